What follows belongs to an exercise in optimizing a design on an open flow for small area; a production flow would make more cautious choices. Where RTL was checked, it was by simulation tests only, not by an equivalence proof against the original. The runs stand in the order in which they began. Some may have run side by side, so a run need not build on the results above it, and the first need not be the original design. The series may have gaps, and a smaller design here may also do less where the tests do not look. Only the layout flow was run in runs 2, 3, 5 to 8, 15, 16 and 21; the RTL was not checked for function there.

[flow/design.v]
module Demosaic_getBayer#(
	parameter Cols = 512,	
			  Lines = 768
)
(	input wire PCLK,
	input wire RSTN,
	input wire VSYNC,
	input wire HSYNC,
	input wire [7:0] BAYERDATA,
	output wire CAL_EN,
	output wire [7:0] O_DATA  	);
reg [10:0] i;   
reg [10:0] j;   
wire rst;
reg o_vsync;
reg o_hsync;
reg [7:0] o_data;
reg cal_en;
assign CAL_EN = cal_en;
assign rst = !RSTN;
assign O_DATA = o_data;
always @(posedge PCLK or posedge rst) begin
	if(rst) begin
		o_data <= 0;
		i <= 0;
		j <= 0;
		cal_en <= 0;
	end
	else if (VSYNC && HSYNC) begin
		o_data <= BAYERDATA;
		if (j == Cols - 1 && i == 2) begin
			j <= 0;
			cal_en <= 1;
		end
		else if (j == Cols - 1) begin
			j <= 0;
			i <= i + 1;
		end
		else begin
			j <= j + 1;
		end
	end
	else if (!VSYNC) begin
		j <= 0;
		i <= 0;
		cal_en <= 0;
	end
	else begin
		o_data <= 0;
		o_hsync <= HSYNC;		
	end
end
endmodule
module Demosaic_pre_G_RB#(
	parameter Lines = 768 + 20,
			  Cols = 512 + 50 	
)
(	input wire INCLK,
	input wire RSTN,
	input wire DATA_EN,
	input wire HSYNC,
	input wire [7:0] DATA1,   
	input wire [7:0] DATA2,
	input wire [7:0] DATA3,
	input wire [7:0] DATA4,
	input wire [7:0] DATA5,
	output wire [7:0] UU,
	output wire [7:0] UPDATA,
	output wire [7:0] MID,
	output wire [7:0] DOWNDATA,
	output wire [7:0] DD,
	output wire [7:0] LEFTDATA,
	output wire [7:0] LL,
	output wire [7:0] RR,
	output wire [7:0] RIGHTDATA,
	output wire O_EN   );
wire rst;
assign rst = !RSTN;
reg [10:0] cntLine;
reg [10:0] cntCol;
reg [7:0] updata;
reg [7:0] downdata;
reg [7:0] leftdata;
reg [7:0] rightdata;
assign UPDATA = updata;
assign DOWNDATA = downdata;
assign LEFTDATA =leftdata;
assign RIGHTDATA = rightdata;
reg [7:0] uu;
reg [7:0] dd;
reg [7:0] ll;
reg [7:0] rr;
reg [7:0] uur;
reg [7:0] uurr;
reg [7:0] ddr;
reg [7:0] ddrr;
reg [7:0] ur;
reg [7:0] urr;
reg [7:0] dr;
reg [7:0] drr;
assign UU = uu;
assign DD = dd;
assign LL = ll;
assign RR = rr;
reg [7:0] mid;
assign MID = mid;
reg o_en;
reg cntDelay;
assign O_EN = o_en;
reg [1:0] state_1;
reg [1:0] state_2;
reg [1:0] state_3;
reg [1:0] state_4;
reg [1:0] state_5;
always @(posedge INCLK or posedge rst) begin
	if (rst) begin
		cntCol <= 0;
		cntLine <= 0;
	end
	else if (DATA_EN && HSYNC) begin
		if (cntCol == Cols) begin
			cntCol <= 0;
			if(cntLine == Lines) begin
				cntLine <= 0;
			end
			else begin
				cntLine <= cntLine + 1;
			end
		end	
		else begin
			cntCol <= cntCol + 1;
		end
	end
end
always @(posedge INCLK or posedge rst) begin
	if(rst) begin
		uu <= 1'd0;
		uur <= 1'd0;
		uurr <= 1'd0;
		state_1 <= 2'b0;
	end
	else if (DATA_EN && HSYNC) begin
		case (state_1)
			2'b00: begin
				if (cntCol == 0) begin
					uu <= (cntLine == 0 || cntLine == 1) ? DATA5 : DATA1;
					state_1 <= 2'b01;
				end
				else begin
					uu <= uur;
					uur <= uurr;
					uurr <= (cntLine == 0 || cntLine == 1) ? DATA5 : DATA1;
				end
			end
			2'b01: begin
				if (cntCol == 1) begin
					uur <= (cntLine == 0 || cntLine == 1) ? DATA5 : DATA1;
				end
				else begin
					uur <= uurr;
				end
				state_1 <= 2'b10;				
			end
			2'b10: begin
				uurr <= DATA1;
				state_1 <= 2'b0;				
			end
		endcase
	end
	else begin
		uu <= 0;
		uur <= 0;
		uurr <= 0;
	end
end
always @(posedge INCLK or posedge rst) begin
	if(rst) begin
		updata <= 0;
		ur <= 0;
		urr <= 0;
		state_2 <= 2'b0;
	end
	else if (DATA_EN && HSYNC) begin
		case (state_2)
			2'b00: begin
				if (cntCol == 0) begin
					updata <= (cntLine == 0) ? DATA4 : DATA2;
					state_2 <= 2'b01;
				end
				else begin
					updata <= ur;
					ur <= urr;
					urr <= (cntLine == 0) ? DATA4 : DATA2;
				end
			end
			2'b01: begin
				ur <= (cntLine == 0) ? DATA4 : DATA2;
				state_2 <= 2'b10;				
			end
			2'b10: begin
				urr <= DATA2;
				state_2 <= 2'b00;				
			end
		endcase
	end	
	else begin
		updata <= 0;
		ur <= 0;
		urr <= 0;
	end
end
always @(posedge INCLK or posedge rst) begin
	if(rst) begin
		ll <= 0;
		leftdata <= 0;
		mid <= 0;
		rightdata <= 0;
		rr <= 0;
		state_3 <= 2'b00;
		o_en <= 0;
		cntDelay <= 0;
	end
	else if (DATA_EN && HSYNC) begin
		case (state_3)
			2'b00: begin
				if (cntCol == 0) begin
					mid <= DATA3;
					state_3 <= 2'b01;
				end
				else if (cntCol == Cols) begin
					o_en <= 0;
				end
				else begin
					mid <= rightdata;
					rightdata <= rr;
					rr <= DATA3;
					leftdata <= mid;
					if (cntCol == 3) begin
						ll <= DATA3;
					end
					else begin
						ll <= leftdata;					
					end
				end
			end
			2'b01: begin
				if (cntCol == 1) begin
					leftdata <= DATA3;
					rightdata <= DATA3;
				end
				else begin
					rightdata <= rightdata;
				end
				state_3 <= 2'b10;				
			end
			2'b10: begin
				rr <= DATA3;
				if (cntCol == 2) begin
					ll <= rr;
				end
				else begin
					ll <= leftdata;
				end
				o_en <= 1;
				state_3 <= 2'b00;				
			end
		endcase
	end
	else begin
		ll <= 0;
		leftdata <= 0;
		mid <= 0;
		rightdata <= 0;
		rr <= 0;		
	end
end
always @(posedge INCLK or posedge rst) begin
	if(rst) begin
		downdata <= 0;
		dr <= 0;
		drr <= 0;
		state_4 <= 2'b00;
	end
	else if (DATA_EN && HSYNC) begin
		case (state_4)
			2'b00: begin
				if (cntCol == 0) begin
					downdata <= (cntLine == Lines - 1) ? DATA2 : DATA4;
					state_4 <= 2'b01;
				end
				else begin
					downdata <= dr;
					dr <= drr;
					drr <= DATA4;
				end
			end
			2'b01: begin
				if (cntCol == 1) begin
					dr <= (cntLine == Lines - 1) ? DATA2 : DATA4;
				end
				else begin
					dr <= drr;
				end
				state_4 <= 2'b10;				
			end
			2'b10: begin
				drr <= (cntLine == Lines - 1) ? DATA2 : DATA4;
				state_4 <= 2'b00;				
			end
		endcase
	end
	else begin
		downdata <= 0;
		dr <= 0;
		drr <= 0;
	end	
end
always @(posedge INCLK or posedge rst) begin
	if(rst) begin
		dd <= 0;
		ddr <= 0;
		ddrr <= 0;
		state_5 <= 2'b00;
	end
	else if (DATA_EN && HSYNC) begin
		case (state_5)
			2'b00: begin
				if (cntCol == 0) begin
					dd <= (cntLine == Lines - 1 || cntLine == Lines - 2) ? DATA1 : DATA5;
					state_5 <= 2'b01;
				end
				else begin
					dd <= ddr;
					ddr <= ddrr;
					ddrr <= DATA5;
				end
			end
			2'b01: begin
				ddr <= (cntLine == Lines - 1 || cntLine == Lines - 2) ? DATA1 : DATA5;
				state_5 <= 2'b10;		
			end
			2'b10: begin
				ddrr <= (cntLine == Lines - 1 || cntLine == Lines - 2) ? DATA1 : DATA5;
				state_5 <= 2'b00;				
			end
		endcase
	end
	else begin
		dd <= 0;
		ddr <= 0;
		ddrr <= 0;
	end	
end
endmodule
module Demosaic_calG_RB#(
	parameter Cols = 512,
			  Lines = 768			  
)
(	input wire INCLK,
	input wire RSTN,
	input wire IN_EN,   
	input wire [7:0] UU,
	input wire [7:0] UPDATA,
	input wire [7:0] MID,
	input wire [7:0] DOWNDATA,
	input wire [7:0] DD,
	input wire [7:0] LEFTDATA,
	input wire [7:0] LL,
	input wire [7:0] RR,
	input wire [7:0] RIGHTDATA,	
	output wire O_EN,
	output wire [23:0] O_DATA	);
wire rst;
assign rst = !RSTN;
reg [1:0] BGR;
reg [1:0] RGB1;
reg [1:0] RGB2;
reg [1:0] RGB3;
reg [1:0] RGB4;
reg is_even;
reg layer1_en;
reg layer2_en;
reg layer3_en;
reg layer4_en;
reg [10:0] cntCol;
reg [10:0] cntLine;
reg o_en;
reg [7:0] updata;
reg [7:0] downdata;
reg [7:0] leftdata;
reg [7:0] rightdata;
reg [7:0] mid;
reg [7:0] uu;
reg [7:0] dd;
reg [7:0] ll;
reg [7:0] rr;
reg [7:0] resultG;
reg [10:0] dH;
reg [10:0] dV;
reg [23:0] o_data;
assign O_DATA = o_data;
reg [7:0] tempA1;
reg [7:0] tempB1;
reg [7:0] tempC1;
reg [7:0] tempD1;
reg [7:0] tempE1;
reg [7:0] tempF1;
reg [7:0] tempG1;
reg [7:0] tempH1;
reg [7:0] tempA2;
reg [7:0] tempB2;
reg [7:0] tempC2;
reg [7:0] tempD2;
reg [7:0] tempE2;
reg [7:0] tempF2;
reg [7:0] tempG2;
reg [7:0] tempH2;
reg [7:0] tempA3;
reg [7:0] tempB3;
reg [7:0] tempC3;
reg [7:0] tempE3;
reg [7:0] tempF3;
reg [7:0] tempG3;
reg [7:0] tempH3;
reg [7:0] G_temp;
reg [7:0] G0;
reg [7:0] G1;
reg [7:0] G2;
reg [7:0] G3;
reg G_Ostatus;
reg G_Ostatus0;
reg G_Ostatus1;
reg G_Ostatus2;
reg G_Ostatus3;
assign O_EN = o_en;
parameter is_B = 2'b00,
		  is_G = 2'b01,
		  is_R = 2'b10;
always @(posedge INCLK or posedge rst) begin
	if (rst) begin
		layer1_en <= 0;
		is_even <= 0;
		BGR <= is_R;
		RGB1 <= 1;
		G_Ostatus <= 0;
		cntCol <= 0;
		cntLine <= 0;
		G_temp <= 0;
		updata <= 0;
		downdata <= 0;
		leftdata <= 0;
		rightdata <= 0;
		uu <= 0;
		dd <= 0;
		ll <= 0;
		rr <= 0;
		mid <= 0;
	end
	else if (IN_EN) begin
		uu <= UU;
		dd <= DD;
		ll <= LL;
		rr <= RR;
		mid <= MID;
		updata <= UPDATA;
		downdata <= DOWNDATA;
		leftdata <= LEFTDATA;
		rightdata <= RIGHTDATA;
		layer1_en <= 1;
		case (BGR)
			is_R: begin
				RGB1 <= 1;
				G_Ostatus <= 0;				
				BGR <= is_G;
			end
			is_B: begin
				RGB1 <= 0;
				G_Ostatus <= 0;				
				BGR <= (cntCol == Cols - 1) ? is_R : is_G;
			end
			is_G: begin
				G_temp <= mid;
				G_Ostatus <= 1;
				BGR <= is_even ? is_B : is_R;
			end
		endcase
		if (cntCol == Cols - 1) begin
			cntCol <= 0;
			if(cntLine == Lines - 1) begin
				cntLine <= 0;
				is_even <= 0;
			end
			else begin
				cntLine <= cntLine + 1;
				is_even <= 1;
			end
		end	
		else begin
			cntCol <= cntCol + 1;
		end		
	end
	else begin
		layer1_en <= 0;
	end
end
always @(posedge INCLK or posedge rst) begin
	if (rst) begin
		tempA1 <= 0;
		layer2_en <= 0;
		RGB2 <= 1;
	end
	else if (layer1_en) begin
		layer2_en <= 1;
		RGB2 <= RGB1;
		tempA1 <= abs(LEFTDATA, RIGHTDATA);
	end
	else begin
		layer2_en <= 0;	
	end
end
always @(posedge INCLK or posedge rst) begin
	if (rst) begin
		tempB1 <= 0;
	end
	else if (layer1_en) begin
		tempB1 <= abs(MID, LL);
	end
	else begin
		tempB1 <= tempB1;
	end
end	
always @(posedge INCLK or posedge rst) begin
	if (rst) begin
		tempC1 <= 0;	
	end
	else if (layer1_en) begin
		tempC1 <= abs(MID, RR);
	end
	else begin
		tempC1 <= tempC1;
	end	
end
always @(posedge INCLK or posedge rst) begin
	if (rst) begin
		tempD1 <= 0;
	end
	else if (layer1_en) begin
		tempD1 <= abs(UPDATA, DOWNDATA);
	end
	else begin
		tempD1 <= tempD1;
	end	
end
always @(posedge INCLK or posedge rst) begin
	if (rst) begin
		tempE1 <= 0;
	end
	else if (layer1_en) begin
		tempE1 <= abs(MID, UU);
	end
	else begin
		tempE1 <= tempE1;
	end	
end
always @(posedge INCLK or posedge rst) begin
	if (rst) begin
		tempF1 <= 0;
	end
	else if (layer1_en) begin
		tempF1 <= abs(MID, DD);
	end
	else begin
		tempF1 <= tempC1;
	end	
end
always @(posedge INCLK or posedge rst) begin
	if(rst) begin
		tempG1 <= 0;
	end
	else if (layer1_en) begin
		tempG1 <= UPDATA + DOWNDATA;
	end
	else begin
		tempG1 <= tempG1;
	end
end
always @(posedge INCLK or posedge rst) begin
	if(rst) begin
		tempH1 <= 0;
	end
	else if (layer1_en) begin
		tempH1 <= LEFTDATA + RIGHTDATA;
	end
	else begin
		tempH1 <= tempH1;
	end
end
always @(posedge INCLK or posedge rst) begin
	if(rst) begin
		tempB2 <= 0;
		RGB3 <= 1;
		layer3_en <= 0;
	end
	else if (layer2_en) begin
		layer3_en <= 1;
		RGB3 <= RGB2;
		tempB2 <= tempB1 + tempC1;
	end
	else begin
		layer3_en <= 0;
	end	
end	
always @(posedge INCLK or posedge rst) begin
	if(rst) begin
		tempE2 <= 0;
	end
	else if (layer2_en) begin
		tempE2 <= tempE1 + tempF1;
	end
	else begin
		tempE2 <= tempE2;
	end
end
always @(posedge INCLK or posedge rst) begin
	if(rst) begin
		tempA2 <= 0;
		tempD2 <= 0;
	end
	else if (layer2_en) begin
		tempA2 <= tempA1;
		tempD2 <= tempD1;
	end
	else begin
		tempA2 <= tempA2;
	end
end
always @(posedge INCLK or posedge rst) begin
	if(rst) begin
		tempG2 <= 0;
		tempH2 <= 0;
	end
	else if (layer2_en) begin
		tempH2 <= tempH1 >> 1;
		tempG2 <= tempG1 >> 1;
	end
	else begin
		tempG2 <= tempG2;
	end
end
always @(posedge INCLK or posedge rst) begin
	if(rst) begin
		dH <= 0;
		dV <= 0;
		RGB4 <= 1;
		layer4_en <= 0;
	end
	else if (layer3_en) begin
		dH <= tempA2 + tempB2;
		dV <= tempD2 + tempE2;
		RGB4 <= RGB3;
		layer4_en <= 1;
	end
	else begin
		layer4_en <= 0;
	end
end
always @(posedge INCLK or posedge rst) begin
	if(rst) begin
		tempG3 <= 0;
		tempH3 <= 0;
	end
	else if (layer3_en) begin
		tempG3 <= tempG2;
		tempH3 <= tempH2;
	end
	else begin
		tempG3 <= tempG3;
	end
end
always @(posedge INCLK or posedge rst) begin
	if(rst) begin
		tempB3 <= 0;
		tempE3 <= 0;
	end
	else if (layer3_en) begin
		tempB3 <= tempB2 >> 2;
		tempE3 <= tempE2 >> 2;
	end
	else begin
		tempB3 <= tempB3;
	end
end 
always @(posedge INCLK or posedge rst) begin
	if(rst) begin
		resultG <= 0;
		o_en <= 0;
	end
	else if (layer4_en) begin
		o_en <= 1;
		if (dH > dV) begin
			resultG <= tempE3 + tempH3;
		end
		else begin
			resultG <= tempB3 + tempG3;
		end
	end
	else begin
		o_en <= 0;
	end
end
always @(posedge INCLK or posedge rst) begin
	if(rst) begin
		G0 <= 0;
		G1 <= 0;
		G2 <= 0;
		G3 <= 0;	
		G_Ostatus0 <= 0;
		G_Ostatus1 <= 0;
		G_Ostatus2 <= 0;
		G_Ostatus3 <= 0;		
	end
	else begin
		G0 <= G_temp;
		G1 <= G0;
		G2 <= G1;
		G3 <= G2;
		G_Ostatus0 <= G_Ostatus;
		G_Ostatus1 <= G_Ostatus0;
		G_Ostatus2 <= G_Ostatus1;
		G_Ostatus3 <= G_Ostatus2;
	end
end
always @(posedge INCLK or posedge rst) begin
	if (rst) begin
		o_data <= 24'b000000000000000000000000;
	end
	else if (RGB4 == 1 && o_en) begin
		o_data [23:16] <= 8'b00000000;
		o_data [15:8] <= resultG;
		o_data [7:0] <= G3;
	end
	else if (G_Ostatus3 == 1) begin
		o_data [23:16] <= 8'b00000000;
		o_data [15:8] <= G3;
		o_data [7:0] <= 8'b00000000;
	end
	else if (RGB4 == 0 && o_en) begin
		o_data [23:16] <= G3;
		o_data [15:8] <= resultG;
		o_data [7:0] <= 8'b00000000;
	end	
	else begin
		o_data <= 0;
	end
end
function [7:0] abs;
input [7:0] a;
input [7:0] b;
reg [7:0] dout;
begin
	if (a > b) begin
		dout = a-b;
	end
	else begin
		dout = b-a;
	end
	abs = dout;
end
endfunction
endmodule
module demosaic_g_rb_top (
	input  wire        clk,
	input  wire        rstn,
	input  wire        vsync,
	input  wire        hsync,
	input  wire [7:0]  bayer_data,
	output wire [7:0]  lb_wdata,
	input  wire [7:0]  lb_tap1,
	input  wire [7:0]  lb_tap2,
	input  wire [7:0]  lb_tap3,
	input  wire [7:0]  lb_tap4,
	input  wire [7:0]  lb_tap5,
	output wire        o_en,
	output wire [23:0] o_data
);
wire cal_en;
wire [7:0] uu, updata, mid, downdata, dd, leftdata, ll, rr, rightdata;
wire pre_en;
Demosaic_getBayer #(.Cols(512), .Lines(768)) getBayer (
	.PCLK(clk),
	.RSTN(rstn),
	.VSYNC(vsync),
	.HSYNC(hsync),
	.BAYERDATA(bayer_data),
	.CAL_EN(cal_en),
	.O_DATA(lb_wdata)
);
Demosaic_pre_G_RB #(.Lines(788), .Cols(532)) pre (
	.INCLK(clk),
	.RSTN(rstn),
	.DATA_EN(cal_en),
	.HSYNC(hsync),
	.DATA1(lb_tap1),
	.DATA2(lb_tap2),
	.DATA3(lb_tap3),
	.DATA4(lb_tap4),
	.DATA5(lb_tap5),
	.UU(uu),
	.UPDATA(updata),
	.MID(mid),
	.DOWNDATA(downdata),
	.DD(dd),
	.LEFTDATA(leftdata),
	.LL(ll),
	.RR(rr),
	.RIGHTDATA(rightdata),
	.O_EN(pre_en)
);
Demosaic_calG_RB #(.Cols(512), .Lines(768)) calG (
	.INCLK(clk),
	.RSTN(rstn),
	.IN_EN(pre_en),
	.UU(uu),
	.UPDATA(updata),
	.MID(mid),
	.DOWNDATA(downdata),
	.DD(dd),
	.LEFTDATA(leftdata),
	.LL(ll),
	.RR(rr),
	.RIGHTDATA(rightdata),
	.O_EN(o_en),
	.O_DATA(o_data)
);
endmodule
[flow/run.sh]
#!/bin/bash
# synth_recipe.tcl (not shown) runs the flow's synth.tcl, then flattens the netlist and writes it again
# the make line also repeats each setting of config.mk as NAME=value (left out here)
make -C /OpenROAD-flow-scripts/flow DESIGN_CONFIG=/design/flow/config.mk WORK_HOME=/design/flow/orfs CLKGATE_MAP_FILE= SYNTH_SCRIPT=/design/flow/synth_recipe.tcl finish
[flow/constraint.sdc]
create_clock -name core_clock -period 4.5 [get_ports {clk}]
set_input_delay 0.9000 -clock core_clock [delete_from_list [all_inputs] [get_ports {clk}]]
set_output_delay 0.9000 -clock core_clock [all_outputs]
set_load 0.01 [all_outputs]
[flow/config.mk]
export PLATFORM = sky130hd
export DESIGN_NAME = demosaic_g_rb_top
export DESIGN_NICKNAME = demosaic_g_rb_top
export VERILOG_FILES = /design/flow/design.v
export SDC_FILE = /design/flow/constraint.sdc
export NUM_CORES = 4
export LEC_CHECK = 0
export CAP_MARGIN = 20
export CORE_MARGIN = 2
export CORE_UTILIZATION = 40
export PLACE_DENSITY = 0.6
export SLEW_MARGIN = 20
==> flow_summary.ini, run 1 <==
[sta]
skew_ns = 0.02327
tns_ns = 0
setup_viol = 0
slew_violations = 0
tightest_slew_ns = 1.050
clock.fmax_ghz = 0.3213
hold_violations = 0
setup_ws_ns = 1.387
maxSlewHeadroom_pct = 29.61
fin_crit_ns = 3.113
rsz0062_at_grt = no
fin_crit_sh_pct = 69.17
whs_ns = 0.3434

[cts]
cts-root-buf = clkbuf_16
htree_levels = 2
clockBufferDepth = 3
cts_hold_buffers = 0
cts_inserted_buffers = 54
cts_setup_buffers = 0
cts_tree = built
clkLatencyLatePin_ns = 0.62
clk_pin_slew_ns = 0.06
cts_resized = 0
cts_sinks = 471

[floorplanning]
ios = 85
core_sq_um = 65510
initial_utilization_pct = 40.26
dieWidth_microns = 260.8
die-area_sq_um = 68000
rows = 94
dieHeight_microns = 260.8

[global_routing]
grt.overflow.total = 0
grt_util_met3_pct = 2.933
grt.total_usage_pct = 19.48
antenna_found_initial = 1
grt_pass1_vias = 19740
busiest_layer = met2
use_met1_pct = 28.16
grt_max_degree = 103
grt_use_met2_pct = 30.45
grt_pass1_wl_microns = 107600

[setup_path]
crit_path_end_kind = flop
crit_chain = inv_1 -> ha_1 -> a211oi_1 -> o21ai_0 -> o21ai_2 -> mux2_2 -> or4_1 -> nand3_1
critical-path-max-stage-delay_ns = 0.48
critPathSlowestCell = dfrtp_1
worst_setup_path_start_kind = flop
cp.required_ns = 5.04
path_buf_inv = 1
reg2reg_from = pre.rr[5]
critical_path_class = reg -> reg
crit_arrival_ns = 3.65
startpoint = pre.rr[5]
cpLargestDelayFamily = compound AO/OA/AOI/OAI gates
cp_max_fo = 8

[routing]
firstDrtPassIters = 5
first_iter_violations = 1395
remaining_drc_errors = 0
ant_nets = 0
wl_per_cell_microns = 17.84
wirelength_microns = 65200
via_per_inst = 5.448
vias = 19910

[yosys]
synthFlopType = dfrtp_1
synth_cells = 2681
syn_nets = 2941
syn_avg_cell_area_sq_um = 9.836
synth_area_sq_um = 26370
async_reset_ff_share_pct = 100.0
synth_warnings = 3
synth_cell_types = 84
synth_seq_cells = 471
synth-edff-count = 0
synth-seq-area-share_pct = 44.72

[layout]
nNetsFinal = 3008
multiInputGateArea_sq_um = 13580
drive_gt1_share_pct = 9.244
seq_area_sq_um = 11800
fillCellCount = 6033
syn_to_final_growth_pct = 14.20
antenna_cells = 0

[hold_path]
hold_class = reg -> reg
hold_path_startpoint = calG.G0[4]

[placed_design]
globalplace.congestion = 0.8690
post-place-ws_ns = 1.002
place_hpwl_microns = 47750
port_buffers = 84

[run]
max_cap_viol_count = 0

[outcome]
outcome = complete, no violations
[cells by family after synthesis]
logic type | Yosys count | share of synthesized area (%)
DFF | 471 | 44.72
adders and majority gates | 208 | 10.44
muxes | 190 | 7.691
buffers and inverters | 260 | 3.819
and+or+nand+nor | 808 | 15.25
AOI/OAI and AO/OA | 665 | 15.46
xor gates and xnor gates | 79 | 2.624
[cell usage in the layout (no fill, tap or decap), drive strengths merged, types with 36 or more instances in the layout]
| cell type | n |
|---|---|
| dfrtp | 466 |
| o21ai | 265 |
| nand2 | 243 |
| nor2 | 202 |
| ha | 188 |
| a21oi | 170 |
| inv | 156 |
| mux2 | 101 |
| mux2i | 89 |
| clkdlybuf4s50 | 83 |
| clkbuf | 82 |
| or3 | 55 |
| xnor2 | 54 |
| nand3 | 48 |
| nand4 | 38 |
| nor2b | 36 |
[Yosys cell counts, drive strengths merged, types with 7 or more instances]
| library cell | number | area [sq um] |
|---|---|---|
| ha | 188 | 2352 |
| o21ai | 265 | 1334 |
| nor4 | 14 | 87.58 |
| nand4 | 38 | 265.3 |
| inv | 156 | 585.6 |
| or3 | 55 | 344.1 |
| nand2 | 243 | 912.1 |
| clkbuf | 81 | 304.0 |
| nand3b | 16 | 120.1 |
| dfrtp | 466 | 11660 |
| mux2i | 89 | 890.9 |
| nand2b | 27 | 168.9 |
| o31a | 7 | 61.31 |
| a21oi | 170 | 854.6 |
| buf | 23 | 117.6 |
| a221oi | 7 | 61.31 |
| nor2 | 202 | 789.5 |
| a211oi | 17 | 127.6 |
| nand3 | 48 | 245.2 |
| fa | 20 | 400.4 |
| a21o | 29 | 217.7 |
| and4 | 14 | 122.6 |
| a22o | 24 | 210.2 |
| o2bb2ai | 25 | 219.0 |
| o211ai | 9 | 67.56 |
| o21a | 21 | 157.7 |
| mux2 | 101 | 1137 |
| xnor2 | 54 | 473.0 |
| xor2 | 25 | 219.0 |
| and2 | 29 | 181.4 |
| and3 | 31 | 193.9 |
| nor3 | 32 | 176.4 |
| o31ai | 11 | 82.58 |
| a211o | 9 | 78.83 |
| a31oi | 18 | 112.6 |
| nor2b | 36 | 225.2 |
[flip-flops by register name, indices dropped and copies added (netlist names), 9 cells and up]
signal,count
getBayer.j,11
calG.cntLine,11
calG.dH,9
pre.cntCol,11
calG.cntCol,11
calG.o_data,24
getBayer.i,11
calG.dV,9
pre.cntLine,11
[area by class of cell]
| type | count | share of cell area [%] |
|---|---|---|
| inverter | 156 | 1.944 |
| clock buffer | 82 | 5.513 |
| tap | 864 | 3.589 |
| clock inverter | 17 | 0.9015 |
| sequential | 471 | 39.17 |
| multi-input combinational | 1950 | 45.10 |
| timing repair buffer | 115 | 3.789 |
[through the flow]
stage,utilization [%],cell area (sq um),std cells
2_1_floorplan,-,26370,2681
3_3_place_gp,43.02,28180,3556
3_5_place_dp,43.02,28180,3556
4_1_cts,45.97,30120,3655
5_1_grt,45.97,30120,3655
6_report,45.97,30120,3655
[path summary, 6_finish.rpt]
| check | end | slack [ns] | depth (start not counted) |
|---|---|---|---|
| setup reg to reg | calG.tempC1[6] | 1.39 | 8 |
| max in group asynchronous | pre.urr[5] | 3.15 | 2 |
| hold reg to reg | calG.G1[4] | 0.34 | 0 |
| min in group asynchronous | calG.tempB3[3] | 0.37 | 1 |
| hold / removal | calG.G1[4] | 0.34 | 0 |
| setup / recovery | calG.tempC1[6] | 1.39 | 8 |
[layer usage]
metal	vias to the layer above	wire length [microns]	share of wire (%)
met1	9717	31650	49
met2	475	29200	45
li1	9614	-	-
met4	2	1423	2.2
met3	104	2909	4.5
met5	-	14	0.021
Power of run 1 is not shown: the default activity estimate is doubtful for this run.
==> inputs of run 2 (changes only) <==
==> flow/design.v (replaced) <==
module Demosaic_getBayer (
	input  wire       PCLK,
	input  wire       RSTN,
	input  wire       VSYNC,
	input  wire       HSYNC,
	input  wire [7:0] BAYERDATA,
	output wire       CAL_EN,
	output wire [7:0] O_DATA );
reg [8:0] j;
reg [1:0] st;
reg [7:0] o_data;
assign CAL_EN = &st;
assign O_DATA = o_data;
always @(posedge PCLK or negedge RSTN) begin
	if (!RSTN) begin
		o_data <= 0;
		j <= 0;
		st <= 0;
	end
	else if (VSYNC && HSYNC) begin
		o_data <= BAYERDATA;
		j <= j + 1'b1;
		if ((&j) && !(&st))
			st <= st + 1'b1;
	end
	else if (!VSYNC) begin
		j <= 0;
		st <= 0;
	end
	else begin
		o_data <= 0;
	end
end
endmodule
module Demosaic_pre_G_RB (
	input  wire       INCLK,
	input  wire       RSTN,
	input  wire       DATA_EN,
	input  wire       HSYNC,
	input  wire [7:0] DATA1,
	input  wire [7:0] DATA2,
	input  wire [7:0] DATA3,
	input  wire [7:0] DATA4,
	input  wire [7:0] DATA5,
	output wire [8:0] DV,       
	output wire [5:0] E2Q,      
	output wire [6:0] GS,       
	output wire [7:0] LL,
	output wire [7:0] LEFTDATA,
	output wire [7:0] MID,
	output wire [7:0] RIGHTDATA,
	output wire [7:0] RR,
	output wire       O_EN );
wire en = DATA_EN & HSYNC;
reg [9:0] cntCol;
reg [9:0] cntLine;
reg o_en;
assign O_EN = o_en;
wire c0   = (cntCol == 10'd0);
wire c1   = (cntCol == 10'd1);
wire c2   = (cntCol == 10'd2);
wire c3   = (cntCol == 10'd3);
wire cend = (cntCol == 10'd532);
always @(posedge INCLK or negedge RSTN) begin
	if (!RSTN) begin
		cntCol <= 0;
		cntLine <= 0;
		o_en <= 0;
	end
	else if (en) begin
		if (cend) begin
			cntCol <= 0;
			cntLine <= (cntLine == 10'd788) ? 10'd0 : cntLine + 1'b1;
			o_en <= 0;
		end
		else begin
			cntCol <= cntCol + 1'b1;
			if (c2) o_en <= 1;
		end
	end
end
wire l01  = (cntLine == 10'd0) || (cntLine == 10'd1);
wire l0   = (cntLine == 10'd0);
wire l787 = (cntLine == 10'd787);
wire l786 = (cntLine == 10'd786);
wire [7:0] s1 = l01 ? DATA5 : DATA1;
wire [7:0] s2 = l0 ? DATA4 : DATA2;
wire [7:0] s4 = l787 ? DATA2 : DATA4;
wire [7:0] s5 = (l787 || l786) ? DATA1 : DATA5;
reg [7:0] uur, uurr, ur, urr, dr, drr, ddr, ddrr;
reg [7:0] ll, left, mid, right, rr;
reg [8:0] dv;
reg [5:0] e2q;
reg [6:0] gs;
assign DV = dv;
assign E2Q = e2q;
assign GS = gs;
assign LL = ll;
assign LEFTDATA = left;
assign MID = mid;
assign RIGHTDATA = right;
assign RR = rr;
always @(posedge INCLK) begin
	if (!en) begin
		uur <= 0; uurr <= 0; ur <= 0; urr <= 0;
		dr <= 0; drr <= 0; ddr <= 0; ddrr <= 0;
	end
	else if (c1) begin
		uur <= s1; ur <= s2; dr <= s4; ddr <= s5;
	end
	else if (c2) begin
		uurr <= DATA1; urr <= DATA2; drr <= s4; ddrr <= s5;
	end
	else if (!c0) begin
		uur <= uurr; ur <= urr; dr <= drr; ddr <= ddrr;
		uurr <= s1; urr <= s2; drr <= DATA4; ddrr <= DATA5;
	end
end
always @(posedge INCLK) begin
	if (!en) begin
		ll <= 0; left <= 0; mid <= 0; right <= 0; rr <= 0;
	end
	else if (c0) begin
		mid <= DATA3;
	end
	else if (c1) begin
		left <= DATA3;
		right <= DATA3;
	end
	else if (c2) begin
		rr <= DATA3;
		ll <= rr;
	end
	else if (!cend) begin
		mid <= right;
		right <= rr;
		rr <= DATA3;
		left <= mid;
		ll <= c3 ? DATA3 : left;
	end
end
wire [7:0] vm  = c0 ? DATA3 : (cend ? mid : right);
wire [7:0] vuu = c0 ? s1 : uur;
wire [7:0] vup = c0 ? s2 : ur;
wire [7:0] vdn = c0 ? s4 : dr;
wire [7:0] vdd = c0 ? s5 : ddr;
wire [7:0] e2  = absd(vm, vuu) + absd(vm, vdd);
wire [7:0] ud  = absd(vup, vdn);
wire [7:0] gsum = vup + vdn;
always @(posedge INCLK) begin
	if (!en) begin
		dv <= 0; e2q <= 0; gs <= 0;
	end
	else if (!(c1 || c2)) begin
		dv <= {1'b0, ud} + {1'b0, e2};
		e2q <= e2[7:2];
		gs <= gsum[7:1];
	end
end
function [7:0] absd;
	input [7:0] a;
	input [7:0] b;
	begin
		absd = (a > b) ? a - b : b - a;
	end
endfunction
endmodule
module Demosaic_calG_RB (
	input  wire        INCLK,
	input  wire        RSTN,
	input  wire        IN_EN,
	input  wire [8:0]  DV,
	input  wire [5:0]  E2Q,
	input  wire [6:0]  GS,
	input  wire [7:0]  LL,
	input  wire [7:0]  LEFTDATA,
	input  wire [7:0]  MID,
	input  wire [7:0]  RIGHTDATA,
	input  wire [7:0]  RR,
	output wire        O_EN,
	output wire [23:0] O_DATA );
localparam is_B = 2'b00, is_G = 2'b01, is_R = 2'b10;
reg [1:0] BGR;
reg [8:0] cntCol;
reg [9:0] cntLine;
wire is_even = |cntLine;
reg [7:0] mid;
reg [7:0] G_temp;
reg G_Ostatus;
reg RGB1;
always @(posedge INCLK or negedge RSTN) begin
	if (!RSTN) begin
		BGR <= is_R;
		cntCol <= 0;
		cntLine <= 0;
		G_temp <= 0;
		G_Ostatus <= 0;
	end
	else if (IN_EN) begin
		case (BGR)
			is_R: begin
				G_Ostatus <= 0;
				BGR <= is_G;
			end
			is_B: begin
				G_Ostatus <= 0;
				BGR <= (&cntCol) ? is_R : is_G;
			end
			default: begin
				G_temp <= mid;
				G_Ostatus <= 1;
				BGR <= is_even ? is_B : is_R;
			end
		endcase
		cntCol <= cntCol + 1'b1;
		if (&cntCol)
			cntLine <= (cntLine == 10'd767) ? 10'd0 : cntLine + 1'b1;
	end
end
always @(posedge INCLK) begin
	if (IN_EN) begin
		mid <= MID;
		if (BGR == is_R) RGB1 <= 1'b1;
		else if (BGR == is_B) RGB1 <= 1'b0;
	end
end
wire [7:0] a1 = absd(LEFTDATA, RIGHTDATA);
wire [7:0] b2 = absd(MID, LL) + absd(MID, RR);
wire [8:0] dH = {1'b0, a1} + {1'b0, b2};
wire [7:0] hsum = LEFTDATA + RIGHTDATA;
wire hsel = dH > DV;
wire [7:0] resG = hsel ? ({2'b0, E2Q} + {1'b0, hsum[7:1]}) : ({2'b0, b2[7:2]} + {1'b0, GS});
reg [7:0] R1, R2, R3, R4;
reg [7:0] G0, G1, G2, G3, Gd;
reg r1, r2, r3;
always @(posedge INCLK) begin
	R1 <= resG; R2 <= R1; R3 <= R2; R4 <= R3;
	G0 <= G_temp; G1 <= G0; G2 <= G1; G3 <= G2; Gd <= G3;
	r1 <= RGB1; r2 <= r1; r3 <= r2;
end
reg l1, l2, l3, l4, o_en;
reg GO0, GO1, GO2, GO3;
reg m2, m0;
reg [7:0] lane1;
always @(posedge INCLK or negedge RSTN) begin
	if (!RSTN) begin
		l1 <= 0; l2 <= 0; l3 <= 0; l4 <= 0; o_en <= 0;
		GO0 <= 0; GO1 <= 0; GO2 <= 0; GO3 <= 0;
		m2 <= 0; m0 <= 0; lane1 <= 0;
	end
	else begin
		l1 <= IN_EN; l2 <= l1; l3 <= l2; l4 <= l3; o_en <= l4;
		GO0 <= G_Ostatus; GO1 <= GO0; GO2 <= GO1; GO3 <= GO2;
		m0 <= r3 & o_en;
		m2 <= o_en & !r3 & !GO3;
		lane1 <= (o_en & (r3 | !GO3)) ? R4 : (GO3 ? G3 : 8'd0);
	end
end
assign O_EN = o_en;
assign O_DATA = {Gd & {8{m2}}, lane1, Gd & {8{m0}}};
function [7:0] absd;
	input [7:0] a;
	input [7:0] b;
	begin
		absd = (a > b) ? a - b : b - a;
	end
endfunction
endmodule
module demosaic_g_rb_top (
	input  wire        clk,
	input  wire        rstn,
	input  wire        vsync,
	input  wire        hsync,
	input  wire [7:0]  bayer_data,
	output wire [7:0]  lb_wdata,
	input  wire [7:0]  lb_tap1,
	input  wire [7:0]  lb_tap2,
	input  wire [7:0]  lb_tap3,
	input  wire [7:0]  lb_tap4,
	input  wire [7:0]  lb_tap5,
	output wire        o_en,
	output wire [23:0] o_data
);
wire cal_en;
wire pre_en;
wire [8:0] dv;
wire [5:0] e2q;
wire [6:0] gs;
wire [7:0] ll, leftdata, mid, rightdata, rr;
Demosaic_getBayer getBayer (
	.PCLK(clk), .RSTN(rstn), .VSYNC(vsync), .HSYNC(hsync),
	.BAYERDATA(bayer_data), .CAL_EN(cal_en), .O_DATA(lb_wdata));
Demosaic_pre_G_RB pre (
	.INCLK(clk), .RSTN(rstn), .DATA_EN(cal_en), .HSYNC(hsync),
	.DATA1(lb_tap1), .DATA2(lb_tap2), .DATA3(lb_tap3), .DATA4(lb_tap4), .DATA5(lb_tap5),
	.DV(dv), .E2Q(e2q), .GS(gs),
	.LL(ll), .LEFTDATA(leftdata), .MID(mid), .RIGHTDATA(rightdata), .RR(rr),
	.O_EN(pre_en));
Demosaic_calG_RB calG (
	.INCLK(clk), .RSTN(rstn), .IN_EN(pre_en),
	.DV(dv), .E2Q(e2q), .GS(gs),
	.LL(ll), .LEFTDATA(leftdata), .MID(mid), .RIGHTDATA(rightdata), .RR(rr),
	.O_EN(o_en), .O_DATA(o_data));
endmodule
==> run 2 against run 1 <==
The layout now fails its checks (negative setup slack); clock skew decreased by 0.0025 ns; worst hold slack got worse by 0.020 ns; global-route usage increased by 1.4 points; register-to-register slack got worse by 2.4 ns; sequential share of layout area decreased by 12 points.
==> flow_summary.ini, run 2 <==
[yosys]
synth_area_sq_um = 17800
synth-edff-count = 9
syn_avg_cell_area_sq_um = 8.883
synth-seq-area-share_pct = 36.64
synth_seq_cells = 299
synth_warnings = 3
synth_top_area_share_pct = 22.60
synth_most_common_cell = nor2_1
syn_nets = 2246
async_reset_ff_share_pct = 29.77
yosysTopAreaCell = dfxtp_1
yosys-top-cells-count = nor2_1, dfxtp_1, a21oi_1
yosys-top-cells-area = dfxtp_1, dfrtp_1, ha_1
synth_cell_types = 64
synthFlopType = dfxtp_1
synth_cells = 2004

[cts]
cts_inserted_buffers = 36
cts_tree = built
clk_pin_slew_ns = 0.06
cts_hold_buffers = 0
clkLatencyLatePin_ns = 0.55
cts_sinks = 299
clockBufferDepth = 3
htree_levels = 2
cts-root-buf = clkbuf_16

[layout]
reg_top3 = calG.cntLine: 10 flops, pre.cntCol: 10 flops, pre.cntLine: 10 flops
mostFrequentLayoutCells = buf_4, nor2_1, dfxtp_1, a21oi_1, ha_1
fillCellCount = 3997
finalCoreUtilization_pct = 55.00
layout_commonest_cell = buf_4
drive_gt1_share_pct = 25.33
syn_to_final_growth_pct = 36.03
antenna_cells = 0
nNetsFinal = 2670

[routing]
remaining_drc_errors = 0
vias = 15540
wl_per_cell_microns = 15.97
firstDrtPassIters = 6
wirelength_microns = 48690
first_iter_violations = 878
via_per_inst = 5.099
ant_nets = 0

[setup_path]
crit_arrival_ns = 5.92
cp_max_fo = 7
critPathSlowestCell = dfrtp_2
cp.required_ns = 4.92
crit_path_end_kind = flop
critical_path_class = reg -> reg
critical-path-max-stage-delay_ns = 0.42
worst_setup_path_start_kind = flop

[sta]
fin_crit_ns = 5.499
tightest_slew_ns = 1.094
clock.fmax_ghz = 0.1819
hold_violations = 0
setup_ws_ns = -0.9990
slew_violations = 0
fin_crit_sh_pct = 122.2
setup_viol = 22
maxSlewHeadroom_pct = 26.76
rsz0062_at_grt = yes
skew_ns = 0.02078

[floorplanning]
rows = 77
ios = 85
dieHeight_microns = 215.0
die-area_sq_um = 46210
initial_utilization_pct = 40.43
core_sq_um = 44030
dieWidth_microns = 215.0

[run]
max_cap_viol_count = 0

[outcome]
outcome = finished with violations
violations = negative setup slack

[global_routing]
grt.total_usage_pct = 20.85
grt.overflow.total = 0
grt_pass1_wl_microns = 78940
antenna_found_initial = 0
grt_pass1_vias = 15500
grt_max_degree = 66

[hold_path]
hold_class = reg -> reg

[placed_design]
place_hpwl_microns = 36050
globalplace.congestion = 0.9164
port_buffers = 84
## run 2: cell count changes after synthesis, moves of 24 or more
cell	before	now
a211oi_1	17	85
dfrtp_1	466	88
dfxtp_1	0	201
mux2_2	101	27
nand2_1	243	150
o21ai_0	263	88
o2bb2ai_1	25	1
or3_1	55	6
xnor2_1	54	80
## run 2: cells by family (layout without fill, tap and decap cells)
kind of cell,Yosys count,count (layout),synth area share (%)
AOI/OAI and AO/OA,510,510,17.92
xor gates and xnor gates,109,109,5.363
adders and majority gates,190,190,14.20
buffers and inverters,241,692,5.292
DFF,299,299,36.64
muxes,115,115,6.656
and+or+nand+nor,540,541,13.94
## run 2: routing by layer
| layer | GRT usage [%] | part of all wire (%) |
|---|---|---|
| met1 | 26.92 | 46 |
| met2 | 36.32 | 48 |
| met3 | 2.859 | 3.6 |
| met4 | 5.926 | 2.3 |
| met5 | 0 | 0 |
## run 2: layout make-up
cell class	instances	area [sq um]	share of cell area, %
tap	592	740.7	3.059
multi-input combinational	1465	11220	46.33
sequential	299	6528	26.95
clock inverter	16	207.7	0.8577
clock buffer	50	1046	4.319
timing repair buffer	481	3928	16.22
inverter	145	546.8	2.258
## run 2: path summary, 6_finish.rpt
check                               start                  to  slack (ns)  cells after the start
max                        pre.cntLine[5]           pre.dv[8]        -1.0                     28
min                            calG.R3[2]          calG.R4[2]        0.32                      0
max reg2reg                pre.cntLine[5]           pre.dv[8]        -1.0                     28
min reg2reg                    calG.R3[2]          calG.R4[2]        0.32                      0
max in group asynchronous            rstn      calG.G_temp[3]        3.15                      2
min in group asynchronous            rstn  getBayer.o_data[3]        0.44                      1
## run 2: timing repair
action / 4_1_cts / 5_1_grt
gates cloned: 1 / 0
setup endpoints to repair: 22 / 22
gates resized for setup: 95 / 40
pin swaps: 59 / 49
setup buffers: 27 / 16
## run 2: worst max-delay path: cells and delay by family (launching register included)
kind	cells	cell delay, ns
AOI/OAI and AO/OA	11	1.70
and+or+nand+nor	6	0.98
adders and majority gates	3	0.85
buffers and inverters	4	0.55
muxes	2	0.50
DFF	1	0.42
xor gates and xnor gates	2	0.36
## run 2: through the flow
stage	hold WS (ns)	cell area [sq um]	worst slack, ns	TNS [ns]	instances
6_report	0.3231	24220	-0.9990	-13.99	3048
3_3_place_gp	0.3100	21890	-1.043	-14.62	2937
2_1_floorplan	0.3096	18040	-0.7804	-6.774	2004
5_1_grt	0.3298	24220	-1.295	-19.83	3048
4_1_cts	0.3232	23870	-0.9457	-12.94	3032
3_5_place_dp	0.3121	21900	-1.166	-16.75	2938
Power of run 2 is not shown: the default activity estimate is doubtful for this run.
==> inputs of run 3 (changes only) <==
--- a/flow/design.v
+++ b/flow/design.v
@@ -42,24 +42,25 @@
 	input  wire [7:0] DATA3,
 	input  wire [7:0] DATA4,
 	input  wire [7:0] DATA5,
-	output wire [8:0] DV,       
-	output wire [5:0] E2Q,      
-	output wire [6:0] GS,       
-	output wire [7:0] LL,
-	output wire [7:0] LEFTDATA,
+	output wire [8:0] DV,
+	output wire [5:0] E2Q,
+	output wire [6:0] GS,
+	output wire [7:0] HA,
+	output wire [7:0] HB,
+	output wire [7:0] HC,
+	output wire [6:0] H7,
 	output wire [7:0] MID,
-	output wire [7:0] RIGHTDATA,
-	output wire [7:0] RR,
 	output wire       O_EN );
 wire en = DATA_EN & HSYNC;
 reg [9:0] cntCol;
 reg [9:0] cntLine;
 reg o_en;
 assign O_EN = o_en;
-wire c0   = (cntCol == 10'd0);
 wire c1   = (cntCol == 10'd1);
 wire c2   = (cntCol == 10'd2);
 wire c3   = (cntCol == 10'd3);
+wire c0   = (cntCol == 10'd0);
+wire c531 = (cntCol == 10'd531);
 wire cend = (cntCol == 10'd532);
 always @(posedge INCLK or negedge RSTN) begin
 	if (!RSTN) begin
@@ -87,76 +88,63 @@
 wire [7:0] s2 = l0 ? DATA4 : DATA2;
 wire [7:0] s4 = l787 ? DATA2 : DATA4;
 wire [7:0] s5 = (l787 || l786) ? DATA1 : DATA5;
-reg [7:0] uur, uurr, ur, urr, dr, drr, ddr, ddrr;
-reg [7:0] ll, left, mid, right, rr;
-reg [8:0] dv;
-reg [5:0] e2q;
-reg [6:0] gs;
-assign DV = dv;
-assign E2Q = e2q;
-assign GS = gs;
-assign LL = ll;
-assign LEFTDATA = left;
-assign MID = mid;
-assign RIGHTDATA = right;
-assign RR = rr;
+wire [7:0] tuu = c2 ? DATA1 : s1;
+wire [7:0] tup = c2 ? DATA2 : s2;
+wire [7:0] tdn = (c1 || c2) ? s4 : DATA4;
+wire [7:0] tdd = (c1 || c2) ? s5 : DATA5;
+reg [7:0] uu2, up2, dn2, dd2;
+reg [7:0] e1_1, e2_1, ud_1;
+reg [6:0] gs_1;
+reg [8:0] dv_0;
+reg [5:0] e2q_0;
+reg [6:0] gs_0;
+reg [7:0] mid, right, rr;
+reg [7:0] ha, hb, hc;
+reg [6:0] h7;
+wire [7:0] pm = (c2 || c531) ? right : rr;
+wire [7:0] gsum = up2 + dn2;
+wire [7:0] e2s = e1_1 + e2_1;
+wire [7:0] hp = c2 ? mid : right;
+wire [7:0] xn = absd(hp, DATA3);
+wire [7:0] msum = mid + rr;
 always @(posedge INCLK) begin
 	if (!en) begin
-		uur <= 0; uurr <= 0; ur <= 0; urr <= 0;
-		dr <= 0; drr <= 0; ddr <= 0; ddrr <= 0;
-	end
-	else if (c1) begin
-		uur <= s1; ur <= s2; dr <= s4; ddr <= s5;
-	end
-	else if (c2) begin
-		uurr <= DATA1; urr <= DATA2; drr <= s4; ddrr <= s5;
-	end
-	else if (!c0) begin
-		uur <= uurr; ur <= urr; dr <= drr; ddr <= ddrr;
-		uurr <= s1; urr <= s2; drr <= DATA4; ddrr <= DATA5;
-	end
-end
-always @(posedge INCLK) begin
-	if (!en) begin
-		ll <= 0; left <= 0; mid <= 0; right <= 0; rr <= 0;
-	end
-	else if (c0) begin
-		mid <= DATA3;
-	end
-	else if (c1) begin
-		left <= DATA3;
-		right <= DATA3;
-	end
-	else if (c2) begin
+		uu2 <= 0; up2 <= 0; dn2 <= 0; dd2 <= 0;
+		e1_1 <= 0; e2_1 <= 0; ud_1 <= 0; gs_1 <= 0;
+		dv_0 <= 0; e2q_0 <= 0; gs_0 <= 0;
+		mid <= 0; right <= 0; rr <= 0;
+		ha <= 0; hb <= 0; hc <= 0; h7 <= 0;
+	end
+	else begin
+		uu2 <= tuu; up2 <= tup; dn2 <= tdn; dd2 <= tdd;
+		e1_1 <= absd(pm, uu2);
+		e2_1 <= absd(pm, dd2);
+		ud_1 <= absd(up2, dn2);
+		gs_1 <= gsum[7:1];
+		dv_0 <= {1'b0, ud_1} + {1'b0, e2s};
+		e2q_0 <= e2s[7:2];
+		gs_0 <= gs_1;
 		rr <= DATA3;
-		ll <= rr;
-	end
-	else if (!cend) begin
-		mid <= right;
-		right <= rr;
-		rr <= DATA3;
-		left <= mid;
-		ll <= c3 ? DATA3 : left;
-	end
-end
-wire [7:0] vm  = c0 ? DATA3 : (cend ? mid : right);
-wire [7:0] vuu = c0 ? s1 : uur;
-wire [7:0] vup = c0 ? s2 : ur;
-wire [7:0] vdn = c0 ? s4 : dr;
-wire [7:0] vdd = c0 ? s5 : ddr;
-wire [7:0] e2  = absd(vm, vuu) + absd(vm, vdd);
-wire [7:0] ud  = absd(vup, vdn);
-wire [7:0] gsum = vup + vdn;
-always @(posedge INCLK) begin
-	if (!en) begin
-		dv <= 0; e2q <= 0; gs <= 0;
-	end
-	else if (!(c1 || c2)) begin
-		dv <= {1'b0, ud} + {1'b0, e2};
-		e2q <= e2[7:2];
-		gs <= gsum[7:1];
-	end
-end
+		if (c0) mid <= DATA3;
+		else if (!(c1 || c2)) mid <= right;
+		if (c1) right <= DATA3;
+		else if (!c2) right <= rr;
+		if (!cend) begin
+			ha <= hc;
+			hb <= c3 ? xn : ha;
+			hc <= xn;
+			h7 <= msum[7:1];
+		end
+	end
+end
+assign DV = dv_0;
+assign E2Q = e2q_0;
+assign GS = gs_0;
+assign HA = ha;
+assign HB = hb;
+assign HC = hc;
+assign H7 = h7;
+assign MID = mid;
 function [7:0] absd;
 	input [7:0] a;
 	input [7:0] b;
@@ -172,11 +160,11 @@
 	input  wire [8:0]  DV,
 	input  wire [5:0]  E2Q,
 	input  wire [6:0]  GS,
-	input  wire [7:0]  LL,
-	input  wire [7:0]  LEFTDATA,
+	input  wire [7:0]  HA,
+	input  wire [7:0]  HB,
+	input  wire [7:0]  HC,
+	input  wire [6:0]  H7,
 	input  wire [7:0]  MID,
-	input  wire [7:0]  RIGHTDATA,
-	input  wire [7:0]  RR,
 	output wire        O_EN,
 	output wire [23:0] O_DATA );
 localparam is_B = 2'b00, is_G = 2'b01, is_R = 2'b10;
@@ -224,17 +212,18 @@
 		else if (BGR == is_B) RGB1 <= 1'b0;
 	end
 end
-wire [7:0] a1 = absd(LEFTDATA, RIGHTDATA);
-wire [7:0] b2 = absd(MID, LL) + absd(MID, RR);
-wire [8:0] dH = {1'b0, a1} + {1'b0, b2};
-wire [7:0] hsum = LEFTDATA + RIGHTDATA;
+wire [7:0] b2 = HB + HC;
+wire [8:0] dH = {1'b0, HA} + {1'b0, b2};
 wire hsel = dH > DV;
-wire [7:0] resG = hsel ? ({2'b0, E2Q} + {1'b0, hsum[7:1]}) : ({2'b0, b2[7:2]} + {1'b0, GS});
-reg [7:0] R1, R2, R3, R4;
+wire [5:0] opA = hsel ? E2Q : b2[7:2];
+wire [6:0] opB = hsel ? H7 : GS;
+reg [5:0] A1;
+reg [6:0] B1;
+reg [7:0] R2, R3, R4;
 reg [7:0] G0, G1, G2, G3, Gd;
 reg r1, r2, r3;
 always @(posedge INCLK) begin
-	R1 <= resG; R2 <= R1; R3 <= R2; R4 <= R3;
+	A1 <= opA; B1 <= opB; R2 <= {2'b0, A1} + {1'b0, B1}; R3 <= R2; R4 <= R3;
 	G0 <= G_temp; G1 <= G0; G2 <= G1; G3 <= G2; Gd <= G3;
 	r1 <= RGB1; r2 <= r1; r3 <= r2;
 end
@@ -286,7 +275,8 @@
 wire [8:0] dv;
 wire [5:0] e2q;
 wire [6:0] gs;
-wire [7:0] ll, leftdata, mid, rightdata, rr;
+wire [7:0] ha, hb, hc, mid;
+wire [6:0] h7;
 Demosaic_getBayer getBayer (
 	.PCLK(clk), .RSTN(rstn), .VSYNC(vsync), .HSYNC(hsync),
 	.BAYERDATA(bayer_data), .CAL_EN(cal_en), .O_DATA(lb_wdata));
@@ -294,11 +284,11 @@
 	.INCLK(clk), .RSTN(rstn), .DATA_EN(cal_en), .HSYNC(hsync),
 	.DATA1(lb_tap1), .DATA2(lb_tap2), .DATA3(lb_tap3), .DATA4(lb_tap4), .DATA5(lb_tap5),
 	.DV(dv), .E2Q(e2q), .GS(gs),
-	.LL(ll), .LEFTDATA(leftdata), .MID(mid), .RIGHTDATA(rightdata), .RR(rr),
+	.HA(ha), .HB(hb), .HC(hc), .H7(h7), .MID(mid),
 	.O_EN(pre_en));
 Demosaic_calG_RB calG (
 	.INCLK(clk), .RSTN(rstn), .IN_EN(pre_en),
 	.DV(dv), .E2Q(e2q), .GS(gs),
-	.LL(ll), .LEFTDATA(leftdata), .MID(mid), .RIGHTDATA(rightdata), .RR(rr),
+	.HA(ha), .HB(hb), .HC(hc), .H7(h7), .MID(mid),
 	.O_EN(o_en), .O_DATA(o_data));
 endmodule
==> run 3 against run 2 <==
The run now finishes clean; worst hold slack worse by 0.0019 ns; via count shrank 28%; worst setup slack better by 1.5 ns; area after synthesis shrank 12%; global-route usage decreased by 3.8 points; sequential share of layout area up 11 points; routed wire length is 30% lower; final area down 25%; highest routed layer unchanged.
==> flow_summary.ini, run 3 <==
[global_routing]
grt_pass1_wl_microns = 56170
grt_pass1_vias = 10890
grt.total_usage_pct = 17.02
antenna_found_initial = 0
grt.overflow.total = 0
grt_max_degree = 69

[yosys]
synth_seq_cells = 318
yosys-top-cells-area = dfxtp_1, dfrtp_1, ha_1
synth-edff-count = 9
synthFlopType = dfxtp_1
yosysTopAreaCell = dfxtp_1
synth_xor_area_share_pct = 4.216
synth_warnings = 3
synth_mux_area_share_pct = 7.075
syn_avg_cell_area_sq_um = 9.873
synth_fa_ha_area_share_pct = 12.69
yosys.area_share.simple_pct = 14.34
synth-seq-area-share_pct = 44.31
synth_most_common_cell = dfxtp_1
synth_cells = 1578
synth_cell_types = 69
synth_compound_area_share_pct = 12.93
synth_top_family_by_area = simple AND/OR/NAND/NOR gates
yosys-top-cells-count = dfxtp_1, ha_1, inv_1
synth_top_area_share_pct = 28.27
synth_area_sq_um = 15580
syn_nets = 1779
async_reset_ff_share_pct = 27.99

[layout]
drive_gt1_share_pct = 6.999
antenna_cells = 0
syn_to_final_growth_pct = 16.61
finalCoreUtilization_pct = 47.12
reg_top3 = calG.cntLine: 10 flops, pre.cntCol: 10 flops, pre.cntLine: 10 flops
mostFrequentLayoutCells = dfxtp_1, ha_1, inv_1, nor2_1, nand2_1
layout_commonest_cell = dfxtp_1
nNetsFinal = 1859
final_cells = 2204

[hold_path]
hold_depth = 0
hold_class = reg -> reg

[cts]
cts-root-buf = clkbuf_16
clk_pin_slew_ns = 0.06
htree_levels = 2
clkLatencyLatePin_ns = 0.53
cts_inserted_buffers = 36
cts_sinks = 318
cts_setup_buffers = 0
cts_hold_buffers = 0
clockBufferDepth = 3
cts_tree = built

[placed_design]
dp.cells = 2138
port_buffers = 84
post-place-ws_ns = 0.3651
place_hpwl_microns = 25660
globalplace.congestion = 0.8704

[sta]
tightest_slew_ns = 1.046
hold_violations = 0
setup_ws_ns = 0.4676
fin_crit_sh_pct = 89.61
rsz0062_at_grt = no
slew_violations = 0
maxSlewHeadroom_pct = 30.26
clock.fmax_ghz = 0.2480
skew_ns = 0.009080
setup_viol = 0
tns_ns = 0
fin_crit_ns = 4.032

[setup_path]
crit_chain = nor4_4 -> and3_1 -> a32oi_4 -> mux2_2 -> inv_1 -> ha_1 -> fa_1 -> nor2b_1 -> o21ai_1 -> o211ai_1 -> nand2_1 -> a31oi_1 -> mux2i_1
cp.required_ns = 4.95
critical_path_class = reg -> reg
reg2reg_depth = 13
crit_path_end_kind = flop
critical-path-max-stage-delay_ns = 0.47
crit_arrival_ns = 4.49
cp_max_fo = 8
critPathSlowestCell = and3_1
worst_setup_path_start_kind = flop

[routing]
ant_nets = 0
wl_per_cell_microns = 15.49
remaining_drc_errors = 0
wirelength_microns = 34140
routed.top_layer = met4
vias = 11170
wl_met1_microns = 15310
wl_met3_microns = 1729
firstDrtPassIters = 5
wl_met2_microns = 16210
via_per_inst = 5.067
first_iter_violations = 576

[floorplanning]
dieWidth_microns = 201.4
ios = 85
core_sq_um = 38560
rows = 72
dieHeight_microns = 201.4
initial_utilization_pct = 40.41
die-area_sq_um = 40540

[run]
max_cap_viol_count = 0

[outcome]
outcome = complete, no violations
run 3: changes by cell type in the layout (fill, tap and decap cells not counted), moves of 15 or more:
cell	delta
inv_1	-19
dfxtp_1	+20
nor2_1	-89
ha_4	-19
a21oi_2	-15
a21o_1	-18
buf_4	-369
a211oi_1	-61
a21oi_1	-82
nand2_1	-47
nor3_1	+15
ha_1	-16
run 3: per-layer routing:
metal  global-route usage, %  up-vias
li1                        -     5623
met1                   22.07     5238
met2                   28.82      247
met3                   3.013       60
met4                   5.436        0
met5                       0        -
run 3: worst max-delay path, delay by kind of cell, from the launching register on:
kind                     cells  cell delay (ns)
multiplexers                 2             0.52
adder cells (fa/ha/maj)      2             0.59
buffers and inverters        1             0.06
AND/OR/NAND/NOR              4             1.31
AO/OA/AOI/OAI                4             1.03
flip-flops                   1             0.45
run 3: cell families after synthesis:
family          count (synthesis)
mux                           106
buf+inv                       172
simple gates                  447
fa+ha+maj                     149
compound gates                311
flops                         318
xor+xnor                       75
run 3: area by class of cell:
type / count / area (sq um)
multi-input combinational: 1088 / 8008
fill: 3609 / 20390
tap: 518 / 648.1
clock inverter: 15 / 217.7
sequential: 318 / 6903
inverter: 120 / 450.4
clock buffer: 51 / 1027
timing repair buffer: 94 / 913.4
run 3: per-stage QoR:
stage	cell area [sq um]	hold WS, ns
floorplan	15580	0.3096
global placement	16910	0.3106
detailed placement	16910	0.3121
CTS	18150	0.3226
global route	18170	0.3265
finish	18170	0.3212
run 3: path summary, 6_finish.rpt:
check / end / from / slack [ns]
worst min-delay path: calG.G2[4] / calG.G1[4] / 0.32
worst min register to register: calG.G2[4] / calG.G1[4] / 0.32
worst max-delay path: pre.e1_1[6] / pre.cntCol[5] / 0.47
max in group asynchronous: calG.cntCol[2] / rstn / 3.14
min in group asynchronous: getBayer.o_data[7] / rstn / 0.49
worst max register to register: pre.e1_1[6] / pre.cntCol[5] / 0.47
run 3: timing repair:
item / CTS / global route
endpoints found under the setup margin: 0 / 4
gates resized for setup: 0 / 2
hold endpoints to repair: 0 / 0
Power of run 3 is not shown: the default activity estimate is doubtful for this run.
==> inputs of run 4 (changes only) <==
--- a/flow/design.v
+++ b/flow/design.v
@@ -247,13 +247,6 @@
 end
 assign O_EN = o_en;
 assign O_DATA = {Gd & {8{m2}}, lane1, Gd & {8{m0}}};
-function [7:0] absd;
-	input [7:0] a;
-	input [7:0] b;
-	begin
-		absd = (a > b) ? a - b : b - a;
-	end
-endfunction
 endmodule
 module demosaic_g_rb_top (
 	input  wire        clk,
==> run 4 against run 3 <==
Routed wire length unchanged; maximum frequency did not move; final cell count is the same; first-iteration DRC count unchanged; via count unchanged; clock skew stayed put; critical path type unchanged; utilization is the same.
==> flow_summary.ini, run 4 <==
[routing]
via_per_inst = 5.067
wl_per_cell_microns = 15.49
first_iter_violations = 576
vias = 11170
wirelength_microns = 34140
firstDrtPassIters = 5
remaining_drc_errors = 0
ant_nets = 0

[sta]
rsz0062_at_grt = no
setup_viol = 0
clock.fmax_ghz = 0.2480
skew_ns = 0.009080
tns_ns = 0
whs_ns = 0.3212
slew_violations = 0
tightest_slew_ns = 1.046
fin_crit_sh_pct = 89.61
hold_violations = 0
fin_crit_ns = 4.032
setup_ws_ns = 0.4676
maxSlewHeadroom_pct = 30.26

[placed_design]
port_buffers = 84
globalplace.congestion = 0.8704
post-place-ws_ns = 0.3651
dpl_cell_area_sq_um = 16910
place_hpwl_microns = 25660

[yosys]
syn_nets = 1779
synth_area_sq_um = 15580
synth_xor_area_share_pct = 4.216
yosys.area_share.simple_pct = 14.34
synth_compound_area_share_pct = 12.93
synth_mux_area_share_pct = 7.075
synth_seq_cells = 318
synth_warnings = 3
synth_cell_types = 69
yosys-top-cells-area = dfxtp_1, dfrtp_1, ha_1
synth-edff-count = 9
synth_most_common_cell = dfxtp_1
synth_top_family_by_area = simple AND/OR/NAND/NOR gates
syn_avg_cell_area_sq_um = 9.873
yosys-top-cells-count = dfxtp_1, ha_1, inv_1
synthFlopType = dfxtp_1
synth-seq-area-share_pct = 44.31
synth_fa_ha_area_share_pct = 12.69
async_reset_ff_share_pct = 27.99
yosysTopAreaCell = dfxtp_1
synth_cells = 1578
synth_top_area_share_pct = 28.27

[floorplanning]
dieWidth_microns = 201.4
rows = 72
die-area_sq_um = 40540
core_sq_um = 38560
ios = 85
dieHeight_microns = 201.4
initial_utilization_pct = 40.41

[setup_path]
reg2reg_slack_ns = 0.47
crit_path_end_kind = flop
crit_arrival_ns = 4.49
critical_path_class = reg -> reg
r2r-end = pre.e1_1[6]
cp.required_ns = 4.95
reg2reg_from = pre.cntCol[5]
cp_max_fo = 8
worst_setup_path_start_kind = flop
reg2reg_depth = 13

[layout]
mostFrequentLayoutCells = dfxtp_1, ha_1, inv_1, nor2_1, nand2_1
syn_to_final_growth_pct = 16.61
layout_commonest_cell = dfxtp_1
reg_top3 = calG.cntLine: 10 flops, pre.cntCol: 10 flops, pre.cntLine: 10 flops
nNetsFinal = 1859
antenna_cells = 0
drive_gt1_share_pct = 6.999
design_area_sq_um = 18170

[outcome]
outcome = complete, no violations

[hold_path]
hold_class = reg -> reg
hold_depth = 0
hold_path_startpoint = calG.G1[4]
whs_endpoint = calG.G2[4]

[global_routing]
antenna_found_initial = 0
grt.overflow.total = 0
grt_pass1_vias = 10890
grt_max_degree = 69
grt.total_usage_pct = 17.02
grt_pass1_wl_microns = 56170

[cts]
htree_levels = 2
clkLatencyLatePin_ns = 0.53
cts_tree = built
cts_sinks = 318
clk_pin_slew_ns = 0.06
clockBufferDepth = 3
cts-root-buf = clkbuf_16
cts_inserted_buffers = 36

[run]
max_cap_viol_count = 0
run 4: cell counts after synthesis:
No cell type changed its count.
run 4: final cells by class:
type | count | area (sq um)
tap | 518 | 648.1
inverter | 120 | 450.4
sequential | 318 | 6903
timing repair buffer | 94 | 913.4
multi-input combinational | 1088 | 8008
clock buffer | 51 | 1027
fill | 3609 | 20390
clock inverter | 15 | 217.7
run 4: repair_timing:
action,CTS,global route
endpoints found under the hold margin,0,0
hold buffers,0,0
buffers inserted,0,0
endpoints found under the setup margin,0,4
resized for setup,0,2
run 4: worst max-delay path by stage:
| stage | from | end | cells after the start |
|---|---|---|---|
| final | pre.cntCol[5] | pre.e1_1[6] | 13 |
| after global placement | pre.cntCol[2] | pre.e2_1[2] | 12 |
| after floorplan | pre.hc[0] | calG.A1[0] | 15 |
| after CTS | pre.cntCol[2] | pre.e2_1[2] | 12 |
| after global routing | pre.cntCol[2] | pre.e1_1[7] | 13 |
| after detailed placement | pre.cntCol[2] | pre.e2_1[2] | 12 |
run 4: cell families after synthesis:
logic type,count (synthesis)
and+or+nand+nor,447
DFF,318
adders and majority gates,149
buffers and inverters,172
muxes,106
AOI/OAI and AO/OA,311
xor gates and xnor gates,75
run 4: critical path, stage by stage, from the launching register on:
cell	delay, ns
dfrtp_1	0.45
nor4_4	0.44
and3_1	0.47
a32oi_4	0.18
mux2_2	0.32
inv_1	0.06
ha_1	0.21
fa_1	0.38
nor2b_1	0.13
o21ai_1	0.12
o211ai_1	0.46
nand2_1	0.27
a31oi_1	0.27
mux2i_1	0.20
run 4: through the flow:
step | util (%) | instances
final | 47.12 | 2204
after global routing | 47.12 | 2204
after CTS | 47.08 | 2204
after detailed placement | 43.85 | 2138
after global placement | 43.85 | 2138
after floorplan | - | 1578
run 4: per-layer routing:
metal | vias up | wire length [microns] | global-route usage [%]
met2 | 247 | 16210 | 28.82
met3 | 60 | 1729 | 3.013
li1 | 5623 | - | -
met5 | - | 0 | 0
met4 | 0 | 903 | 5.436
met1 | 5238 | 15310 | 22.07
Power of run 4 is not shown: the default activity estimate is doubtful for this run.
==> inputs of run 5 (changes only) <==
--- a/flow/design.v
+++ b/flow/design.v
@@ -9,6 +9,8 @@
 reg [8:0] j;
 reg [1:0] st;
 reg [7:0] o_data;
+wire act = VSYNC & HSYNC;
+wire [9:0] jn = rinc9(j, act);
 assign CAL_EN = &st;
 assign O_DATA = o_data;
 always @(posedge PCLK or negedge RSTN) begin
@@ -17,20 +19,32 @@
 		j <= 0;
 		st <= 0;
 	end
-	else if (VSYNC && HSYNC) begin
-		o_data <= BAYERDATA;
-		j <= j + 1'b1;
-		if ((&j) && !(&st))
-			st <= st + 1'b1;
-	end
-	else if (!VSYNC) begin
-		j <= 0;
-		st <= 0;
-	end
 	else begin
-		o_data <= 0;
+		j <= VSYNC ? jn[8:0] : 9'd0;
+		if (!VSYNC)
+			st <= 0;
+		else if (jn[9] && !(&st))
+			st <= st + 1'b1;
+		if (act)
+			o_data <= BAYERDATA;
+		else if (VSYNC)
+			o_data <= 0;
 	end
 end
+function [9:0] rinc9;
+	input [8:0] a;
+	input ci;
+	reg c;
+	integer i;
+	begin
+		c = ci;
+		for (i = 0; i < 9; i = i + 1) begin
+			rinc9[i] = a[i] ^ c;
+			c = a[i] & c;
+		end
+		rinc9[9] = c;
+	end
+endfunction
 endmodule
 module Demosaic_pre_G_RB (
 	input  wire       INCLK,
@@ -46,8 +60,8 @@
 	output wire [5:0] E2Q,
 	output wire [6:0] GS,
 	output wire [7:0] HA,
-	output wire [7:0] HB,
-	output wire [7:0] HC,
+	output wire [8:0] HB,
+	output wire [8:0] HC,
 	output wire [6:0] H7,
 	output wire [7:0] MID,
 	output wire       O_EN );
@@ -56,28 +70,30 @@
 reg [9:0] cntLine;
 reg o_en;
 assign O_EN = o_en;
-wire c1   = (cntCol == 10'd1);
-wire c2   = (cntCol == 10'd2);
-wire c3   = (cntCol == 10'd3);
-wire c0   = (cntCol == 10'd0);
-wire c531 = (cntCol == 10'd531);
-wire cend = (cntCol == 10'd532);
+reg c0, c1, c2, c3, cend, cpm;
+wire wrap = en & cend;
+wire [9:0] colInc  = rinc10(cntCol, en);
+wire [9:0] colNext = wrap ? 10'd0 : colInc;
+always @(posedge INCLK) begin
+	c0   <= (colNext == 10'd0);
+	c1   <= (colNext == 10'd1);
+	c2   <= (colNext == 10'd2);
+	c3   <= (colNext == 10'd3);
+	cpm  <= (colNext == 10'd2) || (colNext == 10'd531);
+	cend <= (colNext == 10'd532);
+end
+wire [9:0] lineInc = rinc10(cntLine, wrap);
 always @(posedge INCLK or negedge RSTN) begin
 	if (!RSTN) begin
 		cntCol <= 0;
 		cntLine <= 0;
 		o_en <= 0;
 	end
-	else if (en) begin
-		if (cend) begin
-			cntCol <= 0;
-			cntLine <= (cntLine == 10'd788) ? 10'd0 : cntLine + 1'b1;
-			o_en <= 0;
-		end
-		else begin
-			cntCol <= cntCol + 1'b1;
-			if (c2) o_en <= 1;
-		end
+	else begin
+		cntCol <= colNext;
+		cntLine <= (wrap && cntLine == 10'd788) ? 10'd0 : lineInc;
+		if (wrap) o_en <= 0;
+		else if (en && c2) o_en <= 1;
 	end
 end
 wire l01  = (cntLine == 10'd0) || (cntLine == 10'd1);
@@ -93,20 +109,23 @@
 wire [7:0] tdn = (c1 || c2) ? s4 : DATA4;
 wire [7:0] tdd = (c1 || c2) ? s5 : DATA5;
 reg [7:0] uu2, up2, dn2, dd2;
-reg [7:0] e1_1, e2_1, ud_1;
+reg [8:0] e1_1, e2_1, ud_1;   
 reg [6:0] gs_1;
 reg [8:0] dv_0;
 reg [5:0] e2q_0;
 reg [6:0] gs_0;
 reg [7:0] mid, right, rr;
-reg [7:0] ha, hb, hc;
+reg [7:0] ha;
+reg [8:0] hb, hc;   
 reg [6:0] h7;
-wire [7:0] pm = (c2 || c531) ? right : rr;
-wire [7:0] gsum = up2 + dn2;
-wire [7:0] e2s = e1_1 + e2_1;
+wire [7:0] pm = cpm ? right : rr;
+wire [8:0] gsum = radd(up2, dn2, 1'b0);
+wire [7:0] e2s = e1_1[7:0] + e2_1[7:0] + e1_1[8] + e2_1[8];
+wire [8:0] dvs = {1'b0, ud_1[7:0]} + {1'b0, e2s} + ud_1[8];
 wire [7:0] hp = c2 ? mid : right;
-wire [7:0] xn = absd(hp, DATA3);
-wire [7:0] msum = mid + rr;
+wire [8:0] xn = absf(hp, DATA3);
+wire [7:0] hcx = rinc8(hc[7:0], hc[8]);
+wire [8:0] msum = radd(mid, rr, 1'b0);
 always @(posedge INCLK) begin
 	if (!en) begin
 		uu2 <= 0; up2 <= 0; dn2 <= 0; dd2 <= 0;
@@ -117,11 +136,11 @@
 	end
 	else begin
 		uu2 <= tuu; up2 <= tup; dn2 <= tdn; dd2 <= tdd;
-		e1_1 <= absd(pm, uu2);
-		e2_1 <= absd(pm, dd2);
-		ud_1 <= absd(up2, dn2);
+		e1_1 <= absf(pm, uu2);
+		e2_1 <= absf(pm, dd2);
+		ud_1 <= absc(up2, dn2);
 		gs_1 <= gsum[7:1];
-		dv_0 <= {1'b0, ud_1} + {1'b0, e2s};
+		dv_0 <= dvs;
 		e2q_0 <= e2s[7:2];
 		gs_0 <= gs_1;
 		rr <= DATA3;
@@ -130,8 +149,8 @@
 		if (c1) right <= DATA3;
 		else if (!c2) right <= rr;
 		if (!cend) begin
-			ha <= hc;
-			hb <= c3 ? xn : ha;
+			ha <= hcx;
+			hb <= c3 ? xn : {1'b0, ha};
 			hc <= xn;
 			h7 <= msum[7:1];
 		end
@@ -145,11 +164,74 @@
 assign HC = hc;
 assign H7 = h7;
 assign MID = mid;
-function [7:0] absd;
+function [8:0] radd;
+	input [7:0] a;
+	input [7:0] b;
+	input ci;
+	reg c;
+	integer i;
+	begin
+		c = ci;
+		for (i = 0; i < 8; i = i + 1) begin
+			radd[i] = a[i] ^ b[i] ^ c;
+			c = (a[i] & b[i]) | (a[i] & c) | (b[i] & c);
+		end
+		radd[8] = c;
+	end
+endfunction
+function [7:0] rinc8;
+	input [7:0] a;
+	input ci;
+	reg c;
+	integer i;
+	begin
+		c = ci;
+		for (i = 0; i < 8; i = i + 1) begin
+			rinc8[i] = a[i] ^ c;
+			c = a[i] & c;
+		end
+	end
+endfunction
+function [9:0] rinc10;
+	input [9:0] a;
+	input ci;
+	reg c;
+	integer i;
+	begin
+		c = ci;
+		for (i = 0; i < 10; i = i + 1) begin
+			rinc10[i] = a[i] ^ c;
+			c = a[i] & c;
+		end
+	end
+endfunction
+function [8:0] absc;
+	input [7:0] a;
+	input [7:0] b;
+	reg [8:0] d;
+	begin
+		d = radd(a, ~b, 1'b1);
+		absc = {~d[8], d[7:0] ^ {8{~d[8]}}};
+	end
+endfunction
+function [8:0] absf;
+	input [7:0] a;
+	input [7:0] b;
+	reg [8:0] d;
+	begin
+		d = {1'b0, a} - {1'b0, b};
+		absf = {d[8], d[7:0] ^ {8{d[8]}}};
+	end
+endfunction
+function [7:0] absx;
 	input [7:0] a;
 	input [7:0] b;
+	reg [8:0] d;
+	reg [8:0] e;
 	begin
-		absd = (a > b) ? a - b : b - a;
+		d = radd(a, ~b, 1'b1);
+		e = radd(b, ~a, 1'b1);
+		absx = d[8] ? d[7:0] : e[7:0];
 	end
 endfunction
 endmodule
@@ -161,8 +243,8 @@
 	input  wire [5:0]  E2Q,
 	input  wire [6:0]  GS,
 	input  wire [7:0]  HA,
-	input  wire [7:0]  HB,
-	input  wire [7:0]  HC,
+	input  wire [8:0]  HB,
+	input  wire [8:0]  HC,
 	input  wire [6:0]  H7,
 	input  wire [7:0]  MID,
 	output wire        O_EN,
@@ -172,6 +254,7 @@
 reg [8:0] cntCol;
 reg [9:0] cntLine;
 wire is_even = |cntLine;
+wire [9:0] colInc = rinc9(cntCol, 1'b1);
 reg [7:0] mid;
 reg [7:0] G_temp;
 reg G_Ostatus;
@@ -192,7 +275,7 @@
 			end
 			is_B: begin
 				G_Ostatus <= 0;
-				BGR <= (&cntCol) ? is_R : is_G;
+				BGR <= colInc[9] ? is_R : is_G;
 			end
 			default: begin
 				G_temp <= mid;
@@ -200,8 +283,8 @@
 				BGR <= is_even ? is_B : is_R;
 			end
 		endcase
-		cntCol <= cntCol + 1'b1;
-		if (&cntCol)
+		cntCol <= colInc[8:0];
+		if (colInc[9])
 			cntLine <= (cntLine == 10'd767) ? 10'd0 : cntLine + 1'b1;
 	end
 end
@@ -212,18 +295,19 @@
 		else if (BGR == is_B) RGB1 <= 1'b0;
 	end
 end
-wire [7:0] b2 = HB + HC;
-wire [8:0] dH = {1'b0, HA} + {1'b0, b2};
-wire hsel = dH > DV;
+wire [7:0] b2 = HB[7:0] + HC[7:0] + HB[8] + HC[8];
+wire [9:0] kd = {1'b0, DV} - {2'b0, HA};
+wire hsel = kd[9] | (~kd[8] & (b2 > kd[7:0]));
 wire [5:0] opA = hsel ? E2Q : b2[7:2];
 wire [6:0] opB = hsel ? H7 : GS;
 reg [5:0] A1;
 reg [6:0] B1;
 reg [7:0] R2, R3, R4;
+wire [8:0] rsum = radd({2'b0, A1}, {1'b0, B1}, 1'b0);
 reg [7:0] G0, G1, G2, G3, Gd;
 reg r1, r2, r3;
 always @(posedge INCLK) begin
-	A1 <= opA; B1 <= opB; R2 <= {2'b0, A1} + {1'b0, B1}; R3 <= R2; R4 <= R3;
+	A1 <= opA; B1 <= opB; R2 <= rsum; R3 <= R2; R4 <= R3;
 	G0 <= G_temp; G1 <= G0; G2 <= G1; G3 <= G2; Gd <= G3;
 	r1 <= RGB1; r2 <= r1; r3 <= r2;
 end
@@ -247,6 +331,47 @@
 end
 assign O_EN = o_en;
 assign O_DATA = {Gd & {8{m2}}, lane1, Gd & {8{m0}}};
+function [8:0] radd;
+	input [7:0] a;
+	input [7:0] b;
+	input ci;
+	reg c;
+	integer i;
+	begin
+		c = ci;
+		for (i = 0; i < 8; i = i + 1) begin
+			radd[i] = a[i] ^ b[i] ^ c;
+			c = (a[i] & b[i]) | (a[i] & c) | (b[i] & c);
+		end
+		radd[8] = c;
+	end
+endfunction
+function [9:0] rinc9;
+	input [8:0] a;
+	input ci;
+	reg c;
+	integer i;
+	begin
+		c = ci;
+		for (i = 0; i < 9; i = i + 1) begin
+			rinc9[i] = a[i] ^ c;
+			c = a[i] & c;
+		end
+		rinc9[9] = c;
+	end
+endfunction
+function gt9;
+	input [8:0] a;
+	input [8:0] b;
+	reg c;
+	integer i;
+	begin
+		c = 1'b0;
+		for (i = 0; i < 9; i = i + 1)
+			c = (a[i] & ~b[i]) | (a[i] & c) | (~b[i] & c);
+		gt9 = c;
+	end
+endfunction
 endmodule
 module demosaic_g_rb_top (
 	input  wire        clk,
@@ -268,7 +393,8 @@
 wire [8:0] dv;
 wire [5:0] e2q;
 wire [6:0] gs;
-wire [7:0] ha, hb, hc, mid;
+wire [7:0] ha, mid;
+wire [8:0] hb, hc;
 wire [6:0] h7;
 Demosaic_getBayer getBayer (
 	.PCLK(clk), .RSTN(rstn), .VSYNC(vsync), .HSYNC(hsync),
==> run 5 against run 4 <==
Still clean; die area is 6.2% lower; clock skew increased by 0.021 ns; register-to-register slack better by 0.098 ns; critical path type unchanged; largest cell class is now sequential cells; highest routed layer unchanged.
==> flow_summary.ini, run 5 <==
[outcome]
outcome = complete, no violations

[setup_path]
reg2reg_from = pre.dn2[0]
critical_path_class = reg -> reg
startpoint = pre.dn2[0]
cp_max_fo = 9
cp.required_ns = 4.90
crit_path_end_kind = flop
crit_arrival_ns = 4.33
reg2reg_depth = 12
worst_setup_path_start_kind = flop

[yosys]
synth_area_sq_um = 14590
yosys-top-cells-count = dfxtp_1, nor2_1, ha_1
syn_nets = 1517
syn_avg_cell_area_sq_um = 11.16
synth_warnings = 3
synthFlopType = dfxtp_1
synth_most_common_cell = dfxtp_1
synth_cells = 1308
synth-seq-area-share_pct = 48.81
yosysTopAreaCell = dfxtp_1
yosys-top-cells-area = dfxtp_1, dfrtp_1, ha_1
synth_cell_types = 69
synth-edff-count = 9
synth_top_area_share_pct = 31.69
synth_seq_cells = 329
async_reset_ff_share_pct = 27.05

[sta]
maxSlewHeadroom_pct = 42.42
rsz0062_at_grt = no
tns_ns = 0
hold_violations = 0
clock.fmax_ghz = 0.2542
setup_viol = 0
tightest_slew_ns = 0.8637
slew_violations = 0
fin_crit_ns = 3.934
skew_ns = 0.02992
fin_crit_sh_pct = 87.42

[cts]
clk_pin_slew_ns = 0.06
htree_levels = 2
cts_inserted_buffers = 37
cts_sinks = 329
cts_hold_buffers = 0
cts_tree = built
clockBufferDepth = 3
clkLatencyLatePin_ns = 0.53
cts_setup_buffers = 0
cts_resized = 0
cts-root-buf = clkbuf_16

[layout]
drive_gt1_share_pct = 9.594
layout_commonest_cell = dfxtp_1
mostFrequentLayoutCells = dfxtp_1, nor2_1, ha_1, dfrtp_1, clkdlybuf4s50_1
syn_to_final_growth_pct = 17.95
reg_top3 = calG.cntLine: 10 flops, pre.cntCol: 10 flops, pre.cntLine: 10 flops
antenna_cells = 0
nNetsFinal = 1608
fillCellCount = 3343

[floorplanning]
initial_utilization_pct = 40.83
rows = 69
ios = 85
core_sq_um = 35740
dieWidth_microns = 195.0
dieHeight_microns = 195.0
die-area_sq_um = 38030

[routing]
wl_met3_microns = 1044
vias = 9226
wirelength_microns = 27800
firstDrtPassIters = 5
wl_met2_microns = 13220
ant_nets = 0
remaining_drc_errors = 0
first_iter_violations = 357
wl_met1_microns = 12990
via_per_inst = 4.884
wl_per_cell_microns = 14.72
routed.top_layer = met4

[global_routing]
grt.overflow.total = 0
grt.total_usage_pct = 14.89
antenna_found_initial = 0
grt_pass1_vias = 9174
grt_max_degree = 65
grt_pass1_wl_microns = 45910

[placed_design]
globalplace.congestion = 0.7834
place_hpwl_microns = 20810
port_buffers = 84

[hold_path]
hold_path_startpoint = calG.R2[5]
hold_class = reg -> reg
hold_depth = 0

[run]
max_cap_viol_count = 0
run 5: final timing paths:
kind                                   to  slack, ns
setup / recovery              pre.ud_1[7]       0.57
hold / removal                 calG.R3[5]       0.30
setup reg to reg              pre.ud_1[7]       0.57
hold reg to reg                calG.R3[5]       0.30
max in group asynchronous   getBayer.j[2]       3.10
min in group asynchronous  calG.cntCol[2]       0.44
run 5: cell families (layout without fill, tap and decap cells):
family                   count (synthesis)  count (layout)  share of synthesized area [%]
AO/OA/AOI/OAI                          176             176                          8.531
XOR/XNOR                                80              80                          4.990
adder cells (fa/ha/maj)                157             157                          15.21
buffers and inverters                  120             240                          3.266
flip-flops                             329             329                          48.81
multiplexers                            98              98                          7.347
AND/OR/NAND/NOR                        348             348                          11.85
run 5: final cells by class:
type / count / area, sq um / share of cell area [%]
clock buffer: 51 / 1114 / 6.469
clock inverter: 17 / 177.7 / 1.032
inverter: 74 / 277.8 / 1.614
multi-input combinational: 859 / 7002 / 40.67
sequential: 329 / 7123 / 41.38
tap: 461 / 576.8 / 3.351
timing repair buffer: 98 / 943.4 / 5.480
run 5: through the flow:
step           cells  utilization [%]  hold slack (ns)  setup WS (ns)  area [sq um]
6_report        1889            48.16           0.3046         0.5660         17210
5_1_grt         1889            48.16           0.3081         0.2977         17210
2_1_floorplan   1308                -           0.3096         0.6328         14590
4_1_cts         1889            48.16           0.3036         0.5136         17210
3_5_place_dp    1821            44.55           0.3121         0.1488         15920
3_3_place_gp    1821            44.55           0.3120         0.1970         15920
run 5: per-layer routing:
layer | global-route usage, % | vias up
met4 | 4.156 | 0
met3 | 2.591 | 40
li1 | - | 4641
met2 | 25.85 | 166
met5 | 0 | -
met1 | 19.09 | 4379
run 5: worst max-delay path, cell delays in order (launching register included):
cell     delay [ns]
dfxtp_1        0.34
ha_1           0.14
inv_1          0.05
fa_1           0.44
fa_1           0.46
fa_1           0.46
fa_1           0.47
fa_1           0.42
inv_1          0.09
fa_1           0.20
fa_1           0.47
xor2_1         0.19
nor2_1         0.05
Power of run 5 is not shown: the default activity estimate is doubtful for this run.
==> inputs of run 6 (changes only) <==
--- a/flow/config.mk
+++ b/flow/config.mk
@@ -8,5 +8,6 @@
 export CAP_MARGIN = 20
 export CORE_MARGIN = 2
 export CORE_UTILIZATION = 40
+export CTS_BUF_LIST = sky130_fd_sc_hd__clkbuf_4
 export PLACE_DENSITY = 0.6
 export SLEW_MARGIN = 20
==> run 6 against run 5 <==
Global-route usage increased by 0.26 points; largest cell class unchanged; flip-flop and latch count unchanged; routed wire length increased by 0.53%; first-iteration DRC count increased by 2.8%; still clean on timing, DRC and antenna; clock skew rose by 0.011 ns; via count is 3.4% higher.
==> flow_summary.ini, run 6 <==
[outcome]
outcome = complete, no violations

[yosys]
synth-seq-area-share_pct = 48.81
syn_nets = 1517
synth_seq_cells = 329
syn_avg_cell_area_sq_um = 11.16
synth_cells = 1308
synth-edff-count = 9
yosys-top-cells-count = dfxtp_1, nor2_1, ha_1
async_reset_ff_share_pct = 27.05
synth_warnings = 3
synth_top_area_share_pct = 31.69
synth_most_common_cell = dfxtp_1
yosys-top-cells-area = dfxtp_1, dfrtp_1, ha_1
synth_cell_types = 69
synth_area_sq_um = 14590
yosysTopAreaCell = dfxtp_1
synthFlopType = dfxtp_1

[floorplanning]
initial_utilization_pct = 40.83
rows = 69
core_sq_um = 35740
dieWidth_microns = 195.0
ios = 85
die-area_sq_um = 38030
dieHeight_microns = 195.0

[setup_path]
critical_path_class = reg -> reg
cp.required_ns = 5.04
crit_arrival_ns = 4.46
crit_path_end_kind = flop
worst_setup_path_start_kind = flop
cp_max_fo = 9

[sta]
tns_ns = 0
maxSlewHeadroom_pct = 40.12
setup_viol = 0
slew_violations = 0
clock.fmax_ghz = 0.2548
fin_crit_sh_pct = 87.21
hold_violations = 0
setup_ws_ns = 0.5754
skew_ns = 0.04134
rsz0062_at_grt = no
fin_crit_ns = 3.925
tightest_slew_ns = 0.8970

[placed_design]
port_buffers = 84
globalplace.congestion = 0.7834
post-place-ws_ns = 0.1488
dpl_cell_area_sq_um = 15920
place_hpwl_microns = 20810

[hold_path]
hold_class = in -> async

[global_routing]
grt.overflow.total = 0
antenna_found_initial = 1
grt_pass1_vias = 9570
grt_max_degree = 65
grt.total_usage_pct = 15.14
grt_pass1_wl_microns = 46460

[cts]
cts_setup_buffers = 0
htree_levels = 3
cts_inserted_buffers = 86
cts_tree = built
clockBufferDepth = 3
cts_hold_buffers = 0
cts_sinks = 329
clk_pin_slew_ns = 0.06
clkLatencyLatePin_ns = 0.70
cts_resized = 0
cts-root-buf = clkbuf_4

[run]
max_cap_viol_count = 0

[layout]
syn_to_final_growth_pct = 16.57
drive_gt1_share_pct = 13.43
mostFrequentLayoutCells = dfxtp_1, nor2_1, ha_1, clkbuf_4, dfrtp_1
nNetsFinal = 1657
layout_commonest_cell = dfxtp_1
reg_top3 = calG.cntLine: 10 flops, pre.cntCol: 10 flops, pre.cntLine: 10 flops
fillCellCount = 3459
design_area_sq_um = 17010

[routing]
wl_per_cell_microns = 14.11
firstDrtPassIters = 6
remaining_drc_errors = 0
wl_met2_microns = 13370
first_iter_violations = 367
wirelength_microns = 27950
vias = 9538
wl_met3_microns = 1379
wl_met1_microns = 12750
via_per_inst = 4.815
ant_nets = 0
routed.top_layer = met4
run 6: cell counts after synthesis:
No cell type changed its count.
run 6: cells by family after synthesis:
kind of cell | Yosys count | synth area share [%]
adders and majority gates | 157 | 15.21
xor gates and xnor gates | 80 | 4.990
muxes | 98 | 7.347
and+or+nand+nor | 348 | 11.85
DFF | 329 | 48.81
buffers and inverters | 120 | 3.266
AOI/OAI and AO/OA | 176 | 8.531
run 6: path summary, 6_finish.rpt:
path,from,endpoint,slack (ns),cells after the start
max,pre.up2[0],pre.ud_1[7],0.58,13
min,rstn,calG.cntCol[2],0.27,1
max reg2reg,pre.up2[0],pre.ud_1[7],0.58,13
min reg2reg,calG.R3[3],calG.R4[3],0.30,0
max in group asynchronous,rstn,calG.l1,3.27,2
min in group core_clock,calG.R3[3],calG.R4[3],0.30,0
run 6: worst max-delay path, cell delays in order (launching register included):
cell and delay, ns:
dfxtp_1 0.31, inv_1 0.05, ha_1 0.12, inv_1 0.05, fa_1 0.44, fa_1 0.46
fa_1 0.46, fa_1 0.47, fa_1 0.42, inv_1 0.09, fa_1 0.20, fa_1 0.46
xor2_1 0.19, nor2_1 0.05
run 6: per-stage QoR:
step                      std cells  hold slack [ns]  util (%)
after floorplan                1308           0.3096         -
after global placement         1821           0.3120     44.55
after detailed placement       1821           0.3121     44.55
after CTS                      1980           0.2392     47.59
after global routing           1981           0.2689     47.60
final                          1981           0.2738     47.60
run 6: per-layer routing:
metal	vias to the layer above	global-route usage [%]
met1	4508	18.73
li1	4797	-
met2	192	26.16
met5	-	0
met3	41	3.454
met4	0	4.919
run 6: layout make-up:
class / instances / area [sq um] / area share (%)
clock buffers: 116 / 870.8 / 5.119
repair buffers: 98 / 943.4 / 5.545
diodes: 1 / 2.502 / 0.01471
inverters: 74 / 277.8 / 1.633
flip-flops and latches: 329 / 7123 / 41.87
well taps: 461 / 576.8 / 3.390
multi-input cells: 859 / 7002 / 41.16
clock inverters: 43 / 216.5 / 1.272
Power of run 6 is not shown: the default activity estimate is doubtful for this run.
==> inputs of run 7 (changes only) <==
--- a/flow/config.mk
+++ b/flow/config.mk
@@ -8,6 +8,8 @@
 export CAP_MARGIN = 20
 export CORE_MARGIN = 2
 export CORE_UTILIZATION = 40
-export CTS_BUF_LIST = sky130_fd_sc_hd__clkbuf_4
+export CTS_BUF_LIST = sky130_fd_sc_hd__clkbuf_16
+export CTS_CLUSTER_DIAMETER = 100
+export CTS_CLUSTER_SIZE = 30
 export PLACE_DENSITY = 0.6
 export SLEW_MARGIN = 20
==> run 7 against run 6 <==
Still clean on timing, DRC and antenna; die area is the same; sequential share of layout area grew 1.6 points; critical endpoint unchanged; final cell count shrank 6.8%; highest routed layer unchanged; register-to-register slack is essentially flat; synthesized cell count is the same.
==> flow_summary.ini, run 7 <==
[setup_path]
critical-path-max-stage-delay_ns = 0.47
cp_max_fo = 9
crit_arrival_ns = 4.32
critPathSlowestCell = fa_1
crit_chain = inv_1 -> ha_1 -> inv_1 -> fa_1 -> fa_1 -> fa_1 -> fa_1 -> fa_1 -> inv_1 -> fa_1 -> fa_1 -> xor2_1 -> nor2_1
critPathMostFrequentCell = fa_1
critical_path_class = reg -> reg
crit_path_end_kind = flop
cp.required_ns = 4.88
worst_setup_path_start_kind = flop

[sta]
maxSlewHeadroom_pct = 42.87
rsz0062_at_grt = no
fin_crit_ns = 3.939
skew_ns = 0.02251
slew_violations = 0
clock.fmax_ghz = 0.2538
fin_crit_sh_pct = 87.54
tightest_slew_ns = 0.8558
hold_violations = 0
tns_ns = 0
setup_viol = 0

[placed_design]
port_buffers = 84
globalplace.congestion = 0.7834
dpl_cell_area_sq_um = 15920
place_hpwl_microns = 20810

[cts]
clk_pin_slew_ns = 0.11
cts_hold_buffers = 0
cts-root-buf = clkbuf_16
cts_setup_buffers = 0
htree_levels = 1
clockBufferDepth = 3
clkLatencyLatePin_ns = 0.51
cts_inserted_buffers = 15
cts_tree = built
cts_resized = 0
cts_sinks = 329

[layout]
nNetsFinal = 1586
drive_gt1_share_pct = 6.710
syn_to_final_growth_pct = 12.18
reg_top3 = calG.cntLine: 10 flops, pre.cntCol: 10 flops, pre.cntLine: 10 flops
antenna_cells = 0
fillCellCount = 3416
design_area_sq_um = 16370
mostFrequentLayoutCells = dfxtp_1, nor2_1, ha_1, dfrtp_1, clkdlybuf4s50_1
layout_commonest_cell = dfxtp_1

[yosys]
syn_avg_cell_area_sq_um = 11.16
async_reset_ff_share_pct = 27.05
synth_most_common_cell = dfxtp_1
syn_nets = 1517
synthFlopType = dfxtp_1
synth_cell_types = 69
synth_seq_cells = 329
synth-seq-area-share_pct = 48.81
yosys-top-cells-count = dfxtp_1, nor2_1, ha_1
synth_warnings = 3
synth_top_area_share_pct = 31.69
synth-edff-count = 9
synth_cells = 1308
yosysTopAreaCell = dfxtp_1
synth_area_sq_um = 14590
yosys-top-cells-area = dfxtp_1, dfrtp_1, ha_1

[floorplanning]
die-area_sq_um = 38030
dieWidth_microns = 195.0
dieHeight_microns = 195.0
ios = 85
initial_utilization_pct = 40.83
rows = 69
core_sq_um = 35740

[routing]
first_iter_violations = 330
via_per_inst = 4.896
remaining_drc_errors = 0
wl_per_cell_microns = 14.68
ant_nets = 0
vias = 9042
wirelength_microns = 27120
firstDrtPassIters = 5

[global_routing]
grt_pass1_wl_microns = 44850
grt_max_degree = 65
antenna_found_initial = 0
grt.total_usage_pct = 14.42
grt_pass1_vias = 8954
grt.overflow.total = 0

[run]
max_cap_viol_count = 0

[outcome]
outcome = complete, no violations

[hold_path]
hold_class = reg -> reg
run 7: worst paths after layout:
| check | from | endpoint | slack, ns | cells past startpoint |
|---|---|---|---|---|
| setup / recovery | pre.up2[0] | pre.ud_1[7] | 0.56 | 13 |
| hold / removal | calG.G0[1] | calG.G1[1] | 0.33 | 0 |
| setup reg to reg | pre.up2[0] | pre.ud_1[7] | 0.56 | 13 |
| hold reg to reg | calG.G0[1] | calG.G1[1] | 0.33 | 0 |
| max in group asynchronous | rstn | getBayer.j[3] | 3.11 | 2 |
| min in group asynchronous | rstn | calG.cntCol[2] | 0.45 | 1 |
run 7: stage by stage:
step           util [%]  hold WS, ns  setup WS (ns)  instances
2_1_floorplan         -       0.3096         0.6328       1308
3_3_place_gp      44.55       0.3120         0.1970       1821
3_5_place_dp      44.55       0.3121         0.1488       1821
4_1_cts           45.81       0.3335         0.5073       1847
5_1_grt           45.81       0.3377         0.2792       1847
6_report          45.81       0.3338         0.5605       1847
run 7: critical path: cells and delay by family (launching register included):
kind / cells / cell delay [ns]
adder cells (fa/ha/maj): 8 / 3.04
flip-flops: 1 / 0.33
buffers and inverters: 3 / 0.19
XOR/XNOR: 1 / 0.19
AND/OR/NAND/NOR: 1 / 0.05
run 7: per-layer routing:
metal	up-vias	global-route usage (%)	wire, microns
li1	4569	-	-
met1	4309	18.86	12890
met2	139	25.40	12860
met3	25	2.073	895
met4	0	2.997	469
met5	-	0	0
run 7: kinds of logic (layout without fill, tap and decap cells):
logic type / after synthesis / count (layout) / synth area share [%]
fa+ha+maj: 157 / 157 / 15.21
mux: 98 / 98 / 7.347
simple gates: 348 / 348 / 11.85
buf+inv: 120 / 198 / 3.266
xor+xnor: 80 / 80 / 4.990
flops: 329 / 329 / 48.81
compound gates: 176 / 176 / 8.531
run 7: cell type report:
cell class / instances / area [sq um] / area share [%]
Clock buffer: 15 / 375.4 / 2.293
Clock inverter: 11 / 73.82 / 0.4509
Inverter: 74 / 277.8 / 1.697
Multi-Input combinational cell: 859 / 7002 / 42.77
Sequential cell: 329 / 7123 / 43.51
Tap cell: 461 / 576.8 / 3.523
Timing Repair Buffer: 98 / 943.4 / 5.762
Power of run 7 is not shown: the default activity estimate is doubtful for this run.
==> inputs of run 8 (changes only) <==
--- a/flow/config.mk
+++ b/flow/config.mk
@@ -8,8 +8,8 @@
 export CAP_MARGIN = 20
 export CORE_MARGIN = 2
 export CORE_UTILIZATION = 40
-export CTS_BUF_LIST = sky130_fd_sc_hd__clkbuf_16
-export CTS_CLUSTER_DIAMETER = 100
-export CTS_CLUSTER_SIZE = 30
+export CTS_BUF_LIST = sky130_fd_sc_hd__clkbuf_8
+export CTS_CLUSTER_DIAMETER = 80
+export CTS_CLUSTER_SIZE = 16
 export PLACE_DENSITY = 0.6
 export SLEW_MARGIN = 20
==> run 8 against run 7 <==
Highest routed layer unchanged; non-clock buffer count unchanged; die area unchanged; final area decreased by 0.17%; still clean on timing, DRC and antenna; worst hold slack got worse by 0.0016 ns; flip-flop and latch count unchanged; critical endpoint unchanged; register-to-register slack improved by 0.02 ns; sequential share of layout area increased by 0.073 points; first-iteration DRC count increased by 5.2%; synthesized cell count unchanged; clock skew increased by 0.025 ns; global-route usage increased by 0.098 points; final cell count increased by 0.87%.
==> flow_summary.ini, run 8 <==
[cts]
cts_sinks = 329
cts_hold_buffers = 0
cts_resized = 0
cts_inserted_buffers = 24
htree_levels = 1
clkLatencyLatePin_ns = 0.58
clockBufferDepth = 3
cts_tree = built
cts-root-buf = clkbuf_8
cts_setup_buffers = 0
clk_pin_slew_ns = 0.10

[yosys]
synthFlopType = dfxtp_1
yosys.area_share.simple_pct = 11.85
synth_seq_cells = 329
synth_area_sq_um = 14590
synth_cells = 1308
synth_most_common_cell = dfxtp_1
synth_fa_ha_area_share_pct = 15.21
synth-edff-count = 9
synth_warnings = 3
syn_nets = 1517
syn_avg_cell_area_sq_um = 11.16
synth_xor_area_share_pct = 4.990
yosys-top-cells-area = dfxtp_1, dfrtp_1, ha_1
yosysTopAreaCell = dfxtp_1
async_reset_ff_share_pct = 27.05
synth_top_family_by_area = adder cells
yosys-top-cells-count = dfxtp_1, nor2_1, ha_1
synth_cell_types = 69
synth_compound_area_share_pct = 8.531
synth_mux_area_share_pct = 7.347
synth-seq-area-share_pct = 48.81
synth_top_area_share_pct = 31.69

[hold_path]
hold_class = reg -> reg

[layout]
layout_commonest_cell = dfxtp_1
drive_gt1_share_pct = 7.204
syn_to_final_growth_pct = 11.99
mostFrequentLayoutCells = dfxtp_1, nor2_1, ha_1, inv_1, dfrtp_1
nNetsFinal = 1595
reg_top3 = calG.cntLine: 10 flops, pre.cntCol: 10 flops, pre.cntLine: 10 flops
fillCellCount = 3437
antenna_cells = 0

[setup_path]
cp.required_ns = 4.95
critical_path_class = reg -> reg
crit_path_end_kind = flop
crit_arrival_ns = 4.37
cp_max_fo = 9
worst_setup_path_start_kind = flop

[sta]
rsz0062_at_grt = no
maxSlewHeadroom_pct = 42.94
slew_violations = 0
hold_violations = 0
tns_ns = 0
setup_viol = 0
fin_crit_ns = 3.922
skew_ns = 0.04791
fin_crit_sh_pct = 87.15
tightest_slew_ns = 0.8559
clock.fmax_ghz = 0.2550

[global_routing]
grt_pass1_wl_microns = 45040
grt_pass1_vias = 9023
grt_max_degree = 65
grt.overflow.total = 0
antenna_found_initial = 0
grt.total_usage_pct = 14.51

[routing]
wirelength_microns = 27340
vias = 9081
first_iter_violations = 347
ant_nets = 0
wl_per_cell_microns = 14.67
remaining_drc_errors = 0
via_per_inst = 4.874
firstDrtPassIters = 4

[placed_design]
globalplace.congestion = 0.7834
place_hpwl_microns = 20810
port_buffers = 84

[floorplanning]
dieHeight_microns = 195.0
ios = 85
dieWidth_microns = 195.0
initial_utilization_pct = 40.83
die-area_sq_um = 38030
core_sq_um = 35740
rows = 69

[run]
max_cap_viol_count = 0

[outcome]
outcome = complete, no violations
## run 8: changes by cell type in the layout (fill, tap and decap cells not counted)
cell,before,now
inv_6,1,0
clkinv_8,1,0
clkinvlp_4,0,1
inv_8,2,0
inv_1,80,88
clkbuf_8,0,26
clkbuf_16,15,0
## run 8: worst max-delay path, cell delays in order (launching register included)
cell	delay (ns)
dfxtp_1	0.33
inv_1	0.05
ha_1	0.12
inv_1	0.05
fa_1	0.44
fa_1	0.46
fa_1	0.46
fa_1	0.47
fa_1	0.42
inv_1	0.09
fa_1	0.20
fa_1	0.46
xor2_1	0.19
nor2_1	0.05
## run 8: cell type report
class / count / area, sq um / share of cell area, %
Sequential cell: 329 / 7123 / 43.58
Timing Repair Buffer: 98 / 943.4 / 5.772
Multi-Input combinational cell: 859 / 7002 / 42.84
Inverter: 74 / 277.8 / 1.699
Tap cell: 461 / 576.8 / 3.529
Clock inverter: 16 / 63.81 / 0.3904
Clock buffer: 26 / 357.8 / 2.189
## run 8: stage by stage
stage / instances / hold WS [ns] / worst slack, ns / utilization [%] / cell area [sq um]
6_report: 1863 / 0.3321 / 0.5780 / 45.73 / 16340
5_1_grt: 1863 / 0.3394 / 0.3138 / 45.73 / 16340
4_1_cts: 1863 / 0.3324 / 0.5143 / 45.73 / 16340
3_5_place_dp: 1821 / 0.3121 / 0.1488 / 44.55 / 15920
3_3_place_gp: 1821 / 0.3120 / 0.1970 / 44.55 / 15920
2_1_floorplan: 1308 / 0.3096 / 0.6328 / - / 14590
## run 8: cells by family (layout without fill, tap and decap cells)
kind of cell | count (synthesis) | after routing
compound gates | 176 | 176
simple gates | 348 | 348
xor+xnor | 80 | 80
flops | 329 | 329
fa+ha+maj | 157 | 157
buf+inv | 120 | 214
mux | 98 | 98
## run 8: metal layers
metal  share of wire [%]  up-vias  GRT usage [%]  wire length (microns)
li1                    -     4592              -                      -
met3                 4.5       37          2.349                   1232
met2                  47      156          25.58                  12980
met4                 1.9        0          3.251                    518
met5                   0        -              0                      0
met1                  46     4296          18.72                  12600
## run 8: worst paths after layout
check | from | endpoint | slack [ns] | depth (start not counted)
worst max-delay path | pre.up2[0] | pre.ud_1[7] | 0.58 | 13
worst min-delay path | calG.G0[6] | calG.G1[6] | 0.33 | 0
worst max register to register | pre.up2[0] | pre.ud_1[7] | 0.58 | 13
worst min register to register | calG.G0[6] | calG.G1[6] | 0.33 | 0
max in group asynchronous | rstn | getBayer.o_data[1] | 3.14 | 2
min in group asynchronous | rstn | pre.cntCol[0] | 0.39 | 1
Power of run 8 is not shown: the default activity estimate is doubtful for this run.
==> inputs of run 9 (changes only) <==
--- a/flow/design.v
+++ b/flow/design.v
@@ -79,7 +79,7 @@
 	c1   <= (colNext == 10'd1);
 	c2   <= (colNext == 10'd2);
 	c3   <= (colNext == 10'd3);
-	cpm  <= (colNext == 10'd2) || (colNext == 10'd531);
+	cpm  <= (colNext == 10'd531);
 	cend <= (colNext == 10'd532);
 end
 wire [9:0] lineInc = rinc10(cntLine, wrap);
@@ -136,8 +136,8 @@
 	end
 	else begin
 		uu2 <= tuu; up2 <= tup; dn2 <= tdn; dd2 <= tdd;
-		e1_1 <= absf(pm, uu2);
-		e2_1 <= absf(pm, dd2);
+		e1_1 <= absc(pm, uu2);
+		e2_1 <= absc(pm, dd2);
 		ud_1 <= absc(up2, dn2);
 		gs_1 <= gsum[7:1];
 		dv_0 <= dvs;
--- a/flow/config.mk
+++ b/flow/config.mk
@@ -8,8 +8,8 @@
 export CAP_MARGIN = 20
 export CORE_MARGIN = 2
 export CORE_UTILIZATION = 40
-export CTS_BUF_LIST = sky130_fd_sc_hd__clkbuf_8
+export CTS_BUF_LIST = sky130_fd_sc_hd__clkbuf_16
 export CTS_CLUSTER_DIAMETER = 80
-export CTS_CLUSTER_SIZE = 16
+export CTS_CLUSTER_SIZE = 24
 export PLACE_DENSITY = 0.6
 export SLEW_MARGIN = 20
==> run 9 against run 8 <==
Still clean on timing, DRC and antenna; worst setup slack worse by 0.32 ns; via count is 2.5% lower; worst hold slack worse by 0.0058 ns; sequential share of layout area rose by 0.20 points; final area down 0.45%; clock-buffer cell count shrank 7; utilization up 0.24 points; final cell count decreased by 1.4%; global-route usage about the same; die area decreased by 1.8%; maximum frequency is 7.5% lower; non-clock buffer count grew 4.
==> flow_summary.ini, run 9 <==
[sta]
hold_violations = 0
skew_ns = 0.02279
maxSlewHeadroom_pct = 30.24
tns_ns = 0
slew_violations = 0
setup_ws_ns = 0.2622
fin_crit_ns = 4.238
rsz0062_at_grt = no
setup_viol = 0
tightest_slew_ns = 1.046
fin_crit_sh_pct = 94.17
clock.fmax_ghz = 0.2360

[routing]
first_iter_violations = 408
wl_met1_microns = 12700
wirelength_microns = 26770
via_per_inst = 4.824
remaining_drc_errors = 0
wl_per_cell_microns = 14.58
vias = 8856
firstDrtPassIters = 4
wl_met2_microns = 12680
routed.top_layer = met4
wl_met3_microns = 892
ant_nets = 0

[layout]
nNetsFinal = 1572
mostFrequentLayoutCells = dfxtp_1, nor2_1, ha_1, dfrtp_1, inv_1
syn_to_final_growth_pct = 13.57
antenna_cells = 0
fillCellCount = 3300
final_cells = 1836
drive_gt1_share_pct = 7.418
design_area_sq_um = 16270
layout_commonest_cell = dfxtp_1
reg_top3 = calG.cntLine: 10 flops, pre.cntCol: 10 flops, pre.cntLine: 10 flops

[setup_path]
reg2reg_depth = 13
crit_arrival_ns = 4.62
critical_path_class = reg -> reg
path_depth = 13
path_buf_inv = 2
reg2reg_from = pre.cpm
critPathMostFrequentCell = fa_1
crit_chain = mux2i_1 -> ha_1 -> inv_1 -> fa_1 -> fa_1 -> fa_1 -> fa_1 -> fa_1 -> inv_1 -> fa_1 -> fa_1 -> xor2_1 -> nor2_1
cp.required_ns = 4.88
worst_setup_path_start_kind = flop
crit_path_end_kind = flop
startpoint = pre.cpm
cpLargestDelayFamily = adder cells
reg2reg_slack_ns = 0.26
endpoint = pre.e1_1[7]
critPathSlowestCell = fa_1
cp_max_fo = 3
r2r-end = pre.e1_1[7]
critical-path-max-stage-delay_ns = 0.43

[cts]
clkLatencyLatePin_ns = 0.52
htree_levels = 1
cts-root-buf = clkbuf_16
cts_setup_buffers = 0
cts_sinks = 329
clockBufferDepth = 3
cts_hold_buffers = 0
clk_pin_slew_ns = 0.09
cts_resized = 0
cts_tree = built
cts_inserted_buffers = 19

[yosys]
synth-edff-count = 9
synth_most_common_cell = dfxtp_1
yosys-top-cells-area = dfxtp_1, dfrtp_1, ha_1
yosysTopAreaCell = dfxtp_1
synth_cell_types = 67
synth_area_sq_um = 14330
synthFlopType = dfxtp_1
synth_top_area_share_pct = 32.28
yosys-top-cells-count = dfxtp_1, nor2_1, ha_1
syn_nets = 1495
synth_cells = 1288
synth_warnings = 3
synth-seq-area-share_pct = 49.72
syn_avg_cell_area_sq_um = 11.12
synth_seq_cells = 329
async_reset_ff_share_pct = 27.05

[global_routing]
grt_max_degree = 98
grt.total_usage_pct = 14.48
antenna_found_initial = 0
grt_pass1_vias = 8884
grt_pass1_wl_microns = 44880
grt.overflow.total = 0

[floorplanning]
ios = 85
die-area_sq_um = 37350
core_sq_um = 35400
dieWidth_microns = 193.3
rows = 69
initial_utilization_pct = 40.47
dieHeight_microns = 193.3

[hold_path]
hold_path_startpoint = calG.G1[1]
hold_class = reg -> reg

[outcome]
outcome = complete, no violations

[placed_design]
place_hpwl_microns = 20170
post-place-ws_ns = 0.2503
port_buffers = 84
dp.cells = 1805
dpl_cell_area_sq_um = 15700
globalplace.congestion = 0.8159

[run]
max_cap_viol_count = 0
-- run 9: worst min-delay path by stage --
stage | endpoint | slack (ns) | cells after the start
after detailed placement | calG.G2[5] | 0.31 | 0
final | calG.G2[1] | 0.33 | 0
after global routing | calG.R4[7] | 0.33 | 0
after floorplan | calG.G1[0] | 0.31 | 0
after global placement | calG.G3[2] | 0.31 | 0
after CTS | calG.R4[7] | 0.32 | 0
-- run 9: per-stage QoR --
stage	util (%)	hold WS [ns]
floorplan	-	0.3096
global placement	44.36	0.3109
detailed placement	44.37	0.3121
CTS	45.97	0.3207
global route	45.97	0.3258
finish	45.97	0.3263
-- run 9: area by class of cell --
type,count,area (sq um),share of cell area [%]
repair buffers,102,973.4,5.983
clock buffers,19,475.5,2.922
well taps,461,576.8,3.545
flip-flops and latches,329,7123,43.78
multi-input cells,831,6723,41.32
clock inverters,12,91.34,0.5614
inverters,82,307.8,1.892
-- run 9: worst reg2reg max path, delay by kind of cell, from the launching register on --
family                     cells  cell delay, ns
DFF                            1            0.39
buffers and inverters          2            0.14
muxes                          1            0.39
and+or+nand+nor                1            0.06
adders and majority gates      8            2.95
xor gates and xnor gates       1            0.16
-- run 9: cells by family after synthesis --
kind of cell | synth area share, %
multiplexers | 6.515
flip-flops | 49.72
XOR/XNOR | 3.729
AND/OR/NAND/NOR | 12.03
AO/OA/AOI/OAI | 8.638
adder cells (fa/ha/maj) | 15.95
buffers and inverters | 3.424
-- run 9: per-layer routing --
metal / up-vias / track usage, %
met5: - / 0
met4: 0 / 3.336
met3: 33 / 1.953
met2: 106 / 25.01
met1: 4181 / 19.31
li1: 4536 / -
Power of run 9 is not shown: the default activity estimate is doubtful for this run.
==> inputs of run 10 (changes only) <==
--- a/flow/config.mk
+++ b/flow/config.mk
@@ -9,7 +9,7 @@
 export CORE_MARGIN = 2
 export CORE_UTILIZATION = 40
 export CTS_BUF_LIST = sky130_fd_sc_hd__clkbuf_16
-export CTS_CLUSTER_DIAMETER = 80
-export CTS_CLUSTER_SIZE = 24
+export CTS_CLUSTER_DIAMETER = 100
+export CTS_CLUSTER_SIZE = 30
 export PLACE_DENSITY = 0.6
 export SLEW_MARGIN = 20
==> run 10 against run 9 <==
Largest cell class unchanged; critical path depth did not move; critical endpoint unchanged; first-iteration DRC count shrank 17%; area after synthesis unchanged; clock skew rose by 0.0043 ns.
==> flow_summary.ini, run 10 <==
[cts]
htree_levels = 1
clk_pin_slew_ns = 0.11
cts_tree = built
cts_hold_buffers = 0
clockBufferDepth = 3
cts_setup_buffers = 0
cts_sinks = 329
clkLatencyLatePin_ns = 0.52
cts_inserted_buffers = 15
cts-root-buf = clkbuf_16
cts_resized = 0

[outcome]
outcome = complete, no violations

[global_routing]
antenna_found_initial = 0
use_met1_pct = 19.34
grt_pass1_vias = 8843
grt.overflow.total = 0
grt_util_met3_pct = 1.743
busiest_layer = met2
grt_pass1_wl_microns = 44590
grt_use_met2_pct = 24.78
grt.total_usage_pct = 14.42
grt_max_degree = 98

[layout]
mostFrequentLayoutCells = dfxtp_1, nor2_1, ha_1, dfrtp_1, inv_1
reg_top3 = calG.cntLine: 10 flops, pre.cntCol: 10 flops, pre.cntLine: 10 flops
antenna_cells = 0
syn_to_final_growth_pct = 12.72
fillCellCount = 3314
layout_commonest_cell = dfxtp_1
drive_gt1_share_pct = 6.944
nNetsFinal = 1568

[setup_path]
critical_path_class = reg -> reg
path_buf_inv = 2
cpLargestDelayFamily = adder cells
crit_path_end_kind = flop
cp.required_ns = 4.87
crit_arrival_ns = 4.59
critical-path-max-stage-delay_ns = 0.43
worst_setup_path_start_kind = flop
critPathMostFrequentCell = fa_1
crit_chain = mux2i_1 -> ha_1 -> inv_1 -> fa_1 -> fa_1 -> fa_1 -> fa_1 -> fa_1 -> inv_1 -> fa_1 -> fa_1 -> xor2_1 -> nor2_1
cp_max_fo = 3
critPathSlowestCell = fa_1

[yosys]
yosys-top-cells-area = dfxtp_1, dfrtp_1, ha_1
synthFlopType = dfxtp_1
yosys-top-cells-count = dfxtp_1, nor2_1, ha_1
synth_most_common_cell = dfxtp_1
yosysTopAreaCell = dfxtp_1
async_reset_ff_share_pct = 27.05
synth_cells = 1288
synth_cell_types = 67
synth_top_area_share_pct = 32.28
synth-edff-count = 9
synth-seq-area-share_pct = 49.72
synth_warnings = 3
synth_area_sq_um = 14330
synth_seq_cells = 329
syn_nets = 1495
syn_avg_cell_area_sq_um = 11.12

[sta]
fin_crit_sh_pct = 93.90
hold_violations = 0
fin_crit_ns = 4.226
skew_ns = 0.02706
clock.fmax_ghz = 0.2366
tns_ns = 0
maxSlewHeadroom_pct = 32.59
tightest_slew_ns = 1.011
slew_violations = 0
rsz0062_at_grt = no
setup_viol = 0

[floorplanning]
rows = 69
core_sq_um = 35400
ios = 85
die-area_sq_um = 37350
dieWidth_microns = 193.3
initial_utilization_pct = 40.47
dieHeight_microns = 193.3

[routing]
vias = 8864
wl_per_cell_microns = 14.56
firstDrtPassIters = 5
ant_nets = 0
wirelength_microns = 26640
via_per_inst = 4.846
remaining_drc_errors = 0
first_iter_violations = 339

[placed_design]
place_hpwl_microns = 20170
port_buffers = 84
globalplace.congestion = 0.8159

[run]
max_cap_viol_count = 0

[hold_path]
hold_class = reg -> reg
run 10: area by class of cell:
class | instances | area, sq um | share of cell area, %
clock buffer | 15 | 375.4 | 2.324
clock inverter | 9 | 68.82 | 0.4262
inverter | 82 | 307.8 | 1.906
multi-input combinational | 831 | 6723 | 41.63
sequential | 329 | 7123 | 44.11
tap | 461 | 576.8 | 3.572
timing repair buffer | 102 | 973.4 | 6.028
run 10: cell families after synthesis:
group | after synthesis | synth area share [%]
simple gates | 344 | 12.03
flops | 329 | 49.72
compound gates | 183 | 8.638
fa+ha+maj | 155 | 15.95
buf+inv | 128 | 3.424
mux | 88 | 6.515
xor+xnor | 61 | 3.729
run 10: final timing paths:
path,startpoint,endpoint,slack (ns),depth (start not counted)
min in group asynchronous,rstn,calG.cntLine[9],0.48,1
worst max register to register,pre.cpm,pre.e1_1[7],0.27,13
worst min register to register,calG.G1[4],calG.G2[4],0.33,0
max in group asynchronous,rstn,calG.BGR[1],3.14,2
worst max-delay path,pre.cpm,pre.e1_1[7],0.27,13
worst min-delay path,calG.G1[4],calG.G2[4],0.33,0
run 10: through the flow:
step	setup WS, ns	util, %	instance area (sq um)	hold WS [ns]	cells
2_1_floorplan	0.2426	-	14330	0.3096	1288
3_3_place_gp	0.2865	44.36	15700	0.3109	1805
3_5_place_dp	0.2503	44.37	15700	0.3121	1805
4_1_cts	0.2342	45.62	16150	0.3373	1829
5_1_grt	0.05168	45.62	16150	0.3393	1829
6_report	0.2743	45.62	16150	0.3340	1829
run 10: per-layer routing:
metal / vias up / routed length (microns)
li1: 4524 / -
met1: 4184 / 12710
met2: 124 / 12490
met3: 32 / 850
met4: 0 / 584
met5: - / 0
Power of run 10 is not shown: the default activity estimate is doubtful for this run.
==> inputs of run 11 (changes only) <==
--- a/flow/design.v
+++ b/flow/design.v
@@ -60,8 +60,8 @@
 	output wire [5:0] E2Q,
 	output wire [6:0] GS,
 	output wire [7:0] HA,
-	output wire [8:0] HB,
-	output wire [8:0] HC,
+	output wire [7:0] HB,
+	output wire [7:0] HC,
 	output wire [6:0] H7,
 	output wire [7:0] MID,
 	output wire       O_EN );
@@ -70,17 +70,16 @@
 reg [9:0] cntLine;
 reg o_en;
 assign O_EN = o_en;
-reg c0, c1, c2, c3, cend, cpm;
+wire c1   = (cntCol == 10'd1);
+wire c2   = (cntCol == 10'd2);
+wire c3   = (cntCol == 10'd3);
+wire cend = (cntCol == 10'd532);
+reg cpm;
 wire wrap = en & cend;
 wire [9:0] colInc  = rinc10(cntCol, en);
 wire [9:0] colNext = wrap ? 10'd0 : colInc;
 always @(posedge INCLK) begin
-	c0   <= (colNext == 10'd0);
-	c1   <= (colNext == 10'd1);
-	c2   <= (colNext == 10'd2);
-	c3   <= (colNext == 10'd3);
 	cpm  <= (colNext == 10'd531);
-	cend <= (colNext == 10'd532);
 end
 wire [9:0] lineInc = rinc10(cntLine, wrap);
 always @(posedge INCLK or negedge RSTN) begin
@@ -115,55 +114,121 @@
 reg [5:0] e2q_0;
 reg [6:0] gs_0;
 reg [7:0] mid, right, rr;
-reg [7:0] ha;
-reg [8:0] hb, hc;   
+reg [7:0] ha, hb, hc;
 reg [6:0] h7;
 wire [7:0] pm = cpm ? right : rr;
 wire [8:0] gsum = radd(up2, dn2, 1'b0);
-wire [7:0] e2s = e1_1[7:0] + e2_1[7:0] + e1_1[8] + e2_1[8];
-wire [8:0] dvs = {1'b0, ud_1[7:0]} + {1'b0, e2s} + ud_1[8];
-wire [7:0] hp = c2 ? mid : right;
-wire [8:0] xn = absf(hp, DATA3);
-wire [7:0] hcx = rinc8(hc[7:0], hc[8]);
+wire [8:0] e2t = bkadd(e1_1[7:0], e2_1[7:0], e1_1[8]);
+wire [7:0] e2s = pinc(e2t[7:0], e2_1[8]);
+wire [8:0] dvs = radd(ud_1[7:0], e2s, ud_1[8]);
+wire [7:0] xn = absq(right, DATA3);
 wire [8:0] msum = radd(mid, rr, 1'b0);
 always @(posedge INCLK) begin
 	if (!en) begin
-		uu2 <= 0; up2 <= 0; dn2 <= 0; dd2 <= 0;
-		e1_1 <= 0; e2_1 <= 0; ud_1 <= 0; gs_1 <= 0;
-		dv_0 <= 0; e2q_0 <= 0; gs_0 <= 0;
 		mid <= 0; right <= 0; rr <= 0;
 		ha <= 0; hb <= 0; hc <= 0; h7 <= 0;
 	end
 	else begin
-		uu2 <= tuu; up2 <= tup; dn2 <= tdn; dd2 <= tdd;
-		e1_1 <= absc(pm, uu2);
-		e2_1 <= absc(pm, dd2);
-		ud_1 <= absc(up2, dn2);
-		gs_1 <= gsum[7:1];
-		dv_0 <= dvs;
-		e2q_0 <= e2s[7:2];
-		gs_0 <= gs_1;
 		rr <= DATA3;
-		if (c0) mid <= DATA3;
-		else if (!(c1 || c2)) mid <= right;
-		if (c1) right <= DATA3;
-		else if (!c2) right <= rr;
+		right <= rr;
+		mid <= right;
 		if (!cend) begin
-			ha <= hcx;
-			hb <= c3 ? xn : {1'b0, ha};
+			ha <= hc;
+			hb <= c3 ? xn : ha;
 			hc <= xn;
 			h7 <= msum[7:1];
 		end
 	end
 end
-assign DV = dv_0;
-assign E2Q = e2q_0;
-assign GS = gs_0;
+reg v2, v1, v0;
+always @(posedge INCLK) begin
+	v2 <= en;
+	v1 <= en & v2;
+	v0 <= en & v1;
+	uu2 <= tuu; up2 <= tup; dn2 <= tdn; dd2 <= tdd;
+	e1_1 <= absc(pm, uu2);
+	e2_1 <= absc(pm, dd2);
+	ud_1 <= absc(up2, dn2);
+	gs_1 <= gsum[7:1];
+	dv_0 <= dvs;
+	e2q_0 <= e2s[7:2];
+	gs_0 <= gs_1;
+end
+assign DV = dv_0 & {9{v0}};
+assign E2Q = e2q_0 & {6{v0}};
+assign GS = gs_0 & {7{v0}};
 assign HA = ha;
 assign HB = hb;
 assign HC = hc;
 assign H7 = h7;
 assign MID = mid;
+function [8:0] bkadd;
+	input [7:0] a;
+	input [7:0] b;
+	input ci;
+	reg [7:0] g, p;
+	reg g10, p10, g32, p32, g54, p54, g76, p76;
+	reg g30, p30, g74, p74;
+	reg [8:0] c;
+	integer i;
+	begin
+		g = a & b;
+		p = a ^ b;
+		g[0] = g[0] | (p[0] & ci);
+		g10 = g[1] | (p[1] & g[0]);                p10 = p[1] & p[0];
+		g32 = g[3] | (p[3] & g[2]);                p32 = p[3] & p[2];
+		g54 = g[5] | (p[5] & g[4]);                p54 = p[5] & p[4];
+		g76 = g[7] | (p[7] & g[6]);                p76 = p[7] & p[6];
+		g30 = g32 | (p32 & g10);
+		g74 = g76 | (p76 & g54);                   p74 = p76 & p54;
+		c[0] = ci;
+		c[1] = g[0];
+		c[2] = g10;
+		c[3] = g[2] | (p[2] & g10);
+		c[4] = g30;
+		c[5] = g[4] | (p[4] & g30);
+		c[6] = g54 | (p54 & g30);
+		c[7] = g[6] | (p[6] & c[6]);
+		c[8] = g74 | (p74 & g30);
+		for (i = 0; i < 8; i = i + 1)
+			bkadd[i] = p[i] ^ c[i];
+		bkadd[8] = c[8];
+	end
+endfunction
+function [7:0] pinc;
+	input [7:0] a;
+	input ci;
+	reg [8:0] c;
+	reg a10, a32, a54, a30;
+	integer i;
+	begin
+		a10 = a[1] & a[0];
+		a32 = a[3] & a[2];
+		a54 = a[5] & a[4];
+		a30 = a32 & a10;
+		c[0] = ci;
+		c[1] = ci & a[0];
+		c[2] = ci & a10;
+		c[3] = ci & a10 & a[2];
+		c[4] = ci & a30;
+		c[5] = ci & a30 & a[4];
+		c[6] = ci & a30 & a54;
+		c[7] = ci & a30 & a54 & a[6];
+		for (i = 0; i < 8; i = i + 1)
+			pinc[i] = a[i] ^ c[i];
+	end
+endfunction
+function [7:0] absbk;
+	input [7:0] a;
+	input [7:0] b;
+	reg [8:0] d;
+	reg s;
+	begin
+		d = bkadd(a, ~b, 1'b1);
+		s = ~d[8];
+		absbk = pinc(d[7:0] ^ {8{s}}, s);
+	end
+endfunction
 function [8:0] radd;
 	input [7:0] a;
 	input [7:0] b;
@@ -214,6 +279,15 @@
 		absc = {~d[8], d[7:0] ^ {8{~d[8]}}};
 	end
 endfunction
+function [7:0] absq;
+	input [7:0] a;
+	input [7:0] b;
+	reg [8:0] d;
+	begin
+		d = {1'b0, a} - {1'b0, b};
+		absq = d[8] ? -d[7:0] : d[7:0];
+	end
+endfunction
 function [8:0] absf;
 	input [7:0] a;
 	input [7:0] b;
@@ -243,8 +317,8 @@
 	input  wire [5:0]  E2Q,
 	input  wire [6:0]  GS,
 	input  wire [7:0]  HA,
-	input  wire [8:0]  HB,
-	input  wire [8:0]  HC,
+	input  wire [7:0]  HB,
+	input  wire [7:0]  HC,
 	input  wire [6:0]  H7,
 	input  wire [7:0]  MID,
 	output wire        O_EN,
@@ -254,17 +328,17 @@
 reg [8:0] cntCol;
 reg [9:0] cntLine;
 wire is_even = |cntLine;
-wire [9:0] colInc = rinc9(cntCol, 1'b1);
+wire [9:0] colInc = rinc9(cntCol, IN_EN);
+wire lwrap = colInc[9] && (cntLine == 10'd767);
+wire [10:0] lineInc = rinc10(cntLine, colInc[9]);
 reg [7:0] mid;
 reg [7:0] G_temp;
 reg G_Ostatus;
+reg l1;
 reg RGB1;
 always @(posedge INCLK or negedge RSTN) begin
 	if (!RSTN) begin
 		BGR <= is_R;
-		cntCol <= 0;
-		cntLine <= 0;
-		G_temp <= 0;
 		G_Ostatus <= 0;
 	end
 	else if (IN_EN) begin
@@ -278,40 +352,56 @@
 				BGR <= colInc[9] ? is_R : is_G;
 			end
 			default: begin
-				G_temp <= mid;
 				G_Ostatus <= 1;
 				BGR <= is_even ? is_B : is_R;
 			end
 		endcase
+	end
+end
+always @(posedge INCLK or negedge RSTN) begin
+	if (!RSTN) begin
+		cntCol <= 0;
+		cntLine <= 0;
+	end
+	else begin
 		cntCol <= colInc[8:0];
-		if (colInc[9])
-			cntLine <= (cntLine == 10'd767) ? 10'd0 : cntLine + 1'b1;
+		cntLine <= lwrap ? 10'd0 : lineInc[9:0];
 	end
 end
 always @(posedge INCLK) begin
 	if (IN_EN) begin
-		mid <= MID;
+		if (BGR != is_G) mid <= MID;
 		if (BGR == is_R) RGB1 <= 1'b1;
 		else if (BGR == is_B) RGB1 <= 1'b0;
 	end
 end
-wire [7:0] b2 = HB[7:0] + HC[7:0] + HB[8] + HC[8];
-wire [9:0] kd = {1'b0, DV} - {2'b0, HA};
-wire hsel = kd[9] | (~kd[8] & (b2 > kd[7:0]));
+always @(posedge INCLK or negedge RSTN) begin
+	if (!RSTN)
+		G_temp <= 0;
+	else if (l1 && G_Ostatus)
+		G_temp <= mid;
+end
+wire [8:0] b2s = bkadd(HB, HC, 1'b0);
+wire [7:0] b2 = b2s[7:0];
+wire [8:0] kl = bkadd(DV[7:0], ~HA, 1'b1);
+wire kneg = ~(DV[8] | kl[8]);
+wire kbig = DV[8] & kl[8];
+wire [8:0] kc = bkadd(kl[7:0], ~b2, 1'b1);
+wire hsel = kneg | (~kbig & ~kc[8]);
 wire [5:0] opA = hsel ? E2Q : b2[7:2];
 wire [6:0] opB = hsel ? H7 : GS;
 reg [5:0] A1;
 reg [6:0] B1;
 reg [7:0] R2, R3, R4;
 wire [8:0] rsum = radd({2'b0, A1}, {1'b0, B1}, 1'b0);
-reg [7:0] G0, G1, G2, G3, Gd;
+reg [7:0] G0, G1, G2, Gd;
 reg r1, r2, r3;
 always @(posedge INCLK) begin
 	A1 <= opA; B1 <= opB; R2 <= rsum; R3 <= R2; R4 <= R3;
-	G0 <= G_temp; G1 <= G0; G2 <= G1; G3 <= G2; Gd <= G3;
+	G0 <= G_temp; G1 <= G0; G2 <= G1; Gd <= G2;
 	r1 <= RGB1; r2 <= r1; r3 <= r2;
 end
-reg l1, l2, l3, l4, o_en;
+reg l2, l3, l4, o_en;
 reg GO0, GO1, GO2, GO3;
 reg m2, m0;
 reg [7:0] lane1;
@@ -326,11 +416,44 @@
 		GO0 <= G_Ostatus; GO1 <= GO0; GO2 <= GO1; GO3 <= GO2;
 		m0 <= r3 & o_en;
 		m2 <= o_en & !r3 & !GO3;
-		lane1 <= (o_en & (r3 | !GO3)) ? R4 : (GO3 ? G3 : 8'd0);
+		lane1 <= (o_en & (r3 | !GO3)) ? R4 : (GO3 ? G2 : 8'd0);
 	end
 end
 assign O_EN = o_en;
 assign O_DATA = {Gd & {8{m2}}, lane1, Gd & {8{m0}}};
+function [8:0] bkadd;
+	input [7:0] a;
+	input [7:0] b;
+	input ci;
+	reg [7:0] g, p;
+	reg g10, p10, g32, p32, g54, p54, g76, p76;
+	reg g30, p30, g74, p74;
+	reg [8:0] c;
+	integer i;
+	begin
+		g = a & b;
+		p = a ^ b;
+		g[0] = g[0] | (p[0] & ci);
+		g10 = g[1] | (p[1] & g[0]);                p10 = p[1] & p[0];
+		g32 = g[3] | (p[3] & g[2]);                p32 = p[3] & p[2];
+		g54 = g[5] | (p[5] & g[4]);                p54 = p[5] & p[4];
+		g76 = g[7] | (p[7] & g[6]);                p76 = p[7] & p[6];
+		g30 = g32 | (p32 & g10);
+		g74 = g76 | (p76 & g54);                   p74 = p76 & p54;
+		c[0] = ci;
+		c[1] = g[0];
+		c[2] = g10;
+		c[3] = g[2] | (p[2] & g10);
+		c[4] = g30;
+		c[5] = g[4] | (p[4] & g30);
+		c[6] = g54 | (p54 & g30);
+		c[7] = g[6] | (p[6] & c[6]);
+		c[8] = g74 | (p74 & g30);
+		for (i = 0; i < 8; i = i + 1)
+			bkadd[i] = p[i] ^ c[i];
+		bkadd[8] = c[8];
+	end
+endfunction
 function [8:0] radd;
 	input [7:0] a;
 	input [7:0] b;
@@ -346,6 +469,20 @@
 		radd[8] = c;
 	end
 endfunction
+function [10:0] rinc10;
+	input [9:0] a;
+	input ci;
+	reg c;
+	integer i;
+	begin
+		c = ci;
+		for (i = 0; i < 10; i = i + 1) begin
+			rinc10[i] = a[i] ^ c;
+			c = a[i] & c;
+		end
+		rinc10[10] = c;
+	end
+endfunction
 function [9:0] rinc9;
 	input [8:0] a;
 	input ci;
@@ -393,8 +530,7 @@
 wire [8:0] dv;
 wire [5:0] e2q;
 wire [6:0] gs;
-wire [7:0] ha, mid;
-wire [8:0] hb, hc;
+wire [7:0] ha, hb, hc, mid;
 wire [6:0] h7;
 Demosaic_getBayer getBayer (
 	.PCLK(clk), .RSTN(rstn), .VSYNC(vsync), .HSYNC(hsync),
==> flow/flow/run.sh (new file) <==
#!/bin/bash
# The standard layout, with the port buffers made from the smallest
# buffer cell. make's full output goes to standard.log; ORFS keeps each
# step's log under orfs/logs/.
export BUFFER_PORTS_ARGS="-buffer_cell sky130_fd_sc_hd__buf_1"
bash standard.sh > standard.log 2>&1
==> flow/standard.sh (new file) <==
#!/bin/bash
# synth_recipe.tcl (not shown) runs the flow's synth.tcl, then flattens the netlist and writes it again
# the make line also repeats each setting of config.mk as NAME=value (left out here)
make -C /OpenROAD-flow-scripts/flow DESIGN_CONFIG=/design/flow/config.mk WORK_HOME=/design/flow/orfs CLKGATE_MAP_FILE= SYNTH_SCRIPT=/design/flow/synth_recipe.tcl "${@:-finish}"
--- a/flow/config.mk
+++ b/flow/config.mk
@@ -7,9 +7,9 @@
 export LEC_CHECK = 0
 export CAP_MARGIN = 20
 export CORE_MARGIN = 2
-export CORE_UTILIZATION = 40
+export CORE_UTILIZATION = 60
 export CTS_BUF_LIST = sky130_fd_sc_hd__clkbuf_16
-export CTS_CLUSTER_DIAMETER = 100
-export CTS_CLUSTER_SIZE = 30
-export PLACE_DENSITY = 0.6
+export CTS_CLUSTER_DIAMETER = 90
+export CTS_CLUSTER_SIZE = 26
+export PLACE_DENSITY = 0.75
 export SLEW_MARGIN = 20
removed: flow/run.sh
==> run 11 against run 10 <==
Still clean; die area decreased by 39%; final cell count down 22%; final area is 13% lower; synthesized cell count decreased by 18%; first-iteration DRC count grew 3.5%; flip-flop and latch count fell by 12; worst hold slack got worse by 0.0011 ns; routed wire length down 16%; global-route usage rose by 6.7 points; critical path type unchanged; critical endpoint is now calG.A1[5].
==> flow_summary.ini, run 11 <==
[outcome]
outcome = complete, no violations

[setup_path]
crit_arrival_ns = 4.73
crit_path_end_kind = flop
worst_setup_path_start_kind = flop
cp_max_fo = 7
cp.required_ns = 4.90
critical_path_class = reg -> reg

[yosys]
syn_avg_cell_area_sq_um = 12.10
syn_nets = 1263
synth_top_area_share_pct = 34.11
synthFlopType = dfxtp_1
synth-edff-count = 9
synth_cell_types = 63
synth_cells = 1062
yosysTopAreaCell = dfxtp_1
synth_seq_cells = 317
synth_most_common_cell = dfxtp_1
yosys-top-cells-count = dfxtp_1, ha_1, dfrtp_1
synth-seq-area-share_pct = 53.55
yosys-top-cells-area = dfxtp_1, dfrtp_1, fa_1
synth_warnings = 3
synth_area_sq_um = 12850
async_reset_ff_share_pct = 28.08

[routing]
firstDrtPassIters = 4
via_per_inst = 5.203
wl_per_cell_microns = 15.57
ant_nets = 0
vias = 7441
remaining_drc_errors = 0
first_iter_violations = 351
wirelength_microns = 22270

[cts]
clk_pin_slew_ns = 0.10
cts-root-buf = clkbuf_16
clockBufferDepth = 3
clkLatencyLatePin_ns = 0.51
cts_inserted_buffers = 16
cts_tree = built
htree_levels = 1
cts_hold_buffers = 0
cts_sinks = 317
cts_setup_buffers = 0
cts_resized = 0

[layout]
drive_gt1_share_pct = 5.801
reg_top3 = calG.cntLine: 10 flops, pre.cntCol: 10 flops, pre.cntLine: 10 flops
mostFrequentLayoutCells = dfxtp_1, ha_1, dfrtp_1, buf_1, inv_1
antenna_cells = 0
syn_to_final_growth_pct = 9.150
nNetsFinal = 1347
layout_commonest_cell = dfxtp_1

[global_routing]
grt.total_usage_pct = 21.13
grt_max_degree = 70
grt_pass1_wl_microns = 37730
antenna_found_initial = 0
grt_pass1_vias = 7655
grt.overflow.total = 0

[floorplanning]
dieHeight_microns = 150.4
core_sq_um = 21020
rows = 53
ios = 85
dieWidth_microns = 150.4
die-area_sq_um = 22610
initial_utilization_pct = 61.15

[sta]
fin_crit_sh_pct = 96.24
slew_violations = 0
fin_crit_ns = 4.331
rsz0062_at_grt = no
skew_ns = 0.02389
tightest_slew_ns = 0.9728
setup_viol = 0
maxSlewHeadroom_pct = 35.15
hold_violations = 0
clock.fmax_ghz = 0.2309
tns_ns = 0

[placed_design]
globalplace.congestion = 0.8400
port_buffers = 84
place_hpwl_microns = 16770

[run]
max_cap_viol_count = 0

[hold_path]
hold_class = reg -> reg
## run 11: layer usage
layer	track usage [%]	share of wire, %
met1	28.75	46
met2	36.41	48
met3	2.485	3.5
met4	5.047	2.3
met5	0	0
## run 11: layout make-up
cell class | instances | area (sq um)
fillers | 1569 | 6992
flip-flops and latches | 317 | 6883
inverters | 73 | 274.0
clock buffers | 17 | 425.4
repair buffers | 97 | 414.1
multi-input cells | 641 | 5625
clock inverters | 10 | 63.81
well taps | 275 | 344.1
## run 11: metrics by stage
stage          utilization (%)  cell area (sq um)  hold WS [ns]  std cells  setup slack, ns
4_1_cts                  66.47              13970        0.3340       1428          0.01763
3_5_place_dp             64.14              13480        0.3121       1401          0.03745
6_report                 66.74              14030        0.3329       1430           0.1692
5_1_grt                  66.74              14030        0.3409       1430         0.003561
3_3_place_gp             64.14              13480        0.3110       1401           0.1003
2_1_floorplan                -              12850        0.3096       1062           0.1230
## run 11: worst paths after layout
path	start	to	slack, ns	depth (start not counted)
min in group asynchronous	rstn	calG.cntLine[6]	0.56	1
hold reg to reg	calG.R3[1]	calG.R4[1]	0.33	0
setup reg to reg	pre.v0	calG.A1[5]	0.17	17
setup / recovery	pre.v0	calG.A1[5]	0.17	17
max in group asynchronous	rstn	calG.lane1[2]	3.09	2
hold / removal	calG.R3[1]	calG.R4[1]	0.33	0
## run 11: cell families after synthesis
| group | count (synthesis) | share of synthesized area [%] |
|---|---|---|
| AOI/OAI and AO/OA | 122 | 6.425 |
| xor gates and xnor gates | 57 | 3.884 |
| adders and majority gates | 149 | 18.01 |
| buffers and inverters | 105 | 3.095 |
| DFF | 317 | 53.55 |
| muxes | 52 | 4.458 |
| and+or+nand+nor | 260 | 10.58 |
## run 11: worst max-delay path: stages (launching register included)
cell and delay (ns):
dfxtp_1 0.34, nand2_1 0.09, ha_1 0.15, inv_1 0.05, fa_1 0.44, a21o_1 0.19, a21o_1 0.21, a22o_1 0.22
or2_2 0.29, fa_1 0.41, xor2_1 0.17, ha_1 0.21, or4_1 0.53, nor2_1 0.10, a211o_1 0.18, nor2_2 0.11
o21a_2 0.28, o221ai_1 0.25
Power of run 11 is not shown: the default activity estimate is doubtful for this run.
==> inputs of run 12 (changes only) <==
--- a/flow/design.v
+++ b/flow/design.v
@@ -323,8 +323,11 @@
 	input  wire [7:0]  MID,
 	output wire        O_EN,
 	output wire [23:0] O_DATA );
-localparam is_B = 2'b00, is_G = 2'b01, is_R = 2'b10;
-reg [1:0] BGR;
+localparam st_Rb = 2'b10, st_Rg = 2'b11, st_B = 2'b01, st_G = 2'b00;
+reg [1:0] st;
+wire isR = st[1];
+wire isG = ~st[1] & ~st[0];
+wire G_Ostatus = st[0];
 reg [8:0] cntCol;
 reg [9:0] cntLine;
 wire is_even = |cntLine;
@@ -333,29 +336,18 @@
 wire [10:0] lineInc = rinc10(cntLine, colInc[9]);
 reg [7:0] mid;
 reg [7:0] G_temp;
-reg G_Ostatus;
 reg l1;
 reg RGB1;
 always @(posedge INCLK or negedge RSTN) begin
-	if (!RSTN) begin
-		BGR <= is_R;
-		G_Ostatus <= 0;
-	end
+	if (!RSTN)
+		st <= st_Rb;
 	else if (IN_EN) begin
-		case (BGR)
-			is_R: begin
-				G_Ostatus <= 0;
-				BGR <= is_G;
-			end
-			is_B: begin
-				G_Ostatus <= 0;
-				BGR <= colInc[9] ? is_R : is_G;
-			end
-			default: begin
-				G_Ostatus <= 1;
-				BGR <= is_even ? is_B : is_R;
-			end
-		endcase
+		if (isR)
+			st <= st_G;
+		else if (st[0])
+			st <= colInc[9] ? st_Rb : st_G;
+		else
+			st <= is_even ? st_B : st_Rg;
 	end
 end
 always @(posedge INCLK or negedge RSTN) begin
@@ -370,9 +362,10 @@
 end
 always @(posedge INCLK) begin
 	if (IN_EN) begin
-		if (BGR != is_G) mid <= MID;
-		if (BGR == is_R) RGB1 <= 1'b1;
-		else if (BGR == is_B) RGB1 <= 1'b0;
+		if (!isG) begin
+			mid <= MID;
+			RGB1 <= isR;
+		end
 	end
 end
 always @(posedge INCLK or negedge RSTN) begin
==> flow/flow/run.sh (replaced) <==
#!/bin/bash
# The standard layout with two changes: the port buffers are made from
# the smallest buffer cell, and after floorplanning the combinational logic
# is re-mapped for area (flow/rmp.tcl) before placement continues.
# Each tool's full output goes to a log file of its own here; ORFS keeps
# each step's log under orfs/logs/.
set -e
export BUFFER_PORTS_ARGS="-buffer_cell sky130_fd_sc_hd__buf_1"
bash standard.sh floorplan > standard_floorplan.log 2>&1
awk -f flow/libfilter.awk "$FLOW_HOME/platforms/sky130hd/lib/sky130_fd_sc_hd__tt_025C_1v80.lib" > rmp_lib.lib
openroad -no_init -exit flow/rmp.tcl > rmp.log 2>&1
rm -f rmp_lib.lib
bash standard.sh > standard.log 2>&1
==> flow/flow/libfilter.awk (new file) <==
# Drop the cells the platform marks don't-use (probe and lpflow cells) from a
# liberty file, so that restructure cannot map to them.
BEGIN { skip = 0; depth = 0 }
{
	if (!skip && $0 ~ /^[ \t]*cell[ \t]*\([ \t]*"?sky130_fd_sc_hd__(lpflow_|probe)/) {
		skip = 1; depth = 0
	}
	if (skip) {
		n = gsub(/\{/, "{"); m = gsub(/\}/, "}")
		depth += n - m
		if (depth <= 0 && (n > 0 || m > 0)) skip = 0
		next
	}
	print
}
==> flow/flow/rmp.tcl (new file) <==
# Area recovery on the floorplanned netlist: re-map the combinational logic
# with OpenROAD's restructure (ABC, area target), then size cells back up
# where setup timing needs it. Registers are not touched. ABC maps to
# rmp_lib.lib, the library without the platform's don't-use cells.
set res orfs/results/sky130hd/demosaic_g_rb_top/base
set lib $::env(FLOW_HOME)/platforms/sky130hd/lib/sky130_fd_sc_hd__tt_025C_1v80.lib
read_db $res/2_floorplan.odb
read_liberty $lib
read_sdc $res/2_floorplan.sdc
source $::env(FLOW_HOME)/platforms/sky130hd/setRC.tcl
set_dont_use [get_lib_cells {*probe* *lpflow*}]
report_design_area
report_worst_slack
file mkdir rmp_work
restructure -target area -liberty_file rmp_lib.lib \
	-tielo_port sky130_fd_sc_hd__conb_1/LO -tiehi_port sky130_fd_sc_hd__conb_1/HI \
	-work_dir rmp_work
report_design_area
report_worst_slack
repair_timing -setup_margin 0 -sequence unbuffer,sizeup,swap
report_design_area
report_worst_slack
write_db $res/2_floorplan.odb
==> run 12 against run 11 <==
Still clean on timing, DRC and antenna; utilization fell by 2.7 points; worst hold slack got worse by 0.00055 ns; area after synthesis fell by 0.58%; via count rose by 26%; sequential share of layout area rose by 2.1 points; maximum frequency rose by 10%; routed wire length rose by 6.9%; global-route usage rose by 0.76 points; critical endpoint is now calG.B1[6].
==> flow_summary.ini, run 12 <==
[outcome]
outcome = complete, no violations

[sta]
skew_ns = 0.02099
rsz0062_at_grt = no
fin_crit_ns = 3.932
maxSlewHeadroom_pct = 37.65
tightest_slew_ns = 0.9255
tns_ns = 0
setup_viol = 0
fin_crit_sh_pct = 87.37
hold_violations = 0
clock.fmax_ghz = 0.2543
slew_violations = 0

[global_routing]
antenna_found_initial = 0
grt_pass1_vias = 8710
grt.total_usage_pct = 21.89
grt_pass1_wl_microns = 40120
grt_max_degree = 54
grt.overflow.total = 0

[routing]
firstDrtPassIters = 4
via_per_inst = 5.441
routed.top_layer = met4
wl_met2_microns = 11470
wl_met3_microns = 843
first_iter_violations = 550
remaining_drc_errors = 0
vias = 9347
wl_met1_microns = 10980
ant_nets = 0
wirelength_microns = 23800
wl_per_cell_microns = 13.85

[placed_design]
port_buffers = 84
place_hpwl_microns = 17680
globalplace.congestion = 0.8364

[cts]
clkLatencyLatePin_ns = 0.50
clk_pin_slew_ns = 0.10
cts_sinks = 316
cts-root-buf = clkbuf_16
cts_tree = built
htree_levels = 1
cts_hold_buffers = 0
cts_inserted_buffers = 16
clockBufferDepth = 3

[hold_path]
hold_class = reg -> reg

[layout]
syn_to_final_growth_pct = 4.984
drive_gt1_share_pct = 3.049
reg_top3 = calG.cntLine: 10 flops, pre.cntCol: 10 flops, pre.cntLine: 10 flops
fillCellCount = 1764
antenna_cells = 0
nNetsFinal = 1486
mostFrequentLayoutCells = dfxtp_1, clkinv_1, nor2_1, o22ai_1
layout_commonest_cell = dfxtp_1

[setup_path]
crit_path_end_kind = flop
cp.required_ns = 4.89
worst_setup_path_start_kind = flop
critical_path_class = reg -> reg
crit_arrival_ns = 4.32
cp_max_fo = 9

[floorplanning]
die-area_sq_um = 22480
rows = 53
dieHeight_microns = 149.9
core_sq_um = 20960
initial_utilization_pct = 60.98
ios = 85
dieWidth_microns = 149.9

[yosys]
yosys-top-cells-count = dfxtp_1, ha_1, dfrtp_1
synth_cell_types = 67
synth_most_common_cell = dfxtp_1
synth_cells = 1050
synth_area_sq_um = 12780
synth-edff-count = 9
synth_top_area_share_pct = 34.31
yosys-top-cells-area = dfxtp_1, dfrtp_1, fa_1
synth_seq_cells = 316
synth-seq-area-share_pct = 53.67
async_reset_ff_share_pct = 27.85
syn_nets = 1251
synth_warnings = 3
yosysTopAreaCell = dfxtp_1
synthFlopType = dfxtp_1
syn_avg_cell_area_sq_um = 12.17

[run]
max_cap_viol_count = 0
==> run 12: worst paths after layout <==
kind | startpoint | to | cells past startpoint | slack, ns
worst min-delay path | calG.G1[7] | calG.G2[7] | 0 | 0.33
max in group asynchronous | rstn | pre.cntLine[3] | 2 | 3.08
worst max-delay path | pre.v0 | calG.B1[6] | 22 | 0.57
worst min register to register | calG.G1[7] | calG.G2[7] | 0 | 0.33
min in group asynchronous | rstn | getBayer.j[1] | 1 | 0.44
worst max register to register | pre.v0 | calG.B1[6] | 22 | 0.57
==> run 12: metal layers <==
layer,GRT usage (%),vias to the layer above
met4,5.472,0
met2,38.81,163
met5,0,-
met1,28.53,4301
met3,2.591,34
li1,-,4849
==> run 12: final cells by class <==
cell class | count | area [sq um] | area share, %
Clock inverter | 10 | 80.08 | 0.5969
Multi-Input combinational cell | 794 | 4487 | 33.45
Sequential cell | 316 | 6859 | 51.13
Inverter | 205 | 773.2 | 5.764
Clock buffer | 17 | 425.4 | 3.171
Tap cell | 275 | 344.1 | 2.565
Timing Repair Buffer | 101 | 446.7 | 3.330
==> run 12: worst max-delay path, cell delays in order (launching register included) <==
cell      delay (ns)
dfxtp_1         0.35
clkinv_1        0.07
o21ai_0         0.31
clkinv_1        0.17
a21oi_1         0.17
a21oi_1         0.08
nor2_1          0.11
o22ai_1         0.12
o22ai_1         0.23
o21a_1          0.19
o22ai_1         0.11
o21ai_0         0.23
nor2_1          0.07
a21oi_1         0.17
a21o_1          0.14
o21a_1          0.11
nor2_1          0.04
a21oi_1         0.14
o21ai_0         0.09
buf_4           0.15
nand2_1         0.24
nand2_1         0.27
a32o_1          0.28
==> run 12: kinds of logic after synthesis <==
family	count (synthesis)	share of synthesized area, %
flip-flops	316	53.67
AND/OR/NAND/NOR	243	10.28
adder cells (fa/ha/maj)	149	18.11
AO/OA/AOI/OAI	131	6.590
buffers and inverters	104	3.114
XOR/XNOR	56	3.838
multiplexers	51	4.396
==> run 12: repair_timing <==
| action | in CTS | in global routing |
|---|---|---|
| setup endpoints to repair | 0 | 16 |
| gates resized for setup | 0 | 7 |
| buffers inserted | 0 | 0 |
==> run 12: through the flow <==
step	instance area [sq um]	cells	worst slack, ns	hold WS (ns)	util (%)
floorplan	12780	1050	0.1881	0.3096	-
global placement	12890	1691	0.4937	0.3104	61.52
detailed placement	12890	1691	0.4279	0.3121	61.52
CTS	13400	1718	0.3550	0.3284	63.94
global route	13420	1718	0.07850	0.3382	64.02
finish	13420	1718	0.5682	0.3323	64.02
Power of run 12 is not shown: the default activity estimate is doubtful for this run.
==> inputs of run 13 (changes only) <==
==> flow/flow/run.sh (replaced) <==
#!/bin/bash
# The standard layout with three changes:
#  - after the standard synthesis, the combinational cells are re-mapped for
#    area by Yosys/ABC (flow/remap.ys); the registers are left as they are;
#  - after floorplanning, OpenROAD's restructure re-maps the logic again for
#    area and cells are sized back up where setup timing needs it
#    (flow/rmp.tcl);
#  - the port buffers are made from the smallest buffer cell.
# Each tool's full output goes to a log file of its own here; ORFS keeps
# each step's log under orfs/logs/.
set -e
export BUFFER_PORTS_ARGS="-buffer_cell sky130_fd_sc_hd__buf_1"
LIB="$FLOW_HOME/platforms/sky130hd/lib/sky130_fd_sc_hd__tt_025C_1v80.lib"
awk -v keep=all  -f flow/libfilter.awk "$LIB" > rmp_lib.lib
awk -v keep=comb -f flow/libfilter.awk "$LIB" > rmp_comb.lib
awk -v keep=seq  -f flow/libfilter.awk "$LIB" > rmp_seq.lib
bash standard.sh synth > standard_synth.log 2>&1
cp orfs/results/sky130hd/demosaic_g_rb_top/base/1_2_yosys.v standard_synth_netlist.v
yosys -s flow/remap.ys > remap.log 2>&1
bash standard.sh floorplan > standard_floorplan.log 2>&1
openroad -no_init -exit flow/rmp.tcl > rmp.log 2>&1
rm -f rmp_lib.lib rmp_comb.lib rmp_seq.lib
bash standard.sh > standard.log 2>&1
==> flow/flow/libfilter.awk (replaced) <==
# Filter a liberty file by cell. Always drops the cells the platform marks
# don't-use (probe and lpflow cells). With -v keep=comb it also drops the
# sequential cells (ff, latch or statetable groups), with -v keep=seq the
# combinational ones; keep=all (the default) keeps both.
BEGIN { incell = 0; depth = 0; buf = ""; if (keep == "") keep = "all" }
{
	if (!incell && $0 ~ /^[ \t]*cell[ \t]*\(/) {
		incell = 1; depth = 0; buf = ""; seq = 0
		dontuse = ($0 ~ /sky130_fd_sc_hd__(lpflow_|probe)/)
	}
	if (!incell) { print; next }
	buf = buf $0 "\n"
	if ($0 ~ /^[ \t]*(ff|latch|statetable)[ \t]*\(/) seq = 1
	n = gsub(/\{/, "{"); m = gsub(/\}/, "}")
	depth += n - m
	if (depth <= 0 && (n > 0 || m > 0)) {
		incell = 0
		if (!dontuse && (keep == "all" || (keep == "comb" && !seq) || (keep == "seq" && seq)))
			printf "%s", buf
	}
}
==> flow/flow/remap.abc (new file) <==
strash
dch -f
amap
mfs2
strash
dch -f
amap
topo
==> flow/flow/remap.ys (new file) <==
# Re-map the combinational cells of the standard synthesis for area. The
# registers are library cells read as black boxes, so they keep their
# instances, names and cell types; everything between them is flattened to
# logic and mapped again by ABC (flow/remap.abc) to rmp_lib.lib, the
# library without the platform's don't-use cells.
read_liberty -lib rmp_seq.lib
read_liberty -ignore_miss_func rmp_comb.lib
read_verilog orfs/results/sky130hd/demosaic_g_rb_top/base/1_2_yosys.v
hierarchy -check -top demosaic_g_rb_top
flatten
opt_clean -purge
abc -liberty rmp_lib.lib -script flow/remap.abc
opt_clean -purge
setundef -zero
hilomap -singleton -hicell sky130_fd_sc_hd__conb_1 HI -locell sky130_fd_sc_hd__conb_1 LO
splitnets
opt_clean -purge
read_liberty -lib -overwrite rmp_comb.lib
stat -liberty rmp_lib.lib
check -assert
write_verilog -noattr -noexpr -nohex -nodec orfs/results/sky130hd/demosaic_g_rb_top/base/1_2_yosys.v
==> run 13 against run 12 <==
Die area is 7.3% lower; final cell count down 4.9%; worst hold slack worse by 0.0036 ns; sequential share of layout area is 0.89 points higher; area after synthesis decreased by 7.5%; still clean on timing, DRC and antenna; non-clock buffer count did not move; flip-flop and latch count did not move; global-route usage rose by 0.11 points; final area shrank 1.7%; synthesized cell count rose by 28%; maximum frequency decreased by 0.91%; register-to-register slack worse by 0.04 ns; highest routed layer is now met5.
==> flow_summary.ini, run 13 <==
[outcome]
outcome = complete, no violations

[yosys]
synth_area_sq_um = 11810
synth_warnings = 3
syn_nets = 1391
synth_cells = 1339
syn_avg_cell_area_sq_um = 8.823

[sta]
skew_ns = 0.02413
fin_crit_ns = 3.968
tns_ns = 0
fin_crit_sh_pct = 88.18
maxSlewHeadroom_pct = 36.19
rsz0062_at_grt = no
setup_viol = 0
tightest_slew_ns = 0.9472
clock.fmax_ghz = 0.2520
slew_violations = 0
hold_violations = 0

[setup_path]
critical_path_class = reg -> reg
reg2reg_depth = 20
crit_chain = inv_2 -> o22ai_2 -> nand2_1 -> nor2_1 -> o21a_1 -> xnor2_1 -> o22a_1 -> xnor2_1 -> o22a_1 -> xnor2_1 -> o22a_1 -> xnor2_1 -> o22a_1 -> xnor2_1 -> o22ai_1 -> nor2_1 -> o21ai_0 -> buf_4 -> clkinv_1 -> xnor2_1
cp_max_fo = 9
crit_path_end_kind = flop
reg2reg_from = pre.cpm
worst_setup_path_start_kind = flop
critPathSlowestCell = dfxtp_1
critPathMostFrequentCell = xnor2_1
critical-path-max-stage-delay_ns = 0.52
crit_arrival_ns = 4.35
reg2reg_slack_ns = 0.53
r2r-end = pre.e1_1[3]
cp.required_ns = 4.88

[hold_path]
hold_class = reg -> reg
hold_depth = 0
whs_endpoint = calG.R4[1]
hold_path_startpoint = calG.R3[1]

[cts]
htree_levels = 1
clk_pin_slew_ns = 0.09
clockBufferDepth = 3
cts_inserted_buffers = 16
cts-root-buf = clkbuf_16
cts_setup_buffers = 0
cts_tree = built
clkLatencyLatePin_ns = 0.49
cts_sinks = 316

[routing]
wl_per_cell_microns = 13.71
vias = 8833
via_per_inst = 5.406
first_iter_violations = 425
firstDrtPassIters = 6
remaining_drc_errors = 0
ant_nets = 0
wirelength_microns = 22400

[global_routing]
grt_pass1_vias = 7961
grt_pass1_wl_microns = 36900
grt.total_usage_pct = 21.99
grt.overflow.total = 0
antenna_found_initial = 1
grt_max_degree = 66

[layout]
nNetsFinal = 1414
design_area_sq_um = 13180
drive_gt1_share_pct = 2.995
antenna_cells = 0
syn_to_final_growth_pct = 11.59
layout_commonest_cell = dfxtp_1
fillCellCount = 1561
finalCoreUtilization_pct = 67.96
reg_top3 = calG.cntLine: 10 flops, pre.cntCol: 10 flops, pre.cntLine: 10 flops
final_cells = 1634
mostFrequentLayoutCells = dfxtp_1, nor2_1, clkinv_1, nand2_1, dfrtp_1

[floorplanning]
dieWidth_microns = 144.3
core_sq_um = 19400
die-area_sq_um = 20830
rows = 51
ios = 85
initial_utilization_pct = 60.90
dieHeight_microns = 144.3

[placed_design]
place_hpwl_microns = 16800
port_buffers = 84
globalplace.congestion = 0.8750
dpl_cell_area_sq_um = 12680
dp.cells = 1609

[run]
max_cap_viol_count = 0
-- run 13: cell types whose count changed in the layout (fill, tap and decap cells not counted), moves of 8 or more --
cell	previous run	this run
o22a_1	4	62
a21oi_1	91	43
clkinv_1	204	159
xnor2_1	20	48
nand2_1	69	96
o22ai_1	112	85
nor2_1	191	176
o21ai_0	91	77
a221oi_1	10	1
or2_0	1	10
a22o_1	8	0
-- run 13: how the worst max path moves through the flow --
stage,cells past startpoint,endpoint,from
3_5_place_dp,21,pre.dv_0[7],pre.e2_1[0]
6_report,20,pre.e1_1[3],pre.cpm
3_3_place_gp,21,pre.dv_0[7],pre.e2_1[0]
2_1_floorplan,14,pre.cntLine[9],hsync
5_1_grt,21,pre.dv_0[7],pre.e2_1[0]
4_1_cts,21,pre.dv_0[7],pre.e2_1[0]
-- run 13: metrics by stage --
step	hold WS, ns	setup WS, ns
final	0.3287	0.5320
after global routing	0.3348	0.04196
after CTS	0.3302	0.2290
after detailed placement	0.3121	0.3007
after global placement	0.3098	0.5374
after floorplan	0.3096	0.1594
-- run 13: layout make-up --
class	instances	area [sq um]	share of cell area, %
clock inverters	8	56.30	0.4271
repair buffers	101	446.7	3.388
flip-flops and latches	316	6858	52.02
well taps	265	331.6	2.515
clock buffers	17	425.4	3.227
multi-input cells	767	4464	33.86
inverters	160	600.6	4.556
-- run 13: worst max-delay path: cells and delay by family (launching register included) --
family	cells	cell delay [ns]
AOI/OAI and AO/OA	8	1.54
xor gates and xnor gates	6	0.96
buffers and inverters	3	0.46
DFF	1	0.52
and+or+nand+nor	3	0.37
-- run 13: metal layers --
layer	wire length, microns	share of wire (%)	vias to the layer above	track usage, %
met5	13	0.058	-	0
met4	469	2.1	2	6.132
li1	-	-	4572	-
met3	970	4.3	32	3.113
met2	10690	48	180	38.09
met1	10260	46	4047	29.01
-- run 13: what timing repair did --
item | CTS | global route
setup endpoints to repair | 0 | 12
resized for setup | 0 | 7
hold buffers | 0 | 0
Power of run 13 is not shown: the default activity estimate is doubtful for this run.
==> inputs of run 14 (changes only) <==
--- a/flow/flow/run.sh
+++ b/flow/flow/run.sh
@@ -18,6 +18,6 @@
 cp orfs/results/sky130hd/demosaic_g_rb_top/base/1_2_yosys.v standard_synth_netlist.v
 yosys -s flow/remap.ys > remap.log 2>&1
 bash standard.sh floorplan > standard_floorplan.log 2>&1
-openroad -no_init -exit flow/rmp.tcl > rmp.log 2>&1
+# (no restructure in this variant)
 rm -f rmp_lib.lib rmp_comb.lib rmp_seq.lib
 bash standard.sh > standard.log 2>&1
removed: flow/flow/rmp.tcl
==> run 14 against run 13 <==
Clock skew rose by 0.0023 ns; final area fell by 0.56%; synthesized cell count did not move; global-route usage rose by 0.71 points; first-iteration DRC count rose by 6.1%; flip-flop and latch count did not move; sequential share of layout area rose by 0.32 points.
==> flow_summary.ini, run 14 <==
[setup_path]
reg2reg_depth = 23
cpLargestDelayFamily = compound AO/OA/AOI/OAI gates
critical_path_class = reg -> reg
r2r-end = calG.A1[1]
cp_max_fo = 8
critPathMostFrequentCell = a21oi_1
crit_chain = and2_0 -> nor2_1 -> a21oi_1 -> a21oi_1 -> and2_0 -> o22ai_1 -> a21oi_1 -> a22oi_1 -> nand2_1 -> o21ai_0 -> nand2_1 -> o21a_1 -> nor2_1 -> nor2_1 -> a21oi_1 -> nand2_1 -> nor2b_1 -> nand2_2 -> clkinv_1 -> o22ai_2 -> nor2b_1 -> buf_4 -> a32o_1
path_depth = 23
reg2reg_from = pre.ha[0]
worst_setup_path_start_kind = flop
critical-path-max-stage-delay_ns = 0.38
cp.required_ns = 4.89
crit_arrival_ns = 4.34
crit_path_end_kind = flop
critPathSlowestCell = dfxtp_1
reg2reg_slack_ns = 0.55
path_buf_inv = 2
endpoint = calG.A1[1]
startpoint = pre.ha[0]

[layout]
mostFrequentLayoutCells = nor2_1, dfxtp_1, clkinv_1, nand2_1, o21ai_0
nNetsFinal = 1507
seq_area_sq_um = 6862
antenna_cells = 0
syn_to_final_growth_pct = 10.96
fillCellCount = 1601
layout_commonest_cell = nor2_1
reg_top3 = calG.cntLine: 10 flops, pre.cntCol: 10 flops, pre.cntLine: 10 flops
multiInputGateArea_sq_um = 4432
drive_gt1_share_pct = 3.076
finalCoreUtilization_pct = 67.58

[cts]
clockBufferDepth = 3
clkLatencyLatePin_ns = 0.51
cts_inserted_buffers = 16
cts_sinks = 316
cts_tree = built
clk_pin_slew_ns = 0.10
htree_levels = 1
cts-root-buf = clkbuf_16
cts_hold_buffers = 0

[yosys]
syn_avg_cell_area_sq_um = 8.823
synth_warnings = 3
synth_area_sq_um = 11810
syn_nets = 1391
synth_cells = 1339

[run]
max_cap_viol_count = 0

[sta]
hold_violations = 0
skew_ns = 0.02644
setup_viol = 0
slew_violations = 0
fin_crit_sh_pct = 87.80
maxSlewHeadroom_pct = 40.73
tightest_slew_ns = 0.8891
clock.fmax_ghz = 0.2531
fin_crit_ns = 3.951

[placed_design]
place_hpwl_microns = 17090
globalplace.congestion = 0.8683
port_buffers = 84

[global_routing]
grt_pass1_vias = 8329
grt_pass1_wl_microns = 38150
antenna_found_initial = 0
grt.total_usage_pct = 22.70
grt_max_degree = 70
grt.overflow.total = 0

[outcome]
outcome = complete, no violations

[hold_path]
hold_class = reg -> reg

[floorplanning]
die-area_sq_um = 20830
dieHeight_microns = 144.3
rows = 51
dieWidth_microns = 144.3
initial_utilization_pct = 60.90
core_sq_um = 19400
ios = 85

[routing]
wl_met1_microns = 10530
wl_met3_microns = 875
routed.top_layer = met4
firstDrtPassIters = 6
vias = 9211
wirelength_microns = 22900
via_per_inst = 5.330
ant_nets = 0
wl_per_cell_microns = 13.25
remaining_drc_errors = 0
wl_met2_microns = 11010
first_iter_violations = 451
==> run 14: cell types whose count changed in the layout (fill, tap and decap cells not counted), moves of 21 or more <==
cell	delta
o21ai_0	+51
a21oi_1	+54
a2bb2oi_1	-22
o22a_1	-21
nor2_1	+61
xnor2_1	-48
nand2_1	+49
o22ai_1	-34
==> run 14: timing repair <==
item | CTS | global route
buffers inserted | 0 | 0
resized for setup | 0 | 31
endpoints found under the setup margin | 0 | 34
==> run 14: how the worst min path moves through the flow <==
stage / slack (ns) / startpoint / to / depth (start not counted)
floorplan: 0.31 / calG.G0[0] / calG.G1[0] / 0
global placement: 0.31 / calG.R2[1] / calG.R3[1] / 0
detailed placement: 0.31 / calG.G1[2] / calG.G2[2] / 0
CTS: 0.33 / calG.G0[7] / calG.G1[7] / 0
global route: 0.34 / calG.R3[5] / calG.R4[5] / 0
finish: 0.33 / calG.G0[4] / calG.G1[4] / 0
==> run 14: area by class of cell <==
cell class                      instances  share of cell area, %
Clock buffer                           17                  3.245
Sequential cell                       316                  52.34
Multi-Input combinational cell        871                  33.81
Timing Repair Buffer                   98                  3.236
Tap cell                              265                  2.529
Inverter                              152                  4.381
Clock inverter                          9                 0.4581
==> run 14: worst register-to-register path: cells and delay by family, from the launching register on <==
family	cells	cell delay (ns)
flops	1	0.38
simple gates	11	1.34
compound gates	10	1.84
buf+inv	2	0.30
==> run 14: stage by stage <==
stage	setup slack [ns]	cells	TNS, ns	hold slack, ns	area (sq um)
floorplan	0.1594	1339	0	0.3096	11810
global placement	0.4296	1702	0	0.3108	12570
detailed placement	0.1677	1702	0	0.3121	12570
CTS	0.05780	1728	0	0.3339	13060
global route	-0.003574	1728	-0.003574	0.3395	13110
finish	0.5490	1728	0	0.3327	13110
==> run 14: routing by layer <==
metal	up-vias	GRT usage (%)
met1	4155	29.28
met4	0	5.570
li1	4850	-
met5	-	0
met3	33	2.715
met2	173	40.86
Power of run 14 is not shown: the default activity estimate is doubtful for this run.
==> inputs of run 15 (changes only) <==
==> flow/design.v (replaced) <==
module Demosaic_getBayer (
	input  wire       PCLK,
	input  wire       RSTN,
	input  wire       VSYNC,
	input  wire       HSYNC,
	input  wire [7:0] BAYERDATA,
	output wire       CAL_EN,
	output wire [7:0] O_DATA );
reg [8:0] j;
reg [1:0] st;
reg [7:0] o_data;
wire act = VSYNC & HSYNC;
assign CAL_EN = &st;
assign O_DATA = o_data;
always @(posedge PCLK or negedge RSTN) begin
	if (!RSTN) begin
		o_data <= 0;
		j <= 0;
		st <= 0;
	end
	else begin
		j <= VSYNC ? j + act : 9'd0;
		if (!VSYNC)
			st <= 0;
		else if (act && (&j) && !(&st))
			st <= st + 1'b1;
		if (act)
			o_data <= BAYERDATA;
		else if (VSYNC)
			o_data <= 0;
	end
end
endmodule
module Demosaic_pre_G_RB (
	input  wire       INCLK,
	input  wire       RSTN,
	input  wire       DATA_EN,
	input  wire       HSYNC,
	input  wire [7:0] DATA1,
	input  wire [7:0] DATA2,
	input  wire [7:0] DATA3,
	input  wire [7:0] DATA4,
	input  wire [7:0] DATA5,
	output wire [8:0] DV,       
	output wire [5:0] E2Q,      
	output wire [6:0] GS,       
	output wire [7:0] HA,
	output wire [7:0] HB,
	output wire [7:0] HC,
	output wire [6:0] H7,
	output wire [7:0] MID,
	output wire       O_EN );
wire en = DATA_EN & HSYNC;
reg [9:0] cntCol;
reg [9:0] cntLine;
reg o_en;
assign O_EN = o_en;
wire c1   = (cntCol == 10'd1);
wire c2   = (cntCol == 10'd2);
wire c3   = (cntCol == 10'd3);
wire cend = (cntCol == 10'd532);
reg cpm;
wire wrap = en & cend;
wire [9:0] colNext = wrap ? 10'd0 : cntCol + en;
always @(posedge INCLK) begin
	cpm <= (colNext == 10'd531);
end
always @(posedge INCLK or negedge RSTN) begin
	if (!RSTN) begin
		cntCol <= 0;
		cntLine <= 0;
		o_en <= 0;
	end
	else begin
		cntCol <= colNext;
		cntLine <= (wrap && cntLine == 10'd788) ? 10'd0 : cntLine + wrap;
		if (wrap) o_en <= 0;
		else if (en && c2) o_en <= 1;
	end
end
wire l01  = (cntLine == 10'd0) || (cntLine == 10'd1);
wire l0   = (cntLine == 10'd0);
wire l787 = (cntLine == 10'd787);
wire l786 = (cntLine == 10'd786);
wire [7:0] s1 = l01 ? DATA5 : DATA1;
wire [7:0] s2 = l0 ? DATA4 : DATA2;
wire [7:0] s4 = l787 ? DATA2 : DATA4;
wire [7:0] s5 = (l787 || l786) ? DATA1 : DATA5;
wire [7:0] tuu = c2 ? DATA1 : s1;
wire [7:0] tup = c2 ? DATA2 : s2;
wire [7:0] tdn = (c1 || c2) ? s4 : DATA4;
wire [7:0] tdd = (c1 || c2) ? s5 : DATA5;
reg [7:0] uu2, up2, dn2, dd2;
reg [7:0] e1_1, e2_1, ud_1;
reg [6:0] gs_1;
reg [8:0] dv_0;
reg [5:0] e2q_0;
reg [6:0] gs_0;
reg [7:0] mid, right, rr;
reg [7:0] ha, hb, hc;
reg [6:0] h7;
wire [7:0] pm = cpm ? right : rr;
wire [7:0] gsum = up2 + dn2;
wire [7:0] e2s = e1_1 + e2_1;
wire [7:0] xn = absd(right, DATA3);
wire [7:0] msum = mid + rr;
always @(posedge INCLK) begin
	if (!en) begin
		mid <= 0; right <= 0; rr <= 0;
		ha <= 0; hb <= 0; hc <= 0; h7 <= 0;
	end
	else begin
		rr <= DATA3;
		right <= rr;
		mid <= right;
		if (!cend) begin
			ha <= hc;
			hb <= c3 ? xn : ha;
			hc <= xn;
			h7 <= msum[7:1];
		end
	end
end
reg v2, v1, v0;
always @(posedge INCLK) begin
	v2 <= en;
	v1 <= en & v2;
	v0 <= en & v1;
	uu2 <= tuu; up2 <= tup; dn2 <= tdn; dd2 <= tdd;
	e1_1 <= absd(pm, uu2);
	e2_1 <= absd(pm, dd2);
	ud_1 <= absd(up2, dn2);
	gs_1 <= gsum[7:1];
	dv_0 <= {1'b0, ud_1} + {1'b0, e2s};
	e2q_0 <= e2s[7:2];
	gs_0 <= gs_1;
end
assign DV = dv_0 & {9{v0}};
assign E2Q = e2q_0 & {6{v0}};
assign GS = gs_0 & {7{v0}};
assign HA = ha;
assign HB = hb;
assign HC = hc;
assign H7 = h7;
assign MID = mid;
function [7:0] absd;
	input [7:0] a;
	input [7:0] b;
	reg [8:0] d;
	begin
		d = {1'b0, a} - {1'b0, b};
		absd = d[8] ? -d[7:0] : d[7:0];
	end
endfunction
endmodule
module Demosaic_calG_RB (
	input  wire        INCLK,
	input  wire        RSTN,
	input  wire        IN_EN,
	input  wire [8:0]  DV,
	input  wire [5:0]  E2Q,
	input  wire [6:0]  GS,
	input  wire [7:0]  HA,
	input  wire [7:0]  HB,
	input  wire [7:0]  HC,
	input  wire [6:0]  H7,
	input  wire [7:0]  MID,
	output wire        O_EN,
	output wire [23:0] O_DATA );
localparam st_Rb = 2'b10, st_Rg = 2'b11, st_B = 2'b01, st_G = 2'b00;
reg [1:0] st;
wire isR = st[1];
wire isG = ~st[1] & ~st[0];
wire G_Ostatus = st[0];
reg [8:0] cntCol;
reg [9:0] cntLine;
wire is_even = |cntLine;
wire colWrap = IN_EN & (&cntCol);
reg [7:0] mid;
reg [7:0] G_temp;
reg l1, l2, l3, l4, o_en;
reg RGB1;
always @(posedge INCLK or negedge RSTN) begin
	if (!RSTN)
		st <= st_Rb;
	else if (IN_EN) begin
		if (isR)
			st <= st_G;
		else if (st[0])
			st <= colWrap ? st_Rb : st_G;
		else
			st <= is_even ? st_B : st_Rg;
	end
end
always @(posedge INCLK or negedge RSTN) begin
	if (!RSTN) begin
		cntCol <= 0;
		cntLine <= 0;
	end
	else begin
		cntCol <= cntCol + IN_EN;
		cntLine <= (colWrap && cntLine == 10'd767) ? 10'd0 : cntLine + colWrap;
	end
end
always @(posedge INCLK) begin
	if (IN_EN && !isG) begin
		mid <= MID;
		RGB1 <= isR;
	end
end
always @(posedge INCLK or negedge RSTN) begin
	if (!RSTN)
		G_temp <= 0;
	else if (l1 && G_Ostatus)
		G_temp <= mid;
end
wire [7:0] b2 = HB + HC;
wire [9:0] dH = {2'b0, HA} + {2'b0, b2};
wire hsel = dH > {1'b0, DV};
wire [5:0] opA = hsel ? E2Q : b2[7:2];
wire [6:0] opB = hsel ? H7 : GS;
reg [5:0] A1;
reg [6:0] B1;
reg [7:0] R2, R3, R4;
reg [7:0] G0, G1, G2, Gd;
reg r1, r2, r3;
always @(posedge INCLK) begin
	A1 <= opA; B1 <= opB; R2 <= {2'b0, A1} + {1'b0, B1}; R3 <= R2; R4 <= R3;
	G0 <= G_temp; G1 <= G0; G2 <= G1; Gd <= G2;
	r1 <= RGB1; r2 <= r1; r3 <= r2;
end
reg GO0, GO1, GO2, GO3;
reg m2, m0;
reg [7:0] lane1;
always @(posedge INCLK or negedge RSTN) begin
	if (!RSTN) begin
		l1 <= 0; l2 <= 0; l3 <= 0; l4 <= 0; o_en <= 0;
		GO0 <= 0; GO1 <= 0; GO2 <= 0; GO3 <= 0;
		m2 <= 0; m0 <= 0; lane1 <= 0;
	end
	else begin
		l1 <= IN_EN; l2 <= l1; l3 <= l2; l4 <= l3; o_en <= l4;
		GO0 <= G_Ostatus; GO1 <= GO0; GO2 <= GO1; GO3 <= GO2;
		m0 <= r3 & o_en;
		m2 <= o_en & !r3 & !GO3;
		lane1 <= (o_en & (r3 | !GO3)) ? R4 : (GO3 ? G2 : 8'd0);
	end
end
assign O_EN = o_en;
assign O_DATA = {Gd & {8{m2}}, lane1, Gd & {8{m0}}};
endmodule
module demosaic_g_rb_top (
	input  wire        clk,
	input  wire        rstn,
	input  wire        vsync,
	input  wire        hsync,
	input  wire [7:0]  bayer_data,
	output wire [7:0]  lb_wdata,
	input  wire [7:0]  lb_tap1,
	input  wire [7:0]  lb_tap2,
	input  wire [7:0]  lb_tap3,
	input  wire [7:0]  lb_tap4,
	input  wire [7:0]  lb_tap5,
	output wire        o_en,
	output wire [23:0] o_data
);
wire cal_en;
wire pre_en;
wire [8:0] dv;
wire [5:0] e2q;
wire [6:0] gs;
wire [7:0] ha, hb, hc, mid;
wire [6:0] h7;
Demosaic_getBayer getBayer (
	.PCLK(clk), .RSTN(rstn), .VSYNC(vsync), .HSYNC(hsync),
	.BAYERDATA(bayer_data), .CAL_EN(cal_en), .O_DATA(lb_wdata));
Demosaic_pre_G_RB pre (
	.INCLK(clk), .RSTN(rstn), .DATA_EN(cal_en), .HSYNC(hsync),
	.DATA1(lb_tap1), .DATA2(lb_tap2), .DATA3(lb_tap3), .DATA4(lb_tap4), .DATA5(lb_tap5),
	.DV(dv), .E2Q(e2q), .GS(gs),
	.HA(ha), .HB(hb), .HC(hc), .H7(h7), .MID(mid),
	.O_EN(pre_en));
Demosaic_calG_RB calG (
	.INCLK(clk), .RSTN(rstn), .IN_EN(pre_en),
	.DV(dv), .E2Q(e2q), .GS(gs),
	.HA(ha), .HB(hb), .HC(hc), .H7(h7), .MID(mid),
	.O_EN(o_en), .O_DATA(o_data));
endmodule
==> flow/flow/run.sh (replaced) <==
#!/bin/bash
# The standard layout with two changes:
#  - after the standard synthesis, the combinational cells are re-mapped for
#    area by Yosys/ABC (flow/remap.ys, flow/remap.abc); the registers are
#    left as they are (same instances, names and cells);
#  - the port buffers are made from the smallest buffer cell.
# Placement, clock tree, routing and their timing repair are the standard
# flow's. Each tool's full output goes to a log file of its own here; ORFS
# keeps each step's log under orfs/logs/.
set -e
export BUFFER_PORTS_ARGS="-buffer_cell sky130_fd_sc_hd__buf_1"
LIB="$FLOW_HOME/platforms/sky130hd/lib/sky130_fd_sc_hd__tt_025C_1v80.lib"
awk -v keep=all  -f flow/libfilter.awk "$LIB" > rmp_lib.lib
awk -v keep=comb -f flow/libfilter.awk "$LIB" > rmp_comb.lib
awk -v keep=seq  -f flow/libfilter.awk "$LIB" > rmp_seq.lib
bash standard.sh synth > standard_synth.log 2>&1
cp orfs/results/sky130hd/demosaic_g_rb_top/base/1_2_yosys.v standard_synth_netlist.v
yosys -s flow/remap.ys > remap.log 2>&1
rm -f rmp_lib.lib rmp_comb.lib rmp_seq.lib
bash standard.sh > standard.log 2>&1
==> flow/flow/remap.abc (replaced) <==
strash
ifraig
dch -f
amap
mfs2
strash
dch -f
amap
topo
==> run 15 against run 14 <==
Via count decreased by 0.39%; worst hold slack is essentially flat; clock-buffer cell count did not move; highest routed layer unchanged.
==> flow_summary.ini, run 15 <==
[outcome]
outcome = complete, no violations

[routing]
wl_met3_microns = 817
remaining_drc_errors = 0
routed.top_layer = met4
via_per_inst = 5.291
ant_nets = 0
wirelength_microns = 23320
first_iter_violations = 440
wl_met2_microns = 11330
firstDrtPassIters = 5
vias = 9175
wl_per_cell_microns = 13.45
wl_met1_microns = 10670

[hold_path]
whs_endpoint = calG.G2[3]
hold_path_startpoint = calG.G1[3]
hold_class = reg -> reg
hold_depth = 0

[yosys]
syn_nets = 1398
syn_avg_cell_area_sq_um = 8.823
synth_area_sq_um = 11880
synth_warnings = 3
synth_cells = 1346

[placed_design]
post-place-ws_ns = 0.01371
globalplace.congestion = 0.8646
place_hpwl_microns = 17270
port_buffers = 84

[sta]
setup_viol = 0
clock.fmax_ghz = 0.2451
hold_violations = 0
tns_ns = 0
skew_ns = 0.02299
setup_ws_ns = 0.4201
maxSlewHeadroom_pct = 41.60
fin_crit_ns = 4.080
slew_violations = 0
fin_crit_sh_pct = 90.66
tightest_slew_ns = 0.8761

[global_routing]
grt.overflow.total = 0
grt_pass1_vias = 8322
grt_pass1_wl_microns = 38580
grt.total_usage_pct = 22.96
grt_max_degree = 68
antenna_found_initial = 0

[cts]
clk_pin_slew_ns = 0.10
cts-root-buf = clkbuf_16
clockBufferDepth = 3
cts_hold_buffers = 0
htree_levels = 1
clkLatencyLatePin_ns = 0.51
cts_inserted_buffers = 16
cts_setup_buffers = 0
cts_tree = built
cts_sinks = 313

[layout]
antenna_cells = 0
finalCoreUtilization_pct = 67.68
mostFrequentLayoutCells = nor2_1, dfxtp_1, clkinv_1, a21oi_1, o21ai_0
syn_to_final_growth_pct = 10.91
nNetsFinal = 1513
reg_top3 = calG.cntLine: 10 flops, pre.cntCol: 10 flops, pre.cntLine: 10 flops
drive_gt1_share_pct = 3.336
layout_commonest_cell = nor2_1

[floorplanning]
ios = 85
dieWidth_microns = 144.7
die-area_sq_um = 20940
core_sq_um = 19460
dieHeight_microns = 144.7
rows = 51
initial_utilization_pct = 61.02

[setup_path]
reg2reg_from = pre.hc[1]
crit_path_end_kind = flop
cp.required_ns = 4.90
r2r-end = calG.A1[0]
crit_arrival_ns = 4.48
reg2reg_slack_ns = 0.42
cp_max_fo = 18
critical_path_class = reg -> reg
worst_setup_path_start_kind = flop
reg2reg_depth = 25

[run]
max_cap_viol_count = 0
run 15: how the worst max path moves through the flow:
stage	slack [ns]	from	to	cells after the start
after floorplan	0.05	hsync	pre.cntLine[9]	18
after CTS	0.07	pre.cpm	pre.e2_1[7]	26
after global routing	-0.05	pre.hc[1]	calG.A1[2]	26
after global placement	0.25	pre.cpm	pre.e2_1[7]	26
final	0.42	pre.hc[1]	calG.A1[0]	25
after detailed placement	0.01	pre.cpm	pre.e1_1[7]	24
run 15: final cells by class:
type                            count  area [sq um]
Fill cell                        1563          6290
Inverter                          174         653.1
Clock buffer                       17         425.4
Multi-Input combinational cell    859          4489
Timing Repair Buffer               97         416.7
Sequential cell                   313          6802
Tap cell                          265         331.6
Clock inverter                      9         55.05
run 15: metal layers:
metal	up-vias	GRT usage, %
met3	32	3.060
met2	153	41.38
met5	-	0
met4	0	5.365
met1	4111	29.49
li1	4879	-
run 15: timing repair:
item / 4_1_cts / 5_1_grt
setup endpoints to repair: 2 / 20
gates resized for setup: 1 / 22
hold endpoints to repair: 0 / 0
run 15: through the flow:
stage | cell area, sq um | instances | hold WS (ns)
2_1_floorplan | 11880 | 1346 | 0.3096
3_3_place_gp | 12620 | 1708 | 0.3103
3_5_place_dp | 12620 | 1708 | 0.3121
4_1_cts | 13110 | 1734 | 0.3334
5_1_grt | 13170 | 1734 | 0.3371
6_report | 13170 | 1734 | 0.3329
run 15: critical path, cell delays in order (launching register included):
cell and delay, ns:
dfxtp_1 0.36, clkinv_1 0.11, o22ai_1 0.23, nor2_1 0.09, a21oi_1 0.17, nor2_1 0.10
a21oi_2 0.14, nor2_1 0.07, a21oi_1 0.22, o22ai_1 0.20, nor2_1 0.19, a21oi_2 0.07
a21oi_1 0.19, nand2_1 0.08, o21ai_0 0.16, a21oi_1 0.11, o21bai_1 0.18, nand2_1 0.10
o21ai_0 0.12, nor2_1 0.15, nor2_1 0.08, o311a_1 0.12, o21ai_1 0.17, clkinv_1 0.08
buf_4 0.20, a32o_1 0.28
Power of run 15 is not shown: the default activity estimate is doubtful for this run.
==> inputs of run 16 (changes only) <==
--- a/flow/design.v
+++ b/flow/design.v
@@ -219,13 +219,12 @@
 wire hsel = dH > {1'b0, DV};
 wire [5:0] opA = hsel ? E2Q : b2[7:2];
 wire [6:0] opB = hsel ? H7 : GS;
-reg [5:0] A1;
-reg [6:0] B1;
-reg [7:0] R2, R3, R4;
+wire [7:0] resG = {2'b0, opA} + {1'b0, opB};
+reg [7:0] R1, R2, R3, R4;
 reg [7:0] G0, G1, G2, Gd;
 reg r1, r2, r3;
 always @(posedge INCLK) begin
-	A1 <= opA; B1 <= opB; R2 <= {2'b0, A1} + {1'b0, B1}; R3 <= R2; R4 <= R3;
+	R1 <= resG; R2 <= R1; R3 <= R2; R4 <= R3;
 	G0 <= G_temp; G1 <= G0; G2 <= G1; Gd <= G2;
 	r1 <= RGB1; r2 <= r1; r3 <= r2;
 end
==> run 16 against run 15 <==
Now fails the layout checks on negative setup slack; flip-flop and latch count shrank 5; final area rose by 4.1%; register-to-register slack worse by 0.54 ns; clock-buffer cell count fell by 1; first-iteration DRC count rose by 13%; sequential share of layout area decreased by 2.7 points; clock skew is 0.0010 ns lower; routed wire length up 4.8%; critical path depth rose by 9; critical path type unchanged.
==> flow_summary.ini, run 16 <==
[cts]
cts-root-buf = clkbuf_16
htree_levels = 1
cts_inserted_buffers = 15
clockBufferDepth = 3
cts_sinks = 308
cts_tree = built
clk_pin_slew_ns = 0.09
clkLatencyLatePin_ns = 0.50

[layout]
nNetsFinal = 1553
reg_top3 = calG.cntLine: 10 flops, pre.cntCol: 10 flops, pre.cntLine: 10 flops
drive_gt1_share_pct = 10.67
mostFrequentLayoutCells = nor2_1, dfxtp_1, clkinv_1, a21oi_1, dfrtp_1
antenna_cells = 0
layout_commonest_cell = nor2_1
finalCoreUtilization_pct = 70.92
final_cells = 1774
syn_to_final_growth_pct = 16.81

[setup_path]
critical-path-max-stage-delay_ns = 0.37
cpLargestDelayFamily = compound AO/OA/AOI/OAI gates
crit_path_end_kind = flop
critPathSlowestCell = dfxtp_4
reg2reg_slack_ns = -0.12
cp.required_ns = 4.89
cp_max_fo = 6
critical_path_class = reg -> reg
path_buf_inv = 3
worst_setup_path_start_kind = flop
critPathMostFrequentCell = a21oi_2
crit_arrival_ns = 5.01

[sta]
clock.fmax_ghz = 0.2163
setup_viol = 4
slew_violations = 0
fin_crit_ns = 4.622
hold_violations = 0
tightest_slew_ns = 0.8879
skew_ns = 0.02198
setup_ws_ns = -0.1224
maxSlewHeadroom_pct = 40.81
rsz0062_at_grt = yes
fin_crit_sh_pct = 102.7

[routing]
vias = 9607
wirelength_microns = 24440
ant_nets = 0
first_iter_violations = 498
wl_per_cell_microns = 13.78
remaining_drc_errors = 0
firstDrtPassIters = 5
via_per_inst = 5.415

[floorplanning]
rows = 51
ios = 85
dieHeight_microns = 143.9
dieWidth_microns = 143.9
die-area_sq_um = 20700
core_sq_um = 19330
initial_utilization_pct = 60.72

[yosys]
synth_warnings = 3
syn_avg_cell_area_sq_um = 8.787
syn_nets = 1388
synth_area_sq_um = 11740
synth_cells = 1336

[global_routing]
grt.overflow.total = 0
grt_pass1_wl_microns = 39270
grt_pass1_vias = 8701
antenna_found_initial = 0
grt_max_degree = 63
grt.total_usage_pct = 23.58

[outcome]
outcome = finished with violations
violations = negative setup slack

[placed_design]
port_buffers = 84
post-place-ws_ns = -0.2240
globalplace.congestion = 0.8813
place_hpwl_microns = 17600
dp.cells = 1734

[hold_path]
hold_class = reg -> reg

[run]
max_cap_viol_count = 0
-- run 16: layout make-up --
| type | instances | area, sq um |
|---|---|---|
| clock buffers | 16 | 400.4 |
| clock inverters | 9 | 38.79 |
| fillers | 1491 | 5622 |
| inverters | 177 | 688.2 |
| multi-input cells | 851 | 4735 |
| flip-flops and latches | 308 | 6709 |
| well taps | 265 | 331.6 |
| repair buffers | 148 | 810.8 |
-- run 16: routing by layer --
metal / up-vias / global-route usage, % / routed length [microns] / share of wire (%)
met4: 0 / 7.069 / 651 / 2.7
met2: 221 / 43.51 / 12390 / 51
met1: 4386 / 28.72 / 10430 / 43
met5: - / 0 / 0 / 0
li1: 4948 / - / - / -
met3: 52 / 3.032 / 965 / 3.9
-- run 16: through the flow --
step,hold WS [ns],instance area (sq um),TNS (ns)
after global routing,0.3318,13710,-1.784
after global placement,0.3100,12830,-0.04144
after detailed placement,0.3121,12830,-0.5204
final,0.3306,13710,-0.3756
after CTS,0.3291,13460,0
after floorplan,0.3096,11810,0
-- run 16: worst register-to-register path, delay by kind of cell (launching register included) --
family	cells	cell delay [ns]
AOI/OAI and AO/OA	19	2.33
and+or+nand+nor	12	1.40
buffers and inverters	3	0.38
DFF	1	0.37
-- run 16: final timing paths --
check,from,end,cells after the start
min in group asynchronous,rstn,getBayer.o_data[2],1
min reg2reg,calG.R3[2],calG.R4[2],0
max reg2reg,pre.hc[1],calG.R1[6],34
max,pre.hc[1],calG.R1[6],34
min,calG.R3[2],calG.R4[2],0
max in group asynchronous,rstn,calG.lane1[4],2
-- run 16: timing repair --
item | 4_1_cts | 5_1_grt
setup endpoints to repair | 3 | 16
hold buffers | 0 | 0
resized for setup | 44 | 49
pin swaps | 16 | 22
setup buffers | 6 | 10
Power of run 16 is not shown: the default activity estimate is doubtful for this run.
==> inputs of run 17 (changes only) <==
--- a/flow/design.v
+++ b/flow/design.v
@@ -91,7 +91,7 @@
 wire [7:0] tdn = (c1 || c2) ? s4 : DATA4;
 wire [7:0] tdd = (c1 || c2) ? s5 : DATA5;
 reg [7:0] uu2, up2, dn2, dd2;
-reg [7:0] e1_1, e2_1, ud_1;
+reg [7:0] e2_1, ud_1;
 reg [6:0] gs_1;
 reg [8:0] dv_0;
 reg [5:0] e2q_0;
@@ -101,7 +101,6 @@
 reg [6:0] h7;
 wire [7:0] pm = cpm ? right : rr;
 wire [7:0] gsum = up2 + dn2;
-wire [7:0] e2s = e1_1 + e2_1;
 wire [7:0] xn = absd(right, DATA3);
 wire [7:0] msum = mid + rr;
 always @(posedge INCLK) begin
@@ -127,12 +126,11 @@
 	v1 <= en & v2;
 	v0 <= en & v1;
 	uu2 <= tuu; up2 <= tup; dn2 <= tdn; dd2 <= tdd;
-	e1_1 <= absd(pm, uu2);
-	e2_1 <= absd(pm, dd2);
+	e2_1 <= absd(pm, uu2) + absd(pm, dd2);
 	ud_1 <= absd(up2, dn2);
 	gs_1 <= gsum[7:1];
-	dv_0 <= {1'b0, ud_1} + {1'b0, e2s};
-	e2q_0 <= e2s[7:2];
+	dv_0 <= {1'b0, ud_1} + {1'b0, e2_1};
+	e2q_0 <= e2_1[7:2];
 	gs_0 <= gs_1;
 end
 assign DV = dv_0 & {9{v0}};
@@ -219,12 +217,13 @@
 wire hsel = dH > {1'b0, DV};
 wire [5:0] opA = hsel ? E2Q : b2[7:2];
 wire [6:0] opB = hsel ? H7 : GS;
-wire [7:0] resG = {2'b0, opA} + {1'b0, opB};
-reg [7:0] R1, R2, R3, R4;
+reg [5:0] A1;
+reg [6:0] B1;
+reg [7:0] R2, R3, R4;
 reg [7:0] G0, G1, G2, Gd;
 reg r1, r2, r3;
 always @(posedge INCLK) begin
-	R1 <= resG; R2 <= R1; R3 <= R2; R4 <= R3;
+	A1 <= opA; B1 <= opB; R2 <= {2'b0, A1} + {1'b0, B1}; R3 <= R2; R4 <= R3;
 	G0 <= G_temp; G1 <= G0; G2 <= G1; Gd <= G2;
 	r1 <= RGB1; r2 <= r1; r3 <= r2;
 end
==> run 17 against run 16 <==
The run now finishes clean; synthesized cell count fell by 1.0%; area after synthesis decreased by 0.92%; register-to-register slack better by 0.46 ns; critical endpoint is now pre.e2_1[7]; non-clock buffer count shrank 39; global-route usage grew 0.053 points; worst setup slack gained 0.46 ns; highest routed layer unchanged.
==> flow_summary.ini, run 17 <==
[outcome]
outcome = complete, no violations

[setup_path]
cp_max_fo = 6
reg2reg_depth = 30
worst_setup_path_start_kind = flop
startpoint = pre.cpm
crit_arrival_ns = 4.60
critical-path-max-stage-delay_ns = 0.40
reg2reg_from = pre.cpm
critPathMostFrequentCell = nor2_1
critPathSlowestCell = dfxtp_4
crit_path_end_kind = flop
critical_path_class = reg -> reg
path_buf_inv = 3
r2r-end = pre.e2_1[7]
cpLargestDelayFamily = compound AO/OA/AOI/OAI gates
reg2reg_slack_ns = 0.34
cp.required_ns = 4.93

[sta]
setup_viol = 0
fin_crit_ns = 4.165
maxSlewHeadroom_pct = 49.11
tightest_slew_ns = 0.7606
whs_ns = 0.3226
tns_ns = 0
hold_violations = 0
fin_crit_sh_pct = 92.55
skew_ns = 0.01409
slew_violations = 0
clock.fmax_ghz = 0.2401

[floorplanning]
die-area_sq_um = 20520
dieHeight_microns = 143.2
core_sq_um = 18890
ios = 85
dieWidth_microns = 143.2
initial_utilization_pct = 61.57
rows = 50

[routing]
wl_met2_microns = 11600
routed.top_layer = met4
wl_per_cell_microns = 13.72
wirelength_microns = 23550
wl_met1_microns = 10480
wl_met3_microns = 972
first_iter_violations = 440
firstDrtPassIters = 5
ant_nets = 0
remaining_drc_errors = 0
vias = 9189
via_per_inst = 5.355

[hold_path]
hold_depth = 0
hold_class = reg -> reg
hold_path_startpoint = pre.gs_1[6]
whs_endpoint = pre.gs_0[6]

[layout]
design_area_sq_um = 13040
antenna_cells = 0
multiInputGateArea_sq_um = 4542
reg_top3 = calG.cntLine: 10 flops, pre.cntCol: 10 flops, pre.cntLine: 10 flops
drive_gt1_share_pct = 5.632
mostFrequentLayoutCells = nor2_1, dfxtp_1, clkinv_1, a21oi_1
syn_to_final_growth_pct = 12.12
seq_area_sq_um = 6641
finalCoreUtilization_pct = 69.03
nNetsFinal = 1500
fillCellCount = 1573
layout_commonest_cell = nor2_1

[yosys]
syn_nets = 1374
synth_area_sq_um = 11630
syn_avg_cell_area_sq_um = 8.799
synth_warnings = 3
synth_cells = 1322

[placed_design]
globalplace.congestion = 0.9125
dpl_cell_area_sq_um = 12450
port_buffers = 84
place_hpwl_microns = 17400

[global_routing]
antenna_found_initial = 0
grt_pass1_vias = 8451
grt.total_usage_pct = 23.64
grt_pass1_wl_microns = 39320
grt.overflow.total = 0
grt_max_degree = 49

[cts]
clkLatencyLatePin_ns = 0.50
cts_inserted_buffers = 15
clk_pin_slew_ns = 0.10
clockBufferDepth = 3
cts-root-buf = clkbuf_16
cts_hold_buffers = 0
cts_sinks = 305
htree_levels = 1
cts_tree = built

[run]
max_cap_viol_count = 0
## run 17: stage by stage
stage,std cells,worst slack [ns]
floorplan,1322,0.2093
global placement,1688,0.1459
detailed placement,1688,-0.04372
CTS,1713,0.05558
global route,1716,-0.07228
finish,1716,0.3353
## run 17: how the worst max path moves through the flow
stage | endpoint | slack [ns] | cells past startpoint
floorplan | pre.e2_1[7] | 0.21 | 30
global placement | pre.e2_1[7] | 0.15 | 30
detailed placement | pre.e2_1[7] | -0.04 | 30
CTS | pre.e2_1[7] | 0.06 | 30
global route | pre.e2_1[7] | -0.07 | 32
finish | pre.e2_1[7] | 0.34 | 30
## run 17: what timing repair did
action / 4_1_cts / 5_1_grt
endpoints found under the setup margin: 1 / 11
gates resized for setup: 7 / 52
pin swaps: 0 / 6
buffers inserted: 0 / 3
endpoints found under the hold margin: 0 / 0
## run 17: worst register-to-register path: cells and delay by family (launching register included)
family	cells	cell delay, ns
simple gates	14	1.44
buf+inv	3	0.33
flops	1	0.40
compound gates	13	1.94
## run 17: layout make-up
| cell class | count | area share, % |
|---|---|---|
| multi-input cells | 856 | 34.82 |
| clock buffers | 15 | 2.878 |
| inverters | 161 | 4.653 |
| well taps | 260 | 2.494 |
| repair buffers | 109 | 3.885 |
| clock inverters | 10 | 0.3454 |
| flip-flops and latches | 305 | 50.92 |
## run 17: layer usage
| metal | vias to the layer above | track usage, % |
|---|---|---|
| li1 | 4794 | - |
| met2 | 204 | 42.91 |
| met4 | 0 | 5.779 |
| met5 | - | 0 |
| met1 | 4154 | 30.10 |
| met3 | 37 | 2.817 |
Power of run 17 is not shown: the default activity estimate is doubtful for this run.
==> inputs of run 18 (changes only) <==
--- a/flow/config.mk
+++ b/flow/config.mk
@@ -11,5 +11,6 @@
 export CTS_BUF_LIST = sky130_fd_sc_hd__clkbuf_16
 export CTS_CLUSTER_DIAMETER = 90
 export CTS_CLUSTER_SIZE = 26
+export GPL_TIMING_DRIVEN = 0
 export PLACE_DENSITY = 0.75
 export SLEW_MARGIN = 20
==> run 18 against run 17 <==
Still clean; routed wire length shrank 4.8%; sequential share of layout area shrank 0.16 points; register-to-register slack lost 0.23 ns; utilization grew 0.21 points; final cell count shrank 0.52%; highest routed layer unchanged.
==> flow_summary.ini, run 18 <==
[layout]
nNetsFinal = 1492
antenna_cells = 0
mostFrequentLayoutCells = nor2_1, dfxtp_1, clkinv_1, a21oi_1, o21ai_0
syn_to_final_growth_pct = 12.47
drive_gt1_share_pct = 5.529
layout_commonest_cell = nor2_1
reg_top3 = calG.cntLine: 10 flops, pre.cntCol: 10 flops, pre.cntLine: 10 flops
final_cells = 1707

[placed_design]
place_hpwl_microns = 16400
dp.cells = 1670
port_buffers = 84
post-place-ws_ns = -1.058
globalplace.congestion = 0.8776

[floorplanning]
core_sq_um = 18890
ios = 85
die-area_sq_um = 20520
dieHeight_microns = 143.2
rows = 50
initial_utilization_pct = 61.57
dieWidth_microns = 143.2

[routing]
wl_per_cell_microns = 13.14
vias = 9159
first_iter_violations = 411
ant_nets = 0
wirelength_microns = 22430
firstDrtPassIters = 5
via_per_inst = 5.366
remaining_drc_errors = 0

[setup_path]
critPathSlowestCell = dfxtp_4
critical_path_class = reg -> reg
reg2reg_depth = 30
crit_arrival_ns = 4.80
cp_max_fo = 8
critPathMostFrequentCell = nor2_1
worst_setup_path_start_kind = flop
crit_path_end_kind = flop
r2r-end = pre.e2_1[7]
reg2reg_slack_ns = 0.11
reg2reg_from = pre.cpm
cp.required_ns = 4.91
critical-path-max-stage-delay_ns = 0.38

[outcome]
outcome = complete, no violations

[cts]
cts_sinks = 305
cts-root-buf = clkbuf_16
clkLatencyLatePin_ns = 0.50
htree_levels = 1
cts_inserted_buffers = 15
cts_hold_buffers = 0
clockBufferDepth = 3
cts_tree = built
clk_pin_slew_ns = 0.10

[sta]
fin_crit_sh_pct = 97.61
skew_ns = 0.02271
clock.fmax_ghz = 0.2277
hold_violations = 0
slew_violations = 0
maxSlewHeadroom_pct = 34.39
setup_viol = 0
setup_ws_ns = 0.1076
rsz0062_at_grt = yes
fin_crit_ns = 4.392
tightest_slew_ns = 0.9767

[global_routing]
grt_pass1_vias = 8296
grt.overflow.total = 0
grt_pass1_wl_microns = 37300
grt.total_usage_pct = 22.35
grt_max_degree = 33
antenna_found_initial = 0

[hold_path]
hold_depth = 0
whs_endpoint = calG.R3[1]
hold_path_startpoint = calG.R2[1]
hold_class = reg -> reg

[yosys]
synth_area_sq_um = 11630
syn_nets = 1374
synth_cells = 1322
syn_avg_cell_area_sq_um = 8.799
synth_warnings = 3

[run]
max_cap_viol_count = 0
-- run 18: changes by cell type in the layout (fill, tap and decap cells not counted), moves of 3 or more --
cell / delta
nand2_1: -3
buf_2: +3
buf_4: -13
buf_12: +3
-- run 18: repair_timing --
item | in CTS | in global routing
setup endpoints to repair | 11 | 23
resized for setup | 24 | 45
setup buffers | 2 | 11
pin swaps | 1 | 14
-- run 18: per-stage QoR --
stage	instance area (sq um)	utilization [%]	hold WS (ns)	setup TNS (ns)
after floorplan	11630	-	0.3096	0
after global placement	12270	64.96	0.3110	-98.10
after detailed placement	12350	65.36	0.3121	-3.751
after CTS	12870	68.11	0.3316	-0.1208
after global routing	13080	69.25	0.3391	-0.4243
final	13080	69.25	0.3295	0
-- run 18: area by class of cell --
type / instances / area, sq um
Clock inverter: 9 / 43.79
Timing Repair Buffer: 101 / 476.7
Clock buffer: 15 / 375.4
Inverter: 161 / 613.1
Sequential cell: 305 / 6641
Multi-Input combinational cell: 856 / 4607
Fill cell: 1580 / 5811
Tap cell: 260 / 325.3
-- run 18: critical path, delay by kind of cell, from the launching register on --
kind / cells / cell delay (ns)
compound gates: 12 / 1.85
simple gates: 15 / 1.65
flops: 1 / 0.38
buf+inv: 3 / 0.43
-- run 18: layer usage --
layer | up-vias | wire, microns | GRT usage [%]
met2 | 169 | 10840 | 39.31
met4 | 0 | 709 | 7.585
met3 | 41 | 899 | 3.018
li1 | 4816 | - | -
met5 | - | 0 | 0
met1 | 4133 | 9985 | 28.44
-- run 18: worst max-delay path by stage --
| stage | from | to | cells past startpoint |
|---|---|---|---|
| 2_1_floorplan | pre.cpm | pre.e2_1[7] | 30 |
| 3_3_place_gp | pre.cntCol[6] | pre.dn2[6] | 9 |
| 3_5_place_dp | pre.cpm | pre.e2_1[7] | 28 |
| 4_1_cts | pre.cpm | pre.e2_1[7] | 33 |
| 5_1_grt | pre.cpm | pre.e2_1[7] | 33 |
| 6_report | pre.cpm | pre.e2_1[7] | 30 |
Power of run 18 is not shown: the default activity estimate is doubtful for this run.
==> inputs of run 19 (changes only) <==
--- a/flow/flow/run.sh
+++ b/flow/flow/run.sh
@@ -3,12 +3,15 @@
 #  - after the standard synthesis, the combinational cells are re-mapped for
 #    area by Yosys/ABC (flow/remap.ys, flow/remap.abc); the registers are
 #    left as they are (same instances, names and cells);
-#  - the port buffers are made from the smallest buffer cell.
+#  - the port buffers are made from the smallest buffer cell;
+#  - the clock tree is built without dummy loads.
 # Placement, clock tree, routing and their timing repair are the standard
 # flow's. Each tool's full output goes to a log file of its own here; ORFS
 # keeps each step's log under orfs/logs/.
 set -e
 export BUFFER_PORTS_ARGS="-buffer_cell sky130_fd_sc_hd__buf_1"
+# the standard clock tree settings, without dummy loads
+export CTS_ARGS="-sink_clustering_enable -repair_clock_nets -sink_clustering_size 26 -sink_clustering_max_diameter 90 -buf_list sky130_fd_sc_hd__clkbuf_16 -dont_use_dummy_load"
 LIB="$FLOW_HOME/platforms/sky130hd/lib/sky130_fd_sc_hd__tt_025C_1v80.lib"
 awk -v keep=all  -f flow/libfilter.awk "$LIB" > rmp_lib.lib
 awk -v keep=comb -f flow/libfilter.awk "$LIB" > rmp_comb.lib
--- a/flow/config.mk
+++ b/flow/config.mk
@@ -11,6 +11,5 @@
 export CTS_BUF_LIST = sky130_fd_sc_hd__clkbuf_16
 export CTS_CLUSTER_DIAMETER = 90
 export CTS_CLUSTER_SIZE = 26
-export GPL_TIMING_DRIVEN = 0
 export PLACE_DENSITY = 0.75
 export SLEW_MARGIN = 20
==> run 19 against run 18 <==
Die area stayed put; register-to-register slack better by 0.24 ns; worst setup slack better by 0.24 ns; final cell count hardly changed; sequential share of layout area is 0.33 points higher; routed wire length is 4.6% higher; utilization is 0.45 points lower; area after synthesis stayed put; critical path depth stayed put; flip-flop and latch count stayed put; via count hardly changed.
==> flow_summary.ini, run 19 <==
[sta]
fin_crit_ns = 4.152
slew_violations = 0
maxSlewHeadroom_pct = 47.61
hold_violations = 0
tightest_slew_ns = 0.7830
clock.fmax_ghz = 0.2409
setup_viol = 0
fin_crit_sh_pct = 92.26
skew_ns = 0.03552

[setup_path]
cpLargestDelayFamily = compound AO/OA/AOI/OAI gates
crit_path_end_kind = flop
critical-path-max-stage-delay_ns = 0.39
startpoint = pre.cpm
reg2reg_slack_ns = 0.35
critPathSlowestCell = dfxtp_4
endpoint = pre.e2_1[7]
cp.required_ns = 4.92
reg2reg_depth = 30
r2r-end = pre.e2_1[7]
path_depth = 30
cp_max_fo = 6
crit_arrival_ns = 4.57
critical_path_class = reg -> reg
reg2reg_from = pre.cpm
critPathMostFrequentCell = nor2_1
worst_setup_path_start_kind = flop
path_buf_inv = 3

[routing]
firstDrtPassIters = 7
vias = 9157
first_iter_violations = 432
via_per_inst = 5.368
wirelength_microns = 23450
remaining_drc_errors = 0
wl_per_cell_microns = 13.75
ant_nets = 0

[hold_path]
hold_depth = 0
hold_class = reg -> reg

[global_routing]
grt_max_degree = 49
grt.overflow.total = 0
grt_pass1_wl_microns = 39140
grt.total_usage_pct = 23.52
antenna_found_initial = 0
grt_pass1_vias = 8443

[layout]
drive_gt1_share_pct = 5.463
nNetsFinal = 1500
reg_top3 = calG.cntLine: 10 flops, pre.cntCol: 10 flops, pre.cntLine: 10 flops
layout_commonest_cell = nor2_1
syn_to_final_growth_pct = 11.74
antenna_cells = 0
mostFrequentLayoutCells = nor2_1, dfxtp_1, clkinv_1, a21oi_1
final_cells = 1706
fillCellCount = 1578

[cts]
clkLatencyLatePin_ns = 0.50
cts_hold_buffers = 0
htree_levels = 1
clockBufferDepth = 3
cts_sinks = 305
cts_tree = built
cts-root-buf = clkbuf_16
cts_inserted_buffers = 15
clk_pin_slew_ns = 0.10

[outcome]
outcome = complete, no violations

[placed_design]
place_hpwl_microns = 17400
port_buffers = 84
dp.cells = 1688
globalplace.congestion = 0.9125

[yosys]
syn_avg_cell_area_sq_um = 8.799
synth_cells = 1322
synth_warnings = 3
syn_nets = 1374
synth_area_sq_um = 11630

[floorplanning]
core_sq_um = 18890
die-area_sq_um = 20520
dieWidth_microns = 143.2
ios = 85
rows = 50
dieHeight_microns = 143.2
initial_utilization_pct = 61.57

[run]
max_cap_viol_count = 0
-- run 19: area by class of cell --
cell class	count	area (sq um)	area share, %
Timing Repair Buffer	109	506.7	3.899
Inverter	161	606.8	4.669
Multi-Input combinational cell	856	4542	34.94
Tap cell	260	325.3	2.503
Sequential cell	305	6641	51.10
Clock buffer	15	375.4	2.888
-- run 19: what timing repair did --
item	in CTS	in global routing
buffers inserted	0	3
setup endpoints to repair	1	10
pin swaps	0	6
hold endpoints to repair	0	0
gates cloned	0	0
gates resized for setup	7	52
-- run 19: stage by stage --
step	setup slack (ns)	area [sq um]	setup TNS (ns)	hold slack (ns)	utilization [%]
after CTS	0.06186	12850	0	0.3065	67.99
after global routing	-0.06501	13000	-0.06501	0.3092	68.79
final	0.3485	13000	0	0.3013	68.79
after detailed placement	-0.04372	12450	-0.04372	0.3121	65.89
after global placement	0.1459	12450	0	0.3098	65.89
after floorplan	0.2093	11630	0	0.3096	-
-- run 19: worst reg2reg max path, delay by kind of cell, from the launching register on --
kind | cells | cell delay [ns]
simple gates | 14 | 1.43
compound gates | 13 | 1.96
flops | 1 | 0.39
buf+inv | 3 | 0.33
-- run 19: worst min path at each step --
| stage | end | slack (ns) | startpoint |
|---|---|---|---|
| after global routing | pre.gs_0[6] | 0.31 | pre.gs_1[6] |
| after detailed placement | calG.G1[1] | 0.31 | calG.G0[1] |
| final | pre.gs_0[6] | 0.30 | pre.gs_1[6] |
| after global placement | calG.G2[5] | 0.31 | calG.G1[5] |
| after CTS | pre.gs_0[4] | 0.31 | pre.gs_1[4] |
| after floorplan | calG.G1[0] | 0.31 | calG.G0[0] |
-- run 19: layer usage --
| layer | share of wire, % | up-vias | global-route usage [%] | wire, microns |
|---|---|---|---|---|
| li1 | - | 4791 | - | - |
| met1 | 45 | 4115 | 30.04 | 10470 |
| met2 | 49 | 213 | 42.58 | 11540 |
| met3 | 4.0 | 38 | 2.817 | 949 |
| met4 | 2.1 | 0 | 5.779 | 499 |
| met5 | 0 | - | 0 | 0 |
Power of run 19 is not shown: the default activity estimate is doubtful for this run.
==> inputs of run 20 (changes only) <==
==> flow/flow/run.sh (replaced) <==
#!/bin/bash
# The standard layout with two changes:
#  - after the standard synthesis, the combinational cells are re-mapped for
#    area by Yosys/ABC (flow/remap.ys, flow/remap.abc); the registers are
#    left as they are (same instances, names and cells);
#  - the port buffers are made from the smallest buffer cell.
# Placement, clock tree, routing and their timing repair are the standard
# flow's. Each tool's full output goes to a log file of its own here; ORFS
# keeps each step's log under orfs/logs/.
set -e
export BUFFER_PORTS_ARGS="-buffer_cell sky130_fd_sc_hd__buf_1"
LIB="$FLOW_HOME/platforms/sky130hd/lib/sky130_fd_sc_hd__tt_025C_1v80.lib"
awk -v keep=all  -f flow/libfilter.awk "$LIB" > rmp_lib.lib
awk -v keep=comb -f flow/libfilter.awk "$LIB" > rmp_comb.lib
awk -v keep=seq  -f flow/libfilter.awk "$LIB" > rmp_seq.lib
bash standard.sh synth > standard_synth.log 2>&1
cp orfs/results/sky130hd/demosaic_g_rb_top/base/1_2_yosys.v standard_synth_netlist.v
yosys -s flow/remap.ys > remap.log 2>&1
rm -f rmp_lib.lib rmp_comb.lib rmp_seq.lib
bash standard.sh > standard.log 2>&1
--- a/flow/config.mk
+++ b/flow/config.mk
@@ -7,9 +7,9 @@
 export LEC_CHECK = 0
 export CAP_MARGIN = 20
 export CORE_MARGIN = 2
-export CORE_UTILIZATION = 60
+export CORE_UTILIZATION = 70
 export CTS_BUF_LIST = sky130_fd_sc_hd__clkbuf_16
 export CTS_CLUSTER_DIAMETER = 90
 export CTS_CLUSTER_SIZE = 26
-export PLACE_DENSITY = 0.75
+export PLACE_DENSITY = 0.85
 export SLEW_MARGIN = 20
==> run 20 against run 19 <==
Still clean on timing, DRC and antenna; utilization rose by 10 points; clock-buffer cell count up 1; final area hardly changed; first-iteration DRC count rose by 24%; global-route usage up 4.3 points; non-clock buffer count fell by 1; routed wire length grew 2.8%; largest cell class unchanged.
==> flow_summary.ini, run 20 <==
[yosys]
synth_area_sq_um = 11630
syn_avg_cell_area_sq_um = 8.799
synth_warnings = 3
synth_cells = 1322
syn_nets = 1374

[global_routing]
grt.overflow.total = 0
grt_pass1_wl_microns = 40350
grt.total_usage_pct = 27.83
antenna_found_initial = 1
grt_max_degree = 53
grt_pass1_vias = 8791

[setup_path]
crit_arrival_ns = 4.57
reg2reg_depth = 31
startpoint = pre.cpm
cp_max_fo = 5
crit_path_end_kind = flop
r2r-end = pre.e2_1[7]
worst_setup_path_start_kind = flop
critical-path-max-stage-delay_ns = 0.39
critPathSlowestCell = dfxtp_4
reg2reg_slack_ns = 0.35
endpoint = pre.e2_1[7]
reg2reg_from = pre.cpm
critPathMostFrequentCell = nor2_1
cp.required_ns = 4.92
critical_path_class = reg -> reg

[run]
max_cap_viol_count = 0

[sta]
clock.fmax_ghz = 0.2409
rsz0062_at_grt = yes
fin_crit_ns = 4.151
setup_ws_ns = 0.3488
skew_ns = 0.01854
tightest_slew_ns = 0.7371
slew_violations = 0
hold_violations = 0
maxSlewHeadroom_pct = 50.68
fin_crit_sh_pct = 92.25
setup_viol = 0

[layout]
drive_gt1_share_pct = 5.299
antenna_cells = 0
syn_to_final_growth_pct = 11.70
reg_top3 = calG.cntLine: 10 flops, pre.cntCol: 10 flops, pre.cntLine: 10 flops
layout_commonest_cell = nor2_1
mostFrequentLayoutCells = nor2_1, dfxtp_1, clkinv_1, a21oi_1, nand2_1
multiInputGateArea_sq_um = 4538
fillCellCount = 1114
seq_area_sq_um = 6641
nNetsFinal = 1499

[placed_design]
place_hpwl_microns = 17440
post-place-ws_ns = -0.04526
globalplace.congestion = 0.9189
port_buffers = 84

[routing]
via_per_inst = 5.613
vias = 9390
remaining_drc_errors = 0
ant_nets = 0
wirelength_microns = 24110
wl_per_cell_microns = 14.41
first_iter_violations = 536
firstDrtPassIters = 5

[cts]
cts_hold_buffers = 0
cts-root-buf = clkbuf_16
htree_levels = 1
cts_tree = built
clockBufferDepth = 3
clk_pin_slew_ns = 0.10
cts_inserted_buffers = 15
cts_sinks = 305
clkLatencyLatePin_ns = 0.50

[floorplanning]
rows = 47
die-area_sq_um = 17670
dieHeight_microns = 132.9
core_sq_um = 16410
initial_utilization_pct = 70.90
dieWidth_microns = 132.9
ios = 85

[outcome]
outcome = complete, no violations

[hold_path]
hold_class = reg -> reg
==> run 20: cell types whose count changed in the layout (fill, tap and decap cells not counted), sizes merged <==
| cell | previous run | this run |
|---|---|---|
| clkinv | 155 | 156 |
| clkbuf | 16 | 17 |
| inv | 6 | 12 |
| buf | 108 | 107 |
==> run 20: cell type report <==
class                           instances  share of cell area (%)
Clock inverter                          7                  0.2504
Multi-Input combinational cell        856                   34.93
Clock buffer                           16                   3.081
Timing Repair Buffer                  108                   3.842
Sequential cell                       305                   51.11
Tap cell                              220                   2.118
Inverter                              161                   4.670
==> run 20: worst min path at each step <==
stage / startpoint / endpoint / slack [ns] / cells past startpoint
2_1_floorplan: calG.G0[0] / calG.G1[0] / 0.31 / 0
3_3_place_gp: calG.R2[1] / calG.R3[1] / 0.31 / 0
3_5_place_dp: calG.G0[7] / calG.G1[7] / 0.31 / 0
4_1_cts: calG.R2[0] / calG.R3[0] / 0.32 / 0
5_1_grt: calG.R3[2] / calG.R4[2] / 0.33 / 0
6_report: pre.gs_1[6] / pre.gs_0[6] / 0.32 / 0
==> run 20: critical path, delay by kind of cell (launching register included) <==
| family | cells | cell delay, ns |
|---|---|---|
| AO/OA/AOI/OAI | 15 | 2.10 |
| AND/OR/NAND/NOR | 14 | 1.40 |
| flip-flops | 1 | 0.39 |
| buffers and inverters | 2 | 0.20 |
==> run 20: metal layers <==
| metal | global-route usage, % | wire [microns] | part of all wire, % | vias to the layer above |
|---|---|---|---|---|
| met5 | 0 | 15 | 0.062 | - |
| met4 | 7.527 | 573 | 2.4 | 2 |
| met3 | 3.755 | 1023 | 4.2 | 51 |
| met2 | 51.04 | 12200 | 51 | 217 |
| met1 | 34.53 | 10290 | 43 | 4298 |
| li1 | - | - | - | 4822 |
==> run 20: per-stage QoR <==
step                utilization, %  cell area [sq um]  hold slack (ns)  std cells   TNS, ns
CTS                          78.26              12840           0.3239       1670         0
detailed placement           75.52              12390           0.3121       1647  -0.04526
global placement             75.52              12390           0.3099       1647         0
floorplan                        -              11630           0.3096       1322         0
finish                       79.20              12990           0.3187       1673         0
global route                 79.20              12990           0.3286       1673  -0.08177
==> run 20: repair_timing <==
action	in CTS	in global routing
pin swaps	0	5
gates resized for setup	5	55
gates cloned	0	0
setup endpoints to repair	1	17
setup buffers	0	3
hold endpoints to repair	0	0
Power of run 20 is not shown: the default activity estimate is doubtful for this run.
==> inputs of run 21 (changes only) <==
--- a/flow/design.v
+++ b/flow/design.v
@@ -58,12 +58,18 @@
 wire c1   = (cntCol == 10'd1);
 wire c2   = (cntCol == 10'd2);
 wire c3   = (cntCol == 10'd3);
-wire cend = (cntCol == 10'd532);
-reg cpm;
+reg cend, cpm;
 wire wrap = en & cend;
 wire [9:0] colNext = wrap ? 10'd0 : cntCol + en;
-always @(posedge INCLK) begin
-	cpm <= (colNext == 10'd531);
+always @(posedge INCLK or negedge RSTN) begin
+	if (!RSTN) begin
+		cend <= 0;
+		cpm <= 0;
+	end
+	else begin
+		cend <= (colNext == 10'd532);
+		cpm <= (colNext == 10'd531);
+	end
 end
 always @(posedge INCLK or negedge RSTN) begin
 	if (!RSTN) begin
--- a/flow/config.mk
+++ b/flow/config.mk
@@ -7,9 +7,9 @@
 export LEC_CHECK = 0
 export CAP_MARGIN = 20
 export CORE_MARGIN = 2
-export CORE_UTILIZATION = 70
+export CORE_UTILIZATION = 60
 export CTS_BUF_LIST = sky130_fd_sc_hd__clkbuf_16
 export CTS_CLUSTER_DIAMETER = 90
 export CTS_CLUSTER_SIZE = 26
-export PLACE_DENSITY = 0.85
+export PLACE_DENSITY = 0.75
 export SLEW_MARGIN = 20
==> run 21 against run 20 <==
Via count increased by 0.38%; routed wire length decreased by 1.7%; synthesized cell count increased by 0.30%; critical path depth decreased by 3; sequential share of layout area decreased by 0.73 points; first-iteration DRC count decreased by 10%; die area increased by 17%; global-route usage decreased by 4.7 points; worst hold slack improved by 0.0065 ns; critical endpoint unchanged; largest cell class unchanged; highest routed layer is now met4.
==> flow_summary.ini, run 21 <==
[layout]
nNetsFinal = 1510
layout_commonest_cell = nor2_1
fillCellCount = 1577
reg_top3 = calG.cntLine: 10 flops, pre.cntCol: 10 flops, pre.cntLine: 10 flops
mostFrequentLayoutCells = nor2_1, dfxtp_1, clkinv_1, a21oi_1
antenna_cells = 0
drive_gt1_share_pct = 7.031
finalCoreUtilization_pct = 68.45
syn_to_final_growth_pct = 12.98

[routing]
wl_per_cell_microns = 13.70
vias = 9426
ant_nets = 0
via_per_inst = 5.449
remaining_drc_errors = 0
first_iter_violations = 480
firstDrtPassIters = 5
wirelength_microns = 23700

[sta]
maxSlewHeadroom_pct = 45.01
setup_viol = 0
slew_violations = 0
hold_violations = 0
fin_crit_ns = 4.217
clock.fmax_ghz = 0.2371
fin_crit_sh_pct = 93.72
skew_ns = 0.01412
tightest_slew_ns = 0.8218

[global_routing]
grt_pass1_wl_microns = 38940
grt.total_usage_pct = 23.15
busiest_layer = met2
use_met1_pct = 30.18
grt_use_met2_pct = 40.58
grt_pass1_vias = 8472
grt.overflow.total = 0
antenna_found_initial = 0
grt_max_degree = 61
grt_util_met3_pct = 2.532

[setup_path]
r2r-end = pre.e2_1[7]
cp.required_ns = 4.93
reg2reg_from = pre.cpm
critical-path-max-stage-delay_ns = 0.44
crit_arrival_ns = 4.65
worst_setup_path_start_kind = flop
critPathSlowestCell = dfrtp_1
crit_path_end_kind = flop
critPathMostFrequentCell = nor2_1
reg2reg_slack_ns = 0.28
critical_path_class = reg -> reg
reg2reg_depth = 28
cp_max_fo = 6
startpoint = pre.cpm

[cts]
cts_sinks = 306
clk_pin_slew_ns = 0.10
clockBufferDepth = 3
cts_inserted_buffers = 15
clkLatencyLatePin_ns = 0.50
cts_tree = built
cts-root-buf = clkbuf_16
htree_levels = 1

[floorplanning]
dieWidth_microns = 143.7
initial_utilization_pct = 60.59
dieHeight_microns = 143.7
die-area_sq_um = 20660
rows = 51
core_sq_um = 19330
ios = 85

[hold_path]
hold_class = reg -> reg
whs_endpoint = pre.gs_0[6]
hold_depth = 0
hold_path_startpoint = pre.gs_1[6]

[placed_design]
port_buffers = 84
globalplace.congestion = 0.9069
place_hpwl_microns = 17420

[yosys]
synth_cells = 1326
syn_avg_cell_area_sq_um = 8.835
synth_area_sq_um = 11710
syn_nets = 1378
synth_warnings = 3

[outcome]
outcome = complete, no violations

[run]
max_cap_viol_count = 0
==> run 21: repair_timing <==
action,4_1_cts,5_1_grt
setup buffers,0,5
hold buffers,0,0
setup endpoints to repair,1,17
pin swaps,0,13
cloned,0,0
resized for setup,6,74
==> run 21: worst max-delay path by stage <==
stage / endpoint / slack, ns / depth (start not counted)
floorplan: pre.e2_1[7] / 0.05 / 30
global placement: pre.e2_1[7] / 0.07 / 29
global route: pre.e2_1[7] / -0.11 / 33
CTS: pre.e2_1[7] / 0.005 / 31
finish: pre.e2_1[7] / 0.28 / 28
detailed placement: pre.e2_1[7] / -0.15 / 29
==> run 21: area by class of cell <==
class	instances	area (sq um)	share of cell area, %
Sequential cell	306	6668	50.38
Multi-Input combinational cell	848	4614	34.86
Inverter	172	649.4	4.906
Timing Repair Buffer	115	555.5	4.197
Clock buffer	15	375.4	2.836
Tap cell	265	331.6	2.505
Clock inverter	9	41.29	0.3120
==> run 21: worst max-delay path: cells and delay by family, from the launching register on <==
kind,cells,cell delay (ns)
buffers and inverters,4,0.58
and+or+nand+nor,10,1.09
DFF,1,0.44
AOI/OAI and AO/OA,14,2.04
==> run 21: stage by stage <==
step | hold WS, ns | cell area (sq um) | instances | setup slack (ns) | setup TNS (ns)
after detailed placement | 0.3121 | 12560 | 1701 | -0.1547 | -0.1547
after floorplan | 0.3096 | 11720 | 1326 | 0.05270 | 0
after global placement | 0.3104 | 12560 | 1701 | 0.07204 | 0
after CTS | 0.3201 | 12980 | 1725 | 0.005168 | 0
after global routing | 0.3263 | 13240 | 1730 | -0.1128 | -0.1866
final | 0.3252 | 13240 | 1730 | 0.2827 | 0
==> run 21: per-layer routing <==
| metal | routed length (microns) | vias to the layer above |
|---|---|---|
| li1 | - | 4884 |
| met1 | 10690 | 4283 |
| met2 | 11430 | 213 |
| met3 | 938 | 46 |
| met4 | 641 | 0 |
| met5 | 0 | - |
Power of run 21 is not shown: the default activity estimate is doubtful for this run.
==> inputs of run 22 (changes only) <==
--- a/flow/design.v
+++ b/flow/design.v
@@ -58,18 +58,12 @@
 wire c1   = (cntCol == 10'd1);
 wire c2   = (cntCol == 10'd2);
 wire c3   = (cntCol == 10'd3);
-reg cend, cpm;
+wire cend = (cntCol == 10'd532);
+reg cpm;
 wire wrap = en & cend;
 wire [9:0] colNext = wrap ? 10'd0 : cntCol + en;
-always @(posedge INCLK or negedge RSTN) begin
-	if (!RSTN) begin
-		cend <= 0;
-		cpm <= 0;
-	end
-	else begin
-		cend <= (colNext == 10'd532);
-		cpm <= (colNext == 10'd531);
-	end
+always @(posedge INCLK) begin
+	cpm <= (colNext == 10'd531);
 end
 always @(posedge INCLK or negedge RSTN) begin
 	if (!RSTN) begin
--- a/flow/flow/run.sh
+++ b/flow/flow/run.sh
@@ -1,8 +1,9 @@
 #!/bin/bash
 # The standard layout with two changes:
 #  - after the standard synthesis, the combinational cells are re-mapped for
-#    area by Yosys/ABC (flow/remap.ys, flow/remap.abc); the registers are
-#    left as they are (same instances, names and cells);
+#    area by Yosys/ABC (flow/remap.ys with each script flow/remap*.abc; the
+#    smallest result is kept); the registers are left as they are (same
+#    instances, names and cells);
 #  - the port buffers are made from the smallest buffer cell.
 # Placement, clock tree, routing and their timing repair are the standard
 # flow's. Each tool's full output goes to a log file of its own here; ORFS
@@ -15,6 +16,20 @@
 awk -v keep=seq  -f flow/libfilter.awk "$LIB" > rmp_seq.lib
 bash standard.sh synth > standard_synth.log 2>&1
 cp orfs/results/sky130hd/demosaic_g_rb_top/base/1_2_yosys.v standard_synth_netlist.v
-yosys -s flow/remap.ys > remap.log 2>&1
+# try each ABC script in flow/remap*.abc and keep the smallest netlist
+best=""
+for s in flow/remap*.abc; do
+	n=$(basename "$s" .abc)
+	cp "$s" remap.abc
+	yosys -s flow/remap.ys > "$n.log" 2>&1
+	mv remap_out.v "$n.v"
+	a=$(grep "Chip area" "$n.log" | tail -1 | awk '{print $NF}')
+	echo "$n $a" >> remap_areas.log
+	if [ -z "$best" ] || awk -v a="$a" -v b="$barea" 'BEGIN { exit !(a < b) }'; then
+		best="$n"; barea="$a"
+	fi
+done
+echo "kept $best" >> remap_areas.log
+cp "$best.v" orfs/results/sky130hd/demosaic_g_rb_top/base/1_2_yosys.v
 rm -f rmp_lib.lib rmp_comb.lib rmp_seq.lib
 bash standard.sh > standard.log 2>&1
==> flow/flow/remap.ys (replaced) <==
# Re-map the combinational cells of the standard synthesis for area. The
# registers are library cells read as black boxes, so they keep their
# instances, names and cell types; everything between them is flattened to
# logic and mapped again by ABC (remap.abc, one of flow/remap*.abc) to
# rmp_lib.lib, the library without the platform's don't-use cells.
read_liberty -lib rmp_seq.lib
read_liberty -ignore_miss_func rmp_comb.lib
read_verilog standard_synth_netlist.v
hierarchy -check -top demosaic_g_rb_top
flatten
opt_clean -purge
abc -liberty rmp_lib.lib -script remap.abc
opt_clean -purge
setundef -zero
hilomap -singleton -hicell sky130_fd_sc_hd__conb_1 HI -locell sky130_fd_sc_hd__conb_1 LO
splitnets
opt_clean -purge
read_liberty -lib -overwrite rmp_comb.lib
stat -liberty rmp_lib.lib
check -assert
write_verilog -noattr -noexpr -nohex -nodec remap_out.v
==> flow/flow/remap0.abc (new file) <==
strash
dch -f
amap
mfs2
strash
dch -f
amap
topo
==> flow/flow/remap1.abc (new file) <==
strash
ifraig
dch -f
amap
mfs2
strash
dch -f
amap
topo
==> flow/flow/remap2.abc (new file) <==
strash
ifraig
dc2
dch -f
amap
mfs2
strash
ifraig
dch -f
amap
mfs2
strash
dch -f
amap
topo
==> flow/flow/remap3.abc (new file) <==
strash
dch -f
amap
mfs2
strash
dch -f
amap
mfs2
strash
dch -f
amap
mfs2
strash
dch -f
amap
topo
removed: flow/flow/remap.abc
==> run 22 against run 21 <==
Register-to-register slack gained 0.14 ns; first-iteration DRC count grew 8.5%; area after synthesis is 1.3% lower; via count decreased by 4.0%; clock-buffer cell count increased by 1; critical path depth down 7; flip-flop and latch count decreased by 1; routed wire length fell by 2.6%; die area decreased by 1.3%; critical endpoint is now calG.B1[0].
==> flow_summary.ini, run 22 <==
[routing]
vias = 9050
wirelength_microns = 23080
remaining_drc_errors = 0
ant_nets = 0
via_per_inst = 5.349
first_iter_violations = 521
wl_per_cell_microns = 13.64
firstDrtPassIters = 5

[yosys]
synth_warnings = 3
synth_cells = 1305
syn_avg_cell_area_sq_um = 8.857
synth_area_sq_um = 11560
syn_nets = 1357

[global_routing]
grt_pass1_wl_microns = 37630
grt.overflow.total = 0
grt.total_usage_pct = 22.67
antenna_found_initial = 0
grt_pass1_vias = 8098
grt_max_degree = 63

[sta]
skew_ns = 0.01859
maxSlewHeadroom_pct = 43.74
setup_viol = 0
fin_crit_sh_pct = 90.69
tns_ns = 0
fin_crit_ns = 4.081
hold_violations = 0
slew_violations = 0
clock.fmax_ghz = 0.2450
tightest_slew_ns = 0.8408

[layout]
drive_gt1_share_pct = 5.377
final_cells = 1692
nNetsFinal = 1477
fillCellCount = 1501
seq_area_sq_um = 6638
finalCoreUtilization_pct = 68.66
syn_to_final_growth_pct = 11.86
multiInputGateArea_sq_um = 4494
antenna_cells = 0
reg_top3 = calG.cntLine: 10 flops, pre.cntCol: 10 flops, pre.cntLine: 10 flops
design_area_sq_um = 12930
mostFrequentLayoutCells = nor2_1, dfxtp_1, clkinv_1, a21oi_1, nand2_1
layout_commonest_cell = nor2_1

[setup_path]
cp_max_fo = 8
crit_path_end_kind = flop
critical_path_class = reg -> reg
cp.required_ns = 4.88
crit_arrival_ns = 4.46
worst_setup_path_start_kind = flop

[cts]
cts_tree = built
cts_sinks = 305
clockBufferDepth = 3
cts_inserted_buffers = 15
cts_hold_buffers = 0
htree_levels = 1
clk_pin_slew_ns = 0.10
cts-root-buf = clkbuf_16
clkLatencyLatePin_ns = 0.50

[hold_path]
hold_class = reg -> reg

[floorplanning]
rows = 50
ios = 85
initial_utilization_pct = 61.38
core_sq_um = 18830
dieWidth_microns = 142.8
dieHeight_microns = 142.8
die-area_sq_um = 20390

[placed_design]
port_buffers = 84
globalplace.congestion = 0.8832
dp.cells = 1662
place_hpwl_microns = 17050
dpl_cell_area_sq_um = 12300

[run]
max_cap_viol_count = 0

[outcome]
outcome = complete, no violations
[run 22: area by class of cell]
cell class	count	area share (%)
Clock buffer	16	3.097
Clock inverter	8	0.2806
Inverter	152	4.442
Multi-Input combinational cell	848	34.76
Sequential cell	305	51.34
Tap cell	260	2.516
Timing Repair Buffer	102	3.513
Timing Repair inverter	1	0.05806
[run 22: stage by stage]
stage               hold slack (ns)  worst slack [ns]
detailed placement           0.3121           -0.2922
CTS                          0.3338           0.02212
global placement             0.3100          -0.01333
global route                 0.3424          -0.03557
floorplan                    0.3096           0.06123
finish                       0.3336            0.4189
[run 22: per-layer routing]
metal | up-vias | global-route usage, % | part of all wire, %
met1 | 4090 | 30.03 | 46
met2 | 178 | 39.93 | 49
li1 | 4750 | - | -
met5 | - | 0 | 0
met3 | 32 | 2.582 | 3.5
met4 | 0 | 5.576 | 1.9
[run 22: worst paths after layout]
path	startpoint	endpoint	slack (ns)	cells after the start
max	pre.hc[1]	calG.B1[0]	0.42	21
min	calG.R3[6]	calG.R4[6]	0.33	0
max reg2reg	pre.hc[1]	calG.B1[0]	0.42	21
min reg2reg	calG.R3[6]	calG.R4[6]	0.33	0
max in group asynchronous	rstn	calG.st[1]	3.04	2
min in group asynchronous	rstn	getBayer.j[2]	0.54	1
[run 22: critical path, stage by stage (launching register included)]
cell        delay (ns)
dfxtp_1           0.39
clkinv_1          0.12
o22ai_1           0.22
nor2_1            0.09
a21oi_2           0.16
o22ai_1           0.12
o21ai_0           0.35
nor2b_1           0.23
nor2_1            0.07
o21ai_0           0.19
nor3_1            0.07
o311ai_0          0.35
o31ai_1           0.13
o21ai_0           0.10
a21oi_1           0.10
nor2_1            0.10
o31a_1            0.14
a21oi_1           0.04
nor2b_1           0.15
nor2_2            0.25
clkinvlp_4        0.26
a32o_1            0.34
[run 22: repair_timing]
item,4_1_cts,5_1_grt
pin swaps,0,9
endpoints found under the setup margin,3,19
gates resized for setup,10,50
gates cloned,0,1
buffers inserted,1,4
Power of run 22 is not shown: the default activity estimate is doubtful for this run.
==> inputs of run 23 (changes only) <==
--- a/flow/config.mk
+++ b/flow/config.mk
@@ -9,7 +9,7 @@
 export CORE_MARGIN = 2
 export CORE_UTILIZATION = 60
 export CTS_BUF_LIST = sky130_fd_sc_hd__clkbuf_16
-export CTS_CLUSTER_DIAMETER = 90
-export CTS_CLUSTER_SIZE = 26
+export CTS_CLUSTER_DIAMETER = 100
+export CTS_CLUSTER_SIZE = 32
 export PLACE_DENSITY = 0.75
 export SLEW_MARGIN = 20
==> run 23 against run 22 <==
Non-clock buffer count down 1; die area unchanged; via count down 0.65%; worst hold slack better by 0.0040 ns; routed wire length down 0.15%; maximum frequency up 1.3%; clock skew up 0.0080 ns; area after synthesis unchanged.
==> flow_summary.ini, run 23 <==
[outcome]
outcome = complete, no violations

[hold_path]
hold_class = reg -> reg

[cts]
cts_hold_buffers = 0
htree_levels = 1
cts_inserted_buffers = 13
clkLatencyLatePin_ns = 0.49
cts_tree = built
cts-root-buf = clkbuf_16
cts_sinks = 305
clk_pin_slew_ns = 0.11
clockBufferDepth = 3

[floorplanning]
ios = 85
initial_utilization_pct = 61.38
die-area_sq_um = 20390
dieHeight_microns = 142.8
rows = 50
dieWidth_microns = 142.8
core_sq_um = 18830

[routing]
firstDrtPassIters = 5
remaining_drc_errors = 0
vias = 8991
wirelength_microns = 23050
first_iter_violations = 437
wl_per_cell_microns = 13.67
via_per_inst = 5.333
ant_nets = 0

[setup_path]
crit_chain = clkinv_1 -> o22ai_1 -> nor2_1 -> a21oi_2 -> o22ai_1 -> nand2_1 -> o21ai_0 -> nor2_1 -> nor2_1 -> nand2_1 -> o21ai_0 -> o22ai_1 -> nor2_1 -> a21oi_2 -> clkinv_1 -> o22ai_1 -> nand2_1 -> o21a_1 -> o31a_1 -> a21oi_1 -> nor2b_1 -> nor2_2 -> buf_4 -> a32o_1
cpLargestDelayFamily = compound AO/OA/AOI/OAI gates
worst_setup_path_start_kind = flop
crit_path_end_kind = flop
cp_max_fo = 11
path_buf_inv = 3
critical_path_class = reg -> reg
cp.required_ns = 4.87
critical-path-max-stage-delay_ns = 0.39
crit_arrival_ns = 4.40
critPathSlowestCell = dfxtp_1

[yosys]
syn_avg_cell_area_sq_um = 8.857
syn_nets = 1357
synth_area_sq_um = 11560
synth_cells = 1305
synth_warnings = 3

[layout]
layout_commonest_cell = nor2_1
fillCellCount = 1540
drive_gt1_share_pct = 4.628
nNetsFinal = 1474
multiInputGateArea_sq_um = 4474
antenna_cells = 0
mostFrequentLayoutCells = nor2_1, dfxtp_1, clkinv_1, a21oi_1, nand2_1
reg_top3 = calG.cntLine: 10 flops, pre.cntCol: 10 flops, pre.cntLine: 10 flops
design_area_sq_um = 12830
finalCoreUtilization_pct = 68.11
syn_to_final_growth_pct = 10.97
seq_area_sq_um = 6638

[run]
max_cap_viol_count = 0

[sta]
fin_crit_ns = 4.029
setup_viol = 0
fin_crit_sh_pct = 89.53
whs_ns = 0.3376
hold_violations = 0
clock.fmax_ghz = 0.2482
skew_ns = 0.02663
tightest_slew_ns = 0.8523
maxSlewHeadroom_pct = 43.18
tns_ns = 0
slew_violations = 0

[placed_design]
place_hpwl_microns = 17050
dpl_cell_area_sq_um = 12300
port_buffers = 84
globalplace.congestion = 0.8832

[global_routing]
grt_max_degree = 63
antenna_found_initial = 0
grt.total_usage_pct = 22.85
grt_pass1_wl_microns = 37870
grt_pass1_vias = 8106
grt.overflow.total = 0
run 23: final cells by class:
cell class | count | area share, %
Timing Repair Buffer | 101 | 3.483
Inverter | 152 | 4.478
Tap cell | 260 | 2.536
Sequential cell | 305 | 51.75
Timing Repair inverter | 1 | 0.05853
Clock inverter | 6 | 0.2731
Clock buffer | 13 | 2.536
Multi-Input combinational cell | 848 | 34.88
run 23: metrics by stage:
step                setup slack (ns)  instances
global route               -0.009288       1686
detailed placement           -0.2922       1662
global placement            -0.01333       1662
CTS                         0.008144       1681
floorplan                    0.06123       1305
finish                        0.4714       1686
run 23: worst paths after layout:
kind | from | to | slack, ns | cells past startpoint
max | pre.hc[1] | calG.A1[0] | 0.47 | 24
min in group asynchronous | rstn | calG.cntCol[8] | 0.55 | 1
max in group asynchronous | rstn | calG.st[1] | 3.03 | 2
min | calG.R3[6] | calG.R4[6] | 0.34 | 0
min reg2reg | calG.R3[6] | calG.R4[6] | 0.34 | 0
max reg2reg | pre.hc[1] | calG.A1[0] | 0.47 | 24
run 23: repair_timing:
item,in CTS,in global routing
pin swaps,1,6
setup buffers,0,4
endpoints found under the setup margin,3,19
cloned,0,1
gates resized for setup,7,46
endpoints found under the hold margin,0,0
run 23: routing by layer:
layer	share of wire, %	vias up	track usage, %
met5	0	-	0
met1	46	4063	30.35
li1	-	4746	-
met2	49	151	40.26
met4	1.8	0	5.888
met3	3.6	31	2.280
Power of run 23 is not shown: the default activity estimate is doubtful for this run.
==> inputs of run 24 (changes only) <==
--- a/flow/config.mk
+++ b/flow/config.mk
@@ -9,7 +9,8 @@
 export CORE_MARGIN = 2
 export CORE_UTILIZATION = 60
 export CTS_BUF_LIST = sky130_fd_sc_hd__clkbuf_16
-export CTS_CLUSTER_DIAMETER = 100
-export CTS_CLUSTER_SIZE = 32
+export CTS_CLUSTER_DIAMETER = 90
+export CTS_CLUSTER_SIZE = 26
 export PLACE_DENSITY = 0.75
+export SETUP_SLACK_MARGIN = -0.15
 export SLEW_MARGIN = 20
==> run 24 against run 23 <==
Still clean on timing, DRC and antenna; synthesized cell count is the same; critical path depth is the same; utilization is essentially flat; via count grew 0.11%.
==> flow_summary.ini, run 24 <==
[outcome]
outcome = complete, no violations

[cts]
clk_pin_slew_ns = 0.10
cts_sinks = 305
cts_inserted_buffers = 15
cts_tree = built
htree_levels = 1
clkLatencyLatePin_ns = 0.49
cts-root-buf = clkbuf_16
clockBufferDepth = 3

[global_routing]
grt_pass1_wl_microns = 37490
grt_max_degree = 62
antenna_found_initial = 0
grt.total_usage_pct = 22.53
grt.overflow.total = 0
grt_pass1_vias = 8232

[sta]
slew_violations = 0
skew_ns = 0.01060
clock.fmax_ghz = 0.2392
tns_ns = 0
setup_viol = 0
fin_crit_sh_pct = 92.92
tightest_slew_ns = 0.8047
fin_crit_ns = 4.181
maxSlewHeadroom_pct = 46.35
hold_violations = 0
rsz0062_at_grt = yes

[setup_path]
critPathMostFrequentCell = nor2_1
cp.required_ns = 4.90
critical_path_class = in -> reg
cp_max_fo = 6
crit_path_end_kind = flop
critPathSlowestCell = a31oi_1
worst_setup_path_start_kind = input port
crit_chain = buf_1 -> clkinv_1 -> nor2_1 -> clkinv_1 -> nor2_1 -> o22ai_1 -> nor2_1 -> o21ai_0 -> nand2_1 -> o21ai_0 -> o22ai_1 -> o22ai_1 -> o22ai_1 -> o22ai_1 -> nor2_1 -> nor2_1 -> a31oi_1 -> nor2_1 -> nand2_1 -> nor2_1 -> a22oi_1 -> o211ai_1 -> o21a_1 -> o22ai_1
critical-path-max-stage-delay_ns = 0.26
crit_arrival_ns = 4.58

[routing]
wirelength_microns = 22630
ant_nets = 0
wl_per_cell_microns = 13.40
first_iter_violations = 458
vias = 9001
firstDrtPassIters = 5
via_per_inst = 5.329
remaining_drc_errors = 0

[floorplanning]
core_sq_um = 18830
ios = 85
initial_utilization_pct = 61.38
die-area_sq_um = 20390
dieHeight_microns = 142.8
rows = 50
dieWidth_microns = 142.8

[layout]
design_area_sq_um = 12820
nNetsFinal = 1475
mostFrequentLayoutCells = nor2_1, dfxtp_1, clkinv_1, a21oi_1, nand2_1
layout_commonest_cell = nor2_1
drive_gt1_share_pct = 3.989
syn_to_final_growth_pct = 10.92
reg_top3 = calG.cntLine: 10 flops, pre.cntCol: 10 flops, pre.cntLine: 10 flops
antenna_cells = 0

[yosys]
synth_warnings = 3
syn_avg_cell_area_sq_um = 8.857
synth_area_sq_um = 11560
syn_nets = 1357
synth_cells = 1305

[placed_design]
place_hpwl_microns = 16880
globalplace.congestion = 0.8731
port_buffers = 84
dpl_cell_area_sq_um = 12320

[hold_path]
hold_class = reg -> reg

[run]
max_cap_viol_count = 0
-- run 24: routing by layer --
metal / track usage, % / vias up / share of wire (%)
met5: 0 / - / 0
met4: 5.680 / 0 / 1.8
met3: 2.247 / 28 / 3.2
met2: 40.11 / 151 / 48
met1: 29.62 / 4076 / 47
li1: - / 4746 / -
-- run 24: path summary, 6_finish.rpt --
path | to | startpoint | cells past startpoint | slack [ns]
max | pre.hc[7] | lb_tap3[0] | 24 | 0.32
min | pre.gs_0[2] | pre.gs_1[2] | 0 | 0.33
max reg2reg | calG.B1[0] | pre.hc[1] | 24 | 0.32
min reg2reg | pre.gs_0[2] | pre.gs_1[2] | 0 | 0.33
max in group asynchronous | pre.cntCol[8] | rstn | 2 | 3.09
min in group asynchronous | calG.cntLine[0] | rstn | 1 | 0.52
-- run 24: per-stage QoR --
| step | std cells | setup WS, ns | hold slack (ns) | utilization (%) |
|---|---|---|---|---|
| floorplan | 1305 | -0.09566 | 0.3096 | - |
| global placement | 1664 | 0.01480 | 0.3104 | 65.40 |
| detailed placement | 1664 | -0.1346 | 0.3121 | 65.40 |
| CTS | 1688 | -0.09023 | 0.3334 | 67.61 |
| global route | 1689 | -0.2334 | 0.3370 | 68.09 |
| finish | 1689 | 0.3188 | 0.3302 | 68.09 |
-- run 24: worst max-delay path: cells and delay by family --
kind | cells | cell delay, ns
buffers and inverters | 3 | 0.33
AO/OA/AOI/OAI | 12 | 2.19
AND/OR/NAND/NOR | 9 | 1.15
-- run 24: final cells by class --
cell class / instances / area [sq um]
Clock buffer: 15 / 375.4
Multi-Input combinational cell: 848 / 4428
Clock inverter: 8 / 32.53
Fill cell: 1524 / 6010
Tap cell: 260 / 325.3
Inverter: 152 / 574.3
Sequential cell: 305 / 6639
Timing Repair Buffer: 101 / 446.7
-- run 24: repair_timing --
item,in CTS,in global routing
endpoints found under the setup margin,1,9
setup buffers,1,1
pin swaps,0,2
gates resized for setup,1,33
hold buffers,0,0
Power of run 24 is not shown: the default activity estimate is doubtful for this run.
==> inputs of run 25 (changes only) <==
--- a/flow/flow/run.sh
+++ b/flow/flow/run.sh
@@ -1,15 +1,19 @@
 #!/bin/bash
-# The standard layout with two changes:
+# The standard layout with three changes:
 #  - after the standard synthesis, the combinational cells are re-mapped for
 #    area by Yosys/ABC (flow/remap.ys with each script flow/remap*.abc; the
 #    smallest result is kept); the registers are left as they are (same
 #    instances, names and cells);
-#  - the port buffers are made from the smallest buffer cell.
+#  - the port buffers are made from the smallest buffer cell;
+#  - ORFS's recover_power step (after global routing) sizes cells down on
+#    paths with positive slack.
 # Placement, clock tree, routing and their timing repair are the standard
 # flow's. Each tool's full output goes to a log file of its own here; ORFS
 # keeps each step's log under orfs/logs/.
 set -e
 export BUFFER_PORTS_ARGS="-buffer_cell sky130_fd_sc_hd__buf_1"
+# after global routing, let ORFS size down cells on paths with positive slack
+export RECOVER_POWER=100
 LIB="$FLOW_HOME/platforms/sky130hd/lib/sky130_fd_sc_hd__tt_025C_1v80.lib"
 awk -v keep=all  -f flow/libfilter.awk "$LIB" > rmp_lib.lib
 awk -v keep=comb -f flow/libfilter.awk "$LIB" > rmp_comb.lib
--- a/flow/config.mk
+++ b/flow/config.mk
@@ -12,5 +12,4 @@
 export CTS_CLUSTER_DIAMETER = 90
 export CTS_CLUSTER_SIZE = 26
 export PLACE_DENSITY = 0.75
-export SETUP_SLACK_MARGIN = -0.15
 export SLEW_MARGIN = 20
==> run 25 against run 24 <==
Now fails the layout checks on max-capacitance violations, max-slew violations; worst setup slack gained 0.059 ns; die area is the same; register-to-register slack gained 0.06 ns; maximum frequency grew 1.4%; sequential share of layout area shrank 0.34 points; first-iteration DRC count grew 14%.
==> flow_summary.ini, run 25 <==
[routing]
ant_nets = 0
wirelength_microns = 23040
firstDrtPassIters = 5
remaining_drc_errors = 0
wl_per_cell_microns = 13.62
via_per_inst = 5.356
vias = 9063
first_iter_violations = 521

[sta]
maxSlewHeadroom_pct = -118.7
slew_violations = 63
setup_viol = 0
clock.fmax_ghz = 0.2426
whs_ns = 0.3336
fin_crit_sh_pct = 91.60
tightest_slew_ns = 3.281
fin_crit_ns = 4.122
hold_violations = 0
skew_ns = 0.01793

[cts]
cts_inserted_buffers = 15
cts_hold_buffers = 0
clkLatencyLatePin_ns = 0.50
cts_sinks = 305
cts_tree = built
htree_levels = 1
clockBufferDepth = 3
clk_pin_slew_ns = 0.10
cts-root-buf = clkbuf_16

[layout]
reg_top3 = calG.cntLine: 10 flops, pre.cntCol: 10 flops, pre.cntLine: 10 flops
nNetsFinal = 1477
layout_commonest_cell = nor2_1
antenna_cells = 0
mostFrequentLayoutCells = nor2_1, dfxtp_1, clkinv_1, a21oi_1, nand2_1
final_cells = 1692
syn_to_final_growth_pct = 11.63
design_area_sq_um = 12900
drive_gt1_share_pct = 4.888

[setup_path]
critPathSlowestCell = dfxtp_1
crit_chain = clkinv_1 -> o22ai_1 -> nor2_1 -> a21oi_2 -> o22ai_1 -> o21ai_0 -> nor2b_1 -> nor2_1 -> o21ai_0 -> nor3_1 -> o311ai_0 -> o31ai_1 -> o21ai_0 -> a21oi_1 -> nor2_1 -> o31a_1 -> a21oi_1 -> nor2b_1 -> nor2_2 -> clkinvlp_2 -> a32o_1
reg2reg_slack_ns = 0.38
r2r-end = calG.B1[5]
cp_max_fo = 7
path_buf_inv = 2
cpLargestDelayFamily = compound AO/OA/AOI/OAI gates
reg2reg_depth = 21
worst_setup_path_start_kind = flop
reg2reg_from = pre.hc[1]
critical-path-max-stage-delay_ns = 0.39
crit_path_end_kind = flop
crit_arrival_ns = 4.51
critical_path_class = reg -> reg
startpoint = pre.hc[1]
cp.required_ns = 4.89
endpoint = calG.B1[5]
path_depth = 21

[global_routing]
grt_pass1_wl_microns = 37630
grt.overflow.total = 0
grt_pass1_vias = 8098
antenna_found_initial = 0
grt_max_degree = 63
grt.total_usage_pct = 22.67

[run]
max_cap_viol_count = 1

[placed_design]
dp.cells = 1662
port_buffers = 84
dpl_cell_area_sq_um = 12300
place_hpwl_microns = 17050
globalplace.congestion = 0.8832

[yosys]
synth_area_sq_um = 11560
synth_cells = 1305
syn_avg_cell_area_sq_um = 8.857
syn_nets = 1357
synth_warnings = 3

[floorplanning]
rows = 50
dieHeight_microns = 142.8
die-area_sq_um = 20390
initial_utilization_pct = 61.38
dieWidth_microns = 142.8
ios = 85
core_sq_um = 18830

[outcome]
outcome = finished with violations
violations = max-capacitance violations, max-slew violations

[hold_path]
hold_class = reg -> reg
hold_depth = 0
==> run 25: worst reg2reg max path, stage by stage, from the launching register on <==
cell,delay [ns]
dfxtp_1,0.39
clkinv_1,0.12
o22ai_1,0.22
nor2_1,0.09
a21oi_2,0.16
o22ai_1,0.12
o21ai_0,0.35
nor2b_1,0.23
nor2_1,0.07
o21ai_0,0.19
nor3_1,0.07
o311ai_0,0.36
o31ai_1,0.13
o21ai_0,0.10
a21oi_1,0.10
nor2_1,0.10
o31a_1,0.14
a21oi_1,0.04
nor2b_1,0.15
nor2_2,0.22
clkinvlp_2,0.33
a32o_1,0.35
==> run 25: worst min path at each step <==
| stage | end | start |
|---|---|---|
| 6_report | calG.R4[6] | calG.R3[6] |
| 5_1_grt | calG.R4[1] | calG.R3[1] |
| 4_1_cts | pre.gs_0[1] | pre.gs_1[1] |
| 3_5_place_dp | calG.r3 | calG.r2 |
| 3_3_place_gp | pre.gs_0[3] | pre.gs_1[3] |
| 2_1_floorplan | calG.G1[0] | calG.G0[0] |
==> run 25: per-layer routing <==
layer | vias to the layer above | share of wire, % | track usage [%]
li1 | 4749 | - | -
met4 | 0 | 1.9 | 5.576
met2 | 188 | 49 | 39.93
met5 | - | 0 | 0
met3 | 34 | 3.7 | 2.582
met1 | 4092 | 46 | 30.03
==> run 25: final cells by class <==
type	instances	area [sq um]
inverter	152	574.3
timing repair inverter	1	5.005
fill	1509	5928
clock buffer	16	400.4
clock inverter	8	36.28
timing repair buffer	102	429.2
tap	260	325.3
sequential	305	6638
multi-input combinational	848	4494
==> run 25: stage by stage <==
| stage | TNS [ns] | utilization, % | worst slack (ns) |
|---|---|---|---|
| finish | 0 | 68.52 | 0.3781 |
| global route | -0.03557 | 68.52 | -0.03557 |
| CTS | 0 | 67.74 | 0.02212 |
| detailed placement | -0.5089 | 65.32 | -0.2922 |
| global placement | -0.01333 | 65.32 | -0.01333 |
| floorplan | 0 | - | 0.06123 |
==> run 25: repair_timing <==
| item | CTS | global route |
|---|---|---|
| pin swaps | 0 | 9 |
| resized for setup | 10 | 50 |
| endpoints found under the setup margin | 3 | 19 |
| cloned | 0 | 1 |
| buffers inserted | 1 | 4 |
Power of run 25 is not shown: the default activity estimate is doubtful for this run.
==> inputs of run 26 (changes only) <==
--- a/flow/flow/run.sh
+++ b/flow/flow/run.sh
@@ -1,19 +1,15 @@
 #!/bin/bash
-# The standard layout with three changes:
+# The standard layout with two changes:
 #  - after the standard synthesis, the combinational cells are re-mapped for
 #    area by Yosys/ABC (flow/remap.ys with each script flow/remap*.abc; the
 #    smallest result is kept); the registers are left as they are (same
 #    instances, names and cells);
-#  - the port buffers are made from the smallest buffer cell;
-#  - ORFS's recover_power step (after global routing) sizes cells down on
-#    paths with positive slack.
+#  - the port buffers are made from the smallest buffer cell.
 # Placement, clock tree, routing and their timing repair are the standard
 # flow's. Each tool's full output goes to a log file of its own here; ORFS
 # keeps each step's log under orfs/logs/.
 set -e
 export BUFFER_PORTS_ARGS="-buffer_cell sky130_fd_sc_hd__buf_1"
-# after global routing, let ORFS size down cells on paths with positive slack
-export RECOVER_POWER=100
 LIB="$FLOW_HOME/platforms/sky130hd/lib/sky130_fd_sc_hd__tt_025C_1v80.lib"
 awk -v keep=all  -f flow/libfilter.awk "$LIB" > rmp_lib.lib
 awk -v keep=comb -f flow/libfilter.awk "$LIB" > rmp_comb.lib
--- a/flow/config.mk
+++ b/flow/config.mk
@@ -9,7 +9,8 @@
 export CORE_MARGIN = 2
 export CORE_UTILIZATION = 60
 export CTS_BUF_LIST = sky130_fd_sc_hd__clkbuf_16
-export CTS_CLUSTER_DIAMETER = 90
-export CTS_CLUSTER_SIZE = 26
+export CTS_CLUSTER_DIAMETER = 100
+export CTS_CLUSTER_SIZE = 32
 export PLACE_DENSITY = 0.75
+export SETUP_SLACK_MARGIN = -0.15
 export SLEW_MARGIN = 20
==> run 26 against run 25 <==
Now clean on timing, DRC and antenna; final cell count fell by 0.35%; maximum frequency fell by 2.2%; critical path depth rose by 12; non-clock buffer count did not move; worst hold slack improved by 0.0029 ns; synthesized cell count did not move; routed wire length fell by 2.3%; clock-buffer cell count fell by 3; global-route usage fell by 0.50 points; critical path type unchanged.
==> flow_summary.ini, run 26 <==
[layout]
final_cells = 1686
mostFrequentLayoutCells = nor2_1, dfxtp_1, clkinv_1, a21oi_1, nand2_1
multiInputGateArea_sq_um = 4434
layout_commonest_cell = nor2_1
drive_gt1_share_pct = 4.067
reg_top3 = calG.cntLine: 10 flops, pre.cntCol: 10 flops, pre.cntLine: 10 flops
fillCellCount = 1520
seq_area_sq_um = 6640
antenna_cells = 0
nNetsFinal = 1474
syn_to_final_growth_pct = 10.64

[sta]
setup_viol = 0
fin_crit_ns = 4.216
tightest_slew_ns = 0.8166
maxSlewHeadroom_pct = 45.36
fin_crit_sh_pct = 93.68
skew_ns = 0.01924
rsz0062_at_grt = yes
clock.fmax_ghz = 0.2372
slew_violations = 0
hold_violations = 0

[routing]
wirelength_microns = 22510
firstDrtPassIters = 4
remaining_drc_errors = 0
vias = 8963
first_iter_violations = 451
ant_nets = 0
via_per_inst = 5.316
wl_per_cell_microns = 13.35

[global_routing]
antenna_found_initial = 0
grt.total_usage_pct = 22.17
grt_pass1_wl_microns = 36910
grt_pass1_vias = 8162
grt_max_degree = 62
grt.overflow.total = 0

[setup_path]
crit_path_end_kind = flop
startpoint = pre.right[1]
critical-path-max-stage-delay_ns = 0.36
critPathSlowestCell = dfxtp_1
reg2reg_slack_ns = 0.28
worst_setup_path_start_kind = flop
crit_arrival_ns = 4.60
reg2reg_from = pre.right[1]
critical_path_class = reg -> reg
cp_max_fo = 5
critPathMostFrequentCell = nand2_1
cp.required_ns = 4.88

[placed_design]
globalplace.congestion = 0.8731
port_buffers = 84
dp.cells = 1664
place_hpwl_microns = 16880

[yosys]
synth_warnings = 3
synth_area_sq_um = 11560
syn_avg_cell_area_sq_um = 8.857
syn_nets = 1357
synth_cells = 1305

[cts]
clkLatencyLatePin_ns = 0.49
cts_tree = built
clockBufferDepth = 3
cts-root-buf = clkbuf_16
htree_levels = 1
clk_pin_slew_ns = 0.12
cts_sinks = 305
cts_inserted_buffers = 13

[floorplanning]
die-area_sq_um = 20390
ios = 85
dieWidth_microns = 142.8
initial_utilization_pct = 61.38
dieHeight_microns = 142.8
core_sq_um = 18830
rows = 50

[hold_path]
hold_class = reg -> reg
hold_path_startpoint = pre.gs_1[3]

[run]
max_cap_viol_count = 0

[outcome]
outcome = complete, no violations
run 26: final cells by class:
type / instances / area share (%)
Multi-Input combinational cell: 848 / 34.67
Sequential cell: 305 / 51.92
Clock inverter: 6 / 0.2739
Clock buffer: 13 / 2.544
Tap cell: 260 / 2.544
Timing Repair Buffer: 102 / 3.552
Inverter: 152 / 4.491
run 26: worst paths after layout:
check | end | cells past startpoint
max | pre.e2_1[7] | 33
min | pre.gs_0[3] | 0
max reg2reg | pre.e2_1[7] | 33
min reg2reg | pre.gs_0[3] | 0
max in group asynchronous | pre.cntLine[0] | 2
min in group asynchronous | calG.cntCol[5] | 1
run 26: routing by layer:
layer	GRT usage [%]	share of wire [%]
met4	4.846	1.7
met5	0	0
met1	28.78	46
met3	2.616	3.3
met2	39.95	49
run 26: through the flow:
stage | setup WS [ns] | util (%) | area, sq um | TNS (ns) | hold slack (ns)
finish | 0.2844 | 67.91 | 12790 | 0 | 0.3364
global route | -0.2144 | 67.91 | 12790 | -1.753 | 0.3419
CTS | -0.1174 | 67.36 | 12680 | -0.1174 | 0.3380
detailed placement | -0.1346 | 65.40 | 12320 | -0.2254 | 0.3121
global placement | 0.01480 | 65.40 | 12320 | 0 | 0.3104
floorplan | -0.09566 | - | 11560 | -0.09566 | 0.3096
run 26: critical path, delay by kind of cell, from the launching register on:
kind,cells,cell delay [ns]
buf+inv,4,0.41
flops,1,0.36
simple gates,11,0.93
compound gates,18,2.44
run 26: repair_timing:
item                                    CTS  global route
setup buffers                             1             2
endpoints found under the setup margin    1             6
gates cloned                              0             0
pin swaps                                 0             4
hold buffers                              0             0
resized for setup                         1            35
Power of run 26 is not shown: the default activity estimate is doubtful for this run.
==> inputs of run 27 (changes only) <==
--- a/flow/config.mk
+++ b/flow/config.mk
@@ -9,8 +9,8 @@
 export CORE_MARGIN = 2
 export CORE_UTILIZATION = 60
 export CTS_BUF_LIST = sky130_fd_sc_hd__clkbuf_16
-export CTS_CLUSTER_DIAMETER = 100
-export CTS_CLUSTER_SIZE = 32
+export CTS_CLUSTER_DIAMETER = 90
+export CTS_CLUSTER_SIZE = 26
 export PLACE_DENSITY = 0.75
-export SETUP_SLACK_MARGIN = -0.15
+export SETUP_SLACK_MARGIN = -0.3
 export SLEW_MARGIN = 20
==> run 27 against run 26 <==
Maximum frequency is 1.1% lower; flip-flop and latch count unchanged; die area unchanged; via count decreased by 0.15%; routed wire length grew 0.37%; area after synthesis unchanged; highest routed layer unchanged.
==> flow_summary.ini, run 27 <==
[floorplanning]
dieHeight_microns = 142.8
ios = 85
dieWidth_microns = 142.8
core_sq_um = 18830
die-area_sq_um = 20390
initial_utilization_pct = 61.38
rows = 50

[layout]
fillCellCount = 1525
seq_area_sq_um = 6639
drive_gt1_share_pct = 3.571
antenna_cells = 0
nNetsFinal = 1474
reg_top3 = calG.cntLine: 10 flops, pre.cntCol: 10 flops, pre.cntLine: 10 flops
design_area_sq_um = 12790
layout_commonest_cell = nor2_1
syn_to_final_growth_pct = 10.63
mostFrequentLayoutCells = nor2_1, dfxtp_1, clkinv_1, a21oi_1, o21ai_0
multiInputGateArea_sq_um = 4405

[yosys]
syn_avg_cell_area_sq_um = 8.857
synth_cells = 1305
synth_area_sq_um = 11560
syn_nets = 1357
synth_warnings = 3

[setup_path]
cp.required_ns = 4.87
crit_path_end_kind = flop
critical-path-max-stage-delay_ns = 0.37
crit_arrival_ns = 4.63
reg2reg_from = pre.cpm
reg2reg_depth = 30
r2r-end = pre.e2_1[7]
reg2reg_slack_ns = 0.24
critPathSlowestCell = dfxtp_2
critPathMostFrequentCell = o21ai_0
critical_path_class = reg -> reg
path_buf_inv = 5
cpLargestDelayFamily = compound AO/OA/AOI/OAI gates
worst_setup_path_start_kind = flop
cp_max_fo = 6

[cts]
clk_pin_slew_ns = 0.10
clkLatencyLatePin_ns = 0.48
htree_levels = 1
cts_tree = built
cts-root-buf = clkbuf_16
cts_inserted_buffers = 15
cts_sinks = 305
clockBufferDepth = 3

[routing]
wirelength_microns = 22590
vias = 8950
remaining_drc_errors = 0
first_iter_violations = 479
via_per_inst = 5.302
wl_per_cell_microns = 13.38
firstDrtPassIters = 5
ant_nets = 0

[hold_path]
whs_endpoint = pre.gs_0[2]
hold_depth = 0
hold_class = reg -> reg
hold_path_startpoint = pre.gs_1[2]

[sta]
skew_ns = 0.009414
fin_crit_sh_pct = 94.70
clock.fmax_ghz = 0.2347
whs_ns = 0.3310
maxSlewHeadroom_pct = 46.34
hold_violations = 0
tightest_slew_ns = 0.8048
fin_crit_ns = 4.261
setup_viol = 0
tns_ns = 0
slew_violations = 0

[placed_design]
globalplace.congestion = 0.8731
port_buffers = 84
dpl_cell_area_sq_um = 12320
place_hpwl_microns = 16880

[global_routing]
grt_pass1_vias = 8223
grt.total_usage_pct = 22.51
grt.overflow.total = 0
grt_pass1_wl_microns = 37470
antenna_found_initial = 0
grt_max_degree = 62

[run]
max_cap_viol_count = 0

[outcome]
outcome = complete, no violations
==> run 27: cell count changes in the layout (fill, tap and decap cells not counted), sizes merged <==
cell / previous run / this run
clkinvlp: 1 / 0
buf: 101 / 99
clkinv: 147 / 149
clkbuf: 14 / 16
inv: 10 / 11
==> run 27: stage by stage <==
step	worst slack (ns)	util [%]	instances
global route	-0.3154	67.91	1688
finish	0.2387	67.91	1688
detailed placement	-0.1346	65.40	1664
global placement	0.01480	65.40	1664
floorplan	-0.09566	-	1305
CTS	-0.1921	67.57	1687
==> run 27: worst max-delay path by stage <==
stage | startpoint | cells past startpoint | endpoint | slack (ns)
floorplan | pre.cpm | 29 | pre.e2_1[7] | -0.1
global placement | pre.cpm | 31 | pre.e2_1[7] | 0.01
detailed placement | pre.cpm | 31 | pre.e2_1[7] | -0.13
CTS | pre.cpm | 31 | pre.e2_1[7] | -0.19
global route | pre.cpm | 31 | pre.e2_1[7] | -0.32
finish | pre.cpm | 30 | pre.e2_1[7] | 0.24
==> run 27: worst register-to-register path: cells and delay by family (launching register included) <==
family,cells,cell delay [ns]
DFF,1,0.37
buffers and inverters,5,0.63
AOI/OAI and AO/OA,17,2.41
and+or+nand+nor,8,0.75
==> run 27: layer usage <==
metal  GRT usage, %  share of wire, %
met1          29.62                47
met5              0                 0
met4          5.680               1.9
met3          2.247               3.2
met2          40.06                48
==> run 27: cell type report <==
type,count,share of cell area (%)
sequential,305,51.92
multi-input combinational,848,34.45
inverter,152,4.462
timing repair buffer,100,3.434
clock buffer,15,2.935
tap,260,2.544
clock inverter,8,0.2544
==> run 27: timing repair <==
action,in CTS,in global routing
setup endpoints to repair,0,3
gates resized for setup,0,25
setup buffers,0,1
hold buffers,0,0
Power of run 27 is not shown: the default activity estimate is doubtful for this run.
==> inputs of run 28 (changes only) <==
--- a/flow/config.mk
+++ b/flow/config.mk
@@ -5,7 +5,7 @@
 export SDC_FILE = /design/flow/constraint.sdc
 export NUM_CORES = 4
 export LEC_CHECK = 0
-export CAP_MARGIN = 20
+export CAP_MARGIN = 5
 export CORE_MARGIN = 2
 export CORE_UTILIZATION = 60
 export CTS_BUF_LIST = sky130_fd_sc_hd__clkbuf_16
@@ -13,4 +13,4 @@
 export CTS_CLUSTER_SIZE = 26
 export PLACE_DENSITY = 0.75
 export SETUP_SLACK_MARGIN = -0.3
-export SLEW_MARGIN = 20
+export SLEW_MARGIN = 5
==> run 28 against run 27 <==
Maximum frequency stayed put; critical path depth stayed put; routed wire length stayed put.
==> flow_summary.ini, run 28 <==
[outcome]
outcome = complete, no violations

[placed_design]
post-place-ws_ns = -0.1346
dp.cells = 1664
place_hpwl_microns = 16880
globalplace.congestion = 0.8731
port_buffers = 84

[sta]
fin_crit_sh_pct = 94.70
hold_violations = 0
slew_violations = 0
fin_crit_ns = 4.261
skew_ns = 0.009414
setup_ws_ns = 0.2387
tightest_slew_ns = 0.8048
maxSlewHeadroom_pct = 46.34
clock.fmax_ghz = 0.2347
setup_viol = 0

[routing]
first_iter_violations = 479
wirelength_microns = 22590
vias = 8950
via_per_inst = 5.302
ant_nets = 0
wl_per_cell_microns = 13.38
firstDrtPassIters = 5
remaining_drc_errors = 0

[layout]
antenna_cells = 0
layout_commonest_cell = nor2_1
drive_gt1_share_pct = 3.571
final_cells = 1688
reg_top3 = calG.cntLine: 10 flops, pre.cntCol: 10 flops, pre.cntLine: 10 flops
multiInputGateArea_sq_um = 4405
seq_area_sq_um = 6639
mostFrequentLayoutCells = nor2_1, dfxtp_1, clkinv_1, a21oi_1, o21ai_0
nNetsFinal = 1474
fillCellCount = 1525
syn_to_final_growth_pct = 10.63

[yosys]
syn_nets = 1357
syn_avg_cell_area_sq_um = 8.857
synth_area_sq_um = 11560
synth_warnings = 3
synth_cells = 1305

[global_routing]
grt.total_usage_pct = 22.51
grt_pass1_wl_microns = 37470
grt.overflow.total = 0
grt_max_degree = 62
antenna_found_initial = 0
grt_pass1_vias = 8223

[cts]
cts_sinks = 305
clockBufferDepth = 3
clkLatencyLatePin_ns = 0.48
cts_hold_buffers = 0
htree_levels = 1
cts-root-buf = clkbuf_16
clk_pin_slew_ns = 0.10
cts_inserted_buffers = 15
cts_tree = built

[setup_path]
reg2reg_from = pre.cpm
startpoint = pre.cpm
cp.required_ns = 4.87
critical_path_class = reg -> reg
critical-path-max-stage-delay_ns = 0.37
worst_setup_path_start_kind = flop
crit_arrival_ns = 4.63
reg2reg_slack_ns = 0.24
reg2reg_depth = 30
critPathSlowestCell = dfxtp_2
r2r-end = pre.e2_1[7]
endpoint = pre.e2_1[7]
critPathMostFrequentCell = o21ai_0
cp_max_fo = 6
crit_path_end_kind = flop

[floorplanning]
initial_utilization_pct = 61.38
core_sq_um = 18830
dieHeight_microns = 142.8
die-area_sq_um = 20390
rows = 50
dieWidth_microns = 142.8
ios = 85

[hold_path]
hold_path_startpoint = pre.gs_1[2]
hold_class = reg -> reg

[run]
max_cap_viol_count = 0
## run 28: cell type report
type | instances | area share [%]
Sequential cell | 305 | 51.92
Clock inverter | 8 | 0.2544
Tap cell | 260 | 2.544
Timing Repair Buffer | 100 | 3.434
Clock buffer | 15 | 2.935
Inverter | 152 | 4.462
Multi-Input combinational cell | 848 | 34.45
## run 28: metal layers
metal	track usage [%]	wire length [microns]
met2	40.06	10910
met3	2.247	731
met1	29.62	10530
met5	0	0
met4	5.680	424
## run 28: worst max-delay path, delay by kind of cell, from the launching register on
kind	cells	cell delay [ns]
flops	1	0.37
compound gates	17	2.40
simple gates	8	0.75
buf+inv	5	0.63
## run 28: stage by stage
step | hold slack (ns) | area, sq um | util [%] | TNS (ns)
2_1_floorplan | 0.3096 | 11560 | - | -0.09566
3_3_place_gp | 0.3104 | 12320 | 65.40 | 0
3_5_place_dp | 0.3121 | 12320 | 65.40 | -0.2254
4_1_cts | 0.3334 | 12720 | 67.57 | -0.2023
5_1_grt | 0.3370 | 12790 | 67.91 | -2.544
6_report | 0.3310 | 12790 | 67.91 | 0
## run 28: worst min path at each step
stage	to	slack (ns)	cells after the start
floorplan	calG.G1[0]	0.31	0
global placement	pre.gs_0[0]	0.31	0
detailed placement	calG.G2[1]	0.31	0
CTS	pre.gs_0[2]	0.33	0
global route	calG.R4[1]	0.34	0
finish	pre.gs_0[2]	0.33	0
## run 28: what timing repair did
item	4_1_cts	5_1_grt
hold endpoints to repair	0	0
resized for setup	0	25
setup endpoints to repair	0	3
buffers inserted	0	1
Power of run 28 is not shown: the default activity estimate is doubtful for this run.

## static timing again, ports no longer ideal
The flow's constraints put no driver on any port. The routed layouts listed below were extracted and timed again, unchanged, in two steps.
Step 1 sets driving cells, clkbuf_16 on the clock port and buf_2 on the other inputs (assumed; they add their load-dependent delay and slew).
Step 2 times the ports against the registers' clock, not the clock port: input delays grow and output delays shrink by t, the midpoint of the rising clock arrivals with the driver on.
a / b / c = ideal ports / drivers / drivers and shift; a / b = the first two.
| run | t (ns) | setup WS [ns] | worst setup path after step 2 | latest minus earliest clock arrival (ns) | cell pins on the clock port's net |
|---|---|---|---|---|---|
| run 1 | 0.667 | 1.387 / 1.387 / 0.935 | input to register | 0.025 / 0.025 | 1 |
| run 2 | 0.595 | -0.999 / -0.999 / -1.058 | input to register | 0.022 / 0.023 | 1 |
| run 3 | 0.579 | 0.468 / 0.468 / 0.468 | register to register | 0.009 / 0.009 | 1 |
| run 4 | 0.579 | 0.468 / 0.468 / 0.468 | register to register | 0.009 / 0.009 | 1 |
| run 5 | 0.571 | 0.566 / 0.566 / 0.108 | input to register | 0.032 / 0.032 | 1 |
| run 6 | 0.726 | 0.575 / 0.575 / 0.126 | input to register | 0.043 / 0.042 | 1 |
| run 7 | 0.550 | 0.561 / 0.561 / 0.103 | input to register | 0.023 / 0.023 | 1 |
| run 8 | 0.609 | 0.578 / 0.578 / 0.119 | input to register | 0.049 / 0.050 | 1 |
| run 9 | 0.564 | 0.262 / 0.262 / 0.262 | register to register | 0.025 / 0.026 | 1 |
| run 10 | 0.554 | 0.274 / 0.274 / 0.274 | register to register | 0.028 / 0.027 | 1 |
| run 11 | 0.544 | 0.169 / 0.169 / 0.169 | register to register | 0.025 / 0.025 | 1 |
| run 12 | 0.540 | 0.568 / 0.568 / 0.446 | input to register | 0.021 / 0.021 | 1 |
| run 13 | 0.533 | 0.532 / 0.532 / 0.532 | register to register | 0.025 / 0.026 | 1 |
| run 14 | 0.542 | 0.549 / 0.549 / 0.549 | register to register | 0.027 / 0.026 | 1 |
| run 15 | 0.540 | 0.420 / 0.420 / 0.360 | input to register | 0.025 / 0.024 | 1 |
| run 16 | 0.538 | -0.122 / -0.122 / -0.122 | register to register | 0.023 / 0.023 | 1 |
| run 17 | 0.534 | 0.335 / 0.335 / 0.228 | input to register | 0.015 / 0.015 | 1 |
| run 18 | 0.536 | 0.108 / 0.108 / -0.070 | input to register | 0.023 / 0.023 | 1 |
| run 19 | 0.527 | 0.348 / 0.348 / 0.247 | input to register | 0.036 / 0.036 | 1 |
| run 20 | 0.536 | 0.349 / 0.349 / 0.057 | input to register | 0.020 / 0.019 | 1 |
| run 21 | 0.534 | 0.283 / 0.283 / 0.283 | register to register | 0.016 / 0.016 | 1 |
| run 22 | 0.538 | 0.419 / 0.419 / -0.046 | input to register | 0.019 / 0.019 | 1 |
| run 23 | 0.522 | 0.471 / 0.471 / -0.023 | input to register | 0.027 / 0.026 | 1 |
| run 24 | 0.530 | 0.319 / 0.324 / -0.189 | input to register | 0.012 / 0.012 | 1 |
| run 25 | 0.538 | 0.378 / 0.378 / -0.041 | input to register | 0.019 / 0.019 | 1 |
| run 26 | 0.531 | 0.284 / 0.284 / -0.152 | input to register | 0.020 / 0.020 | 1 |
| run 27 | 0.530 | 0.239 / 0.239 / -0.193 | input to register | 0.011 / 0.011 | 1 |
| run 28 | 0.530 | 0.239 / 0.239 / -0.193 | input to register | 0.011 / 0.011 | 1 |
For run 24, which loses most, drivers alone change the setup slack by +0.005 ns; drivers and shift together by -0.508 ns.
